Background: an optimization exercise with open tools, aiming at a short achievable clock period and few clock cycles. Do not read the settings as production practice.
RTL that was checked went through simulation tests only; none was proved equivalent to the original.
The runs stand in the order in which they began. Some may have run side by side, so a run need not build on the results above it, and the first need not be the original design.
Not every run is shown, and edits may drop behaviour that the tests do not exercise.
Only the layout flow was run in runs 2 to 4, 6, 7, 9, 11, 12 and 16; the RTL was not checked for function there.
Power figures rest on the tool's default switching activity, not on a simulated workload.

==> flow/design.v <==
module inst_decoder(
	input  logic [31:0] instr,       
	output logic [6:0]  opcode,
	output logic [4:0]  rd,
	output logic [4:0]  rs1,
	output logic [4:0]  rs2,
	output logic [2:0]  funct3,
	output logic [6:0]  funct7
);
	assign opcode = instr[6:0];
	assign rd     = instr[11:7];
	assign funct3 = instr[14:12];
	assign rs1    = instr[19:15];
	assign rs2    = instr[24:20];
	assign funct7 = instr[31:25];
endmodule
module control(
	input  logic [6:0] opcode,
	input  logic [2:0] funct3,
	input  logic [6:0] funct7,
	input  logic [4:0] rs2,
	output logic       Branch,
	output logic       MemRead,
	output logic       MemtoReg,
	output logic [1:0] ALUOp,
	output logic       MemWrite,
	output logic       ALUSrc,
	output logic       RegWrite,
	output logic       Jump,     
	output logic       Jalr,      
	output logic [1:0] NByteOp,   
	output logic       Unsigned,
	output logic       CSRRead,   
	output logic       CSRWrite,  
	output logic       IsEcall,
	output logic       IsMret
);
	always_comb begin
		Branch   = 1'b0;
		MemRead  = 1'b0;
		MemtoReg = 1'b0;
		ALUOp    = 2'b00;
		MemWrite = 1'b0;
		ALUSrc   = 1'b0;
		RegWrite = 1'b0;
		Jump     = 1'b0;
		Jalr     = 1'b0;
		NByteOp  = 2'b00;  
		Unsigned = 1'b0;
		CSRRead  = 1'b0;
		CSRWrite = 1'b0;
		IsEcall  = 1'b0;
		IsMret   = 1'b0;
		unique case (opcode)
			7'b1110011: begin  
				if (funct3 == 3'b000) begin
					if (funct7 == 7'b0000000 && rs2 == 5'b00000) IsEcall = 1'b1;
					if (funct7 == 7'b0011000 && rs2 == 5'b00010) IsMret  = 1'b1;
				end else begin  
					RegWrite = 1'b1;  
					CSRRead  = 1'b1;  
					CSRWrite = 1'b1;  
				end
			end
			7'b0110011: begin  
				RegWrite = 1'b1;
				ALUSrc   = 1'b0;
				ALUOp    = 2'b10;
			end
			7'b0010011: begin  
				RegWrite = 1'b1;
				ALUSrc   = 1'b1;
				ALUOp    = 2'b10;
			end
			7'b0110111: begin  
				RegWrite = 1'b1;
				ALUSrc   = 1'b1;
				ALUOp    = 2'b11;
			end
			7'b0010111: begin  
				RegWrite = 1'b1;
				ALUSrc   = 1'b1;
				ALUOp    = 2'b11;
			end
			7'b0000011: begin  
				RegWrite = 1'b1;
				MemRead  = 1'b1;
				MemtoReg = 1'b1;
				ALUSrc   = 1'b1;
				ALUOp    = 2'b00;
				case (funct3)
					3'b000: NByteOp = 2'b01;  
					3'b001: NByteOp = 2'b10;  
					3'b010: NByteOp = 2'b00;  
					3'b100: begin
						NByteOp = 2'b01;  
						Unsigned = 1'b1;
					end
					3'b101: begin
						NByteOp = 2'b10;  
						Unsigned = 1'b1;
					end
					default: NByteOp = 2'b11;
				endcase
			end
			7'b0100011: begin  
				RegWrite = 1'b0;
				MemWrite = 1'b1;
				ALUSrc   = 1'b1;
				ALUOp    = 2'b00;
				case (funct3)
					3'b000: NByteOp = 2'b01;  
					3'b001: NByteOp = 2'b10;  
					3'b010: NByteOp = 2'b00;  
					default: NByteOp = 2'bxx;
				endcase
			end
			7'b1100011: begin  
				Branch   = 1'b1;
				ALUSrc   = 1'b0;
				ALUOp    = 2'b01;
			end
			7'b1100111: begin  
				Jump     = 1'b1;   
				Jalr     = 1'b1;   
				RegWrite = 1'b1;   
				ALUSrc   = 1'b1;   
				ALUOp    = 2'b00;  
			end
			7'b1101111: begin  
				Jump     = 1'b1;   
				Jalr     = 1'b0;
				RegWrite = 1'b1;   
				ALUOp    = 2'b00;  
			end
			default: begin
			end
		endcase
	end
endmodule
module control_ALU(
    input  logic [1:0] ALUOp,
    input  logic [6:0] opcode,
    input  logic [2:0] funct3,
    input  logic [6:0] funct7,
    output logic [3:0] ALU_ctl
);
    logic funct30;
    assign funct30 = funct7[5];  
    localparam ALU_ADD  = 4'b0010;
    localparam ALU_SUB  = 4'b0110;
    localparam ALU_AND  = 4'b0000;
    localparam ALU_OR   = 4'b0111;
    localparam ALU_XOR  = 4'b0100;
    localparam ALU_SLT  = 4'b1010;  
    localparam ALU_SLTU = 4'b0011;
    localparam ALU_SLL  = 4'b0001;
    localparam ALU_SRL  = 4'b0101;
    localparam ALU_SRA  = 4'b1101;
    localparam ALU_LUI  = 4'b1111;  
    localparam ALU_COPY_B = 4'b1000;  
    always_comb begin
        unique case (ALUOp)
            2'b00: ALU_ctl = ALU_ADD;   
            2'b01: ALU_ctl = ALU_SUB;   
            2'b11: ALU_ctl = ALU_COPY_B;  
            2'b10: begin  
                unique case (funct3)
                    3'b000: ALU_ctl = (funct7[5] && opcode == 7'b0110011) ? ALU_SUB : ALU_ADD;  
                    3'b001: ALU_ctl = ALU_SLL;   
                    3'b010: ALU_ctl = ALU_SLT;   
                    3'b011: ALU_ctl = ALU_SLTU;  
                    3'b100: ALU_ctl = ALU_XOR;   
                    3'b101: ALU_ctl = (funct7[5]) ? ALU_SRA : ALU_SRL;  
                    3'b110: ALU_ctl = ALU_OR;    
                    3'b111: ALU_ctl = ALU_AND;   
                    default: ALU_ctl = 4'bxxxx;
                endcase
            end
            default: ALU_ctl = 4'bxxxx;
        endcase
    end
endmodule
module immGen(
    input  logic [31:0] instr,        
    input  logic [31:0] pc,           
    output logic [31:0] imm_out       
);
    localparam OP_LUI   = 7'b0110111;  
    localparam OP_AUIPC = 7'b0010111;  
    localparam OP_JAL   = 7'b1101111;  
    localparam OP_JALR  = 7'b1100111;  
    localparam OP_BRANCH= 7'b1100011;  
    localparam OP_LOAD  = 7'b0000011;  
    localparam OP_STORE = 7'b0100011;  
    localparam OP_IMM   = 7'b0010011;  
    localparam OP_SYSTEM= 7'b1110011;  
    logic [6:0] opcode;
    assign opcode = instr[6:0];
    always_comb begin
        unique case (opcode)
            OP_IMM,      
            OP_JALR,     
            OP_LOAD,     
            OP_SYSTEM:   
                imm_out = {{20{instr[31]}}, instr[31:20]};
            OP_STORE:    
                imm_out = {{20{instr[31]}}, instr[31:25], instr[11:7]};
            OP_LUI:      
                imm_out = {instr[31:12], 12'b0};
            OP_AUIPC:    
                imm_out = {instr[31:12], 12'b0} + pc;
            OP_BRANCH:   
                imm_out = {{19{instr[31]}}, instr[31], instr[7], instr[30:25], instr[11:8], 1'b0};
            OP_JAL:      
                imm_out = {{11{instr[31]}}, instr[31], instr[19:12], instr[20], instr[30:21], 1'b0};
            default:
                imm_out = 32'b0;  
        endcase
    end
endmodule
module register_file #(ADDR_WIDTH = 5, DATA_WIDTH = 32) (
    input  logic        clk,
    input  logic        RegWrite,
    input  logic [ADDR_WIDTH-1:0]  rs1_addr,
    input  logic [ADDR_WIDTH-1:0]  rs2_addr,
    input  logic [ADDR_WIDTH-1:0]  rd_addr,
    input  logic [DATA_WIDTH-1:0] rd_wdata,
    output logic [DATA_WIDTH-1:0] rs1_rdata,
    output logic [DATA_WIDTH-1:0] rs2_rdata
);
    logic [DATA_WIDTH-1:0] regs [0:2**ADDR_WIDTH-1];
    always_ff @(posedge clk) begin
        if (RegWrite && (rd_addr != {ADDR_WIDTH{1'b0}})) begin
            regs[rd_addr] <= rd_wdata;
        end
    end
    assign rs1_rdata = (rs1_addr == {ADDR_WIDTH{1'b0}}) ? {DATA_WIDTH{1'b0}} : regs[rs1_addr];
    assign rs2_rdata = (rs2_addr == {ADDR_WIDTH{1'b0}}) ? {DATA_WIDTH{1'b0}} : regs[rs2_addr];
endmodule
module csr_file(
    input  logic        clk,
    input  logic        rst,
    input  logic [11:0] csr_addr,
    input  logic [31:0] csr_wdata,
    input  logic        csr_write,
    input  logic [31:0] pc,
    input  logic        is_ecall,
    input  logic        is_mret,
    output logic [31:0] csr_rdata,
    output logic [31:0] mtvec_out,
    output logic [31:0] mepc_out
);
    localparam MSTATUS_ADDR   = 12'h300;
    localparam MTVEC_ADDR     = 12'h305;
    localparam MEPC_ADDR      = 12'h341;
    localparam MCAUSE_ADDR    = 12'h342;
    localparam MCYCLE_ADDR    = 12'hB00;
    localparam MCYCLEH_ADDR   = 12'hB80;
    localparam MVENDORID_ADDR = 12'hF11;
    localparam MARCHID_ADDR   = 12'hF12;
    logic [63:0] mcycle;
    logic [31:0] mstatus;
    logic [31:0] mtvec;
    logic [31:0] mepc;
    logic [31:0] mcause;
    assign mtvec_out = mtvec;
    assign mepc_out  = mepc;
    always_comb begin
        case (csr_addr)
            MSTATUS_ADDR:   csr_rdata = mstatus;
            MTVEC_ADDR:     csr_rdata = mtvec;
            MEPC_ADDR:      csr_rdata = mepc;
            MCAUSE_ADDR:    csr_rdata = mcause;
            MCYCLE_ADDR:    csr_rdata = mcycle[31:0];
            MCYCLEH_ADDR:   csr_rdata = mcycle[63:32];
            MVENDORID_ADDR: csr_rdata = 32'h79737978;  
            MARCHID_ADDR:   csr_rdata = 32'h26964ECE;  
            default:        csr_rdata = 32'b0;
        endcase
    end
    always_ff @(posedge clk or posedge rst) begin
        if (rst) begin
            mcycle  <= 64'b0;
            mstatus <= 32'h1800;  
            mtvec   <= 32'b0;
            mepc    <= 32'b0;
            mcause  <= 32'b0;
        end else begin
            mcycle <= mcycle + 1;
            if (is_ecall) begin
                mepc   <= pc;
                mcause <= 32'd11;  
            end else if (csr_write) begin
                case (csr_addr)
                    MSTATUS_ADDR: mstatus <= csr_wdata;
                    MTVEC_ADDR:   mtvec   <= csr_wdata;
                    MEPC_ADDR:    mepc    <= csr_wdata;
                    MCAUSE_ADDR:  mcause  <= csr_wdata;
                    MCYCLE_ADDR:  mcycle[31:0]  <= csr_wdata;
                    MCYCLEH_ADDR: mcycle[63:32] <= csr_wdata;
                endcase
            end
        end
    end
endmodule
module alu(
    input  logic [3:0]  alu_ctrl,
    input  logic [31:0] data1,
    input  logic [31:0] data2,
    output logic [31:0] ALU_out,
    output logic        zero,
    output logic        less,
    output logic        less_unsigned
);
    logic [4:0] shift_amount;
    assign shift_amount = data2[4:0];  
    assign less = ($signed(data1) < $signed(data2));
    assign less_unsigned = (data1 < data2);
    always_comb begin
        unique case (alu_ctrl)
            4'b0010: ALU_out = data1 + data2;  
            4'b0110: ALU_out = data1 - data2;  
            4'b0000: ALU_out = data1 & data2;  
            4'b0111: ALU_out = data1 | data2;  
            4'b0100: ALU_out = data1 ^ data2;  
            4'b1010: ALU_out = ($signed(data1) < $signed(data2)) ? 32'd1 : 32'd0;  
            4'b0011: ALU_out = (data1 < data2) ? 32'd1 : 32'd0;  
            4'b0001: ALU_out = data1 << shift_amount;  
            4'b0101: ALU_out = data1 >> shift_amount;  
            4'b1101: ALU_out = $signed(data1) >>> shift_amount;  
            4'b1000: ALU_out = data2;  
            default: ALU_out = 32'hdeadbeef;
        endcase
    end
    assign zero = (ALU_out == 32'b0);
endmodule
module mux_rs2orImm(
    input  logic        ALUSrc,     
    input  logic [31:0] rs2_data,
    input  logic [31:0] imm_data,
    output logic [31:0] mux_out    
);
    always_comb begin
        if (ALUSrc) begin
            mux_out = imm_data;  
        end else begin
            mux_out = rs2_data;  
        end
    end
endmodule
module memory(
  input  logic        clk,
  input  logic        MemRead,
  input  logic        MemWrite,
  input  logic [1:0]  NByteOp,     
  input  logic        Unsigned,
  input  logic [31:0] addr,
  input  logic [31:0] write_data,
  output logic [31:0] read_data,
  input  logic [31:0] mem_rdata,   
  output logic        mem_we,      
  output logic [1:0]  mem_size,    
  output logic [31:0] mem_wdata
);
  always_comb begin
    mem_we    = 1'b0;
    mem_size  = NByteOp;
    mem_wdata = 32'b0;
    if (MemWrite) begin
      if (NByteOp == 2'b01) begin  
          mem_we = 1'b1;
          mem_wdata = write_data & 32'h000000FF;
      end else if (NByteOp == 2'b10) begin  
          mem_we = 1'b1;
          mem_wdata = write_data & 32'h0000FFFF;
      end else if (NByteOp == 2'b00) begin  
          mem_we = 1'b1;
          mem_wdata = write_data;
      end
    end
  end
  logic [31:0] mem_data;
  always_comb begin
    if (MemRead) begin
      mem_data = mem_rdata;
      unique case ({NByteOp, Unsigned})
        {2'b01, 1'b1}:  
          read_data = mem_data & 32'h000000FF;
        {2'b01, 1'b0}:  
          read_data = {{24{mem_data[7]}}, mem_data[7:0]};
        {2'b10, 1'b1}:  
          read_data = mem_data & 32'h0000FFFF;
        {2'b10, 1'b0}:  
          read_data = {{16{mem_data[15]}}, mem_data[15:0]};
        {2'b00, 1'b0},  
        {2'b00, 1'b1}:
          read_data = mem_data;
        default:
          read_data = 32'hdeadbeef;  
      endcase
    end else begin
      mem_data = 32'b0;  
      read_data = 32'b0;  
    end
  end
endmodule
module mux_memorAluorPc(
  input logic        Jump,
  input logic        MemtoReg,
  input logic        CSRRead,  
  input logic [31:0] alu_result,
  input logic [31:0] pc,
  input logic [31:0] mem_read_data,
  input logic [31:0] csr_rdata,  
  output logic [31:0] wb_data
);
  always_comb begin
    if (Jump) begin
      wb_data = pc + 4;
    end else if (MemtoReg) begin
      wb_data = mem_read_data;
    end else if (CSRRead) begin  
      wb_data = csr_rdata;
    end else begin
      wb_data = alu_result;
    end
  end
endmodule
module add_branch(
    input  logic [31:0] pc,
    input  logic [31:0] imm,
    output logic [31:0] branch_target
);
    assign branch_target = pc + imm;
endmodule
module mux_branch(
    input  logic        Branch,
    input  logic        zero,
    input  logic        less,
    input  logic        less_unsigned,
    input  logic [2:0]  funct3,
    input  logic        Jump,            
    input  logic        Jalr,            
    input  logic        IsEcall,         
    input  logic        IsMret,          
    input  logic [31:0] pc,
    input  logic [31:0] branch_target,  
    input  logic [31:0] jalr_target,    
    input  logic [31:0] mtvec,          
    input  logic [31:0] mepc,           
    output logic [31:0] pc_next
);
    logic branch_taken;
    always_comb begin
        case (funct3)
            3'b000: branch_taken = zero;           
            3'b001: branch_taken = !zero;          
            3'b100: branch_taken = less;           
            3'b101: branch_taken = !less;          
            3'b110: branch_taken = less_unsigned;  
            3'b111: branch_taken = !less_unsigned; 
            default: branch_taken = 1'b0;
        endcase
    end
    always_comb begin
        if (IsEcall) begin
            pc_next = mtvec;
        end else if (IsMret) begin
            pc_next = mepc;
        end else if (Jump && Jalr) begin              
            pc_next = {jalr_target[31:1], 1'b0};
        end else if (Jump && !Jalr) begin    
            pc_next = branch_target;
        end else if (Branch && branch_taken) begin
            pc_next = branch_target;
        end else begin
            pc_next = pc + 4;
        end
    end
endmodule
module pc(
    input  logic        clk,
    input  logic        rst,
    input  logic [31:0] next_pc,
    output logic [31:0] pc
);
    always_ff @(posedge clk or posedge rst) begin
        if (rst) begin
            pc <= 32'h80000000;  
        end else begin
            pc <= next_pc;  
        end
    end
endmodule  
module npc(
    input  wire clk,
    input  wire rst,
    output wire [31:0] pc,           
    input  wire [31:0] instr,        
    output wire [31:0] dmem_addr,    
    input  wire [31:0] dmem_rdata,   
    output wire        dmem_we,
    output wire [1:0]  dmem_size,
    output wire [31:0] dmem_wdata
);
    wire [31:0] t_pc, t_pc_next;
    wire [31:0] t_instr;
    wire        t_Branch, t_MemRead, t_MemtoReg, t_MemWrite, t_ALUSrc, t_RegWrite, t_Jump, t_Jalr, t_Unsigned;
    wire        t_CSRRead, t_CSRWrite;  
    wire        t_zero, t_less, t_less_unsigned;
    wire [1:0]  t_ALUOp, t_NByteOp;
    wire [3:0]  t_ALU_control;
    wire [6:0]  t_opcode;
    wire [4:0]  t_rd, t_rs1, t_rs2;
    wire [2:0]  t_funct3;
    wire [6:0]  t_funct7;
    wire [31:0] t_rs1_rdata, t_rs2_rdata, t_imm_data;
    wire [31:0] t_ALU_input2, t_ALU_result;
    wire [31:0] t_mem_read_data;
    wire [31:0] t_write_back_data;
    wire [31:0] t_branch_target;
    wire [31:0] t_csr_rdata;  
    wire [31:0] t_csr_wdata;  
    wire [11:0] t_csr_addr;   
    wire        t_IsEcall, t_IsMret;
    wire [31:0] t_mtvec, t_mepc;
    reg  [31:0] t_csr_wdata_comb;
    assign pc =  t_pc;
    assign dmem_addr = t_ALU_result;
    assign t_instr = instr;
    assign t_csr_addr = t_imm_data[11:0];  
    assign t_csr_wdata = t_csr_wdata_comb;
    pc pc_inst( 
        .clk        (clk),
        .rst        (rst),
        .next_pc    (t_pc_next),
        .pc         (t_pc)
    );
    inst_decoder inst_decoder_inst( 
        .instr      (t_instr),
        .opcode     (t_opcode),
        .rd         (t_rd),
        .rs1        (t_rs1),
        .rs2        (t_rs2),
        .funct3     (t_funct3),
        .funct7     (t_funct7)
    );
    control control_inst( 
        .opcode     (t_opcode),
        .funct3     (t_funct3),
        .funct7     (t_funct7),
        .rs2        (t_rs2),
        .Branch     (t_Branch),
        .MemRead    (t_MemRead),
        .MemtoReg   (t_MemtoReg),
        .ALUOp      (t_ALUOp),
        .MemWrite   (t_MemWrite),
        .ALUSrc     (t_ALUSrc),
        .RegWrite   (t_RegWrite),
        .Jump       (t_Jump),
        .Jalr       (t_Jalr),
        .NByteOp    (t_NByteOp),
        .Unsigned   (t_Unsigned),
        .CSRRead    (t_CSRRead),
        .CSRWrite   (t_CSRWrite),
        .IsEcall    (t_IsEcall),
        .IsMret     (t_IsMret)
    );
    register_file register_file_inst( 
        .clk        (clk),
        .RegWrite   (t_RegWrite),
        .rs1_addr   (t_rs1),
        .rs2_addr   (t_rs2),
        .rd_addr    (t_rd),
        .rd_wdata   (t_write_back_data),
        .rs1_rdata  (t_rs1_rdata),
        .rs2_rdata  (t_rs2_rdata)
    );
    csr_file csr_file_inst( 
        .clk        (clk),
        .rst        (rst),
        .csr_addr   (t_csr_addr),
        .csr_wdata  (t_csr_wdata),
        .csr_write  (t_CSRWrite && (
            (t_funct3 == 3'b001) ||  
            (t_funct3 == 3'b101) ||  
            ((t_funct3 == 3'b010 || t_funct3 == 3'b011) && t_rs1 != 5'b0) ||  
            ((t_funct3 == 3'b110 || t_funct3 == 3'b111) && t_rs1 != 5'b0)     
        )),
        .pc         (t_pc),
        .is_ecall   (t_IsEcall),
        .is_mret    (t_IsMret),
        .csr_rdata  (t_csr_rdata),
        .mtvec_out  (t_mtvec),
        .mepc_out   (t_mepc)
    );
    always_comb begin
        case (t_funct3)
            3'b001: t_csr_wdata_comb = t_rs1_rdata;  
            3'b010: t_csr_wdata_comb = t_csr_rdata | t_rs1_rdata;  
            3'b011: t_csr_wdata_comb = t_csr_rdata & ~t_rs1_rdata;  
            3'b101: t_csr_wdata_comb = {27'b0, t_rs1};  
            3'b110: t_csr_wdata_comb = t_csr_rdata | {27'b0, t_rs1};  
            3'b111: t_csr_wdata_comb = t_csr_rdata & ~{27'b0, t_rs1};  
            default: t_csr_wdata_comb = 32'b0;
        endcase
    end
    immGen immGen_inst( 
        .instr     (t_instr),
        .pc        (t_pc),
        .imm_out   (t_imm_data)
    );
    control_ALU control_ALU_inst( 
        .ALUOp      (t_ALUOp),
        .opcode     (t_opcode),
        .funct3     (t_funct3),
        .funct7     (t_funct7),
        .ALU_ctl    (t_ALU_control)
    );
    mux_rs2orImm mux_rs2orImm_inst( 
        .ALUSrc     (t_ALUSrc),
        .rs2_data   (t_rs2_rdata),
        .imm_data   (t_imm_data),
        .mux_out    (t_ALU_input2)
    );
    alu alu_inst( 
        .alu_ctrl   (t_ALU_control),
        .data1      (t_rs1_rdata),
        .data2      (t_ALU_input2),
        .ALU_out    (t_ALU_result),
        .zero       (t_zero),
        .less       (t_less),
        .less_unsigned(t_less_unsigned)
    );
    memory memory_inst( 
        .clk         (clk),
        .MemRead     (t_MemRead),
        .MemWrite    (t_MemWrite),
        .NByteOp     (t_NByteOp),
        .Unsigned    (t_Unsigned),
        .addr        (t_ALU_result),
        .write_data  (t_rs2_rdata),
        .read_data   (t_mem_read_data),
        .mem_rdata   (dmem_rdata),
        .mem_we      (dmem_we),
        .mem_size    (dmem_size),
        .mem_wdata   (dmem_wdata)
    );
    mux_memorAluorPc mux_memorAluorPc_inst( 
        .Jump         (t_Jump),
        .MemtoReg     (t_MemtoReg),
        .CSRRead      (t_CSRRead),
        .alu_result   (t_ALU_result),
        .pc           (t_pc),
        .mem_read_data(t_mem_read_data),
        .csr_rdata    (t_csr_rdata),
        .wb_data      (t_write_back_data)
    );
    add_branch add_branch_inst( 
        .pc           (t_pc),
        .imm          (t_imm_data),
        .branch_target(t_branch_target)
    );
    mux_branch mux_branch_inst( 
        .Branch       (t_Branch),
        .zero         (t_zero),
        .less         (t_less),
        .less_unsigned(t_less_unsigned),
        .funct3       (t_funct3),
        .Jump         (t_Jump),
        .Jalr         (t_Jalr),
        .IsEcall      (t_IsEcall),
        .IsMret       (t_IsMret),
        .pc           (t_pc),
        .branch_target(t_branch_target),
        .jalr_target  (t_ALU_result),
        .mtvec        (t_mtvec),
        .mepc         (t_mepc),
        .pc_next      (t_pc_next)
    );
endmodule
==> flow/run.sh <==
#!/bin/bash
# synth_recipe.tcl (not shown) runs the flow's synth.tcl, then flattens the netlist and writes it again
# the make line also repeats each setting of config.mk as NAME=value (left out here)
make -C /OpenROAD-flow-scripts/flow DESIGN_CONFIG=/design/flow/config.mk WORK_HOME=/design/flow/orfs CLKGATE_MAP_FILE= SYNTH_SCRIPT=/design/flow/synth_recipe.tcl finish
==> flow/config.mk <==
export PLATFORM = sky130hd
export DESIGN_NAME = npc
export DESIGN_NICKNAME = npc
export VERILOG_FILES = /design/flow/design.v
export SDC_FILE = /design/flow/constraint.sdc
export NUM_CORES = 4
export LEC_CHECK = 0
export CAP_MARGIN = 20
export CORE_MARGIN = 2
export CORE_UTILIZATION = 40
export SETUP_SLACK_MARGIN = 0.3
export SLEW_MARGIN = 20
==> flow/constraint.sdc <==
create_clock -name core_clock -period 11.0 [get_ports {clk}]
set_input_delay 2.2000 -clock core_clock [delete_from_list [all_inputs] [get_ports {clk}]]
set_output_delay 2.2000 -clock core_clock [all_outputs]
set_load 0.01 [all_outputs]
==> results of run 1 <==
## power by group through the flow
stage	Combinational (mW)	Sequential [mW]	Clock (mW)
after CTS	5.12	5.95	4.62
after global placement	5.06	6.04	0
after floorplan	2.36	6.01	0
after global routing	5.51	5.95	4.81
final	5.37	5.96	4.58
after detailed placement	5.07	6.04	0
## metal layers
metal	track usage [%]	routed length, um	part of all wire [%]	up-vias
met5	0	92	0.026	-
met4	27.1	31500	8.8	14
met3	8.12	38100	11	1136
met2	56.1	157000	44	4548
met1	47.6	131000	37	31800
li1	-	-	-	25100
## cell families after synthesis
kind of cell	count (synthesis)	share of synthesized area [%]
xor+xnor	146	1.73
compound gates	1513	14.0
mux	847	19.9
fa+ha+maj	154	2.64
simple gates	1490	9.26
buf+inv	581	3.37
flops	1248	49.1
other cells	1	0.00506
## how the worst min path moves through the flow
| stage | start | to | slack (ns) |
|---|---|---|---|
| 2_1_floorplan | csr_file_inst.mstatus[14]$_DFFE_PP0P_ | csr_file_inst.mstatus[14]$_DFFE_PP0P_ | 0.45 |
| 3_3_place_gp | csr_file_inst.mstatus[20]$_DFFE_PP0P_ | csr_file_inst.mstatus[20]$_DFFE_PP0P_ | 0.46 |
| 3_5_place_dp | csr_file_inst.mstatus[2]$_DFFE_PP0P_ | csr_file_inst.mstatus[2]$_DFFE_PP0P_ | 0.47 |
| 4_1_cts | csr_file_inst.mstatus[2]$_DFFE_PP0P_ | csr_file_inst.mstatus[2]$_DFFE_PP0P_ | 0.48 |
| 5_1_grt | csr_file_inst.mstatus[11]$_DFFE_PP1P_ | csr_file_inst.mstatus[11]$_DFFE_PP1P_ | 0.49 |
| 6_report | csr_file_inst.mstatus[2]$_DFFE_PP0P_ | csr_file_inst.mstatus[2]$_DFFE_PP0P_ | 0.48 |
## sequential cells by signal (all words and copies together), names as in the netlist
name and flops:
pc_inst.pc 32, register_file_inst.regs 1024, csr_file_inst.mepc 32, csr_file_inst.mcause 32, csr_file_inst.mcycle 64, csr_file_inst.mstatus 32, csr_file_inst.mtvec 32
## per-stage QoR
step,cell area (um2),setup TNS [ns],worst slack [ns],util (%)
finish,88600,0,0.297,48.2
detailed placement,83300,-0.102,-0.0844,45.4
global route,88600,0,0.180,48.2
CTS,88100,0,0.0967,47.9
floorplan,74300,0,0.286,-
global placement,83300,-0.0380,-0.0380,45.3
## cells in the mapped netlist (25+ instances only)
cell,n
sky130_fd_sc_hd__a211oi_1,60
sky130_fd_sc_hd__inv_1,136
sky130_fd_sc_hd__o21ai_0,348
sky130_fd_sc_hd__clkbuf_1,281
sky130_fd_sc_hd__nor2_1,407
sky130_fd_sc_hd__and3_1,57
sky130_fd_sc_hd__nand3_1,169
sky130_fd_sc_hd__nand2_1,513
sky130_fd_sc_hd__a21oi_1,260
sky130_fd_sc_hd__or3_1,25
sky130_fd_sc_hd__edfxtp_1,1024
sky130_fd_sc_hd__buf_1,58
sky130_fd_sc_hd__nor3_1,104
sky130_fd_sc_hd__mux4_2,494
sky130_fd_sc_hd__o211ai_1,44
sky130_fd_sc_hd__xor2_1,53
sky130_fd_sc_hd__mux2i_1,284
sky130_fd_sc_hd__a222oi_1,32
sky130_fd_sc_hd__xnor2_1,93
sky130_fd_sc_hd__dfrtp_1,221
sky130_fd_sc_hd__buf_2,59
sky130_fd_sc_hd__a31oi_1,48
sky130_fd_sc_hd__mux2_2,63
sky130_fd_sc_hd__nand4_1,34
sky130_fd_sc_hd__a21o_1,53
sky130_fd_sc_hd__nand2b_1,28
sky130_fd_sc_hd__a221oi_1,76
sky130_fd_sc_hd__a22oi_1,186
sky130_fd_sc_hd__ha_1,150
sky130_fd_sc_hd__a22o_1,25
sky130_fd_sc_hd__o22ai_1,66
## layout make-up
cell class              count  area, um2  area share (%)
clock buffers             164       3630            4.10
well taps                2464       3080            3.48
multi-input cells        4182      36300            40.9
inverters                 145        559           0.631
flip-flops and latches   1248      36400            41.1
clock inverters            78        878           0.992
repair buffers            888       7780            8.78
diodes                     11       27.5          0.0311
## what timing repair did
| action | 4_1_cts | 5_1_grt |
|---|---|---|
| setup endpoints to repair | 9 | 12 |
| buffers inserted | 6 | 8 |
| gates cloned | 3 | 3 |
| gates resized for setup | 27 | 64 |
| pin swaps | 1 | 8 |
## critical path: stages
cell                              delay [ns]
sky130_fd_sc_hd__clkdlybuf4s50_1        0.54
sky130_fd_sc_hd__ha_1                   0.41
sky130_fd_sc_hd__a21oi_1                0.09
sky130_fd_sc_hd__o21bai_1               0.20
sky130_fd_sc_hd__a21oi_1                0.13
sky130_fd_sc_hd__o21ai_0                0.36
sky130_fd_sc_hd__a21oi_1                0.14
sky130_fd_sc_hd__xnor2_1                0.48
sky130_fd_sc_hd__mux2i_1                0.14
sky130_fd_sc_hd__o21ai_1                0.35
sky130_fd_sc_hd__buf_4                  0.25
sky130_fd_sc_hd__a21o_1                 0.15
sky130_fd_sc_hd__ha_1                   0.32
sky130_fd_sc_hd__a21oi_2                0.24
sky130_fd_sc_hd__nor2_1                 0.10
sky130_fd_sc_hd__nor2_1                 0.16
sky130_fd_sc_hd__o311ai_1               0.22
sky130_fd_sc_hd__buf_4                  0.22
sky130_fd_sc_hd__a21o_1                 0.22
sky130_fd_sc_hd__a2111o_1               0.42
sky130_fd_sc_hd__o311ai_0               0.16
sky130_fd_sc_hd__nand2_1                0.10
sky130_fd_sc_hd__mux2_2                 0.28
sky130_fd_sc_hd__o211ai_1               0.28
sky130_fd_sc_hd__dlygate4sd2_1          0.34
## cell usage in the layout, fill, tap and decap left out, drive strengths merged, types with 77 or more instances in the layout
cell and instances:
dfrtp 221, a21oi 260, nand2 515, clkbuf 167, mux4 496, inv 145
nor3 105, nand3 169, edfxtp 1024, o21ai 358, buf 734, xnor2 93
a22oi 187, mux2i 285, ha 150, clkdlybuf4s50 145, a221oi 77, nor2 408
==> results.py, run 1 <==
metrics = {
    "yosys": {
        "asyncSetResetFlopFracSynth_pct": 17.9,
        "post_synth_instance_area_um2": 74100,
        "synth_seq_area_share_pct": 49.1,
        "synth-edff-count": 1024,
        "post_synth_top_area_share_pct": 41.5,
        "post_synth.cell_area_avg_um2": 12.4,
        "synth_flop_cell": "sky130_fd_sc_hd__edfxtp_1",
        "netlist_top_cells_area": "sky130_fd_sc_hd__edfxtp_1 41%, sky130_fd_sc_hd__mux4_2 15%, sky130_fd_sc_hd__dfrtp_1 7.5%",
        "post_synth_inst_count": 5980,
        "synth.yosys.warnings": 12,
        "synth.largest_area_cell": "sky130_fd_sc_hd__edfxtp_1",
        "synth.lib_cells_used.distinct": 119,
        "synth-seq-cells": 1248,
    },
    "worst_setup_path": {
        "end_kind": "output port",
        "reg2reg_to": "pc_inst.pc[5]$_DFF_PP0_",
        "critical_path.startpoint": "instr[14]",
        "reg2regPathDepth": 32,
        "crit_type": "in2out",
        "setup.reg_to_reg.worst_slack_ns": 2.71,
        "critical_path.max_fanout": 7,
        "crit-reg2reg-launch": "pc_inst.pc[14]$_DFF_PP0_",
        "crit_path_start_kind": "input port",
        "cp.arrival_ns": 8.50,
        "worst_path_required_ns": 8.80,
        "crit_end": "dmem_addr[31]",
    },
    "routing": {
        "ant_nets": 0,
        "detailedRoute.firstPassIterationCount": 6,
        "totalWireLength_um": 358000,
        "via_count": 62600,
        "drt_first_iter_violations": 9736,
        "detail_route.vias_per_cell": 6.82,
        "wl_per_cell_um": 38.9,
        "drc": 0,
    },
    "power_and_ir_drop": {
        "static-leakage-power_nw": 32.4,
        "p_seq_share_pct": 37.4,
        "p_total_mw": 15.9,
        "sw_share_pct": 36.1,
        "power_density_nw_per_um2": 180,
        "internal_power_mw": 10.2,
        "p_sw_mw": 5.75,
        "share_comb_of_total_power_pct": 33.8,
        "p_clk_share_pct": 28.8,
        "worst_ir_drop_vdd_mv": 0.128,
    },
    "sta": {
        "rsz0062_at_grt": "true",
        "tightest_pin_transition_ns": 1.34,
        "fin_skew_ns": 0.0675,
        "hold_violation_total_from_the_final_report": 0,
        "timing.final.crit_period_ns": 10.70,
        "number_of_setup_violations_in_the_final_report": 0,
        "relSlewSlack_pct": 10.5,
        "highest_attainable_clock_frequency_mhz": 93.4,
        "final.hold.worst_slack_ns": 0.482,
        "final_max_slew_viol_count": 0,
        "timing.final.crit_share_pct": 97.3,
    },
    "floorplanning": {
        "rows": 157,
        "fp.dieW_um": 434,
        "start_util_pct": 40.4,
        "ios": 165,
        "core_region_area_um2": 184000,
        "die_area_um2": 189000,
        "chipHeight_um": 434,
    },
    "finish": {
        "fin_cells": 9180,
        "layout.nets": 6821,
        "layout-drive-gt1-share_pct": 25.6,
        "area_growth_pct": 19.5,
        "fillerInstances": 16400,
    },
    "clock_tree": {
        "clkSlewWorstSetupHoldPaths_ns": 0.06,
        "cts_tree": "done",
        "cts_made_buffers": 136,
        "worstSkewPairLatency_ns": 0.84,
        "clock_sink_count": 1248,
        "cts_max_level": 4,
        "clock_tree.buffer_depth": 3,
        "cts_root_buffer": "sky130_fd_sc_hd__clkbuf_16",
        "holdBufCountCts": 0,
    },
    "grt": {
        "grt_max_degree": 101,
        "grt_util_all_layers_pct": 37.3,
        "grt_antenna_before_repair": 29,
        "grt_first_pass_wirelength_um": 486000,
        "first_global_vias": 59500,
        "global_route.overflow_total": 0,
    },
    "hold_path": {
        "hold_path_depth": 2,
        "hp-class": "reg2reg",
    },
    "flow_run": {
        "drv.max_cap_violation_count": 0,
    },
    "placed_design": {
        "gp_congestion": 1.09,
        "hpwlAfterDp_um": 255000,
        "placement.io_buffers": 164,
        "placed_cells": 8905,
    },
    "run_status": {
        "status": "no timing/DRC/antenna violations",
    },
}
Testbench counts, summed over its fixed seeds: cycles 542,865.
==> run 2: changes to the inputs <==
==> flow/design.v (replaced) <==
module npc(
    input  wire        clk,
    input  wire        rst,
    output wire [31:0] pc,
    input  wire [31:0] instr,
    output wire [31:0] dmem_addr,
    input  wire [31:0] dmem_rdata,
    output wire        dmem_we,
    output wire [1:0]  dmem_size,
    output wire [31:0] dmem_wdata
);
    localparam OP_LUI   = 7'b0110111;
    localparam OP_AUIPC = 7'b0010111;
    localparam OP_JAL   = 7'b1101111;
    localparam OP_JALR  = 7'b1100111;
    localparam OP_BR    = 7'b1100011;
    localparam OP_LD    = 7'b0000011;
    localparam OP_ST    = 7'b0100011;
    localparam OP_IMM   = 7'b0010011;
    localparam OP_OP    = 7'b0110011;
    localparam OP_SYS   = 7'b1110011;
    reg  [31:0] pc_f;
    reg         v_d;
    reg  [31:0] ins_d, pc_d;
    reg         v_x;
    reg  [31:0] pc_x, a_x, b_x, s_x, dval_x, alt_x, imm_x;
    reg  [4:0]  rd_x, zimm_x;
    reg  [2:0]  f3_x;
    reg         wen_x, ld_x, st_x, br_x, jalr_x, ecall_x, csr_x, csrw_x, pred_x;
    reg         sub_x;
    reg         s_add, s_sll, s_sr, s_sra, s_slt, s_sltu, s_xor, s_or, s_and, s_dval, s_csr;
    reg         fa_m, fa_w, fb_m, fb_w, fs_m, fs_w;
    reg         c_mstatus, c_mtvec, c_mepc, c_mcause, c_mvendorid, c_marchid;
    reg         wen_m, ld_m, we_m;
    reg  [4:0]  rd_m;
    reg  [2:0]  f3_m;
    reg  [31:0] res_m, wd_m;
    reg  [1:0]  sz_m;
    reg         wen_w;
    reg  [4:0]  rd_w;
    reg  [31:0] res_w;
    reg  [31:0] regs [1:31];
    reg  [31:0] mstatus, mtvec, mepc, mcause;
    wire [6:0] op_d  = ins_d[6:0];
    wire [4:0] rd_d  = ins_d[11:7];
    wire [2:0] f3_d  = ins_d[14:12];
    wire [4:0] rs1_d = ins_d[19:15];
    wire [4:0] rs2_d = ins_d[24:20];
    wire is_lui   = op_d == OP_LUI;
    wire is_auipc = op_d == OP_AUIPC;
    wire is_jal   = op_d == OP_JAL;
    wire is_jalr  = op_d == OP_JALR;
    wire is_br    = op_d == OP_BR;
    wire is_ld    = op_d == OP_LD;
    wire is_st    = op_d == OP_ST;
    wire is_imm   = op_d == OP_IMM;
    wire is_op    = op_d == OP_OP;
    wire is_sys   = op_d == OP_SYS;
    wire is_csr   = is_sys && f3_d != 3'b000;
    wire is_ecall = is_sys && f3_d == 3'b000 && ins_d[31:25] == 7'b0000000 && rs2_d == 5'b00000;
    wire is_mret  = is_sys && f3_d == 3'b000 && ins_d[31:25] == 7'b0011000 && rs2_d == 5'b00010;
    wire [31:0] imm_i = {{20{ins_d[31]}}, ins_d[31:20]};
    wire [31:0] imm_s = {{20{ins_d[31]}}, ins_d[31:25], ins_d[11:7]};
    wire [31:0] imm_b = {{19{ins_d[31]}}, ins_d[31], ins_d[7], ins_d[30:25], ins_d[11:8], 1'b0};
    wire [31:0] imm_u = {ins_d[31:12], 12'b0};
    wire [31:0] imm_j = {{11{ins_d[31]}}, ins_d[31], ins_d[19:12], ins_d[20], ins_d[30:21], 1'b0};
    wire [31:0] imm_d = is_st ? imm_s : imm_i;                  
    wire [31:0] tgt_d = pc_d + (is_jal ? imm_j : imm_b);        
    wire [31:0] pc4_d = pc_d + 32'd4;
    wire [31:0] dval_d = is_lui ? imm_u : is_auipc ? (pc_d + imm_u) : pc4_d;
    wire wen_d  = (is_lui | is_auipc | is_jal | is_jalr | is_ld | is_imm | is_op | is_csr) && rd_d != 5'd0;
    wire use1_d = is_jalr | is_br | is_ld | is_st | is_imm | is_op | (is_csr & ~f3_d[2]);
    wire use2_d = is_br | is_st | is_op;
    wire useimm_d = is_ld | is_st | is_imm | is_jalr;
    wire [31:0] rf1 = (rs1_d == 5'd0) ? 32'd0 : (wen_w && rd_w == rs1_d) ? res_w : regs[rs1_d];
    wire [31:0] rf2 = (rs2_d == 5'd0) ? 32'd0 : (wen_w && rd_w == rs2_d) ? res_w : regs[rs2_d];
    wire m1 = wen_x && rd_x == rs1_d;
    wire w1 = wen_m && rd_m == rs1_d;
    wire m2 = wen_x && rd_x == rs2_d;
    wire w2 = wen_m && rd_m == rs2_d;
    wire lduse   = v_x && ld_x && ((use1_d && m1) || (use2_d && m2));
    wire csrhaz  = v_x && (csr_x || ecall_x) && (is_ecall || is_mret);
    wire stall_d = v_d && (lduse || csrhaz);
    wire pred_d  = is_jal || (is_br && ins_d[31]) || is_ecall || is_mret;
    wire [31:0] dtgt_d = is_ecall ? mtvec : is_mret ? mepc : tgt_d;
    wire [31:0] A  = fa_m ? res_m : fa_w ? res_w : a_x;
    wire [31:0] B  = fb_m ? res_m : fb_w ? res_w : b_x;
    wire [31:0] SD = fs_m ? res_m : fs_w ? res_w : s_x;
    wire [31:0] sum  = A + B;
    wire [31:0] diff = A - B;
    wire        eq   = A == B;
    wire        ltu  = A < B;
    wire        lts  = $signed(A) < $signed(B);
    wire [31:0] shl  = A << B[4:0];
    wire [31:0] shr  = {{32{s_sra & A[31]}}, A} >> B[4:0];
    wire [31:0] csr_old = ({32{c_mstatus}} & mstatus) | ({32{c_mtvec}} & mtvec) |
                          ({32{c_mepc}} & mepc) | ({32{c_mcause}} & mcause) |
                          ({32{c_mvendorid}} & 32'h79737978) | ({32{c_marchid}} & 32'h26964ECE);
    wire [31:0] csr_src = f3_x[2] ? {27'd0, zimm_x} : A;
    wire [31:0] csr_new = (f3_x[1:0] == 2'b01) ? csr_src :
                          (f3_x[1:0] == 2'b10) ? (csr_old | csr_src) : (csr_old & ~csr_src);
    wire [31:0] res_x = ({32{s_add & ~sub_x}} & sum) | ({32{s_add & sub_x}} & diff) |
                        ({32{s_sll}} & shl) | ({32{s_sr}} & shr[31:0]) |
                        {31'd0, (s_slt & lts) | (s_sltu & ltu)} |
                        ({32{s_xor}} & (A ^ B)) | ({32{s_or}} & (A | B)) | ({32{s_and}} & (A & B)) |
                        ({32{s_dval}} & dval_x) | ({32{s_csr}} & csr_old);
    reg taken_x;
    always @(*) begin
        case (f3_x)
            3'b000: taken_x = eq;
            3'b001: taken_x = ~eq;
            3'b100: taken_x = lts;
            3'b101: taken_x = ~lts;
            3'b110: taken_x = ltu;
            3'b111: taken_x = ~ltu;
            default: taken_x = 1'b0;
        endcase
    end
    wire redir_x = v_x && ((br_x && (taken_x != pred_x)) || jalr_x);
    wire [31:0] xtgt = jalr_x ? {sum[31:1], 1'b0} : alt_x;
    reg [31:0] ldv;
    always @(*) begin
        case (f3_m[1:0])
            2'b00:   ldv = {{24{~f3_m[2] & dmem_rdata[7]}},  dmem_rdata[7:0]};
            2'b01:   ldv = {{16{~f3_m[2] & dmem_rdata[15]}}, dmem_rdata[15:0]};
            default: ldv = dmem_rdata;
        endcase
    end
    assign pc         = pc_f;
    assign dmem_addr  = res_m;
    assign dmem_we    = we_m;
    assign dmem_size  = sz_m;
    assign dmem_wdata = wd_m;
    wire redir_d = v_d && pred_d && !stall_d;
    always @(posedge clk or posedge rst) begin
        if (rst) begin
            pc_f  <= 32'h80000000;
            v_d   <= 1'b0;
            v_x   <= 1'b0;
            wen_x <= 1'b0;
            ld_x  <= 1'b0;
            st_x  <= 1'b0;
            br_x  <= 1'b0;
            jalr_x  <= 1'b0;
            ecall_x <= 1'b0;
            csr_x   <= 1'b0;
            csrw_x  <= 1'b0;
            wen_m <= 1'b0;
            we_m  <= 1'b0;
            ld_m  <= 1'b0;
            wen_w <= 1'b0;
            mstatus <= 32'h1800;
            mtvec   <= 32'd0;
            mepc    <= 32'd0;
            mcause  <= 32'd0;
        end else begin
            if (redir_x)       pc_f <= xtgt;
            else if (stall_d)  pc_f <= pc_f;
            else if (redir_d)  pc_f <= dtgt_d;
            else               pc_f <= pc_f + 32'd4;
            if (redir_x || redir_d) v_d <= 1'b0;
            else if (!stall_d)      v_d <= 1'b1;
            v_x     <= v_d && !stall_d && !redir_x;
            wen_x   <= v_d && !stall_d && !redir_x && wen_d;
            ld_x    <= v_d && !stall_d && !redir_x && is_ld;
            st_x    <= v_d && !stall_d && !redir_x && is_st;
            br_x    <= v_d && !stall_d && !redir_x && is_br;
            jalr_x  <= v_d && !stall_d && !redir_x && is_jalr;
            ecall_x <= v_d && !stall_d && !redir_x && is_ecall;
            csr_x   <= v_d && !stall_d && !redir_x && is_csr;
            csrw_x  <= v_d && !stall_d && !redir_x && is_csr &&
                       (f3_d[1:0] == 2'b01 || (f3_d[1] && rs1_d != 5'd0));
            wen_m <= wen_x;
            ld_m  <= ld_x;
            we_m  <= st_x && (f3_x[1:0] != 2'b11);
            wen_w <= wen_m;
            if (ecall_x) begin
                mepc   <= pc_x;
                mcause <= 32'd11;
            end else if (csrw_x) begin
                if (c_mstatus) mstatus <= csr_new;
                if (c_mtvec)   mtvec   <= csr_new;
                if (c_mepc)    mepc    <= csr_new;
                if (c_mcause)  mcause  <= csr_new;
            end
        end
    end
    always @(posedge clk) begin
        if (!stall_d) begin
            ins_d <= instr;
            pc_d  <= pc_f;
        end
        pc_x   <= pc_d;
        a_x    <= rf1;
        b_x    <= useimm_d ? imm_d : rf2;
        s_x    <= rf2;
        imm_x  <= imm_d;
        dval_x <= dval_d;
        alt_x  <= pred_d ? pc4_d : tgt_d;
        rd_x   <= rd_d;
        zimm_x <= rs1_d;
        f3_x   <= f3_d;
        pred_x <= pred_d;
        sub_x  <= (is_op && f3_d == 3'b000 && ins_d[30]);
        s_add  <= (is_op || is_imm) && f3_d == 3'b000 || is_ld || is_st;
        s_sll  <= (is_op || is_imm) && f3_d == 3'b001;
        s_sr   <= (is_op || is_imm) && f3_d == 3'b101;
        s_sra  <= (is_op || is_imm) && f3_d == 3'b101 && ins_d[30];
        s_slt  <= (is_op || is_imm) && f3_d == 3'b010;
        s_sltu <= (is_op || is_imm) && f3_d == 3'b011;
        s_xor  <= (is_op || is_imm) && f3_d == 3'b100;
        s_or   <= (is_op || is_imm) && f3_d == 3'b110;
        s_and  <= (is_op || is_imm) && f3_d == 3'b111;
        s_dval <= is_lui || is_auipc || is_jal || is_jalr;
        s_csr  <= is_csr;
        fa_m   <= m1;
        fa_w   <= !m1 && w1;
        fb_m   <= !useimm_d && m2;
        fb_w   <= !useimm_d && !m2 && w2;
        fs_m   <= m2;
        fs_w   <= !m2 && w2;
        c_mstatus   <= ins_d[31:20] == 12'h300;
        c_mtvec     <= ins_d[31:20] == 12'h305;
        c_mepc      <= ins_d[31:20] == 12'h341;
        c_mcause    <= ins_d[31:20] == 12'h342;
        c_mvendorid <= ins_d[31:20] == 12'hF11;
        c_marchid   <= ins_d[31:20] == 12'hF12;
        res_m <= res_x;
        rd_m  <= rd_x;
        f3_m  <= f3_x;
        sz_m  <= (f3_x[1:0] == 2'b00) ? 2'b01 : (f3_x[1:0] == 2'b01) ? 2'b10 : 2'b00;
        wd_m  <= (f3_x[1:0] == 2'b00) ? {24'd0, SD[7:0]} :
                 (f3_x[1:0] == 2'b01) ? {16'd0, SD[15:0]} : SD;
        res_w <= ld_m ? ldv : res_m;
        rd_w  <= rd_m;
        if (wen_w) regs[rd_w] <= res_w;
    end
endmodule
==> run 2 against run 1 <==
Against the previous run: clock power grew 25%; worst setup slack better by 4.5 ns; area after synthesis grew 11%; combinational power shrank 27%; register-to-register slack improved by 2.1 ns; synthesized cell count up 10%; final cell count up 2.6%; clock skew down 0.019 ns; non-clock buffer count shrank 559.
==> results.py, run 2 <==
metrics = {
    "hold_path": {
        "hold-path-endpoint": "rd_m[3]$_DFF_P_",
        "hold_path_depth": 0,
        "min_from": "rd_x[3]$_DFF_P_",
        "hp-class": "reg2reg",
    },
    "floorplanning": {
        "chipHeight_um": 457,
        "die_area_um2": 209000,
        "start_util_pct": 40.2,
        "core_region_area_um2": 204000,
        "ios": 165,
        "rows": 166,
        "fp.dieW_um": 457,
    },
    "flow_run": {
        "drv.max_cap_violation_count": 0,
    },
    "power_and_ir_drop": {
        "worst_ir_drop_vdd_mv": 0.149,
        "power_density_nw_per_um2": 184,
        "static-leakage-power_nw": 32.5,
        "p_total_mw": 17.0,
    },
    "grt": {
        "grt_first_pass_wirelength_um": 444000,
        "first_global_vias": 58300,
        "grt_util_all_layers_pct": 29.8,
        "grt_max_degree": 109,
        "global_route.overflow_total": 0,
        "grt_antenna_before_repair": 14,
    },
    "yosys": {
        "post_synth_instance_area_um2": 82000,
        "post_synth_top_area_share_pct": 38.7,
        "netlist_top_cells_area": "sky130_fd_sc_hd__edfxtp_1 39%, sky130_fd_sc_hd__mux4_2 15%, sky130_fd_sc_hd__dfxtp_1 8.4%",
        "synth.largest_area_cell": "sky130_fd_sc_hd__edfxtp_1",
        "synth.lib_cells_used.distinct": 91,
        "netlist_top_cells_count": "1,056 x sky130_fd_sc_hd__edfxtp_1, 606 x sky130_fd_sc_hd__nand2_1, 537 x sky130_fd_sc_hd__mux4_2",
        "post_synth_inst_count": 6580,
        "synth_flop_cell": "sky130_fd_sc_hd__edfxtp_1",
        "synth.yosys.warnings": 1,
        "synth_seq_area_share_pct": 52.4,
        "post_synth.cell_area_avg_um2": 12.5,
        "synth-seq-cells": 1575,
        "synth.most_common_cell": "sky130_fd_sc_hd__edfxtp_1",
        "asyncSetResetFlopFracSynth_pct": 11.0,
        "synth-edff-count": 1056,
    },
    "finish": {
        "mostFrequentLayoutCells": "1,056 x sky130_fd_sc_hd__edfxtp_1, 605 x sky130_fd_sc_hd__nand2_1, 537 x sky130_fd_sc_hd__mux4_2, 483 x sky130_fd_sc_hd__nor2_1, 396 x sky130_fd_sc_hd__o21ai_0",
        "layout.cells.most_common": "sky130_fd_sc_hd__edfxtp_1",
        "finalInstanceArea_um2": 92300,
        "layout.nets": 6794,
        "area_growth_pct": 12.6,
        "max_ffs_per_register": 992,
        "largest_register": "regs",
        "layout-drive-gt1-share_pct": 16.7,
    },
    "worst_setup_path": {
        "reg2reg_to": "csrw_x$_DFF_PP0_",
        "reg2regPathDepth": 18,
        "end_kind": "register",
        "critical_path.max_fanout": 46,
        "crit_type": "reg2reg",
        "crit-reg2reg-launch": "fb_w$_DFF_P_",
        "crit_path_start_kind": "register",
        "worst_path_required_ns": 11.74,
        "cp.arrival_ns": 6.91,
        "setup.reg_to_reg.worst_slack_ns": 4.83,
    },
    "routing": {
        "wl_met3_um": 29000,
        "routed.top_layer": "met4",
        "ant_nets": 0,
        "detailedRoute.firstPassIterationCount": 6,
        "totalWireLength_um": 317000,
        "dr_wl_met2_um": 143000,
        "detail_route.vias_per_cell": 6.36,
        "drc": 0,
        "drt_first_iter_violations": 8466,
        "route.layer.met1.wl_um": 124000,
        "wl_per_cell_um": 33.6,
        "via_count": 59900,
    },
    "clock_tree": {
        "ctsResizeCount": 0,
        "clock_sink_count": 1575,
        "post-cts-setup-buffers": 0,
        "worstSkewPairLatency_ns": 0.87,
        "cts_root_buffer": "sky130_fd_sc_hd__clkbuf_16",
        "cts_max_level": 4,
        "cts_made_buffers": 170,
        "holdBufCountCts": 0,
        "clkSlewWorstSetupHoldPaths_ns": 0.06,
        "clock_tree.buffer_depth": 3,
        "cts_tree": "done",
    },
    "sta": {
        "rsz0062_at_grt": "false",
        "final.hold.worst_slack_ns": 0.407,
        "tightest_pin_transition_ns": 1.24,
        "fin_skew_ns": 0.0488,
        "hold_violation_total_from_the_final_report": 0,
        "number_of_setup_violations_in_the_final_report": 0,
        "highest_attainable_clock_frequency_mhz": 162,
        "final.setup.tns_ns": 0,
        "timing.final.crit_period_ns": 6.17,
        "relSlewSlack_pct": 17.4,
        "final_max_slew_viol_count": 0,
        "timing.final.crit_share_pct": 56.1,
    },
    "placed_design": {
        "dpl-instance-area_um2": 86700,
        "hpwlAfterDp_um": 211000,
        "placement.io_buffers": 164,
        "gp_congestion": 1.02,
    },
    "run_status": {
        "status": "no timing/DRC/antenna violations",
    },
}
[run 2: stage by stage]
stage	util [%]	setup WS, ns	std cells
after floorplan	-	3.97	6580
after global placement	42.5	4.99	9091
after detailed placement	42.5	5.03	9091
after CTS	45.2	4.99	9403
after global routing	45.2	4.55	9408
final	45.2	4.83	9415
[run 2: power by group]
part	leakage (nW)	total (mW)	switching [mW]	internal [mW]
Combinational	14.9	3.90	2.45	1.45
Clock	2.67	5.71	2.52	3.20
Sequential	14.9	7.37	0.662	6.71
Total	32.5	17.0	5.62	11.4
[run 2: how the worst max path moves through the flow]
stage,startpoint,to,cells after the start
after global placement,fb_w$_DFF_P_,csrw_x$_DFF_PP0_,18
after floorplan,ins_d[3]$_DFFE_PN_,ins_d[0]$_DFFE_PN_,8
after global routing,ins_d[5]$_DFFE_PN_,pc_f[31]$_DFFE_PP1P_,17
final,fb_w$_DFF_P_,csrw_x$_DFF_PP0_,18
after CTS,fb_w$_DFF_P_,csrw_x$_DFF_PP0_,18
after detailed placement,fb_w$_DFF_P_,csrw_x$_DFF_PP0_,18
[run 2: cell type report]
class / count / area (um2)
inverters: 143 / 543
well taps: 2688 / 3360
flip-flops and latches: 1575 / 43000
repair buffers: 329 / 2960
fillers: 18300 / 112000
clock inverters: 92 / 936
diodes: 11 / 27.5
clock buffers: 220 / 4580
multi-input cells: 4357 / 36900
[run 2: per-layer routing]
metal	track usage, %	up-vias
li1	-	25300
met1	39.8	30500
met2	45.8	3401
met3	5.31	721
met4	16.9	0
met5	0	-
[run 2: cells by family (layout without fill, tap and decap cells)]
| family | after synthesis | count (layout) | share of synthesized area, % |
|---|---|---|---|
| DFF | 1575 | 1575 | 52.4 |
| AOI/OAI and AO/OA | 1526 | 1526 | 11.9 |
| and+or+nand+nor | 1516 | 1516 | 8.07 |
| muxes | 959 | 959 | 20.0 |
| buffers and inverters | 648 | 784 | 3.06 |
| xor gates and xnor gates | 204 | 204 | 2.20 |
| adders and majority gates | 152 | 152 | 2.36 |
| other | 0 | 11 | 0 |
[run 2: worst max-delay path, cell delays in order, from the launching register on]
cell                        delay (ns)
sky130_fd_sc_hd__dfxtp_2          0.31
sky130_fd_sc_hd__buf_4            0.51
sky130_fd_sc_hd__mux2i_1          0.27
sky130_fd_sc_hd__o21a_2           0.14
sky130_fd_sc_hd__buf_4            0.55
sky130_fd_sc_hd__inv_1            0.08
sky130_fd_sc_hd__buf_4            0.33
sky130_fd_sc_hd__ha_1             0.33
sky130_fd_sc_hd__fa_1             0.45
sky130_fd_sc_hd__nor3_1           0.27
sky130_fd_sc_hd__o31a_1           0.25
sky130_fd_sc_hd__o311a_1          0.35
sky130_fd_sc_hd__o31ai_1          0.16
sky130_fd_sc_hd__and3_1           0.23
sky130_fd_sc_hd__a21o_1           0.25
sky130_fd_sc_hd__a211o_1          0.28
sky130_fd_sc_hd__buf_4            0.26
sky130_fd_sc_hd__or2_1            0.47
sky130_fd_sc_hd__a2111oi_4        0.37
==> run 3: changes to the inputs <==
--- a/flow/design.v
+++ b/flow/design.v
@@ -22,4 +22,7 @@
     reg  [31:0] pc_f;
-    reg         v_d;
+    reg         v_d, pb_d;
     reg  [31:0] ins_d, pc_d;
+    reg  [7:0]  bt_v;
+    reg  [26:0] bt_tag [0:7];
+    reg  [31:0] bt_tgt [0:7];
     reg         v_x;
@@ -36,3 +39,3 @@
     reg  [2:0]  f3_m;
-    reg  [31:0] res_m, wd_m;
+    reg  [31:0] res_m, wd_m, ad_m;
     reg  [1:0]  sz_m;
@@ -81,6 +84,11 @@
     wire lduse   = v_x && ld_x && ((use1_d && m1) || (use2_d && m2));
-    wire csrhaz  = v_x && (csr_x || ecall_x) && (is_ecall || is_mret);
-    wire stall_d = v_d && (lduse || csrhaz);
+    wire stall_d = v_d && lduse;
+    wire [31:0] mtvec_f = (csrw_x && c_mtvec) ? csr_new : mtvec;
+    wire [31:0] mepc_f  = ecall_x ? pc_x : (csrw_x && c_mepc) ? csr_new : mepc;
     wire pred_d  = is_jal || (is_br && ins_d[31]) || is_ecall || is_mret;
-    wire [31:0] dtgt_d = is_ecall ? mtvec : is_mret ? mepc : tgt_d;
+    wire [31:0] dtgt_d = is_ecall ? mtvec_f : is_mret ? mepc_f : tgt_d;
+    wire dfix_d  = pred_d ? (!pb_d || ((is_ecall || is_mret) && pc_f != dtgt_d)) : pb_d;
+    wire [31:0] dnext_d = pred_d ? dtgt_d : pc4_d;
+    wire [2:0]  bi_f  = pc_f[4:2];
+    wire        hit_f = bt_v[bi_f] && bt_tag[bi_f] == pc_f[31:5];
     wire [31:0] A  = fa_m ? res_m : fa_w ? res_w : a_x;
@@ -129,3 +137,3 @@
     assign pc         = pc_f;
-    assign dmem_addr  = res_m;
+    assign dmem_addr  = ad_m;
     assign dmem_we    = we_m;
@@ -133,3 +141,3 @@
     assign dmem_wdata = wd_m;
-    wire redir_d = v_d && pred_d && !stall_d;
+    wire redir_d = v_d && dfix_d && !stall_d;
     always @(posedge clk or posedge rst) begin
@@ -138,2 +146,3 @@
             v_d   <= 1'b0;
+            bt_v  <= 8'd0;
             v_x   <= 1'b0;
@@ -158,4 +167,6 @@
             else if (stall_d)  pc_f <= pc_f;
-            else if (redir_d)  pc_f <= dtgt_d;
+            else if (redir_d)  pc_f <= dnext_d;
+            else if (hit_f)    pc_f <= bt_tgt[bi_f];
             else               pc_f <= pc_f + 32'd4;
+            if (redir_d && !redir_x && pred_d) bt_v[pc_d[4:2]] <= 1'b1;
             if (redir_x || redir_d) v_d <= 1'b0;
@@ -191,2 +202,7 @@
             pc_d  <= pc_f;
+            pb_d  <= hit_f;
+        end
+        if (redir_d && !redir_x && pred_d) begin
+            bt_tag[pc_d[4:2]] <= pc_d[31:5];
+            bt_tgt[pc_d[4:2]] <= dtgt_d;
         end
@@ -228,2 +244,3 @@
         res_m <= res_x;
+        if (ld_x || st_x) ad_m <= sum;
         rd_m  <= rd_x;
==> flow/flow/run.sh (new file) <==
#!/bin/bash
# Own layout flow: the standard synthesis unchanged, then the standard ORFS layout with
# a larger setup margin for repair_timing, so the resizer aims at a cycle much shorter than
# the 11 ns clock of the (unchanged) SDC. Each tool's output goes to a log file here.
set -euo pipefail
MARGIN=$(cat flow/margin.txt)
bash standard.sh synth > synth.log 2>&1
bash standard.sh SETUP_SLACK_MARGIN=$MARGIN finish > layout.log 2>&1
==> flow/flow/margin.txt (new file) <==
7.4
==> flow/standard.sh (new file) <==
#!/bin/bash
# synth_recipe.tcl (not shown) runs the flow's synth.tcl, then flattens the netlist and writes it again
# the make line also repeats each setting of config.mk as NAME=value (left out here)
make -C /OpenROAD-flow-scripts/flow DESIGN_CONFIG=/design/flow/config.mk WORK_HOME=/design/flow/orfs CLKGATE_MAP_FILE= SYNTH_SCRIPT=/design/flow/synth_recipe.tcl "${@:-finish}"
--- a/flow/config.mk
+++ b/flow/config.mk
@@ -7,2 +7,3 @@
 export LEC_CHECK = 0
+export ABC_CLOCK_PERIOD_IN_PS = 3000
 export CAP_MARGIN = 20
@@ -10,3 +11,2 @@
 export CORE_UTILIZATION = 40
-export SETUP_SLACK_MARGIN = 0.3
 export SLEW_MARGIN = 20
removed: flow/run.sh
==> run 3 against run 2 <==
Against the previous run: still clean; global-route usage grew 1.9 points; register-to-register slack gained 0.21 ns; critical path depth grew 4; area after synthesis rose by 26%; clock power increased by 35%; count of clock-buffer cells in the layout grew 61; sequential share of layout area shrank 0.68 points; design area increased by 38%; first-iteration DRC count is 36% higher; critical endpoint is now bt_tag[4][1]$_DFFE_PP_; largest cell class unchanged; largest power group unchanged.
==> results.py, run 3 <==
metrics = {
    "finish": {
        "mostFrequentLayoutCells": "1,561 x sky130_fd_sc_hd__edfxtp_1, 652 x sky130_fd_sc_hd__mux4_2, 635 x sky130_fd_sc_hd__nand2_1, 534 x sky130_fd_sc_hd__nor2_1, 420 x sky130_fd_sc_hd__buf_4",
        "finalInstanceArea_um2": 127000,
        "layout.nets": 8513,
        "area_growth_pct": 23.4,
        "max_ffs_per_register": 992,
        "layout-drive-gt1-share_pct": 29.1,
        "fin_cells": 11900,
        "largest_register": "regs",
        "layout.cells.most_common": "sky130_fd_sc_hd__edfxtp_1",
    },
    "routing": {
        "ant_nets": 0,
        "drc": 0,
        "totalWireLength_um": 431000,
        "detailedRoute.firstPassIterationCount": 8,
        "detail_route.vias_per_cell": 6.50,
        "wl_per_cell_um": 36.3,
        "via_count": 77300,
        "drt_first_iter_violations": 11500,
    },
    "power_and_ir_drop": {
        "static-leakage-power_nw": 45.1,
        "worst_ir_drop_vdd_mv": 0.199,
        "power_density_nw_per_um2": 206,
        "p_seq_share_pct": 36.5,
        "share_comb_of_total_power_pct": 34.2,
        "p_clk_share_pct": 29.3,
        "p_total_mw": 26.3,
        "p_sw_mw": 9.21,
        "internal_power_mw": 17.0,
        "sw_share_pct": 35.1,
    },
    "yosys": {
        "synth.largest_area_cell": "sky130_fd_sc_hd__edfxtp_1",
        "synth_flop_cell": "sky130_fd_sc_hd__edfxtp_1",
        "netlist_top_cells_count": "1,561 x sky130_fd_sc_hd__edfxtp_1, 652 x sky130_fd_sc_hd__mux4_2, 644 x sky130_fd_sc_hd__nand2_1",
        "post_synth_top_area_share_pct": 45.4,
        "post_synth_instance_area_um2": 103000,
        "synth-edff-count": 1561,
        "synth.most_common_cell": "sky130_fd_sc_hd__edfxtp_1",
        "asyncSetResetFlopFracSynth_pct": 8.67,
        "synth.lib_cells_used.distinct": 94,
        "synth_seq_area_share_pct": 56.5,
        "post_synth_inst_count": 7769,
        "synth.yosys.warnings": 1,
        "netlist_top_cells_area": "sky130_fd_sc_hd__edfxtp_1 45%, sky130_fd_sc_hd__mux4_2 14%, sky130_fd_sc_hd__dfxtp_1 6.7%",
        "post_synth.cell_area_avg_um2": 13.3,
        "synth-seq-cells": 2087,
    },
    "grt": {
        "busiest_layer": "met2",
        "global_route.overflow_total": 0,
        "grt_first_pass_wirelength_um": 584000,
        "first_global_vias": 73500,
        "gr-usage-met1_pct": 41.0,
        "grt_antenna_before_repair": 28,
        "grt_max_degree": 95,
        "grtUsageMet3_pct": 7.41,
        "grt_use_met2_pct": 48.1,
        "grt_util_all_layers_pct": 31.6,
    },
    "floorplanning": {
        "die_area_um2": 262000,
        "rows": 186,
        "fp.dieW_um": 512,
        "start_util_pct": 40.2,
        "chipHeight_um": 512,
        "core_region_area_um2": 257000,
        "ios": 165,
    },
    "worst_setup_path": {
        "max_stage_delay_ns": 0.78,
        "critical_path.max_fanout": 10,
        "delay_heaviest_family_cp": "compound AO/OA/AOI/OAI gates",
        "cpMaxStageDelayCell": "sky130_fd_sc_hd__a21boi_1",
        "worst_path_bufs_invs": 8,
        "end_kind": "register",
        "worst_path_required_ns": 11.63,
        "crit_path_cell_trace": "buf_4, buf_16, mux2i_1, o21a_2, inv_1, a21boi_1, o211ai_1, a221o_2, xnor2_1, nand4_1, or4_4, nor4_4, nand4_1, o21ai_4, nor2_4, buf_6, nand3_4, buf_6, nor2_4, buf_12, buf_8, buf_16",
        "cp.arrival_ns": 6.59,
        "crit_type": "reg2reg",
        "crit_path_start_kind": "register",
    },
    "sta": {
        "timing.final.crit_period_ns": 5.96,
        "tightest_pin_transition_ns": 1.36,
        "hold_violation_total_from_the_final_report": 0,
        "timing.final.crit_share_pct": 54.2,
        "highest_attainable_clock_frequency_mhz": 168,
        "relSlewSlack_pct": 8.87,
        "fin_skew_ns": 0.119,
        "rsz0062_at_grt": "true",
        "final_max_slew_viol_count": 0,
        "number_of_setup_violations_in_the_final_report": 0,
        "final.setup.tns_ns": 0,
    },
    "hold_path": {
        "hp-class": "reg2reg",
    },
    "placed_design": {
        "gp_congestion": 1.04,
        "hpwlAfterDp_um": 270000,
        "placed_cells": 11000,
        "placement.io_buffers": 164,
        "dpl-instance-area_um2": 110000,
    },
    "run_status": {
        "status": "no timing/DRC/antenna violations",
    },
    "clock_tree": {
        "cts_tree": "done",
        "clkSlewWorstSetupHoldPaths_ns": 0.06,
        "cts_max_level": 4,
        "cts_root_buffer": "sky130_fd_sc_hd__clkbuf_16",
        "cts_made_buffers": 218,
        "clock_tree.buffer_depth": 3,
        "clock_sink_count": 2087,
        "worstSkewPairLatency_ns": 0.94,
    },
    "flow_run": {
        "drv.max_cap_violation_count": 0,
    },
}
run 3: cell count changes after synthesis, moves of 35 or more:
cell / before / now
sky130_fd_sc_hd__a211oi_1: 175 / 223
sky130_fd_sc_hd__a21oi_1: 372 / 429
sky130_fd_sc_hd__clkbuf_1: 369 / 445
sky130_fd_sc_hd__edfxtp_1: 1056 / 1561
sky130_fd_sc_hd__mux4_2: 537 / 652
sky130_fd_sc_hd__nand2_1: 606 / 644
sky130_fd_sc_hd__nor2_1: 517 / 612
sky130_fd_sc_hd__xnor2_1: 127 / 162
run 3: layout make-up:
type | count | area, um2
Fill cell | 21700 | 129000
Clock buffer | 281 | 5990
Multi-Input combinational cell | 4932 | 46000
Tap cell | 3384 | 4230
Inverter | 166 | 661
Sequential cell | 2087 | 58500
Timing Repair Buffer | 887 | 10400
Antenna cell | 13 | 32.5
Clock inverter | 132 | 1580
run 3: path summary, 6_finish.rpt:
| path | start | endpoint | slack (ns) | cells past startpoint |
|---|---|---|---|---|
| max | fa_w$_DFF_P_ | bt_tag[4][1]$_DFFE_PP_ | 5.04 | 22 |
| min | rd_x[3]$_DFF_P_ | rd_m[3]$_DFF_P_ | 0.39 | 0 |
| max reg2reg | fa_w$_DFF_P_ | bt_tag[4][1]$_DFFE_PP_ | 5.04 | 22 |
| min reg2reg | rd_x[3]$_DFF_P_ | rd_m[3]$_DFF_P_ | 0.39 | 0 |
| max in group asynchronous | rst | mtvec[3]$_DFFE_PP0P_ | 7.57 | 4 |
| min in group asynchronous | rst | jalr_x$_DFF_PP0_ | 1.96 | 2 |
run 3: cells by family after synthesis:
| family | after synthesis | synth area share [%] |
|---|---|---|
| AO/OA/AOI/OAI | 1709 | 10.8 |
| XOR/XNOR | 244 | 2.07 |
| adder cells (fa/ha/maj) | 155 | 1.91 |
| buffers and inverters | 754 | 2.80 |
| flip-flops | 2087 | 56.5 |
| multiplexers | 1086 | 18.5 |
| AND/OR/NAND/NOR | 1734 | 7.39 |
run 3: what timing repair did:
item,in CTS,in global routing
cloned,58,28
pin swaps,161,165
buffers inserted,290,106
gates resized for setup,1166,308
setup endpoints to repair,1178,1001
hold buffers,0,0
run 3: metrics by stage:
step           hold WS [ns]  util [%]  worst slack (ns)
6_report              0.392      49.6              5.04
5_1_grt               0.387      49.6              5.03
4_1_cts               0.390      48.4              5.27
3_5_place_dp          0.387      42.7              3.50
3_3_place_gp          0.387      42.7              3.46
2_1_floorplan         0.329         -              4.91
run 3: power by group through the flow:
stage	Clock, mW	Combinational [mW]	Sequential (mW)
5_1_grt	8.06	9.14	9.59
3_3_place_gp	0	6.48	9.94
6_report	7.69	8.97	9.59
2_1_floorplan	0	3.79	9.64
3_5_place_dp	0	6.49	9.94
4_1_cts	7.76	7.97	9.58
run 3: routing by layer:
layer | part of all wire (%) | vias up | wire length [um]
li1 | - | 31300 | -
met1 | 37 | 39400 | 159000
met2 | 44 | 5325 | 191000
met3 | 11 | 1235 | 48500
met4 | 7.6 | 8 | 32600
met5 | 0.014 | - | 61
==> run 4: changes to the inputs <==
--- a/flow/design.v
+++ b/flow/design.v
@@ -22,4 +22,2 @@
     reg  [31:0] pc_f;
-    reg         v_d, pb_d;
-    reg  [31:0] ins_d, pc_d;
     reg  [7:0]  bt_v;
@@ -27,10 +25,11 @@
     reg  [31:0] bt_tgt [0:7];
+    reg         v_d, pb_d;
+    reg  [31:0] ins_d, pc_d;
     reg         v_x;
-    reg  [31:0] pc_x, a_x, b_x, s_x, dval_x, alt_x, imm_x;
+    reg  [31:0] pc_x, a_x, b_x, s_x, dval_x, alt_x;
     reg  [4:0]  rd_x, zimm_x;
     reg  [2:0]  f3_x;
-    reg         wen_x, ld_x, st_x, br_x, jalr_x, ecall_x, csr_x, csrw_x, pred_x;
+    reg         wen_x, ld_x, st_x, br_x, jalr_x, ecall_x, csrw_x, dv_x, pred_x;
     reg         sub_x;
     reg         s_add, s_sll, s_sr, s_sra, s_slt, s_sltu, s_xor, s_or, s_and, s_dval, s_csr;
-    reg         fa_m, fa_w, fb_m, fb_w, fs_m, fs_w;
     reg         c_mstatus, c_mtvec, c_mepc, c_mcause, c_mvendorid, c_marchid;
@@ -46,2 +45,3 @@
     reg  [31:0] mstatus, mtvec, mepc, mcause;
+    wire [31:0] res_x, wres_m, mtvec_fw, mepc_fw;
     wire [6:0] op_d  = ins_d[6:0];
@@ -83,15 +83,20 @@
     wire w2 = wen_m && rd_m == rs2_d;
-    wire lduse   = v_x && ld_x && ((use1_d && m1) || (use2_d && m2));
+    wire [31:0] op1 = m1 ? res_x : w1 ? wres_m : rf1;
+    wire [31:0] op2 = m2 ? res_x : w2 ? wres_m : rf2;
+    wire lduse   = ld_x && ((use1_d && m1) || (use2_d && m2));
     wire stall_d = v_d && lduse;
-    wire [31:0] mtvec_f = (csrw_x && c_mtvec) ? csr_new : mtvec;
-    wire [31:0] mepc_f  = ecall_x ? pc_x : (csrw_x && c_mepc) ? csr_new : mepc;
-    wire pred_d  = is_jal || (is_br && ins_d[31]) || is_ecall || is_mret;
-    wire [31:0] dtgt_d = is_ecall ? mtvec_f : is_mret ? mepc_f : tgt_d;
-    wire dfix_d  = pred_d ? (!pb_d || ((is_ecall || is_mret) && pc_f != dtgt_d)) : pb_d;
-    wire [31:0] dnext_d = pred_d ? dtgt_d : pc4_d;
+    wire jalr_ok = is_jalr && m1 && dv_x;       
+    wire [31:0] jtgt = dval_x + imm_i;
+    wire want_d  = is_jal || (is_br && ins_d[31]) || is_ecall || is_mret || jalr_ok;
+    wire [31:0] dtgt_d = is_ecall ? mtvec_fw : is_mret ? mepc_fw :
+                         jalr_ok ? {jtgt[31:1], 1'b0} : tgt_d;
+    wire trap_ok = is_ecall ? (pc_f == mtvec && !(csrw_x && c_mtvec)) :
+                              (pc_f == mepc && !ecall_x && !(csrw_x && c_mepc));
+    wire dfix_d  = want_d ? (!pb_d || ((is_ecall || is_mret) && !trap_ok) || jalr_ok) : pb_d;
+    wire [31:0] dnext_d = want_d ? dtgt_d : pc4_d;
     wire [2:0]  bi_f  = pc_f[4:2];
     wire        hit_f = bt_v[bi_f] && bt_tag[bi_f] == pc_f[31:5];
-    wire [31:0] A  = fa_m ? res_m : fa_w ? res_w : a_x;
-    wire [31:0] B  = fb_m ? res_m : fb_w ? res_w : b_x;
-    wire [31:0] SD = fs_m ? res_m : fs_w ? res_w : s_x;
+    wire [31:0] pc4_f = pc_f + 32'd4;
+    wire [31:0] A = a_x;
+    wire [31:0] B = b_x;
     wire [31:0] sum  = A + B;
@@ -109,7 +114,9 @@
                           (f3_x[1:0] == 2'b10) ? (csr_old | csr_src) : (csr_old & ~csr_src);
-    wire [31:0] res_x = ({32{s_add & ~sub_x}} & sum) | ({32{s_add & sub_x}} & diff) |
-                        ({32{s_sll}} & shl) | ({32{s_sr}} & shr[31:0]) |
-                        {31'd0, (s_slt & lts) | (s_sltu & ltu)} |
-                        ({32{s_xor}} & (A ^ B)) | ({32{s_or}} & (A | B)) | ({32{s_and}} & (A & B)) |
-                        ({32{s_dval}} & dval_x) | ({32{s_csr}} & csr_old);
+    assign mtvec_fw = (csrw_x && c_mtvec) ? csr_new : mtvec;
+    assign mepc_fw  = ecall_x ? pc_x : (csrw_x && c_mepc) ? csr_new : mepc;
+    assign res_x = ({32{s_add & ~sub_x}} & sum) | ({32{s_add & sub_x}} & diff) |
+                   ({32{s_sll}} & shl) | ({32{s_sr}} & shr[31:0]) |
+                   {31'd0, (s_slt & lts) | (s_sltu & ltu)} |
+                   ({32{s_xor}} & (A ^ B)) | ({32{s_or}} & (A | B)) | ({32{s_and}} & (A & B)) |
+                   ({32{s_dval}} & dval_x) | ({32{s_csr}} & csr_old);
     reg taken_x;
@@ -126,3 +133,3 @@
     end
-    wire redir_x = v_x && ((br_x && (taken_x != pred_x)) || jalr_x);
+    wire redir_x = v_x && ((br_x && (taken_x != pred_x)) || (jalr_x && !pred_x));
     wire [31:0] xtgt = jalr_x ? {sum[31:1], 1'b0} : alt_x;
@@ -136,2 +143,3 @@
     end
+    assign wres_m = ld_m ? ldv : res_m;
     assign pc         = pc_f;
@@ -142,20 +150,22 @@
     wire redir_d = v_d && dfix_d && !stall_d;
+    wire go_d    = v_d && !stall_d && !redir_x;       
+    wire bt_wr   = redir_d && !redir_x && want_d && !jalr_ok;
     always @(posedge clk or posedge rst) begin
         if (rst) begin
-            pc_f  <= 32'h80000000;
-            v_d   <= 1'b0;
-            bt_v  <= 8'd0;
-            v_x   <= 1'b0;
-            wen_x <= 1'b0;
-            ld_x  <= 1'b0;
-            st_x  <= 1'b0;
-            br_x  <= 1'b0;
+            pc_f    <= 32'h80000000;
+            bt_v    <= 8'd0;
+            v_d     <= 1'b0;
+            v_x     <= 1'b0;
+            wen_x   <= 1'b0;
+            ld_x    <= 1'b0;
+            st_x    <= 1'b0;
+            br_x    <= 1'b0;
             jalr_x  <= 1'b0;
             ecall_x <= 1'b0;
-            csr_x   <= 1'b0;
             csrw_x  <= 1'b0;
-            wen_m <= 1'b0;
-            we_m  <= 1'b0;
-            ld_m  <= 1'b0;
-            wen_w <= 1'b0;
+            dv_x    <= 1'b0;
+            wen_m   <= 1'b0;
+            we_m    <= 1'b0;
+            ld_m    <= 1'b0;
+            wen_w   <= 1'b0;
             mstatus <= 32'h1800;
@@ -169,16 +179,15 @@
             else if (hit_f)    pc_f <= bt_tgt[bi_f];
-            else               pc_f <= pc_f + 32'd4;
-            if (redir_d && !redir_x && pred_d) bt_v[pc_d[4:2]] <= 1'b1;
+            else               pc_f <= pc4_f;
+            if (bt_wr) bt_v[pc_d[4:2]] <= 1'b1;
             if (redir_x || redir_d) v_d <= 1'b0;
             else if (!stall_d)      v_d <= 1'b1;
-            v_x     <= v_d && !stall_d && !redir_x;
-            wen_x   <= v_d && !stall_d && !redir_x && wen_d;
-            ld_x    <= v_d && !stall_d && !redir_x && is_ld;
-            st_x    <= v_d && !stall_d && !redir_x && is_st;
-            br_x    <= v_d && !stall_d && !redir_x && is_br;
-            jalr_x  <= v_d && !stall_d && !redir_x && is_jalr;
-            ecall_x <= v_d && !stall_d && !redir_x && is_ecall;
-            csr_x   <= v_d && !stall_d && !redir_x && is_csr;
-            csrw_x  <= v_d && !stall_d && !redir_x && is_csr &&
-                       (f3_d[1:0] == 2'b01 || (f3_d[1] && rs1_d != 5'd0));
+            v_x     <= go_d;
+            wen_x   <= go_d && wen_d;
+            ld_x    <= go_d && is_ld;
+            st_x    <= go_d && is_st;
+            br_x    <= go_d && is_br;
+            jalr_x  <= go_d && is_jalr;
+            ecall_x <= go_d && is_ecall;
+            dv_x    <= go_d && (is_lui || is_auipc || is_jal || is_jalr);
+            csrw_x  <= go_d && is_csr && (f3_d[1:0] == 2'b01 || (f3_d[1] && rs1_d != 5'd0));
             wen_m <= wen_x;
@@ -204,3 +213,3 @@
         end
-        if (redir_d && !redir_x && pred_d) begin
+        if (bt_wr) begin
             bt_tag[pc_d[4:2]] <= pc_d[31:5];
@@ -209,8 +218,8 @@
         pc_x   <= pc_d;
-        a_x    <= rf1;
-        b_x    <= useimm_d ? imm_d : rf2;
-        s_x    <= rf2;
-        imm_x  <= imm_d;
+        a_x    <= op1;
+        b_x    <= useimm_d ? imm_d : op2;
+        s_x    <= op2;
         dval_x <= dval_d;
-        alt_x  <= pred_d ? pc4_d : tgt_d;
+        alt_x  <= want_d ? pc4_d : tgt_d;
+        pred_x <= want_d;
         rd_x   <= rd_d;
@@ -218,4 +227,3 @@
         f3_x   <= f3_d;
-        pred_x <= pred_d;
-        sub_x  <= (is_op && f3_d == 3'b000 && ins_d[30]);
+        sub_x  <= is_op && f3_d == 3'b000 && ins_d[30];
         s_add  <= (is_op || is_imm) && f3_d == 3'b000 || is_ld || is_st;
@@ -231,8 +239,2 @@
         s_csr  <= is_csr;
-        fa_m   <= m1;
-        fa_w   <= !m1 && w1;
-        fb_m   <= !useimm_d && m2;
-        fb_w   <= !useimm_d && !m2 && w2;
-        fs_m   <= m2;
-        fs_w   <= !m2 && w2;
         c_mstatus   <= ins_d[31:20] == 12'h300;
@@ -248,5 +250,5 @@
         sz_m  <= (f3_x[1:0] == 2'b00) ? 2'b01 : (f3_x[1:0] == 2'b01) ? 2'b10 : 2'b00;
-        wd_m  <= (f3_x[1:0] == 2'b00) ? {24'd0, SD[7:0]} :
-                 (f3_x[1:0] == 2'b01) ? {16'd0, SD[15:0]} : SD;
-        res_w <= ld_m ? ldv : res_m;
+        wd_m  <= (f3_x[1:0] == 2'b00) ? {24'd0, s_x[7:0]} :
+                 (f3_x[1:0] == 2'b01) ? {16'd0, s_x[15:0]} : s_x;
+        res_w <= wres_m;
         rd_w  <= rd_m;
==> run 4 against run 3 <==
Against the previous run: die area increased by 0.46%; still clean; final cell count rose by 0.48%; combinational power is 1% higher; register-to-register slack improved by 1.6 ns; fmax increased by 37%; sequential power is 0.9% higher; utilization increased by 1.3 points; via count increased by 0.43%; largest power group unchanged; hold slack worse by 0.063 ns.
==> results.py, run 4 <==
metrics = {
    "run_status": {
        "status": "no timing/DRC/antenna violations",
    },
    "floorplanning": {
        "rows": 186,
        "die_area_um2": 263000,
        "ios": 165,
        "core_region_area_um2": 257000,
        "start_util_pct": 40.3,
        "fp.dieW_um": 513,
        "chipHeight_um": 513,
    },
    "worst_setup_path": {
        "end_kind": "register",
        "crit_path_start_kind": "register",
        "crit_end": "bt_tgt[5][29]$_DFFE_PP_",
        "reg2regPathDepth": 17,
        "reg2reg_to": "bt_tgt[5][29]$_DFFE_PP_",
        "setup.reg_to_reg.worst_slack_ns": 6.65,
        "crit_type": "reg2reg",
        "critical_path.max_fanout": 12,
        "cp.arrival_ns": 4.95,
        "critical_path.startpoint": "a_x[27]$_DFF_P_",
        "worst_path_required_ns": 11.60,
        "crit-reg2reg-launch": "a_x[27]$_DFF_P_",
    },
    "yosys": {
        "synth-edff-count": 1561,
        "synth-seq-cells": 2087,
        "post_synth_inst_count": 7616,
        "synth.yosys.warnings": 1,
        "synth_seq_area_share_pct": 56.3,
        "synth_flop_cell": "sky130_fd_sc_hd__edfxtp_1",
        "synth.lib_cells_used.distinct": 99,
        "post_synth_top_area_share_pct": 45.2,
        "netlist_top_cells_count": "1,561 x sky130_fd_sc_hd__edfxtp_1, 709 x sky130_fd_sc_hd__mux4_2, 539 x sky130_fd_sc_hd__nor2_1",
        "asyncSetResetFlopFracSynth_pct": 8.72,
        "post_synth_instance_area_um2": 104000,
        "synth.most_common_cell": "sky130_fd_sc_hd__edfxtp_1",
        "synth.largest_area_cell": "sky130_fd_sc_hd__edfxtp_1",
        "netlist_top_cells_area": "sky130_fd_sc_hd__edfxtp_1 45%, sky130_fd_sc_hd__mux4_2 15%, sky130_fd_sc_hd__dfxtp_1 6.6%",
        "post_synth.cell_area_avg_um2": 13.6,
    },
    "flow_run": {
        "drv.max_cap_violation_count": 0,
    },
    "sta": {
        "relSlewSlack_pct": 14.0,
        "final.setup.tns_ns": 0,
        "rsz0062_at_grt": "true",
        "timing.final.crit_share_pct": 39.5,
        "number_of_setup_violations_in_the_final_report": 0,
        "final_max_slew_viol_count": 0,
        "timing.final.crit_period_ns": 4.35,
        "tightest_pin_transition_ns": 1.26,
        "fin_skew_ns": 0.122,
        "hold_violation_total_from_the_final_report": 0,
        "highest_attainable_clock_frequency_mhz": 230,
    },
    "power_and_ir_drop": {
        "internal_power_mw": 17.3,
        "p_clk_share_pct": 29.6,
        "share_comb_of_total_power_pct": 34.1,
        "p_seq_share_pct": 36.4,
        "sw_share_pct": 35.1,
        "worst_ir_drop_vdd_mv": 0.179,
        "p_sw_mw": 9.35,
        "static-leakage-power_nw": 47.2,
        "power_density_nw_per_um2": 203,
    },
    "clock_tree": {
        "cts_made_buffers": 224,
        "clock_tree.buffer_depth": 3,
        "cts_max_level": 4,
        "clock_sink_count": 2087,
        "clkSlewWorstSetupHoldPaths_ns": 0.07,
        "worstSkewPairLatency_ns": 0.95,
        "cts_tree": "done",
        "holdBufCountCts": 0,
        "cts_root_buffer": "sky130_fd_sc_hd__clkbuf_16",
    },
    "finish": {
        "largest_register": "regs",
        "layout.nets": 8590,
        "sequential_cell_area_um2": 58600,
        "area_growth_pct": 26.3,
        "multi_input_comb_area_um2": 47200,
        "mostFrequentLayoutCells": "1,561 x sky130_fd_sc_hd__edfxtp_1, 709 x sky130_fd_sc_hd__mux4_2, 501 x sky130_fd_sc_hd__buf_4, 499 x sky130_fd_sc_hd__nand2_1, 469 x sky130_fd_sc_hd__nor2_1",
        "layout-drive-gt1-share_pct": 33.2,
        "fillerInstances": 21100,
        "layout.cells.most_common": "sky130_fd_sc_hd__edfxtp_1",
        "max_ffs_per_register": 992,
        "finalCoreUtilization_pct": 50.9,
    },
    "hold_path": {
        "hp-class": "reg2reg",
        "hold_path_depth": 0,
    },
    "routing": {
        "drt_first_iter_violations": 11600,
        "via_count": 77600,
        "detail_route.vias_per_cell": 6.50,
        "ant_nets": 0,
        "totalWireLength_um": 434000,
        "drc": 0,
        "wl_per_cell_um": 36.3,
        "detailedRoute.firstPassIterationCount": 9,
    },
    "grt": {
        "grt_first_pass_wirelength_um": 588000,
        "global_route.overflow_total": 0,
        "grt_antenna_before_repair": 25,
        "grt_max_degree": 160,
        "first_global_vias": 74300,
        "grt_util_all_layers_pct": 31.7,
    },
    "placed_design": {
        "gp_congestion": 1.03,
        "hpwlAfterDp_um": 258000,
        "placement.io_buffers": 164,
    },
}
-- run 4: worst min path at each step --
stage,start,to
after floorplan,s_x[0]$_DFF_P_,wd_m[0]$_DFF_P_
after global placement,s_x[6]$_DFF_P_,wd_m[6]$_DFF_P_
after detailed placement,s_x[6]$_DFF_P_,wd_m[6]$_DFF_P_
after CTS,s_x[6]$_DFF_P_,wd_m[6]$_DFF_P_
after global routing,s_x[6]$_DFF_P_,wd_m[6]$_DFF_P_
final,s_x[6]$_DFF_P_,wd_m[6]$_DFF_P_
-- run 4: area by class of cell --
cell class	count	area share (%)
flip-flops and latches	2087	44.8
multi-input cells	4795	36.0
repair buffers	1035	9.36
clock buffers	272	4.55
well taps	3384	3.23
clock inverters	152	1.33
inverters	190	0.633
diodes	20	0.0382
repair inverters	4	0.0268
-- run 4: kinds of logic (layout without fill, tap and decap cells) --
family | count (synthesis) | count (layout) | synth area share (%)
flip-flops | 2087 | 2087 | 56.3
XOR/XNOR | 324 | 324 | 2.74
multiplexers | 1058 | 1058 | 18.8
buffers and inverters | 746 | 1653 | 2.84
AO/OA/AOI/OAI | 1655 | 1657 | 10.3
adder cells (fa/ha/maj) | 187 | 187 | 2.29
other | 0 | 20 | 0
AND/OR/NAND/NOR | 1559 | 1569 | 6.76
-- run 4: metal layers --
layer | vias to the layer above | global-route usage (%) | wire, um
li1 | 31300 | - | -
met1 | 39600 | 40.7 | 157000
met2 | 5465 | 48.6 | 195000
met3 | 1280 | 7.74 | 48200
met4 | 12 | 19.2 | 33300
met5 | - | 0 | 84
-- run 4: power groups by stage --
stage | clock network (mW) | registers [mW] | logic [mW]
global placement | 0 | 10.1 | 5.99
floorplan | 0 | 9.60 | 3.76
global route | 8.25 | 9.68 | 9.22
detailed placement | 0 | 10.1 | 6.01
finish | 7.87 | 9.68 | 9.07
CTS | 7.93 | 9.66 | 8.02
-- run 4: metrics by stage --
step | worst slack [ns] | total power [mW] | cells | hold WS, ns | instance area (um2)
final | 6.65 | 26.6 | 11900 | 0.328 | 131000
after global placement | 4.47 | 16.1 | 10800 | 0.315 | 110000
after detailed placement | 4.44 | 16.1 | 10800 | 0.315 | 110000
after CTS | 6.76 | 25.6 | 11700 | 0.330 | 127000
after floorplan | 5.57 | 13.4 | 7616 | 0.310 | 104000
after global routing | 6.58 | 27.1 | 11900 | 0.335 | 131000
-- run 4: worst max-delay path: stages (launching register included) --
cell and delay [ns]:
sky130_fd_sc_hd__dfxtp_4 0.42, sky130_fd_sc_hd__inv_1 0.10, sky130_fd_sc_hd__ha_4 0.38, sky130_fd_sc_hd__inv_1 0.17, sky130_fd_sc_hd__a21o_1 0.20, sky130_fd_sc_hd__o41a_1 0.14, sky130_fd_sc_hd__o41ai_4 0.48, sky130_fd_sc_hd__o32ai_2 0.18
sky130_fd_sc_hd__o311a_1 0.39, sky130_fd_sc_hd__a221oi_4 0.23, sky130_fd_sc_hd__buf_12 0.16, sky130_fd_sc_hd__nand3_4 0.15, sky130_fd_sc_hd__clkinv_8 0.14, sky130_fd_sc_hd__nand3_4 0.13, sky130_fd_sc_hd__nor3b_4 0.31, sky130_fd_sc_hd__buf_6 0.24
sky130_fd_sc_hd__buf_12 0.13, sky130_fd_sc_hd__buf_16 0.12
-- run 4: repair_timing --
action	in CTS	in global routing
cloned	90	16
endpoints found under the setup margin	1153	1041
gates resized for setup	1436	351
buffers inserted	412	174
pin swaps	178	195
==> run 5: changes to the inputs <==
--- a/flow/design.v
+++ b/flow/design.v
@@ -25,4 +25,8 @@
     reg  [31:0] bt_tgt [0:7];
+    reg         bw_v;                 
+    reg  [2:0]  bw_i;
+    reg  [26:0] bw_tag;
+    reg  [31:0] bw_tgt;
     reg         v_d, pb_d;
-    reg  [31:0] ins_d, pc_d;
+    reg  [31:0] ins_d, pc_d, pc4_d;
     reg         v_x;
@@ -70,4 +74,5 @@
     wire [31:0] imm_d = is_st ? imm_s : imm_i;                  
-    wire [31:0] tgt_d = pc_d + (is_jal ? imm_j : imm_b);        
-    wire [31:0] pc4_d = pc_d + 32'd4;
+    wire [31:0] tgtb_d = pc_d + imm_b;
+    wire [31:0] tgtj_d = pc_d + imm_j;
+    wire [31:0] tgt_d = is_jal ? tgtj_d : tgtb_d;               
     wire [31:0] dval_d = is_lui ? imm_u : is_auipc ? (pc_d + imm_u) : pc4_d;
@@ -151,3 +156,3 @@
     wire go_d    = v_d && !stall_d && !redir_x;       
-    wire bt_wr   = redir_d && !redir_x && want_d && !jalr_ok;
+    wire bt_wr   = redir_d && want_d && !jalr_ok;
     always @(posedge clk or posedge rst) begin
@@ -156,2 +161,3 @@
             bt_v    <= 8'd0;
+            bw_v    <= 1'b0;
             v_d     <= 1'b0;
@@ -180,3 +186,4 @@
             else               pc_f <= pc4_f;
-            if (bt_wr) bt_v[pc_d[4:2]] <= 1'b1;
+            bw_v <= bt_wr;
+            if (bw_v) bt_v[bw_i] <= 1'b1;
             if (redir_x || redir_d) v_d <= 1'b0;
@@ -212,6 +219,10 @@
             pb_d  <= hit_f;
+            pc4_d  <= pc4_f;
         end
-        if (bt_wr) begin
-            bt_tag[pc_d[4:2]] <= pc_d[31:5];
-            bt_tgt[pc_d[4:2]] <= dtgt_d;
+        bw_i   <= pc_d[4:2];
+        bw_tag <= pc_d[31:5];
+        bw_tgt <= dtgt_d;
+        if (bw_v) begin
+            bt_tag[bw_i] <= bw_tag;
+            bt_tgt[bw_i] <= bw_tgt;
         end
==> run 5 against run 4 <==
Against the previous run: die area increased by 1.4%; still clean on timing, DRC and antenna; final cell count decreased by 1.2%; highest routed layer unchanged; clock skew decreased by 0.015 ns.
==> results.py, run 5 <==
metrics = {
    "run_status": {
        "status": "no timing/DRC/antenna violations",
    },
    "sta": {
        "fin_skew_ns": 0.108,
        "final.hold.worst_slack_ns": 0.327,
        "final_max_slew_viol_count": 0,
        "tightest_pin_transition_ns": 1.19,
        "timing.final.crit_share_pct": 40.3,
        "final.setup.tns_ns": 0,
        "highest_attainable_clock_frequency_mhz": 226,
        "rsz0062_at_grt": "true",
        "hold_violation_total_from_the_final_report": 0,
        "timing.final.crit_period_ns": 4.43,
        "number_of_setup_violations_in_the_final_report": 0,
        "relSlewSlack_pct": 20.7,
    },
    "routing": {
        "ant_nets": 0,
        "via_count": 75400,
        "detail_route.vias_per_cell": 6.39,
        "totalWireLength_um": 420000,
        "drc": 0,
        "drt_first_iter_violations": 9960,
        "detailedRoute.firstPassIterationCount": 8,
        "wl_per_cell_um": 35.6,
    },
    "worst_setup_path": {
        "worst_path_required_ns": 11.79,
        "cp.arrival_ns": 5.22,
        "critical_path.max_fanout": 4,
        "end_kind": "register",
        "crit_path_start_kind": "register",
        "crit_type": "reg2reg",
    },
    "yosys": {
        "synth.most_common_cell": "sky130_fd_sc_hd__edfxtp_1",
        "synth_seq_area_share_pct": 57.0,
        "post_synth.cell_area_avg_um2": 13.7,
        "netlist_top_cells_area": "sky130_fd_sc_hd__edfxtp_1 45%, sky130_fd_sc_hd__mux4_2 15%, sky130_fd_sc_hd__dfxtp_1 7.2%",
        "synth_fa_ha_area_share_pct": 2.25,
        "synthesized_area_fraction_occupied_by_xor_and_xnor_cells_pct": 2.48,
        "synth-edff-count": 1591,
        "post_synth_inst_count": 7682,
        "largest_family_of_logic_cells_by_synthesized_area": "multiplexers",
        "netlist_top_cells_count": "1,591 x sky130_fd_sc_hd__edfxtp_1, 720 x sky130_fd_sc_hd__mux4_2, 614 x sky130_fd_sc_hd__nand2_1",
        "synth_flop_cell": "sky130_fd_sc_hd__edfxtp_1",
        "synth.lib_cells_used.distinct": 96,
        "synth_mux_area_share_pct": 18.4,
        "synth-compound-area-share_pct": 10.2,
        "synth.largest_area_cell": "sky130_fd_sc_hd__edfxtp_1",
        "post_synth_instance_area_um2": 105000,
        "synth-seq-cells": 2151,
        "post_synth_top_area_share_pct": 45.5,
        "asyncSetResetFlopFracSynth_pct": 8.51,
        "synth.yosys.warnings": 1,
        "synthSimpleGateAreaFrac_pct": 6.92,
    },
    "finish": {
        "finalCoreUtilization_pct": 48.4,
        "layout.cells.most_common": "sky130_fd_sc_hd__edfxtp_1",
        "layout-drive-gt1-share_pct": 29.5,
        "sequential_cell_area_um2": 60200,
        "max_ffs_per_register": 992,
        "fillerInstances": 22400,
        "multi_input_comb_area_um2": 46100,
        "area_growth_pct": 20.7,
        "largest_register": "regs",
        "layout.nets": 8333,
        "mostFrequentLayoutCells": "1,591 x sky130_fd_sc_hd__edfxtp_1, 720 x sky130_fd_sc_hd__mux4_2, 597 x sky130_fd_sc_hd__nand2_1, 452 x sky130_fd_sc_hd__nor2_1, 402 x sky130_fd_sc_hd__buf_4",
    },
    "power_and_ir_drop": {
        "static-leakage-power_nw": 45.1,
        "p_total_mw": 26.3,
        "power_density_nw_per_um2": 207,
        "worst_ir_drop_vdd_mv": 0.160,
    },
    "floorplanning": {
        "ios": 165,
        "core_region_area_um2": 262000,
        "fp.dieW_um": 517,
        "chipHeight_um": 517,
        "start_util_pct": 40.1,
        "rows": 188,
        "die_area_um2": 267000,
    },
    "grt": {
        "grt_antenna_before_repair": 28,
        "global_route.overflow_total": 0,
        "grt_util_all_layers_pct": 30.7,
        "grt_max_degree": 159,
        "grt_first_pass_wirelength_um": 576000,
        "first_global_vias": 72800,
    },
    "clock_tree": {
        "holdBufCountCts": 0,
        "clkSlewWorstSetupHoldPaths_ns": 0.06,
        "worstSkewPairLatency_ns": 0.92,
        "cts_made_buffers": 234,
        "cts_max_level": 4,
        "clock_tree.buffer_depth": 4,
        "clock_sink_count": 2151,
        "cts_root_buffer": "sky130_fd_sc_hd__clkbuf_16",
        "cts_tree": "done",
    },
    "flow_run": {
        "drv.max_cap_violation_count": 0,
    },
    "hold_path": {
        "hp-class": "reg2reg",
    },
    "placed_design": {
        "gp_congestion": 1.00,
        "placement.io_buffers": 164,
        "hpwlAfterDp_um": 267000,
    },
}
run 5: cell types whose count changed after synthesis, moves of 26 or more:
cell,previous run,this run
sky130_fd_sc_hd__a211oi_1,117,178
sky130_fd_sc_hd__a21oi_1,439,381
sky130_fd_sc_hd__clkbuf_1,360,426
sky130_fd_sc_hd__dfxtp_1,344,377
sky130_fd_sc_hd__edfxtp_1,1561,1591
sky130_fd_sc_hd__mux2i_1,311,265
sky130_fd_sc_hd__nand2_1,534,614
sky130_fd_sc_hd__nand3_1,109,70
sky130_fd_sc_hd__nor2_1,539,513
sky130_fd_sc_hd__xnor2_1,227,155
sky130_fd_sc_hd__xor2_1,97,143
run 5: routing by layer:
layer  vias up  global-route usage (%)  wire length [um]
li1      30800                       -                 -
met1     38900                    39.3            155000
met2      4614                    47.9            192000
met3      1093                    6.99             43200
met4         8                    17.7             29300
met5         -                       0                48
run 5: area by class of cell:
type	instances	area share, %
Timing Repair Buffer	729	6.03
Clock inverter	123	0.943
Timing Repair inverter	5	0.0316
Sequential cell	2151	47.5
Antenna cell	11	0.0217
Tap cell	3515	3.47
Multi-Input combinational cell	4777	36.4
Inverter	183	0.600
Clock buffer	301	5.07
run 5: power by group:
group | switching (mW) | internal, mW | total (mW)
combinational | 4.56 | 3.30 | 7.86
clock | 3.34 | 4.58 | 7.92
sequential | 0.987 | 9.51 | 10.5
run 5: worst paths after layout:
check	slack [ns]	from	cells past startpoint	endpoint
min reg2reg	0.33	s_x[5]$_DFF_P_	0	wd_m[5]$_DFF_P_
max in group asynchronous	7.62	rst	5	pc_f[21]$_DFFE_PP0P_
max reg2reg	6.57	ins_d[1]$_DFFE_PN_	18	pc_f[21]$_DFFE_PP0P_
min in group asynchronous	2.17	rst	3	br_x$_DFF_PP0_
max	6.57	ins_d[1]$_DFFE_PN_	18	pc_f[21]$_DFFE_PP0P_
min	0.33	s_x[5]$_DFF_P_	0	wd_m[5]$_DFF_P_
run 5: metrics by stage:
stage	cell area (um2)	cells	setup slack [ns]
after floorplan	106000	7682	6.45
after global placement	111000	11000	4.88
after detailed placement	111000	11000	4.67
after CTS	125000	11700	6.64
after global routing	127000	11800	6.43
final	127000	11800	6.57
run 5: timing repair:
item,4_1_cts,5_1_grt
gates resized for setup,1197,212
setup buffers,250,83
setup endpoints to repair,478,253
cloned,38,7
pin swaps,142,131
run 5: worst max-delay path: stages, from the launching register on:
cell and delay [ns]:
sky130_fd_sc_hd__edfxtp_1 0.42, sky130_fd_sc_hd__nand3_1 0.13, sky130_fd_sc_hd__or2_4 0.29, sky130_fd_sc_hd__nor2_4 0.17, sky130_fd_sc_hd__mux2_4 0.33, sky130_fd_sc_hd__ha_4 0.17, sky130_fd_sc_hd__fa_2 0.37, sky130_fd_sc_hd__a211oi_2 0.25
sky130_fd_sc_hd__o21ai_2 0.12, sky130_fd_sc_hd__a31oi_4 0.21, sky130_fd_sc_hd__o31ai_4 0.10, sky130_fd_sc_hd__buf_12 0.16, sky130_fd_sc_hd__o31ai_4 0.35, sky130_fd_sc_hd__nor2_4 0.07, sky130_fd_sc_hd__a2111oi_4 0.35, sky130_fd_sc_hd__mux2_4 0.25
sky130_fd_sc_hd__o21ai_2 0.05, sky130_fd_sc_hd__a221o_1 0.34, sky130_fd_sc_hd__a31oi_1 0.17
run 5: cell families after synthesis:
family | count (synthesis)
compound gates | 1645
fa+ha+maj | 186
mux | 1025
flops | 2151
buf+inv | 756
xor+xnor | 298
simple gates | 1621
Testbench counts for the RTL of run 5, summed over its fixed seeds: cycles 636,206.
==> run 6: changes to the inputs <==
--- a/flow/design.v
+++ b/flow/design.v
@@ -1 +1,50 @@
+module pfx_gp(input wire gh, input wire ph, input wire gl, input wire pl, output wire g, output wire p);
+    assign g = gh | (ph & gl);
+    assign p = ph & pl;
+endmodule
+module pfx_g(input wire gh, input wire ph, input wire gl, output wire g);
+    assign g = gh | (ph & gl);
+endmodule
+module ks32(input wire [31:0] g, input wire [31:0] p, output wire [31:0] G);
+    wire [31:0] gl [0:5];
+    wire [31:0] pl [0:4];
+    assign gl[0] = g;
+    assign pl[0] = p;
+    genvar l, i;
+    generate
+        for (l = 0; l < 5; l = l + 1) begin : lv
+            for (i = 0; i < 32; i = i + 1) begin : bt
+                if (i >= (1 << l)) begin : c
+                    if (l < 4) begin : gp
+                        pfx_gp u(.gh(gl[l][i]), .ph(pl[l][i]), .gl(gl[l][i - (1 << l)]),
+                                 .pl(pl[l][i - (1 << l)]), .g(gl[l+1][i]), .p(pl[l+1][i]));
+                    end else begin : go
+                        pfx_g u(.gh(gl[l][i]), .ph(pl[l][i]), .gl(gl[l][i - (1 << l)]), .g(gl[l+1][i]));
+                    end
+                end else begin : k
+                    assign gl[l+1][i] = gl[l][i];
+                    if (l < 4) begin : kp
+                        assign pl[l+1][i] = pl[l][i];
+                    end
+                end
+            end
+        end
+    endgenerate
+    assign G = gl[5];
+endmodule
+module add32(input wire [31:0] a, input wire [31:0] b, output wire [31:0] s);
+    wire [31:0] p = a ^ b;
+    wire [31:0] G;
+    ks32 u(.g(a & b), .p(p), .G(G));
+    assign s = p ^ {G[30:0], 1'b0};
+endmodule
+module sub32(input wire [31:0] a, input wire [31:0] b, output wire [31:0] d,
+             output wire ltu, output wire lts);
+    wire [31:0] p = a ^ ~b;
+    wire [31:0] G;
+    ks32 u(.g({a[31:1] & ~b[31:1], a[0] | ~b[0]}), .p(p), .G(G));
+    assign d   = p ^ {G[30:0], 1'b1};
+    assign ltu = ~G[31];
+    assign lts = ~G[31] ^ a[31] ^ b[31];
+endmodule
 module npc(
@@ -31,3 +80,14 @@
     reg  [31:0] ins_d, pc_d, pc4_d;
-    reg         v_x;
+    reg  [31:0] tgtb_d, tgtj_d, aui_d, jtgt_d;
+    reg         q_jal, q_jalr, q_br, q_ecall, q_mret;
+    reg         v_xr, wen_xr, ld_xr, st_xr, br_xr, jalr_xr, ecall_xr, csrw_xr, dv_xr, kill_x;
+    wire        v_x     = v_xr     & ~kill_x;
+    wire        wen_x   = wen_xr   & ~kill_x;
+    wire        ld_x    = ld_xr    & ~kill_x;
+    wire        st_x    = st_xr    & ~kill_x;
+    wire        br_x    = br_xr    & ~kill_x;
+    wire        jalr_x  = jalr_xr  & ~kill_x;
+    wire        ecall_x = ecall_xr & ~kill_x;
+    wire        csrw_x  = csrw_xr  & ~kill_x;
+    wire        dv_x    = dv_xr    & ~kill_x;
     reg  [31:0] pc_x, a_x, b_x, s_x, dval_x, alt_x;
@@ -35,3 +95,3 @@
     reg  [2:0]  f3_x;
-    reg         wen_x, ld_x, st_x, br_x, jalr_x, ecall_x, csrw_x, dv_x, pred_x;
+    reg         pred_x;
     reg         sub_x;
@@ -48,3 +108,10 @@
     reg  [31:0] regs [1:31];
-    reg  [31:0] mstatus, mtvec, mepc, mcause;
+    reg  [31:0] mstatus_r, mtvec_r, mepc_r, mcause_r;
+    reg         mst_w, mtv_w, mep_w, mca_w;
+    wire [31:0] mstatus = mst_w ? mstatus_r : 32'h1800;
+    wire [31:0] mtvec   = mtv_w ? mtvec_r   : 32'd0;
+    wire [31:0] mepc    = mep_w ? mepc_r    : 32'd0;
+    wire [31:0] mcause  = mca_w ? mcause_r  : 32'd0;
+    reg  [31:0] pc_o;
+    wire [31:0] npc_f;
     wire [31:0] res_x, wres_m, mtvec_fw, mepc_fw;
@@ -57,5 +124,5 @@
     wire is_auipc = op_d == OP_AUIPC;
-    wire is_jal   = op_d == OP_JAL;
-    wire is_jalr  = op_d == OP_JALR;
-    wire is_br    = op_d == OP_BR;
+    wire is_jal   = q_jal;
+    wire is_jalr  = q_jalr;
+    wire is_br    = q_br;
     wire is_ld    = op_d == OP_LD;
@@ -66,4 +133,4 @@
     wire is_csr   = is_sys && f3_d != 3'b000;
-    wire is_ecall = is_sys && f3_d == 3'b000 && ins_d[31:25] == 7'b0000000 && rs2_d == 5'b00000;
-    wire is_mret  = is_sys && f3_d == 3'b000 && ins_d[31:25] == 7'b0011000 && rs2_d == 5'b00010;
+    wire is_ecall = q_ecall;
+    wire is_mret  = q_mret;
     wire [31:0] imm_i = {{20{ins_d[31]}}, ins_d[31:20]};
@@ -74,6 +141,4 @@
     wire [31:0] imm_d = is_st ? imm_s : imm_i;                  
-    wire [31:0] tgtb_d = pc_d + imm_b;
-    wire [31:0] tgtj_d = pc_d + imm_j;
     wire [31:0] tgt_d = is_jal ? tgtj_d : tgtb_d;               
-    wire [31:0] dval_d = is_lui ? imm_u : is_auipc ? (pc_d + imm_u) : pc4_d;
+    wire [31:0] dval_d = is_lui ? imm_u : is_auipc ? aui_d : pc4_d;
     wire wen_d  = (is_lui | is_auipc | is_jal | is_jalr | is_ld | is_imm | is_op | is_csr) && rd_d != 5'd0;
@@ -93,3 +158,3 @@
     wire jalr_ok = is_jalr && m1 && dv_x;       
-    wire [31:0] jtgt = dval_x + imm_i;
+    wire [31:0] jtgt = jtgt_d;
     wire want_d  = is_jal || (is_br && ins_d[31]) || is_ecall || is_mret || jalr_ok;
@@ -104,9 +169,18 @@
     wire [31:0] pc4_f = pc_f + 32'd4;
+    wire [31:0] fimm_i = {{20{instr[31]}}, instr[31:20]};
+    wire [31:0] fimm_b = {{19{instr[31]}}, instr[31], instr[7], instr[30:25], instr[11:8], 1'b0};
+    wire [31:0] fimm_j = {{11{instr[31]}}, instr[31], instr[19:12], instr[20], instr[30:21], 1'b0};
+    wire [31:0] fimm_u = {instr[31:12], 12'b0};
+    wire [31:0] tgtb_f, tgtj_f, aui_f, jtgt_f;
+    add32 u_tgtb(.a(pc_f), .b(fimm_b), .s(tgtb_f));
+    add32 u_tgtj(.a(pc_f), .b(fimm_j), .s(tgtj_f));
+    add32 u_aui(.a(pc_f), .b(fimm_u), .s(aui_f));
+    add32 u_jtgt(.a(dval_d), .b(fimm_i), .s(jtgt_f));
     wire [31:0] A = a_x;
     wire [31:0] B = b_x;
-    wire [31:0] sum  = A + B;
-    wire [31:0] diff = A - B;
+    wire [31:0] sum, diff;
+    wire        ltu, lts;
+    add32 u_sum(.a(A), .b(B), .s(sum));
+    sub32 u_sub(.a(A), .b(B), .d(diff), .ltu(ltu), .lts(lts));
     wire        eq   = A == B;
-    wire        ltu  = A < B;
-    wire        lts  = $signed(A) < $signed(B);
     wire [31:0] shl  = A << B[4:0];
@@ -149,3 +223,3 @@
     assign wres_m = ld_m ? ldv : res_m;
-    assign pc         = pc_f;
+    assign pc         = pc_o;
     assign dmem_addr  = ad_m;
@@ -155,3 +229,3 @@
     wire redir_d = v_d && dfix_d && !stall_d;
-    wire go_d    = v_d && !stall_d && !redir_x;       
+    wire go_d    = v_d && !stall_d;                   
     wire bt_wr   = redir_d && want_d && !jalr_ok;
@@ -161,28 +235,9 @@
             bt_v    <= 8'd0;
-            bw_v    <= 1'b0;
             v_d     <= 1'b0;
-            v_x     <= 1'b0;
-            wen_x   <= 1'b0;
-            ld_x    <= 1'b0;
-            st_x    <= 1'b0;
-            br_x    <= 1'b0;
-            jalr_x  <= 1'b0;
-            ecall_x <= 1'b0;
-            csrw_x  <= 1'b0;
-            dv_x    <= 1'b0;
-            wen_m   <= 1'b0;
-            we_m    <= 1'b0;
-            ld_m    <= 1'b0;
-            wen_w   <= 1'b0;
-            mstatus <= 32'h1800;
-            mtvec   <= 32'd0;
-            mepc    <= 32'd0;
-            mcause  <= 32'd0;
+            mst_w   <= 1'b0;
+            mtv_w   <= 1'b0;
+            mep_w   <= 1'b0;
+            mca_w   <= 1'b0;
         end else begin
-            if (redir_x)       pc_f <= xtgt;
-            else if (stall_d)  pc_f <= pc_f;
-            else if (redir_d)  pc_f <= dnext_d;
-            else if (hit_f)    pc_f <= bt_tgt[bi_f];
-            else               pc_f <= pc4_f;
-            bw_v <= bt_wr;
+            pc_f <= npc_f;
             if (bw_v) bt_v[bw_i] <= 1'b1;
@@ -190,11 +245,30 @@
             else if (!stall_d)      v_d <= 1'b1;
-            v_x     <= go_d;
-            wen_x   <= go_d && wen_d;
-            ld_x    <= go_d && is_ld;
-            st_x    <= go_d && is_st;
-            br_x    <= go_d && is_br;
-            jalr_x  <= go_d && is_jalr;
-            ecall_x <= go_d && is_ecall;
-            dv_x    <= go_d && (is_lui || is_auipc || is_jal || is_jalr);
-            csrw_x  <= go_d && is_csr && (f3_d[1:0] == 2'b01 || (f3_d[1] && rs1_d != 5'd0));
+            if (ecall_x) begin
+                mep_w <= 1'b1;
+                mca_w <= 1'b1;
+            end else if (csrw_x) begin
+                if (c_mstatus) mst_w <= 1'b1;
+                if (c_mtvec)   mtv_w <= 1'b1;
+                if (c_mepc)    mep_w <= 1'b1;
+                if (c_mcause)  mca_w <= 1'b1;
+            end
+        end
+    end
+    wire ecall_f = instr == 32'h00000073 && !(is_sys && ins_d[31:20] == 12'h305);
+    wire pf_f    = ecall_f || hit_f;
+    assign npc_f = redir_x ? xtgt : stall_d ? pc_f : redir_d ? dnext_d :
+                   ecall_f ? mtvec_fw : hit_f ? bt_tgt[bi_f] : pc4_f;
+    always @(posedge clk) begin
+            pc_o <= rst ? 32'h80000000 : npc_f;
+            bw_v <= bt_wr;
+            kill_x   <= redir_x;
+            v_xr     <= go_d;
+            wen_xr   <= go_d && wen_d;
+            ld_xr    <= go_d && is_ld;
+            st_xr    <= go_d && is_st;
+            br_xr    <= go_d && is_br;
+            jalr_xr  <= go_d && is_jalr;
+            ecall_xr <= go_d && is_ecall;
+            dv_xr    <= go_d && (is_lui || is_auipc || is_jal || is_jalr);
+            csrw_xr  <= go_d && is_csr && (f3_d[1:0] == 2'b01 || (f3_d[1] && rs1_d != 5'd0));
             wen_m <= wen_x;
@@ -204,11 +278,10 @@
             if (ecall_x) begin
-                mepc   <= pc_x;
-                mcause <= 32'd11;
+                mepc_r   <= pc_x;
+                mcause_r <= 32'd11;
             end else if (csrw_x) begin
-                if (c_mstatus) mstatus <= csr_new;
-                if (c_mtvec)   mtvec   <= csr_new;
-                if (c_mepc)    mepc    <= csr_new;
-                if (c_mcause)  mcause  <= csr_new;
+                if (c_mstatus) mstatus_r <= csr_new;
+                if (c_mtvec)   mtvec_r   <= csr_new;
+                if (c_mepc)    mepc_r    <= csr_new;
+                if (c_mcause)  mcause_r  <= csr_new;
             end
-        end
     end
@@ -218,4 +291,15 @@
             pc_d  <= pc_f;
-            pb_d  <= hit_f;
+            pb_d  <= pf_f;
             pc4_d  <= pc4_f;
+            tgtb_d <= tgtb_f;
+            tgtj_d <= tgtj_f;
+            aui_d  <= aui_f;
+            jtgt_d <= jtgt_f;
+            q_jal   <= instr[6:0] == OP_JAL;
+            q_jalr  <= instr[6:0] == OP_JALR;
+            q_br    <= instr[6:0] == OP_BR;
+            q_ecall <= instr[6:0] == OP_SYS && instr[14:12] == 3'b000 && instr[31:25] == 7'b0000000 &&
+                       instr[24:20] == 5'b00000;
+            q_mret  <= instr[6:0] == OP_SYS && instr[14:12] == 3'b000 && instr[31:25] == 7'b0011000 &&
+                       instr[24:20] == 5'b00010;
         end
@@ -257,3 +341,3 @@
         res_m <= res_x;
-        if (ld_x || st_x) ad_m <= sum;
+        ad_m  <= sum;
         rd_m  <= rd_x;
==> flow/flow/run.sh (replaced) <==
#!/bin/bash
# Own layout flow: the standard synthesis unchanged, then the standard ORFS layout with
#  - a larger setup margin for repair_timing, so the resizer aims at a cycle much shorter than
#    the 11 ns clock of the (unchanged) SDC;
#  - port buffers of a stronger cell than the default choice (every port still gets one).
# Each tool's output goes to a log file here.
set -euo pipefail
MARGIN=$(cat flow/margin.txt)
bash standard.sh synth > synth.log 2>&1
bash standard.sh SETUP_SLACK_MARGIN=$MARGIN "BUFFER_PORTS_ARGS=-buffer_cell sky130_fd_sc_hd__buf_4" finish > layout.log 2>&1
--- a/flow/config.mk
+++ b/flow/config.mk
@@ -12 +12,2 @@
 export SLEW_MARGIN = 20
+export SYNTH_HIERARCHICAL = 1
==> run 6 against run 5 <==
Against the previous run: die area rose by 14%; critical path depth up 2; fmax increased by 4.4%; final cell count is 15% higher; clock skew shrank 0.024 ns; worst setup slack better by 0.19 ns; global-route usage is 1.2 points higher; combinational power rose by 35%; still clean on timing, DRC and antenna.
==> results.py, run 6 <==
metrics = {
    "grt": {
        "grt_util_all_layers_pct": 31.9,
        "first_global_vias": 83500,
        "global_route.overflow_total": 0,
        "grt_first_pass_wirelength_um": 676000,
        "grt_max_degree": 85,
        "grt_antenna_before_repair": 40,
    },
    "sta": {
        "number_of_setup_violations_in_the_final_report": 0,
        "final_max_slew_viol_count": 0,
        "timing.final.crit_share_pct": 38.5,
        "highest_attainable_clock_frequency_mhz": 236,
        "final.hold.worst_slack_ns": 0.326,
        "layout_setup_ws_ns": 6.76,
        "hold_violation_total_from_the_final_report": 0,
        "relSlewSlack_pct": 9.42,
        "final.setup.tns_ns": 0,
        "fin_skew_ns": 0.0836,
        "tightest_pin_transition_ns": 1.35,
        "rsz0062_at_grt": "true",
        "timing.final.crit_period_ns": 4.24,
    },
    "floorplanning": {
        "core_region_area_um2": 297000,
        "start_util_pct": 40.2,
        "fp.dieW_um": 551,
        "ios": 165,
        "chipHeight_um": 551,
        "rows": 200,
        "die_area_um2": 303000,
    },
    "routing": {
        "drc": 0,
        "totalWireLength_um": 497000,
        "wl_per_cell_um": 36.5,
        "via_count": 86100,
        "detailedRoute.firstPassIterationCount": 9,
        "drt_first_iter_violations": 12300,
        "ant_nets": 0,
        "detail_route.vias_per_cell": 6.33,
    },
    "worst_setup_path": {
        "delay_heaviest_family_cp": "compound AO/OA/AOI/OAI gates",
        "worst_path_required_ns": 11.77,
        "cp.arrival_ns": 5.01,
        "worst_path_bufs_invs": 5,
        "critical_path_cell_count": 20,
        "critical_path.max_fanout": 11,
        "crit_path_start_kind": "register",
        "crit_type": "reg2reg",
        "crit_path_cell_trace": "ha_4, and2_4, a21o_1, a21o_1, a21o_1, a21o_4, xnor3_1, mux2i_2, xnor2_1, nand2_1, nand4_1, and3_4, buf_12, clkinvlp_4, buf_8, buf_6, buf_4, nor2_4, nor2_4, a211oi_2",
        "cpMaxStageDelayCell": "sky130_fd_sc_hd__dfxtp_4",
        "max_stage_delay_ns": 0.52,
        "cp_common_cell": "sky130_fd_sc_hd__a21o_1",
        "reg2regPathDepth": 20,
        "end_kind": "register",
    },
    "clock_tree": {
        "clock_sink_count": 2320,
        "cts_tree": "done",
        "cts_made_buffers": 264,
        "cts_root_buffer": "sky130_fd_sc_hd__clkbuf_16",
        "worstSkewPairLatency_ns": 0.92,
        "clkSlewWorstSetupHoldPaths_ns": 0.06,
        "clock_tree.buffer_depth": 4,
        "cts_max_level": 5,
    },
    "yosys": {
        "post_synth.cell_area_avg_um2": 13.1,
        "post_synth_inst_count": 9096,
        "synth.yosys.warnings": 8,
        "post_synth_instance_area_um2": 119000,
    },
    "placed_design": {
        "placed_cells": 12800,
        "place_worst_setup_slack_ns": 5.31,
        "placement.io_buffers": 164,
        "dpl-instance-area_um2": 127000,
        "gp_congestion": 1.02,
        "hpwlAfterDp_um": 328000,
    },
    "power_and_ir_drop": {
        "power_density_nw_per_um2": 219,
        "static-leakage-power_nw": 55.0,
        "worst_ir_drop_vdd_mv": 0.154,
    },
    "finish": {
        "layout.cells.most_common": "sky130_fd_sc_hd__edfxtp_1",
        "finalInstanceArea_um2": 143000,
        "fillerInstances": 25600,
        "area_growth_pct": 20.0,
        "layout-drive-gt1-share_pct": 28.1,
        "mostFrequentLayoutCells": "1,787 x sky130_fd_sc_hd__edfxtp_1, 768 x sky130_fd_sc_hd__a21o_1, 698 x sky130_fd_sc_hd__mux4_2, 550 x sky130_fd_sc_hd__and2_1, 520 x sky130_fd_sc_hd__nor2_1",
        "max_ffs_per_register": 992,
        "layout.nets": 9765,
        "fin_cells": 13600,
        "largest_register": "regs",
    },
    "run_status": {
        "status": "no timing/DRC/antenna violations",
    },
    "hold_path": {
        "hp-class": "reg2reg",
        "hold_path_depth": 0,
    },
    "flow_run": {
        "drv.max_cap_violation_count": 0,
    },
}
## run 6: changes by cell type in the layout (fill, tap and decap cells not counted), moves of 99 or more
cell / change
sky130_fd_sc_hd__o21ai_0: -114
sky130_fd_sc_hd__dfrtp_1: -124
sky130_fd_sc_hd__ha_4: +109
sky130_fd_sc_hd__a21oi_1: -99
sky130_fd_sc_hd__a21o_1: +695
sky130_fd_sc_hd__nand2_1: -121
sky130_fd_sc_hd__edfxtp_1: +196
sky130_fd_sc_hd__and2_1: +502
## run 6: path summary, 6_finish.rpt
kind                              startpoint             endpoint  slack [ns]
min                        pc_d[3]$_DFFE_PN_      pc_x[3]$_DFF_P_        0.33
min reg2reg                pc_d[3]$_DFFE_PN_      pc_x[3]$_DFF_P_        0.33
max reg2reg                   a_x[2]$_DFF_P_  pc_o[29]$_SDFF_PP0_        6.76
min in group asynchronous                rst   pc_f[20]$_DFF_PP0_        1.76
max                           a_x[2]$_DFF_P_  pc_o[29]$_SDFF_PP0_        6.76
max in group asynchronous                rst    pc_f[2]$_DFF_PP0_        8.42
## run 6: through the flow
step | utilization [%] | power, mW
floorplan | - | 17.1
global placement | 42.8 | 21.2
detailed placement | 42.8 | 21.2
CTS | 47.5 | 30.9
global route | 48.3 | 32.2
finish | 48.3 | 31.4
## run 6: worst reg2reg max path: cells and delay by family, from the launching register on
family / cells / cell delay, ns
AOI/OAI and AO/OA: 5 / 1.06
muxes: 1 / 0.23
xor gates and xnor gates: 2 / 0.39
DFF: 1 / 0.52
and+or+nand+nor: 6 / 0.86
adders and majority gates: 1 / 0.28
buffers and inverters: 5 / 0.81
## run 6: what timing repair did
action | in CTS | in global routing
endpoints found under the hold margin | 0 | 0
setup buffers | 157 | 93
pin swaps | 53 | 79
gates resized for setup | 678 | 257
hold buffers | 0 | 0
gates cloned | 29 | 10
endpoints found under the setup margin | 467 | 248
## run 6: final cells by class
class,count,area [um2],share of cell area [%]
timing repair inverter,1,8.76,0.00611
clock buffer,359,7480,5.22
clock inverter,117,1200,0.835
inverter,242,957,0.668
multi-input combinational,5902,56100,39.1
sequential,2320,64900,45.3
tap,3939,4930,3.44
antenna,16,40.0,0.0279
timing repair buffer,707,7760,5.41
## run 6: power by group
part           internal, mW  leakage (nW)  total, mW  switching, mW
registers              10.7          21.3       11.8           1.11
clock network          5.22          4.25       8.96           3.74
logic                  4.24          29.5       10.6           6.38
total                  20.2          55.0       31.4           11.2
## run 6: routing by layer
layer | global-route usage, % | vias up | share of wire (%) | routed length [um]
met5 | 0 | - | 0.032 | 160
met4 | 17.0 | 24 | 6.4 | 31700
met3 | 7.32 | 1192 | 10 | 49700
met2 | 49.9 | 5225 | 46 | 226000
met1 | 41.3 | 44100 | 38 | 189000
li1 | - | 35600 | - | -
==> run 7: changes to the inputs <==
--- a/flow/design.v
+++ b/flow/design.v
@@ -41,3 +41,3 @@
 module sub32(input wire [31:0] a, input wire [31:0] b, output wire [31:0] d,
-             output wire ltu, output wire lts);
+             output wire ltu, output wire lts, output wire co);
     wire [31:0] p = a ^ ~b;
@@ -48,2 +48,3 @@
     assign lts = ~G[31] ^ a[31] ^ b[31];
+    assign co  = G[31];
 endmodule
@@ -96,2 +97,3 @@
     reg         pred_x;
+    reg         bq_eq, bq_lt, bq_lu, bq_nv, bk_x;
     reg         sub_x;
@@ -181,5 +183,5 @@
     wire [31:0] sum, diff;
-    wire        ltu, lts;
+    wire        ltu, lts, sub_co;
     add32 u_sum(.a(A), .b(B), .s(sum));
-    sub32 u_sub(.a(A), .b(B), .d(diff), .ltu(ltu), .lts(lts));
+    sub32 u_sub(.a(A), .b(B), .d(diff), .ltu(ltu), .lts(lts), .co(sub_co));
     wire        eq   = A == B;
@@ -212,3 +214,5 @@
     end
-    wire redir_x = v_x && ((br_x && (taken_x != pred_x)) || (jalr_x && !pred_x));
+    wire bmis_x  = (bq_eq && (eq ^ bk_x)) || (bq_lt && (sub_co ^ ~(A[31] ^ B[31] ^ bk_x))) ||
+                   (bq_lu && (sub_co ^ ~bk_x)) || (bq_nv && pred_x);
+    wire redir_x = v_x && (bmis_x || (jalr_x && !pred_x));
     wire [31:0] xtgt = jalr_x ? {sum[31:1], 1'b0} : alt_x;
@@ -256,6 +260,9 @@
     end
-    wire ecall_f = instr == 32'h00000073 && !(is_sys && ins_d[31:20] == 12'h305);
-    wire pf_f    = ecall_f || hit_f;
+    wire ecall_f = instr[6:0] == OP_SYS && instr[14:12] == 3'b000 && !instr[20] && !instr[21] &&
+                   !instr[28] && !(is_sys && ins_d[31:20] == 12'h305);
+    wire jal_f   = instr[6:0] == OP_JAL;
+    wire bwd_f   = instr[6:0] == OP_BR && instr[31];
+    wire pf_f    = ecall_f || jal_f || bwd_f || hit_f;
     assign npc_f = redir_x ? xtgt : stall_d ? pc_f : redir_d ? dnext_d :
-                   ecall_f ? mtvec_fw : hit_f ? bt_tgt[bi_f] : pc4_f;
+                   ecall_f ? mtvec_fw : jal_f ? tgtj_f : bwd_f ? tgtb_f : hit_f ? bt_tgt[bi_f] : pc4_f;
     always @(posedge clk) begin
@@ -319,2 +326,7 @@
         pred_x <= want_d;
+        bq_eq  <= is_br && f3_d[2:1] == 2'b00;
+        bq_lt  <= is_br && f3_d[2:1] == 2'b10;
+        bq_lu  <= is_br && f3_d[2:1] == 2'b11;
+        bq_nv  <= is_br && f3_d[2:1] == 2'b01;
+        bk_x   <= f3_d[0] ^ want_d;
         rd_x   <= rd_d;
==> run 7 against run 6 <==
Against the previous run: sequential power is essentially flat; register-to-register slack got worse by 0.05 ns; critical path type unchanged; clock power increased by 3.2%; critical path depth increased by 5; flip-flop and latch count is 4 higher; total power is 5.7% higher; still clean; design area rose by 1.1%.
==> results.py, run 7 <==
metrics = {
    "routing": {
        "detail_route.vias_per_cell": 6.47,
        "drt_first_iter_violations": 13100,
        "via_count": 88800,
        "totalWireLength_um": 516000,
        "detailedRoute.firstPassIterationCount": 9,
        "drc": 0,
        "wl_per_cell_um": 37.5,
        "ant_nets": 0,
    },
    "floorplanning": {
        "fp.dieW_um": 552,
        "start_util_pct": 40.1,
        "chipHeight_um": 552,
        "ios": 165,
        "rows": 201,
        "die_area_um2": 305000,
        "core_region_area_um2": 299000,
    },
    "power_and_ir_drop": {
        "sw_share_pct": 37.1,
        "p_sw_mw": 12.3,
        "share_comb_of_total_power_pct": 35.7,
        "p_total_mw": 33.2,
        "power_density_nw_per_um2": 229,
        "static-leakage-power_nw": 56.0,
        "worst_ir_drop_vdd_mv": 0.149,
        "p_clk_share_pct": 27.9,
        "internal_power_mw": 20.9,
        "p_seq_share_pct": 36.4,
    },
    "placed_design": {
        "placement.io_buffers": 164,
        "hpwlAfterDp_um": 344000,
        "gp_congestion": 1.04,
    },
    "finish": {
        "max_ffs_per_register": 992,
        "layout.cells.most_common": "sky130_fd_sc_hd__edfxtp_1",
        "area_growth_pct": 20.7,
        "layout-drive-gt1-share_pct": 28.5,
        "mostFrequentLayoutCells": "1,787 x sky130_fd_sc_hd__edfxtp_1, 768 x sky130_fd_sc_hd__a21o_1, 694 x sky130_fd_sc_hd__mux4_2, 564 x sky130_fd_sc_hd__buf_4, 551 x sky130_fd_sc_hd__and2_1",
        "largest_register": "regs",
        "layout.nets": 9865,
    },
    "sta": {
        "timing.final.crit_share_pct": 39.0,
        "fin_skew_ns": 0.0844,
        "number_of_setup_violations_in_the_final_report": 0,
        "final_max_slew_viol_count": 0,
        "final.setup.tns_ns": 0,
        "rsz0062_at_grt": "true",
        "timing.final.crit_period_ns": 4.29,
        "relSlewSlack_pct": 8.93,
        "highest_attainable_clock_frequency_mhz": 233,
        "hold_violation_total_from_the_final_report": 0,
        "tightest_pin_transition_ns": 1.35,
    },
    "worst_setup_path": {
        "reg2regPathDepth": 25,
        "crit_type": "reg2reg",
        "setup.reg_to_reg.worst_slack_ns": 6.71,
        "worst_path_required_ns": 11.78,
        "critical_path.startpoint": "b_x[3]$_DFF_P_",
        "reg2reg_to": "pc_o[30]$_SDFF_PP0_",
        "crit-reg2reg-launch": "b_x[3]$_DFF_P_",
        "cp.arrival_ns": 5.07,
        "critical_path.max_fanout": 8,
        "crit_end": "pc_o[30]$_SDFF_PP0_",
        "end_kind": "register",
        "crit_path_start_kind": "register",
    },
    "grt": {
        "global_route.overflow_total": 0,
        "grt_max_degree": 146,
        "grt_antenna_before_repair": 41,
        "first_global_vias": 85700,
        "grt_first_pass_wirelength_um": 698000,
        "grt_util_all_layers_pct": 32.9,
    },
    "clock_tree": {
        "cts_made_buffers": 266,
        "holdBufCountCts": 0,
        "clkSlewWorstSetupHoldPaths_ns": 0.06,
        "clock_sink_count": 2324,
        "worstSkewPairLatency_ns": 0.92,
        "clock_tree.buffer_depth": 4,
        "cts_root_buffer": "sky130_fd_sc_hd__clkbuf_16",
        "cts_tree": "done",
        "cts_max_level": 5,
    },
    "yosys": {
        "post_synth.cell_area_avg_um2": 13.1,
        "post_synth_instance_area_um2": 120000,
        "post_synth_inst_count": 9135,
        "synth.yosys.warnings": 8,
    },
    "run_status": {
        "status": "no timing/DRC/antenna violations",
    },
    "flow_run": {
        "drv.max_cap_violation_count": 0,
    },
    "hold_path": {
        "hold_path_depth": 0,
        "hp-class": "reg2reg",
    },
}
-- run 7: metrics by stage --
stage	cells	util, %	instance area, um2	worst slack, ns	hold slack, ns
CTS	13600	47.7	143000	6.79	0.322
floorplan	9148	-	122000	6.62	0.310
finish	13700	48.4	145000	6.71	0.321
global route	13700	48.4	145000	6.58	0.321
global placement	12900	42.6	128000	4.81	0.315
detailed placement	12900	42.7	128000	4.86	0.317
-- run 7: worst min-delay path by stage --
| stage | startpoint | end | slack (ns) |
|---|---|---|---|
| 2_1_floorplan | s_x[0]$_DFF_P_ | wd_m[0]$_DFF_P_ | 0.31 |
| 3_3_place_gp | s_x[3]$_DFF_P_ | wd_m[3]$_DFF_P_ | 0.31 |
| 3_5_place_dp | s_x[1]$_DFF_P_ | wd_m[1]$_DFF_P_ | 0.32 |
| 4_1_cts | s_x[5]$_DFF_P_ | wd_m[5]$_DFF_P_ | 0.32 |
| 5_1_grt | s_x[5]$_DFF_P_ | wd_m[5]$_DFF_P_ | 0.32 |
| 6_report | s_x[5]$_DFF_P_ | wd_m[5]$_DFF_P_ | 0.32 |
-- run 7: layout make-up --
type                    instances  area, um2
well taps                    3958       4950
repair inverters                1       8.76
clock buffers                 349       7360
fillers                     25900     154000
diodes                         24       60.1
multi-input cells            5945      56900
inverters                     225        873
repair buffers                775       8040
clock inverters               136       1680
flip-flops and latches       2324      65000
-- run 7: power groups by stage --
stage	registers, mW	clock network, mW	logic (mW)
floorplan	11.6	0	6.09
global placement	12.2	0	10.1
detailed placement	12.3	0	10.0
CTS	12.0	9.31	11.1
global route	12.1	9.65	12.1
finish	12.1	9.25	11.9
-- run 7: timing repair --
action,CTS,global route
cloned,34,9
setup endpoints to repair,578,183
pin swaps,77,99
gates resized for setup,755,251
setup buffers,215,103
-- run 7: worst max-delay path: stages, from the launching register on --
cell and delay, ns:
sky130_fd_sc_hd__dfxtp_4 0.35, sky130_fd_sc_hd__buf_12 0.13, sky130_fd_sc_hd__inv_6 0.05, sky130_fd_sc_hd__ha_4 0.20
sky130_fd_sc_hd__a21o_1 0.19, sky130_fd_sc_hd__a21o_1 0.18, sky130_fd_sc_hd__a21o_1 0.23, sky130_fd_sc_hd__a21o_1 0.22
sky130_fd_sc_hd__a21o_4 0.27, sky130_fd_sc_hd__xor2_2 0.16, sky130_fd_sc_hd__a31oi_1 0.16, sky130_fd_sc_hd__o21ai_1 0.09
sky130_fd_sc_hd__and2_4 0.17, sky130_fd_sc_hd__a31oi_4 0.17, sky130_fd_sc_hd__buf_12 0.17, sky130_fd_sc_hd__clkinvlp_4 0.12
sky130_fd_sc_hd__buf_12 0.15, sky130_fd_sc_hd__a311oi_4 0.22, sky130_fd_sc_hd__buf_4 0.16, sky130_fd_sc_hd__buf_6 0.11
sky130_fd_sc_hd__buf_8 0.14, sky130_fd_sc_hd__buf_16 0.16, sky130_fd_sc_hd__buf_4 0.14, sky130_fd_sc_hd__nand2_4 0.04
sky130_fd_sc_hd__o211ai_2 0.06, sky130_fd_sc_hd__and2_1 0.14
-- run 7: layer usage --
| metal | up-vias | share of wire, % | track usage [%] |
|---|---|---|---|
| met3 | 1486 | 11 | 8.30 |
| met1 | 45200 | 37 | 42.0 |
| li1 | 36100 | - | - |
| met4 | 22 | 8.0 | 21.0 |
| met2 | 6051 | 44 | 50.1 |
| met5 | - | 0.030 | 0 |
==> run 8: changes to the inputs <==
--- a/flow/design.v
+++ b/flow/design.v
@@ -50,2 +50,9 @@
 endmodule
+module redir_unit(input wire v, input wire bq_eq, input wire bq_lt, input wire bq_lu, input wire bq_nv,
+                  input wire bk, input wire pred, input wire jalr, input wire eq, input wire co,
+                  input wire a31, input wire b31, output wire redir);
+    wire bmis = (bq_eq && (eq ^ bk)) || (bq_lt && (co ^ ~(a31 ^ b31 ^ bk))) ||
+                (bq_lu && (co ^ ~bk)) || (bq_nv && pred);
+    assign redir = v && (bmis || (jalr && !pred));
+endmodule
 module npc(
@@ -214,5 +221,9 @@
     end
-    wire bmis_x  = (bq_eq && (eq ^ bk_x)) || (bq_lt && (sub_co ^ ~(A[31] ^ B[31] ^ bk_x))) ||
-                   (bq_lu && (sub_co ^ ~bk_x)) || (bq_nv && pred_x);
-    wire redir_x = v_x && (bmis_x || (jalr_x && !pred_x));
+    wire redir_x, redir_o;
+    redir_unit u_redir(.v(v_x), .bq_eq(bq_eq), .bq_lt(bq_lt), .bq_lu(bq_lu), .bq_nv(bq_nv), .bk(bk_x),
+                       .pred(pred_x), .jalr(jalr_x), .eq(eq), .co(sub_co), .a31(A[31]), .b31(B[31]),
+                       .redir(redir_x));
+    redir_unit u_redir_o(.v(v_x), .bq_eq(bq_eq), .bq_lt(bq_lt), .bq_lu(bq_lu), .bq_nv(bq_nv), .bk(bk_x),
+                         .pred(pred_x), .jalr(jalr_x), .eq(eq), .co(sub_co), .a31(A[31]), .b31(B[31]),
+                         .redir(redir_o));
     wire [31:0] xtgt = jalr_x ? {sum[31:1], 1'b0} : alt_x;
@@ -265,6 +276,7 @@
     wire pf_f    = ecall_f || jal_f || bwd_f || hit_f;
-    assign npc_f = redir_x ? xtgt : stall_d ? pc_f : redir_d ? dnext_d :
+    wire [31:0] npc_nx = stall_d ? pc_f : redir_d ? dnext_d :
                    ecall_f ? mtvec_fw : jal_f ? tgtj_f : bwd_f ? tgtb_f : hit_f ? bt_tgt[bi_f] : pc4_f;
+    assign npc_f = redir_x ? xtgt : npc_nx;
     always @(posedge clk) begin
-            pc_o <= rst ? 32'h80000000 : npc_f;
+            pc_o <= rst ? 32'h80000000 : redir_o ? xtgt : npc_nx;
             bw_v <= bt_wr;
==> run 8 against run 7 <==
Against the previous run: design area increased by 0.25%; utilization increased by 0.49 points; via count decreased by 1.4%; flip-flop and latch count unchanged; hold slack got worse by 0.044 ns; combinational power increased by 5%; critical path depth decreased by 14; sequential share of layout area decreased by 0.12 points; register-to-register slack improved by 0.28 ns; total power decreased by 0.48%.
==> results.py, run 8 <==
metrics = {
    "floorplanning": {
        "fp.dieW_um": 551,
        "ios": 165,
        "rows": 200,
        "start_util_pct": 40.2,
        "chipHeight_um": 551,
        "core_region_area_um2": 297000,
        "die_area_um2": 303000,
    },
    "routing": {
        "drt_first_iter_violations": 12600,
        "detail_route.vias_per_cell": 6.40,
        "wl_met3_um": 56000,
        "totalWireLength_um": 502000,
        "drc": 0,
        "routed.top_layer": "met5",
        "wl_per_cell_um": 36.7,
        "ant_nets": 0,
        "via_count": 87600,
        "route.layer.met1.wl_um": 192000,
        "dr_wl_met2_um": 222000,
        "detailedRoute.firstPassIterationCount": 9,
    },
    "power_and_ir_drop": {
        "worst_ir_drop_vdd_mv": 0.160,
        "power_density_nw_per_um2": 227,
        "static-leakage-power_nw": 55.7,
    },
    "sta": {
        "relSlewSlack_pct": 13.9,
        "timing.final.crit_share_pct": 37.9,
        "final_max_slew_viol_count": 0,
        "highest_attainable_clock_frequency_mhz": 240,
        "fin_skew_ns": 0.0958,
        "number_of_setup_violations_in_the_final_report": 0,
        "tightest_pin_transition_ns": 1.26,
        "hold_violation_total_from_the_final_report": 0,
        "rsz0062_at_grt": "true",
        "timing.final.crit_period_ns": 4.17,
        "final.setup.tns_ns": 0,
    },
    "yosys": {
        "post_synth_inst_count": 9074,
        "post_synth_instance_area_um2": 120000,
        "synth.yosys.warnings": 8,
        "post_synth.cell_area_avg_um2": 13.2,
    },
    "finish": {
        "mostFrequentLayoutCells": "1,787 x sky130_fd_sc_hd__edfxtp_1, 748 x sky130_fd_sc_hd__a21o_1, 708 x sky130_fd_sc_hd__mux4_2, 570 x sky130_fd_sc_hd__buf_4, 494 x sky130_fd_sc_hd__nand2_1",
        "layout.nets": 9833,
        "max_ffs_per_register": 992,
        "layout-drive-gt1-share_pct": 30.4,
        "area_growth_pct": 21.5,
        "finalInstanceArea_um2": 145000,
        "largest_register": "regs",
        "layout.cells.most_common": "sky130_fd_sc_hd__edfxtp_1",
    },
    "placed_design": {
        "placement.io_buffers": 164,
        "dpl-instance-area_um2": 127000,
        "gp_congestion": 1.05,
        "hpwlAfterDp_um": 334000,
    },
    "grt": {
        "grt_first_pass_wirelength_um": 681000,
        "global_route.overflow_total": 0,
        "grt_antenna_before_repair": 46,
        "grt_max_degree": 113,
        "grt_util_all_layers_pct": 32.2,
        "first_global_vias": 83900,
    },
    "hold_path": {
        "hp-class": "reg2reg",
    },
    "worst_setup_path": {
        "worst_path_bufs_invs": 2,
        "cpMaxStageDelayCell": "sky130_fd_sc_hd__a222oi_1",
        "crit_path_cell_trace": "buf_16, ha_4, buf_4, and2_4, a21o_1, a21o_4, xor2_4, a222oi_1, nand3_1, o221ai_2, mux2i_1",
        "worst_path_required_ns": 11.81,
        "max_stage_delay_ns": 0.99,
        "cp.arrival_ns": 4.98,
        "crit_path_start_kind": "input port",
        "end_kind": "register",
        "delay_heaviest_family_cp": "compound AO/OA/AOI/OAI gates",
        "crit_type": "in2reg",
        "critical_path.max_fanout": 4,
    },
    "clock_tree": {
        "cts_tree": "done",
        "cts_made_buffers": 245,
        "clkSlewWorstSetupHoldPaths_ns": 0.07,
        "holdBufCountCts": 0,
        "cts_max_level": 4,
        "clock_tree.buffer_depth": 4,
        "cts_root_buffer": "sky130_fd_sc_hd__clkbuf_16",
        "clock_sink_count": 2324,
        "worstSkewPairLatency_ns": 0.94,
    },
    "run_status": {
        "status": "no timing/DRC/antenna violations",
    },
    "flow_run": {
        "drv.max_cap_violation_count": 0,
    },
}
run 8: worst reg2reg max path: cells and delay by family, from the launching register on:
family	cells	cell delay (ns)
and+or+nand+nor	3	0.63
buffers and inverters	3	1.13
muxes	1	0.14
DFF	1	0.68
AOI/OAI and AO/OA	4	1.35
run 8: per-layer routing:
metal  vias up  GRT usage [%]
met2      5593           48.8
met4        14           17.3
met3      1302           8.38
met5         -              0
li1      35800              -
met1     44900           42.3
run 8: cell type report:
type / instances / area, um2
Antenna cell: 23 / 57.6
Clock buffer: 313 / 6690
Clock inverter: 142 / 1360
Fill cell: 25600 / 152000
Inverter: 233 / 931
Multi-Input combinational cell: 5876 / 57300
Sequential cell: 2324 / 65000
Tap cell: 3939 / 4930
Timing Repair Buffer: 826 / 9040
run 8: per-stage QoR:
step / utilization, % / total power [mW] / worst slack, ns / instances / hold slack (ns)
after detailed placement: 42.7 / 22.3 / 5.00 / 12800 / 0.315
final: 48.9 / 33.0 / 6.83 / 13700 / 0.277
after global routing: 48.9 / 33.8 / 6.82 / 13700 / 0.279
after global placement: 42.7 / 22.3 / 4.89 / 12800 / 0.314
after floorplan: - / 17.7 / 6.69 / 9087 / 0.310
after CTS: 48.0 / 32.0 / 7.08 / 13500 / 0.271
run 8: final timing paths:
check                      depth (start not counted)  slack [ns]                 end               start
max in group asynchronous                          3        8.14   pc_f[3]$_DFF_PP0_                 rst
setup / recovery                                  11        6.83   pc_f[5]$_DFF_PP0_           instr[23]
hold / removal                                     0        0.28    pc_x[13]$_DFF_P_  pc_d[13]$_DFFE_PN_
hold reg to reg                                    0        0.28    pc_x[13]$_DFF_P_  pc_d[13]$_DFFE_PN_
min in group asynchronous                          2        1.46  pc_f[18]$_DFF_PP0_                 rst
setup reg to reg                                  11        6.99  pc_f[29]$_DFF_PP0_  pc_f[29]$_DFF_PP0_
run 8: timing repair:
action | CTS | global route
pin swaps | 142 | 182
setup endpoints to repair | 464 | 223
buffers inserted | 258 | 119
resized for setup | 991 | 265
gates cloned | 27 | 10
run 8: power by group:
part | switching [mW] | internal [mW] | total (mW)
combinational | 7.45 | 5.06 | 12.5
sequential | 1.26 | 10.9 | 12.1
clock | 3.65 | 4.77 | 8.42
Testbench counts for the RTL of run 8, summed over its fixed seeds: cycles 610,580.
==> run 9: changes to the inputs <==
--- a/flow/design.v
+++ b/flow/design.v
@@ -1,11 +1,15 @@
-module pfx_gp(input wire gh, input wire ph, input wire gl, input wire pl, output wire g, output wire p);
-    assign g = gh | (ph & gl);
-    assign p = ph & pl;
+module pfx_gp_n(input wire gh, input wire ph, input wire gl, input wire pl, output wire gn, output wire pn);
+    assign gn = ~(gh | (ph & gl));
+    assign pn = ~(ph & pl);
 endmodule
-module pfx_g(input wire gh, input wire ph, input wire gl, output wire g);
-    assign g = gh | (ph & gl);
+module pfx_gp_p(input wire gnh, input wire pnh, input wire gnl, input wire pnl, output wire g, output wire p);
+    assign g = ~(gnh & (pnh | gnl));
+    assign p = ~(pnh | pnl);
 endmodule
-module ks32(input wire [31:0] g, input wire [31:0] p, output wire [31:0] G);
+module pfx_inv(input wire a, output wire y);
+    assign y = ~a;
+endmodule
+module ks32(input wire [31:0] g, input wire [31:0] p, output wire [31:0] GN);
     wire [31:0] gl [0:5];
-    wire [31:0] pl [0:4];
+    wire [31:0] pl [0:5];
     assign gl[0] = g;
@@ -17,13 +21,12 @@
                 if (i >= (1 << l)) begin : c
-                    if (l < 4) begin : gp
-                        pfx_gp u(.gh(gl[l][i]), .ph(pl[l][i]), .gl(gl[l][i - (1 << l)]),
-                                 .pl(pl[l][i - (1 << l)]), .g(gl[l+1][i]), .p(pl[l+1][i]));
-                    end else begin : go
-                        pfx_g u(.gh(gl[l][i]), .ph(pl[l][i]), .gl(gl[l][i - (1 << l)]), .g(gl[l+1][i]));
+                    if (l % 2 == 0) begin : n
+                        pfx_gp_n u(.gh(gl[l][i]), .ph(pl[l][i]), .gl(gl[l][i - (1 << l)]),
+                                   .pl(pl[l][i - (1 << l)]), .gn(gl[l+1][i]), .pn(pl[l+1][i]));
+                    end else begin : q
+                        pfx_gp_p u(.gnh(gl[l][i]), .pnh(pl[l][i]), .gnl(gl[l][i - (1 << l)]),
+                                   .pnl(pl[l][i - (1 << l)]), .g(gl[l+1][i]), .p(pl[l+1][i]));
                     end
                 end else begin : k
-                    assign gl[l+1][i] = gl[l][i];
-                    if (l < 4) begin : kp
-                        assign pl[l+1][i] = pl[l][i];
-                    end
+                    pfx_inv ug(.a(gl[l][i]), .y(gl[l+1][i]));
+                    pfx_inv up(.a(pl[l][i]), .y(pl[l+1][i]));
                 end
@@ -32,3 +35,3 @@
     endgenerate
-    assign G = gl[5];
+    assign GN = gl[5];
 endmodule
@@ -36,5 +39,5 @@
     wire [31:0] p = a ^ b;
-    wire [31:0] G;
-    ks32 u(.g(a & b), .p(p), .G(G));
-    assign s = p ^ {G[30:0], 1'b0};
+    wire [31:0] GN;
+    ks32 u(.g(a & b), .p(p), .GN(GN));
+    assign s = p ^ ~{GN[30:0], 1'b1};
 endmodule
@@ -43,16 +46,19 @@
     wire [31:0] p = a ^ ~b;
-    wire [31:0] G;
-    ks32 u(.g({a[31:1] & ~b[31:1], a[0] | ~b[0]}), .p(p), .G(G));
-    assign d   = p ^ {G[30:0], 1'b1};
-    assign ltu = ~G[31];
-    assign lts = ~G[31] ^ a[31] ^ b[31];
-    assign co  = G[31];
+    wire [31:0] GN;
+    ks32 u(.g({a[31:1] & ~b[31:1], a[0] | ~b[0]}), .p(p), .GN(GN));
+    assign d   = p ^ ~{GN[30:0], 1'b0};
+    assign ltu = GN[31];
+    assign lts = GN[31] ^ a[31] ^ b[31];
+    assign co  = ~GN[31];
 endmodule
 module redir_unit(input wire v, input wire bq_eq, input wire bq_lt, input wire bq_lu, input wire bq_nv,
-                  input wire bk, input wire pred, input wire jalr, input wire eq, input wire co,
+                  input wire bk, input wire pred, input wire jalr, input wire eq, input wire ltu,
                   input wire a31, input wire b31, output wire redir);
-    wire bmis = (bq_eq && (eq ^ bk)) || (bq_lt && (co ^ ~(a31 ^ b31 ^ bk))) ||
-                (bq_lu && (co ^ ~bk)) || (bq_nv && pred);
+    wire bmis = (bq_eq && (eq ^ bk)) || (bq_lt && (ltu ^ a31 ^ b31 ^ bk)) ||
+                (bq_lu && (ltu ^ bk)) || (bq_nv && pred);
     assign redir = v && (bmis || (jalr && !pred));
 endmodule
+module mux32(input wire sel, input wire [31:0] a, input wire [31:0] b, output wire [31:0] y);
+    assign y = sel ? a : b;
+endmodule
 module npc(
@@ -223,6 +229,6 @@
     redir_unit u_redir(.v(v_x), .bq_eq(bq_eq), .bq_lt(bq_lt), .bq_lu(bq_lu), .bq_nv(bq_nv), .bk(bk_x),
-                       .pred(pred_x), .jalr(jalr_x), .eq(eq), .co(sub_co), .a31(A[31]), .b31(B[31]),
+                       .pred(pred_x), .jalr(jalr_x), .eq(eq), .ltu(ltu), .a31(A[31]), .b31(B[31]),
                        .redir(redir_x));
     redir_unit u_redir_o(.v(v_x), .bq_eq(bq_eq), .bq_lt(bq_lt), .bq_lu(bq_lu), .bq_nv(bq_nv), .bk(bk_x),
-                         .pred(pred_x), .jalr(jalr_x), .eq(eq), .co(sub_co), .a31(A[31]), .b31(B[31]),
+                         .pred(pred_x), .jalr(jalr_x), .eq(eq), .ltu(ltu), .a31(A[31]), .b31(B[31]),
                          .redir(redir_o));
@@ -249,2 +255,3 @@
             pc_f    <= 32'h80000000;
+            pc_o    <= 32'h80000000;
             bt_v    <= 8'd0;
@@ -257,2 +264,3 @@
             pc_f <= npc_f;
+            pc_o <= npc_o;
             if (bw_v) bt_v[bw_i] <= 1'b1;
@@ -276,7 +284,12 @@
     wire pf_f    = ecall_f || jal_f || bwd_f || hit_f;
-    wire [31:0] npc_nx = stall_d ? pc_f : redir_d ? dnext_d :
-                   ecall_f ? mtvec_fw : jal_f ? tgtj_f : bwd_f ? tgtb_f : hit_f ? bt_tgt[bi_f] : pc4_f;
-    assign npc_f = redir_x ? xtgt : npc_nx;
+    wire [31:0] fe  = ecall_f ? mtvec_fw : hit_f ? bt_tgt[bi_f] : pc4_f;
+    wire [31:0] dh  = stall_d ? pc_f : dnext_d;
+    wire [31:0] fjb, fg, npc_nx;
+    mux32 u_fjb(.sel(jal_f), .a(tgtj_f), .b(tgtb_f), .y(fjb));
+    mux32 u_fg(.sel(jal_f || bwd_f), .a(fjb), .b(fe), .y(fg));
+    mux32 u_fd(.sel(stall_d || redir_d), .a(dh), .b(fg), .y(npc_nx));
+    mux32 u_npc(.sel(redir_x), .a(xtgt), .b(npc_nx), .y(npc_f));
+    wire [31:0] npc_o;
+    mux32 u_npc_o(.sel(redir_o), .a(xtgt), .b(npc_nx), .y(npc_o));
     always @(posedge clk) begin
-            pc_o <= rst ? 32'h80000000 : redir_o ? xtgt : npc_nx;
             bw_v <= bt_wr;
==> run 9 against run 8 <==
Against the previous run: utilization decreased by 1.3 points; design area fell by 0.85%; clock power grew 0.6%; flip-flop and latch count stayed put; die area increased by 1.5%; area after synthesis grew 1.5%; critical path depth down 3; sequential power is essentially flat; hold slack improved by 0.051 ns; highest routed layer unchanged; first-iteration DRC count shrank 1.8%; largest cell class unchanged; total power grew 1.8%; wire length is 1.3% lower.
==> results.py, run 9 <==
metrics = {
    "worst_setup_path": {
        "end_kind": "register",
        "cp_common_cell": "sky130_fd_sc_hd__mux2_4",
        "crit_path_start_kind": "register",
        "critical_path.max_fanout": 28,
        "worst_path_required_ns": 11.82,
        "crit_path_cell_trace": "buf_4, mux2i_2, o21ai_0, a22oi_1, a221o_1, a21oi_1, mux2_4, mux2_4",
        "cpMaxStageDelayCell": "sky130_fd_sc_hd__edfxtp_1",
        "crit-reg2reg-launch": "q_jal$_DFFE_PN_",
        "crit_type": "reg2reg",
        "max_stage_delay_ns": 0.74,
        "cp.arrival_ns": 4.98,
        "worst_path_bufs_invs": 1,
        "critical_path.startpoint": "q_jal$_DFFE_PN_",
        "delay_heaviest_family_cp": "compound AO/OA/AOI/OAI gates",
    },
    "finish": {
        "fin_cells": 13500,
        "finalInstanceArea_um2": 144000,
        "largest_register": "regs",
        "finalCoreUtilization_pct": 47.6,
        "layout.nets": 9658,
        "max_ffs_per_register": 992,
        "layout.cells.most_common": "sky130_fd_sc_hd__edfxtp_1",
        "mostFrequentLayoutCells": "1,787 x sky130_fd_sc_hd__edfxtp_1, 751 x sky130_fd_sc_hd__mux4_2, 600 x sky130_fd_sc_hd__nand2_1, 570 x sky130_fd_sc_hd__nor2_1, 395 x sky130_fd_sc_hd__buf_4",
        "layout-drive-gt1-share_pct": 37.0,
        "area_growth_pct": 18.7,
    },
    "routing": {
        "detailedRoute.firstPassIterationCount": 9,
        "detail_route.vias_per_cell": 6.38,
        "drc": 0,
        "totalWireLength_um": 496000,
        "wl_per_cell_um": 36.6,
        "drt_first_iter_violations": 12400,
        "via_count": 86500,
        "ant_nets": 0,
    },
    "floorplanning": {
        "die_area_um2": 308000,
        "start_util_pct": 40.1,
        "fp.dieW_um": 555,
        "chipHeight_um": 555,
        "rows": 202,
        "ios": 165,
        "core_region_area_um2": 302000,
    },
    "clock_tree": {
        "clock_sink_count": 2324,
        "worstSkewPairLatency_ns": 0.99,
        "clkSlewWorstSetupHoldPaths_ns": 0.07,
        "cts_tree": "done",
        "cts_made_buffers": 245,
        "cts_max_level": 4,
        "cts_root_buffer": "sky130_fd_sc_hd__clkbuf_16",
        "clock_tree.buffer_depth": 4,
    },
    "placed_design": {
        "place_worst_setup_slack_ns": 4.99,
        "dpl-instance-area_um2": 127000,
        "gp_congestion": 1.03,
        "placement.io_buffers": 164,
        "placed_cells": 12800,
        "hpwlAfterDp_um": 330000,
    },
    "sta": {
        "final.setup.tns_ns": 0,
        "fin_skew_ns": 0.128,
        "tightest_pin_transition_ns": 1.25,
        "layout_setup_ws_ns": 6.84,
        "hold_violation_total_from_the_final_report": 0,
        "final.hold.worst_slack_ns": 0.328,
        "timing.final.crit_period_ns": 4.16,
        "timing.final.crit_share_pct": 37.8,
        "final_max_slew_viol_count": 0,
        "rsz0062_at_grt": "true",
        "highest_attainable_clock_frequency_mhz": 241,
        "relSlewSlack_pct": 15.8,
        "number_of_setup_violations_in_the_final_report": 0,
    },
    "power_and_ir_drop": {
        "static-leakage-power_nw": 50.6,
        "p_total_mw": 33.6,
        "worst_ir_drop_vdd_mv": 0.169,
        "power_density_nw_per_um2": 234,
    },
    "yosys": {
        "post_synth_instance_area_um2": 121000,
        "synth.yosys.warnings": 8,
        "post_synth_inst_count": 9018,
        "post_synth.cell_area_avg_um2": 13.5,
    },
    "grt": {
        "grt_first_pass_wirelength_um": 674000,
        "grt_max_degree": 102,
        "grt_util_all_layers_pct": 31.3,
        "global_route.overflow_total": 0,
        "first_global_vias": 83600,
        "grt_antenna_before_repair": 56,
    },
    "flow_run": {
        "drv.max_cap_violation_count": 0,
    },
    "hold_path": {
        "min_from": "pc_d[24]$_DFFE_PN_",
        "hp-class": "reg2reg",
    },
    "run_status": {
        "status": "no timing/DRC/antenna violations",
    },
}
[run 9: cell types whose count changed in the layout (fill, tap and decap cells not counted), moves of 121 or more]
| cell | change |
|---|---|
| sky130_fd_sc_hd__xnor2_1 | +123 |
| sky130_fd_sc_hd__mux2i_1 | -147 |
| sky130_fd_sc_hd__a21oi_2 | +338 |
| sky130_fd_sc_hd__and2_1 | -445 |
| sky130_fd_sc_hd__buf_4 | -175 |
| sky130_fd_sc_hd__a21o_1 | -729 |
| sky130_fd_sc_hd__inv_1 | +168 |
| sky130_fd_sc_hd__o21ai_2 | +284 |
| sky130_fd_sc_hd__mux2_4 | +129 |
| sky130_fd_sc_hd__xor2_1 | -121 |
[run 9: final cells by class]
class	count	area [um2]
fill	26000	158000
sequential	2324	65000
multi-input combinational	5751	57400
timing repair buffer	620	6960
clock buffer	319	6800
tap	3978	4980
inverter	389	1500
clock inverter	137	1330
antenna	25	62.6
[run 9: worst paths after layout]
path                       cells past startpoint                 end  slack, ns
max in group asynchronous                      3   pc_o[5]$_DFF_PP0_       8.26
min in group asynchronous                      2   pc_f[2]$_DFF_PP0_       1.40
setup / recovery                               8  pc_f[25]$_DFF_PP0_       6.84
hold reg to reg                                0    pc_x[24]$_DFF_P_       0.33
hold / removal                                 0    pc_x[24]$_DFF_P_       0.33
setup reg to reg                               8  pc_f[25]$_DFF_PP0_       6.84
[run 9: layer usage]
| layer | global-route usage [%] | vias to the layer above | wire length (um) |
|---|---|---|---|
| met5 | 0.188 | - | 275 |
| met4 | 17.8 | 38 | 34100 |
| met3 | 8.06 | 1317 | 55200 |
| met2 | 48.2 | 5380 | 223000 |
| met1 | 40.1 | 44200 | 184000 |
| li1 | - | 35500 | - |
[run 9: power by group]
| group | internal, mW | switching (mW) |
|---|---|---|
| Sequential | 10.8 | 1.20 |
| Combinational | 5.12 | 8.03 |
| Clock | 4.84 | 3.63 |
[run 9: repair_timing]
action                     4_1_cts  5_1_grt
pin swaps                      122       75
buffers inserted               125       51
gates resized for setup        937      235
cloned                          32        8
setup endpoints to repair      539      201
hold buffers                     0        0
==> run 10: changes to the inputs <==
--- a/flow/design.v
+++ b/flow/design.v
@@ -63,2 +63,9 @@
 endmodule
+module sel7(input wire s0, input wire [31:0] d0, input wire s1, input wire [31:0] d1,
+            input wire s2, input wire [31:0] d2, input wire s3, input wire [31:0] d3,
+            input wire s4, input wire [31:0] d4, input wire s5, input wire [31:0] d5,
+            input wire s6, input wire [31:0] d6, output wire [31:0] y);
+    assign y = ({32{s0}} & d0) | ({32{s1}} & d1) | ({32{s2}} & d2) | ({32{s3}} & d3) |
+               ({32{s4}} & d4) | ({32{s5}} & d5) | ({32{s6}} & d6);
+endmodule
 module npc(
@@ -85,12 +92,7 @@
     reg  [31:0] pc_f;
-    reg  [7:0]  bt_v;
-    reg  [26:0] bt_tag [0:7];
-    reg  [31:0] bt_tgt [0:7];
-    reg         bw_v;                 
-    reg  [2:0]  bw_i;
-    reg  [26:0] bw_tag;
-    reg  [31:0] bw_tgt;
     reg         v_d, pb_d;
+    reg         dfx_q;
+    reg  [31:0] dtgt_q;
     reg  [31:0] ins_d, pc_d, pc4_d;
-    reg  [31:0] tgtb_d, tgtj_d, aui_d, jtgt_d;
+    reg  [31:0] tgtb_d, tgtj_d, dval_d, jtgt_d;
     reg         q_jal, q_jalr, q_br, q_ecall, q_mret;
@@ -130,2 +132,4 @@
     reg  [31:0] pc_o;
+    reg  [31:0] rp;
+    reg         rp_v;
     wire [31:0] npc_f;
@@ -157,3 +161,2 @@
     wire [31:0] tgt_d = is_jal ? tgtj_d : tgtb_d;               
-    wire [31:0] dval_d = is_lui ? imm_u : is_auipc ? aui_d : pc4_d;
     wire wen_d  = (is_lui | is_auipc | is_jal | is_jalr | is_ld | is_imm | is_op | is_csr) && rd_d != 5'd0;
@@ -177,8 +180,5 @@
                          jalr_ok ? {jtgt[31:1], 1'b0} : tgt_d;
-    wire trap_ok = is_ecall ? (pc_f == mtvec && !(csrw_x && c_mtvec)) :
-                              (pc_f == mepc && !ecall_x && !(csrw_x && c_mepc));
-    wire dfix_d  = want_d ? (!pb_d || ((is_ecall || is_mret) && !trap_ok) || jalr_ok) : pb_d;
+    wire trap_ok = pc_f == (is_ecall ? mtvec_fw : mepc_fw);
+    wire dfix_d  = want_d ? (!pb_d || ((is_ecall || is_mret) && !trap_ok)) : pb_d;
     wire [31:0] dnext_d = want_d ? dtgt_d : pc4_d;
-    wire [2:0]  bi_f  = pc_f[4:2];
-    wire        hit_f = bt_v[bi_f] && bt_tag[bi_f] == pc_f[31:5];
     wire [31:0] pc4_f = pc_f + 32'd4;
@@ -251,3 +251,2 @@
     wire go_d    = v_d && !stall_d;                   
-    wire bt_wr   = redir_d && want_d && !jalr_ok;
     always @(posedge clk or posedge rst) begin
@@ -256,4 +255,5 @@
             pc_o    <= 32'h80000000;
-            bt_v    <= 8'd0;
+            rp_v    <= 1'b0;
             v_d     <= 1'b0;
+            dfx_q   <= 1'b0;
             mst_w   <= 1'b0;
@@ -265,4 +265,5 @@
             pc_o <= npc_o;
-            if (bw_v) bt_v[bw_i] <= 1'b1;
-            if (redir_x || redir_d) v_d <= 1'b0;
+            if (ecall_x) rp_v <= 1'b1;
+            dfx_q <= redir_d && !redir_x;
+            if (redir_x || redir_d || dfx_q) v_d <= 1'b0;
             else if (!stall_d)      v_d <= 1'b1;
@@ -279,13 +280,22 @@
     end
-    wire ecall_f = instr[6:0] == OP_SYS && instr[14:12] == 3'b000 && !instr[20] && !instr[21] &&
+    wire ecall_f = instr[6:2] == 5'b11100 && instr[14:12] == 3'b000 && !instr[20] && !instr[21] &&
                    !instr[28] && !(is_sys && ins_d[31:20] == 12'h305);
-    wire jal_f   = instr[6:0] == OP_JAL;
-    wire bwd_f   = instr[6:0] == OP_BR && instr[31];
-    wire pf_f    = ecall_f || jal_f || bwd_f || hit_f;
-    wire [31:0] fe  = ecall_f ? mtvec_fw : hit_f ? bt_tgt[bi_f] : pc4_f;
-    wire [31:0] dh  = stall_d ? pc_f : dnext_d;
-    wire [31:0] fjb, fg, npc_nx;
-    mux32 u_fjb(.sel(jal_f), .a(tgtj_f), .b(tgtb_f), .y(fjb));
-    mux32 u_fg(.sel(jal_f || bwd_f), .a(fjb), .b(fe), .y(fg));
-    mux32 u_fd(.sel(stall_d || redir_d), .a(dh), .b(fg), .y(npc_nx));
+    wire jal_f   = instr[6:2] == 5'b11011;
+    wire bwd_f   = instr[6:2] == 5'b11000 && instr[31];
+    wire jalr_f  = instr[6:2] == 5'b11001 && v_d && wen_d && rd_d == instr[19:15] &&
+                   (is_lui || is_auipc || is_jal || is_jalr);
+    wire mret_f  = instr[6:2] == 5'b11100 && instr[14:12] == 3'b000 && instr[21] && instr[28] &&
+                   instr[29] && rp_v;
+    wire pf_f    = ecall_f || mret_f || jal_f || bwd_f || jalr_f;
+    wire [31:0] dh    = dfx_q ? dtgt_q : pc_f;
+    wire        ovr_d = stall_d || dfx_q;
+    wire        f_any = ecall_f || mret_f || jal_f || bwd_f || jalr_f;
+    wire [31:0] npc_nx;
+    sel7 u_fsel(.s0(ovr_d), .d0(dh),
+                .s1(!ovr_d && jal_f), .d1(tgtj_f),
+                .s2(!ovr_d && bwd_f), .d2(tgtb_f),
+                .s3(!ovr_d && jalr_f), .d3({jtgt_f[31:1], 1'b0}),
+                .s4(!ovr_d && ecall_f), .d4(mtvec_fw),
+                .s5(!ovr_d && mret_f), .d5(rp),
+                .s6(!ovr_d && !f_any), .d6(pc4_f), .y(npc_nx));
     mux32 u_npc(.sel(redir_x), .a(xtgt), .b(npc_nx), .y(npc_f));
@@ -294,3 +304,2 @@
     always @(posedge clk) begin
-            bw_v <= bt_wr;
             kill_x   <= redir_x;
@@ -327,3 +336,3 @@
             tgtj_d <= tgtj_f;
-            aui_d  <= aui_f;
+            dval_d <= (instr[6:2] == 5'b01101) ? fimm_u : (instr[6:2] == 5'b00101) ? aui_f : pc4_f;
             jtgt_d <= jtgt_f;
@@ -337,10 +346,5 @@
         end
-        bw_i   <= pc_d[4:2];
-        bw_tag <= pc_d[31:5];
-        bw_tgt <= dtgt_d;
-        if (bw_v) begin
-            bt_tag[bw_i] <= bw_tag;
-            bt_tgt[bw_i] <= bw_tgt;
-        end
         pc_x   <= pc_d;
+        dtgt_q <= dnext_d;
+        if (ecall_x) rp <= alt_x;
         a_x    <= op1;
==> run 10 against run 9 <==
Against the previous run: largest power group unchanged; worst setup slack gained 0.24 ns; design area shrank 14%; global-route usage grew 0.75 points; total power shrank 20%.
==> results.py, run 10 <==
metrics = {
    "routing": {
        "detailedRoute.firstPassIterationCount": 12,
        "detail_route.vias_per_cell": 6.43,
        "ant_nets": 0,
        "totalWireLength_um": 430000,
        "wl_per_cell_um": 35.4,
        "via_count": 78200,
        "drt_first_iter_violations": 11300,
        "drc": 0,
    },
    "yosys": {
        "post_synth_inst_count": 8204,
        "synth.yosys.warnings": 8,
        "post_synth_instance_area_um2": 102000,
        "post_synth.cell_area_avg_um2": 12.5,
    },
    "floorplanning": {
        "start_util_pct": 40.2,
        "chipHeight_um": 510,
        "die_area_um2": 260000,
        "fp.dieW_um": 510,
        "ios": 165,
        "core_region_area_um2": 254000,
        "rows": 185,
    },
    "finish": {
        "layout.nets": 8906,
        "layout-drive-gt1-share_pct": 38.3,
        "area_growth_pct": 21.7,
        "finalCoreUtilization_pct": 49.0,
        "max_ffs_per_register": 992,
        "layout.cells.most_common": "sky130_fd_sc_hd__edfxtp_1",
        "fin_cells": 12200,
        "finalInstanceArea_um2": 124000,
        "largest_register": "regs",
        "mostFrequentLayoutCells": "1,347 x sky130_fd_sc_hd__edfxtp_1, 624 x sky130_fd_sc_hd__mux4_2, 582 x sky130_fd_sc_hd__nand2_1, 543 x sky130_fd_sc_hd__nor2_1, 461 x sky130_fd_sc_hd__buf_4",
    },
    "sta": {
        "fin_skew_ns": 0.117,
        "timing.final.crit_period_ns": 3.92,
        "layout_setup_ws_ns": 7.08,
        "highest_attainable_clock_frequency_mhz": 255,
        "relSlewSlack_pct": 20.1,
        "timing.final.crit_share_pct": 35.6,
        "tightest_pin_transition_ns": 1.20,
        "rsz0062_at_grt": "true",
        "final.setup.tns_ns": 0,
        "final.hold.worst_slack_ns": 0.295,
        "hold_violation_total_from_the_final_report": 0,
        "final_max_slew_viol_count": 0,
        "number_of_setup_violations_in_the_final_report": 0,
    },
    "worst_setup_path": {
        "crit-reg2reg-launch": "pc_f[6]$_DFF_PP0_",
        "setup.reg_to_reg.worst_slack_ns": 7.31,
        "reg2regPathDepth": 12,
        "crit_type": "in2reg",
        "critical_path.max_fanout": 6,
        "crit_path_start_kind": "input port",
        "cp.arrival_ns": 4.67,
        "worst_path_required_ns": 11.75,
        "reg2reg_to": "pc_f[29]$_DFF_PP0_",
        "crit_end": "pc_o[7]$_DFF_PP0_",
        "end_kind": "register",
        "critical_path.startpoint": "instr[12]",
    },
    "power_and_ir_drop": {
        "worst_ir_drop_vdd_mv": 0.172,
        "power_density_nw_per_um2": 216,
        "static-leakage-power_nw": 44.3,
        "p_total_mw": 26.9,
    },
    "hold_path": {
        "hp-class": "reg2reg",
    },
    "placed_design": {
        "placement.io_buffers": 164,
        "hpwlAfterDp_um": 280000,
        "gp_congestion": 1.00,
        "placed_cells": 11500,
        "place_worst_setup_slack_ns": 5.50,
        "dpl-instance-area_um2": 108000,
    },
    "grt": {
        "grt_max_degree": 86,
        "first_global_vias": 74800,
        "global_route.overflow_total": 0,
        "grt_first_pass_wirelength_um": 586000,
        "grt_util_all_layers_pct": 32.1,
        "grt_antenna_before_repair": 33,
    },
    "flow_run": {
        "drv.max_cap_violation_count": 0,
    },
    "run_status": {
        "status": "no timing/DRC/antenna violations",
    },
    "clock_tree": {
        "cts_tree": "done",
        "clock_tree.buffer_depth": 3,
        "clkSlewWorstSetupHoldPaths_ns": 0.07,
        "worstSkewPairLatency_ns": 0.92,
        "cts_root_buffer": "sky130_fd_sc_hd__clkbuf_16",
        "cts_max_level": 4,
        "clock_sink_count": 1877,
        "cts_made_buffers": 198,
        "holdBufCountCts": 0,
    },
}
[run 10: final cells by class]
cell class                      count  area, um2
Clock inverter                     88       1130
Antenna cell                       41        103
Inverter                          414       1590
Fill cell                       22100     130000
Clock buffer                      279       5710
Sequential cell                  1877      51700
Multi-Input combinational cell   5424      52700
Tap cell                         3366       4210
Timing Repair Buffer              667       7310
[run 10: how the worst min path moves through the flow]
stage / endpoint / start / slack [ns] / depth (start not counted)
5_1_grt: pc_x[15]$_DFF_P_ / pc_d[15]$_DFFE_PN_ / 0.30 / 0
2_1_floorplan: wd_m[0]$_DFF_P_ / s_x[0]$_DFF_P_ / 0.31 / 0
3_3_place_gp: wd_m[2]$_DFF_P_ / s_x[2]$_DFF_P_ / 0.31 / 0
4_1_cts: pc_x[15]$_DFF_P_ / pc_d[15]$_DFFE_PN_ / 0.29 / 0
6_report: pc_x[15]$_DFF_P_ / pc_d[15]$_DFFE_PN_ / 0.30 / 0
3_5_place_dp: wd_m[2]$_DFF_P_ / s_x[2]$_DFF_P_ / 0.31 / 0
[run 10: critical path, stage by stage]
cell	delay [ns]
sky130_fd_sc_hd__buf_12	0.11
sky130_fd_sc_hd__nor4b_4	0.43
sky130_fd_sc_hd__nand2_2	0.15
sky130_fd_sc_hd__or3_4	0.40
sky130_fd_sc_hd__and3_4	0.19
sky130_fd_sc_hd__nand3_4	0.07
sky130_fd_sc_hd__nor2_4	0.10
sky130_fd_sc_hd__bufbuf_16	0.30
sky130_fd_sc_hd__a222oi_1	0.26
sky130_fd_sc_hd__nand3_1	0.15
sky130_fd_sc_hd__mux2_4	0.29
[run 10: what timing repair did]
item / CTS / global route
hold endpoints to repair: 0 / 0
gates resized for setup: 854 / 382
buffers inserted: 167 / 83
pin swaps: 123 / 124
cloned: 26 / 11
setup endpoints to repair: 371 / 227
[run 10: metal layers]
metal  share of wire, %  vias up  track usage (%)
li1                   -    32000                -
met1                 37    39600             41.6
met2                 45     5291             48.9
met3                 11     1228             7.51
met4                7.2       28             19.1
met5              0.045        -                0
[run 10: power by group]
group          internal [mW]  total (mW)  switching, mW
Sequential              8.64        9.59          0.950
Combinational           3.87        10.3           6.46
Clock                   3.97        7.02           3.04
Testbench counts for the RTL of run 10, summed over its fixed seeds: cycles 592,159.
==> run 11: changes to the inputs <==
--- a/flow/design.v
+++ b/flow/design.v
@@ -284,4 +284,3 @@
     wire bwd_f   = instr[6:2] == 5'b11000 && instr[31];
-    wire jalr_f  = instr[6:2] == 5'b11001 && v_d && wen_d && rd_d == instr[19:15] &&
-                   (is_lui || is_auipc || is_jal || is_jalr);
+    wire jalr_f  = instr[6:2] == 5'b11001;
     wire mret_f  = instr[6:2] == 5'b11100 && instr[14:12] == 3'b000 && instr[21] && instr[28] &&
==> run 11 against run 10 <==
Against the previous run: still clean on timing, DRC and antenna; register-to-register slack lost 0.27 ns; total power shrank 0.14%; final cell count shrank 0.12%; synthesized cell count grew 0.20%; wire length grew 1.7%; clock power shrank 2%; sequential power shrank 0.4%; hold slack gained 0.015 ns; highest routed layer unchanged.
==> results.py, run 11 <==
metrics = {
    "run_status": {
        "status": "no timing/DRC/antenna violations",
    },
    "power_and_ir_drop": {
        "worst_ir_drop_vdd_mv": 0.210,
        "p_sw_mw": 10.5,
        "p_total_mw": 26.9,
        "sw_share_pct": 38.9,
        "share_comb_of_total_power_pct": 39.0,
        "internal_power_mw": 16.4,
        "static-leakage-power_nw": 43.8,
        "p_clk_share_pct": 25.5,
        "power_density_nw_per_um2": 217,
        "p_seq_share_pct": 35.5,
    },
    "finish": {
        "max_ffs_per_register": 992,
        "finalCoreUtilization_pct": 48.8,
        "layout.nets": 8909,
        "layout.cells.most_common": "sky130_fd_sc_hd__edfxtp_1",
        "fin_cells": 12100,
        "fillerInstances": 22100,
        "mostFrequentLayoutCells": "1,347 x sky130_fd_sc_hd__edfxtp_1, 606 x sky130_fd_sc_hd__nand2_1, 604 x sky130_fd_sc_hd__mux4_2, 550 x sky130_fd_sc_hd__nor2_1, 486 x sky130_fd_sc_hd__buf_4",
        "largest_register": "regs",
        "layout-drive-gt1-share_pct": 38.4,
        "finalInstanceArea_um2": 124000,
        "area_growth_pct": 21.0,
    },
    "worst_setup_path": {
        "cpMaxStageDelayCell": "sky130_fd_sc_hd__and2_1",
        "crit_type": "reg2reg",
        "worst_path_required_ns": 11.71,
        "critical_path.max_fanout": 19,
        "crit_path_cell_trace": "buf_6, and2_1, o21ai_0, o211ai_2, inv_2, o211ai_1, o21ai_1, o32ai_1, o2111ai_1, or4b_1, o32ai_2",
        "cp.arrival_ns": 4.67,
        "max_stage_delay_ns": 0.60,
        "crit_path_start_kind": "register",
        "end_kind": "register",
        "worst_path_bufs_invs": 2,
        "delay_heaviest_family_cp": "compound AO/OA/AOI/OAI gates",
    },
    "sta": {
        "hold_violation_total_from_the_final_report": 0,
        "final.hold.worst_slack_ns": 0.311,
        "tightest_pin_transition_ns": 1.37,
        "relSlewSlack_pct": 8.10,
        "fin_skew_ns": 0.0845,
        "layout_setup_ws_ns": 7.04,
        "highest_attainable_clock_frequency_mhz": 253,
        "final_max_slew_viol_count": 0,
        "timing.final.crit_period_ns": 3.96,
        "number_of_setup_violations_in_the_final_report": 0,
        "final.setup.tns_ns": 0,
        "timing.final.crit_share_pct": 36.0,
        "rsz0062_at_grt": "true",
    },
    "clock_tree": {
        "clock_tree.buffer_depth": 3,
        "clock_sink_count": 1877,
        "holdBufCountCts": 0,
        "cts_root_buffer": "sky130_fd_sc_hd__clkbuf_16",
        "worstSkewPairLatency_ns": 0.91,
        "clkSlewWorstSetupHoldPaths_ns": 0.06,
        "cts_max_level": 4,
        "cts_tree": "done",
        "cts_made_buffers": 198,
    },
    "routing": {
        "detail_route.vias_per_cell": 6.45,
        "wl_per_cell_um": 36.1,
        "detailedRoute.firstPassIterationCount": 9,
        "drc": 0,
        "totalWireLength_um": 438000,
        "drt_first_iter_violations": 11500,
        "ant_nets": 0,
        "via_count": 78300,
    },
    "floorplanning": {
        "chipHeight_um": 510,
        "ios": 165,
        "start_util_pct": 40.3,
        "die_area_um2": 261000,
        "core_region_area_um2": 255000,
        "rows": 185,
        "fp.dieW_um": 510,
    },
    "grt": {
        "grt_first_pass_wirelength_um": 597000,
        "first_global_vias": 75500,
        "busiest_layer": "met2",
        "grt_antenna_before_repair": 35,
        "gr-usage-met1_pct": 42.0,
        "grt_max_degree": 132,
        "grtUsageMet3_pct": 7.81,
        "global_route.overflow_total": 0,
        "grt_util_all_layers_pct": 32.7,
        "grt_use_met2_pct": 50.0,
    },
    "hold_path": {
        "hp-class": "reg2reg",
    },
    "placed_design": {
        "hpwlAfterDp_um": 289000,
        "gp_congestion": 0.992,
        "place_worst_setup_slack_ns": 5.46,
        "placement.io_buffers": 164,
        "dpl-instance-area_um2": 109000,
        "placed_cells": 11500,
    },
    "yosys": {
        "post_synth.cell_area_avg_um2": 12.5,
        "post_synth_instance_area_um2": 103000,
        "synth.yosys.warnings": 8,
        "post_synth_inst_count": 8220,
    },
    "flow_run": {
        "drv.max_cap_violation_count": 0,
    },
}
run 11: final cells by class:
class,instances,area (um2),share of cell area (%)
Clock buffer,270,5520,4.44
Clock inverter,101,1140,0.918
Tap cell,3366,4210,3.39
Sequential cell,1877,51600,41.6
Timing Repair Buffer,675,7160,5.76
Multi-Input combinational cell,5483,53200,42.8
Inverter,350,1330,1.07
Antenna cell,19,47.5,0.0383
run 11: path summary, 6_finish.rpt:
| check | start | endpoint | slack (ns) | cells past startpoint |
|---|---|---|---|---|
| setup / recovery | f3_x[0]$_DFF_P_ | v_d$_DFFE_PP0P_ | 7.04 | 11 |
| hold / removal | pc_d[9]$_DFFE_PN_ | pc_x[9]$_DFF_P_ | 0.31 | 0 |
| max in group asynchronous | rst | pc_o[15]$_DFF_PP0_ | 8.19 | 3 |
| hold reg to reg | pc_d[9]$_DFFE_PN_ | pc_x[9]$_DFF_P_ | 0.31 | 0 |
| setup reg to reg | f3_x[0]$_DFF_P_ | v_d$_DFFE_PP0P_ | 7.04 | 11 |
| min in group asynchronous | rst | pc_f[30]$_DFF_PP0_ | 1.40 | 2 |
run 11: per-layer routing:
layer	wire length, um	vias to the layer above
met3	46800	1199
met5	164	-
met4	32000	24
li1	-	32200
met2	196000	5067
met1	163000	39800
run 11: power by group through the flow:
stage	Clock (mW)	Sequential [mW]	Combinational (mW)
floorplan	0	9.22	5.29
global placement	0	9.62	8.76
detailed placement	0	9.63	8.76
CTS	6.92	9.51	9.81
global route	7.19	9.57	10.8
finish	6.85	9.55	10.5
run 11: what timing repair did:
item                                    in CTS  in global routing
gates cloned                                29                  6
resized for setup                          849                257
pin swaps                                  162                121
endpoints found under the setup margin     517                271
setup buffers                              172                 81
==> run 12: changes to the inputs <==
--- a/flow/design.v
+++ b/flow/design.v
@@ -280,9 +280,9 @@
     end
-    wire ecall_f = instr[6:2] == 5'b11100 && instr[14:12] == 3'b000 && !instr[20] && !instr[21] &&
-                   !instr[28] && !(is_sys && ins_d[31:20] == 12'h305);
+    wire sys0_f  = instr[6:2] == 5'b11100 && instr[14:12] == 3'b000;
+    wire ecall_f = sys0_f && !instr[21];
     wire jal_f   = instr[6:2] == 5'b11011;
     wire bwd_f   = instr[6:2] == 5'b11000 && instr[31];
-    wire jalr_f  = instr[6:2] == 5'b11001;
-    wire mret_f  = instr[6:2] == 5'b11100 && instr[14:12] == 3'b000 && instr[21] && instr[28] &&
-                   instr[29] && rp_v;
+    wire jalr_f  = instr[6:2] == 5'b11001 && v_d && wen_d && rd_d == instr[19:15] &&
+                   (is_lui || is_auipc || is_jal || is_jalr);
+    wire mret_f  = sys0_f && instr[21] && rp_v;
     wire pf_f    = ecall_f || mret_f || jal_f || bwd_f || jalr_f;
==> run 12 against run 11 <==
Against the previous run: still clean on timing, DRC and antenna; utilization is 0.36 points lower; sequential share of layout area is 0.36 points higher; total power is 2.5% lower; clock power hardly changed; global-route usage is 0.84 points lower; design area is 0.83% lower; first-iteration DRC count is 3.8% lower; wire length is 2.4% lower; die area is 0.22% lower; largest cell class unchanged; largest power group unchanged.
==> results.py, run 12 <==
metrics = {
    "run_status": {
        "status": "no timing/DRC/antenna violations",
    },
    "finish": {
        "finalCoreUtilization_pct": 48.4,
        "mostFrequentLayoutCells": "1,347 x sky130_fd_sc_hd__edfxtp_1, 629 x sky130_fd_sc_hd__nand2_1, 609 x sky130_fd_sc_hd__mux4_2, 565 x sky130_fd_sc_hd__nor2_1, 415 x sky130_fd_sc_hd__buf_4",
        "finalInstanceArea_um2": 123000,
        "area_growth_pct": 20.3,
        "layout-drive-gt1-share_pct": 37.4,
        "largest_register": "regs",
        "layout.nets": 8922,
        "layout.cells.most_common": "sky130_fd_sc_hd__edfxtp_1",
        "fillerInstances": 22100,
        "max_ffs_per_register": 992,
    },
    "hold_path": {
        "hp-class": "reg2reg",
        "hold_path_depth": 0,
        "hold-path-endpoint": "pc_x[30]$_DFF_P_",
        "min_from": "pc_d[30]$_DFFE_PN_",
    },
    "sta": {
        "timing.final.crit_period_ns": 3.86,
        "number_of_setup_violations_in_the_final_report": 0,
        "fin_skew_ns": 0.124,
        "highest_attainable_clock_frequency_mhz": 259,
        "hold_violation_total_from_the_final_report": 0,
        "rsz0062_at_grt": "true",
        "relSlewSlack_pct": 14.4,
        "tightest_pin_transition_ns": 1.28,
        "timing.final.crit_share_pct": 35.1,
        "final.setup.tns_ns": 0,
        "final_max_slew_viol_count": 0,
    },
    "worst_setup_path": {
        "crit_type": "reg2reg",
        "cp_common_cell": "sky130_fd_sc_hd__and2_1",
        "crit_path_start_kind": "register",
        "delay_heaviest_family_cp": "compound AO/OA/AOI/OAI gates",
        "worst_path_required_ns": 11.79,
        "crit-reg2reg-launch": "c_mcause$_DFF_P_",
        "critical_path.startpoint": "c_mcause$_DFF_P_",
        "end_kind": "register",
        "max_stage_delay_ns": 0.74,
        "critical_path.max_fanout": 27,
        "cpMaxStageDelayCell": "sky130_fd_sc_hd__o21ai_0",
        "reg2regPathDepth": 9,
        "crit_path_cell_trace": "buf_4, and2_1, a221oi_1, a31o_2, and2_1, o21ai_0, o2111ai_1, or4_1, o21ai_1",
        "setup.reg_to_reg.worst_slack_ns": 7.14,
        "cp.arrival_ns": 4.65,
        "worst_path_bufs_invs": 1,
        "reg2reg_to": "v_d$_DFFE_PP0P_",
    },
    "grt": {
        "grt_antenna_before_repair": 29,
        "global_route.overflow_total": 0,
        "first_global_vias": 75500,
        "grt_util_all_layers_pct": 31.9,
        "grt_max_degree": 84,
        "grt_first_pass_wirelength_um": 584000,
    },
    "placed_design": {
        "hpwlAfterDp_um": 280000,
        "placement.io_buffers": 164,
        "dpl-instance-area_um2": 108000,
        "gp_congestion": 1.01,
    },
    "clock_tree": {
        "cts_made_buffers": 197,
        "clock_tree.buffer_depth": 3,
        "cts_root_buffer": "sky130_fd_sc_hd__clkbuf_16",
        "cts_tree": "done",
        "clock_sink_count": 1877,
        "cts_max_level": 4,
        "clkSlewWorstSetupHoldPaths_ns": 0.06,
        "worstSkewPairLatency_ns": 0.93,
    },
    "power_and_ir_drop": {
        "internal_power_mw": 16.1,
        "p_sw_mw": 10.1,
        "share_comb_of_total_power_pct": 37.3,
        "power_density_nw_per_um2": 213,
        "static-leakage-power_nw": 43.5,
        "p_clk_share_pct": 26.0,
        "p_seq_share_pct": 36.7,
        "sw_share_pct": 38.5,
        "worst_ir_drop_vdd_mv": 0.170,
    },
    "routing": {
        "detailedRoute.firstPassIterationCount": 9,
        "drt_first_iter_violations": 11000,
        "ant_nets": 0,
        "detail_route.vias_per_cell": 6.41,
        "wl_per_cell_um": 35.2,
        "via_count": 77900,
        "drc": 0,
        "totalWireLength_um": 427000,
    },
    "flow_run": {
        "drv.max_cap_violation_count": 0,
    },
    "yosys": {
        "post_synth_inst_count": 8256,
        "post_synth.cell_area_avg_um2": 12.4,
        "post_synth_instance_area_um2": 102000,
        "synth.yosys.warnings": 8,
    },
    "floorplanning": {
        "start_util_pct": 40.2,
        "chipHeight_um": 510,
        "ios": 165,
        "fp.dieW_um": 510,
        "rows": 185,
        "core_region_area_um2": 254000,
        "die_area_um2": 260000,
    },
}
run 12: power by group through the flow:
stage	clock network, mW	registers [mW]	logic (mW)
final	6.82	9.62	9.80
after floorplan	0	9.16	5.09
after detailed placement	0	9.68	8.13
after global routing	7.14	9.62	10.1
after global placement	0	9.66	8.10
after CTS	6.85	9.56	9.03
run 12: worst max path at each step:
stage / endpoint / slack (ns) / depth (start not counted)
after floorplan: dval_d[0]$_SDFFCE_PP0N_ / 5.45 / 8
after global placement: pc_o[13]$_DFF_PP0_ / 5.79 / 10
after detailed placement: pc_f[12]$_DFF_PP0_ / 5.80 / 12
after CTS: pc[31] / 7.13 / 1
after global routing: pc_o[10]$_DFF_PP0_ / 7.12 / 13
final: v_d$_DFFE_PP0P_ / 7.14 / 9
run 12: timing repair:
action	CTS	global route
endpoints found under the setup margin	569	300
gates resized for setup	797	341
pin swaps	91	122
hold buffers	0	0
cloned	31	10
buffers inserted	123	108
run 12: cell type report:
class | count | area (um2) | area share, %
tap | 3366 | 4210 | 3.42
timing repair buffer | 642 | 7080 | 5.75
timing repair inverter | 2 | 10.0 | 0.00813
inverter | 392 | 1500 | 1.22
clock inverter | 107 | 1220 | 0.995
antenna | 13 | 32.5 | 0.0264
sequential | 1877 | 51700 | 41.9
multi-input combinational | 5486 | 52000 | 42.2
clock buffer | 265 | 5430 | 4.41
run 12: routing by layer:
layer | GRT usage (%) | wire (um)
met4 | 21.2 | 35800
met2 | 49.2 | 190000
met3 | 7.66 | 47000
met5 | 0.238 | 225
met1 | 39.8 | 154000
run 12: metrics by stage:
stage / std cells / hold slack [ns] / total power [mW] / setup slack (ns)
6_report: 12200 / 0.301 / 26.2 / 7.14
5_1_grt: 12100 / 0.331 / 26.9 / 7.12
4_1_cts: 12000 / 0.297 / 25.4 / 7.13
3_5_place_dp: 11500 / 0.315 / 17.8 / 5.80
3_3_place_gp: 11500 / 0.315 / 17.8 / 5.79
2_1_floorplan: 8270 / 0.310 / 14.3 / 5.45
run 12: worst register-to-register path, cell delays in order (launching register included):
cell and delay [ns]:
sky130_fd_sc_hd__dfxtp_1 0.31, sky130_fd_sc_hd__buf_4 0.40, sky130_fd_sc_hd__and2_1 0.52, sky130_fd_sc_hd__a221oi_1 0.20, sky130_fd_sc_hd__a31o_2 0.32, sky130_fd_sc_hd__and2_1 0.23
sky130_fd_sc_hd__o21ai_0 0.74, sky130_fd_sc_hd__o2111ai_1 0.37, sky130_fd_sc_hd__or4_1 0.60, sky130_fd_sc_hd__o21ai_1 0.14
==> run 13: changes to the inputs <==
--- a/flow/design.v
+++ b/flow/design.v
@@ -254,3 +254,2 @@
             pc_f    <= 32'h80000000;
-            pc_o    <= 32'h80000000;
             rp_v    <= 1'b0;
@@ -264,3 +263,2 @@
             pc_f <= npc_f;
-            pc_o <= npc_o;
             if (ecall_x) rp_v <= 1'b1;
@@ -289,3 +287,3 @@
     wire [31:0] dh    = dfx_q ? dtgt_q : pc_f;
-    wire        ovr_d = stall_d || dfx_q;
+    wire        ovr_d = stall_d || dfx_q || rst;
     wire        f_any = ecall_f || mret_f || jal_f || bwd_f || jalr_f;
@@ -303,2 +301,3 @@
     always @(posedge clk) begin
+            pc_o <= npc_o;
             kill_x   <= redir_x;
==> run 13 against run 12 <==
Against the previous run: utilization is 0.57 points higher; sequential power is 0.9% lower; clock skew is 0.044 ns lower; still clean on timing, DRC and antenna; combinational power is 0.6% lower; largest cell class unchanged; global-route usage is 0.29 points lower.
==> results.py, run 13 <==
metrics = {
    "run_status": {
        "status": "no timing/DRC/antenna violations",
    },
    "hold_path": {
        "hold-path-endpoint": "pc_x[5]$_DFF_P_",
        "hold_path_depth": 0,
        "min_from": "pc_d[5]$_DFFE_PN_",
        "hp-class": "reg2reg",
    },
    "power_and_ir_drop": {
        "worst_ir_drop_vdd_mv": 0.172,
        "power_density_nw_per_um2": 210,
        "static-leakage-power_nw": 44.1,
    },
    "sta": {
        "timing.final.crit_share_pct": 34.7,
        "final.setup.tns_ns": 0,
        "number_of_setup_violations_in_the_final_report": 0,
        "final_max_slew_viol_count": 0,
        "fin_skew_ns": 0.0799,
        "hold_violation_total_from_the_final_report": 0,
        "highest_attainable_clock_frequency_mhz": 262,
        "rsz0062_at_grt": "true",
        "relSlewSlack_pct": 21.6,
        "timing.final.crit_period_ns": 3.82,
        "tightest_pin_transition_ns": 1.18,
        "layout_setup_ws_ns": 7.18,
    },
    "floorplanning": {
        "die_area_um2": 259000,
        "start_util_pct": 40.2,
        "ios": 165,
        "fp.dieW_um": 509,
        "rows": 185,
        "core_region_area_um2": 254000,
        "chipHeight_um": 509,
    },
    "finish": {
        "sequential_cell_area_um2": 51600,
        "area_growth_pct": 21.9,
        "largest_register": "regs",
        "multi_input_comb_area_um2": 53000,
        "mostFrequentLayoutCells": "1,347 x sky130_fd_sc_hd__edfxtp_1, 625 x sky130_fd_sc_hd__mux4_2, 581 x sky130_fd_sc_hd__nand2_1, 563 x sky130_fd_sc_hd__nor2_1, 480 x sky130_fd_sc_hd__buf_4",
        "layout.cells.most_common": "sky130_fd_sc_hd__edfxtp_1",
        "layout.nets": 8921,
        "fillerInstances": 21800,
        "layout-drive-gt1-share_pct": 38.9,
        "finalInstanceArea_um2": 124000,
        "max_ffs_per_register": 992,
    },
    "clock_tree": {
        "clock_tree.buffer_depth": 3,
        "clkSlewWorstSetupHoldPaths_ns": 0.06,
        "cts_tree": "done",
        "holdBufCountCts": 0,
        "cts_made_buffers": 193,
        "cts_root_buffer": "sky130_fd_sc_hd__clkbuf_16",
        "clock_sink_count": 1877,
        "cts_max_level": 4,
        "worstSkewPairLatency_ns": 0.89,
    },
    "worst_setup_path": {
        "worst_path_bufs_invs": 2,
        "cp.arrival_ns": 4.60,
        "critical_path.max_fanout": 8,
        "critical_path.startpoint": "instr[13]",
        "end_kind": "register",
        "max_stage_delay_ns": 0.55,
        "crit_path_start_kind": "input port",
        "crit-reg2reg-launch": "a_x[3]$_DFF_P_",
        "cpMaxStageDelayCell": "sky130_fd_sc_hd__or4b_4",
        "reg2reg_to": "b_x[8]$_DFF_P_",
        "reg2regPathDepth": 14,
        "worst_path_required_ns": 11.77,
        "crit_type": "in2reg",
        "setup.reg_to_reg.worst_slack_ns": 7.30,
        "delay_heaviest_family_cp": "simple AND/OR/NAND/NOR gates",
        "crit_path_cell_trace": "buf_12, or4b_4, nor4_4, o21ai_1, nand4_1, buf_6, nor2_4, a222oi_1, nand3_1, mux2_4",
    },
    "routing": {
        "via_count": 78300,
        "drc": 0,
        "detailedRoute.firstPassIterationCount": 10,
        "wl_per_cell_um": 35.0,
        "totalWireLength_um": 425000,
        "detail_route.vias_per_cell": 6.45,
        "drt_first_iter_violations": 11200,
        "ant_nets": 0,
    },
    "yosys": {
        "synth.yosys.warnings": 8,
        "post_synth.cell_area_avg_um2": 12.4,
        "post_synth_inst_count": 8204,
        "post_synth_instance_area_um2": 102000,
    },
    "grt": {
        "global_route.overflow_total": 0,
        "grt_first_pass_wirelength_um": 578000,
        "grt_max_degree": 86,
        "first_global_vias": 75000,
        "grt_antenna_before_repair": 23,
        "grt_util_all_layers_pct": 31.6,
    },
    "placed_design": {
        "hpwlAfterDp_um": 278000,
        "dpl-instance-area_um2": 108000,
        "placement.io_buffers": 164,
        "place_worst_setup_slack_ns": 5.60,
        "gp_congestion": 1.03,
    },
    "flow_run": {
        "drv.max_cap_violation_count": 0,
    },
}
-- run 13: how the worst max path moves through the flow --
stage,end,slack [ns],depth (start not counted)
finish,pc_o[12]$_DFF_P_,7.18,10
global route,pc_f[15]$_DFF_PP0_,7.18,10
CTS,pc_f[29]$_DFF_PP0_,7.30,11
detailed placement,pc_f[10]$_DFF_PP0_,5.60,8
global placement,pc_f[10]$_DFF_PP0_,5.62,8
floorplan,dval_d[0]$_SDFFCE_PP0N_,5.53,8
-- run 13: what timing repair did --
action / in CTS / in global routing
buffers inserted: 142 / 124
gates cloned: 25 / 16
pin swaps: 115 / 180
endpoints found under the setup margin: 518 / 287
resized for setup: 922 / 462
-- run 13: metrics by stage --
step                hold slack [ns]  util, %  cells  total power [mW]
finish                        0.325     49.0  12100              26.1
global route                  0.321     49.0  12100              26.7
CTS                           0.316     47.6  12000              25.1
detailed placement            0.313     42.5  11500              17.5
global placement              0.321     42.5  11500              17.4
floorplan                     0.310        -   8218              14.0
-- run 13: report_power, final --
part / switching, mW / leakage, nW / internal [mW]
combinational: 6.06 / 23.4 / 3.69
clock: 3.00 / 3.23 / 3.83
sequential: 0.913 / 17.4 / 8.61
-- run 13: cell type report --
type | count | area share [%]
diodes | 16 | 0.0322
clock inverters | 110 | 0.912
flip-flops and latches | 1877 | 41.4
well taps | 3366 | 3.39
multi-input cells | 5433 | 42.6
inverters | 406 | 1.25
repair buffers | 686 | 5.95
clock buffers | 254 | 4.39
-- run 13: routing by layer --
layer	vias up	track usage, %	wire, um
li1	32100	-	-
met3	1279	7.94	50200
met4	12	19.1	32700
met2	5411	48.4	188000
met1	39600	40.3	154000
met5	-	0	69
Testbench counts for the RTL of run 13, summed over its fixed seeds: cycles 592,019.
==> run 14: changes to the inputs <==
--- a/flow/design.v
+++ b/flow/design.v
@@ -171,4 +171,8 @@
     wire w2 = wen_m && rd_m == rs2_d;
-    wire [31:0] op1 = m1 ? res_x : w1 ? wres_m : rf1;
-    wire [31:0] op2 = m2 ? res_x : w2 ? wres_m : rf2;
+    wire [31:0] op1, op2, opb;
+    wire [31:0] op1_nx = w1 ? wres_m : rf1;
+    wire [31:0] op2_nx = w2 ? wres_m : rf2;
+    mux32 u_op1(.sel(m1), .a(res_x), .b(op1_nx), .y(op1));
+    mux32 u_op2(.sel(m2), .a(res_x), .b(op2_nx), .y(op2));
+    mux32 u_opb(.sel(m2 && !useimm_d), .a(res_x), .b(useimm_d ? imm_d : op2_nx), .y(opb));
     wire lduse   = ld_x && ((use1_d && m1) || (use2_d && m2));
@@ -210,4 +214,6 @@
     assign mepc_fw  = ecall_x ? pc_x : (csrw_x && c_mepc) ? csr_new : mepc;
-    assign res_x = ({32{s_add & ~sub_x}} & sum) | ({32{s_add & sub_x}} & diff) |
-                   ({32{s_sll}} & shl) | ({32{s_sr}} & shr[31:0]) |
+    wire [31:0] as_x, oth_x;
+    mux32 u_as(.sel(sub_x), .a(diff), .b(sum), .y(as_x));
+    mux32 u_res(.sel(s_add), .a(as_x), .b(oth_x), .y(res_x));
+    assign oth_x = ({32{s_sll}} & shl) | ({32{s_sr}} & shr[31:0]) |
                    {31'd0, (s_slt & lts) | (s_sltu & ltu)} |
@@ -288,3 +294,5 @@
     wire        ovr_d = stall_d || dfx_q || rst;
-    wire        f_any = ecall_f || mret_f || jal_f || bwd_f || jalr_f;
+    wire        f_any = instr[6] && instr[5] &&
+                        ((!instr[4] && (instr[2] || (!instr[3] && instr[31]))) ||
+                         (sys0_f && (!instr[21] || rp_v)));
     wire [31:0] npc_nx;
@@ -348,3 +356,3 @@
         a_x    <= op1;
-        b_x    <= useimm_d ? imm_d : op2;
+        b_x    <= opb;
         s_x    <= op2;
==> run 14 against run 13 <==
Against the previous run: synthesized cell count increased by 0.32%; global-route usage barely moved; critical endpoint is now a_x[11]$_DFF_P_; largest power group is now registers; area after synthesis grew 1.1%; final cell count is 0.60% lower; still clean on timing, DRC and antenna; register-to-register slack improved by 0.04 ns; largest cell class unchanged; sequential share of layout area rose by 0.62 points; wire length rose by 1.2%; utilization fell by 1.3 points.
==> results.py, run 14 <==
metrics = {
    "run_status": {
        "status": "no timing/DRC/antenna violations",
    },
    "grt": {
        "grt_max_degree": 89,
        "gr-usage-met1_pct": 41.9,
        "grt_util_all_layers_pct": 31.6,
        "grt_antenna_before_repair": 30,
        "grt_use_met2_pct": 47.0,
        "grtUsageMet3_pct": 7.22,
        "busiest_layer": "met2",
        "grt_first_pass_wirelength_um": 585000,
        "global_route.overflow_total": 0,
        "first_global_vias": 73600,
    },
    "finish": {
        "finalInstanceArea_um2": 122000,
        "max_ffs_per_register": 992,
        "mostFrequentLayoutCells": "1,347 x sky130_fd_sc_hd__edfxtp_1, 573 x sky130_fd_sc_hd__mux4_2, 567 x sky130_fd_sc_hd__nor2_1, 560 x sky130_fd_sc_hd__nand2_1, 409 x sky130_fd_sc_hd__dfxtp_1",
        "fillerInstances": 22400,
        "layout.cells.most_common": "sky130_fd_sc_hd__edfxtp_1",
        "layout.nets": 8823,
        "largest_register": "regs",
        "layout-drive-gt1-share_pct": 36.4,
        "area_growth_pct": 18.6,
    },
    "clock_tree": {
        "clock_tree.buffer_depth": 3,
        "cts_max_level": 4,
        "cts_tree": "done",
        "cts_made_buffers": 199,
        "worstSkewPairLatency_ns": 0.96,
        "clkSlewWorstSetupHoldPaths_ns": 0.06,
        "clock_sink_count": 1877,
        "cts_root_buffer": "sky130_fd_sc_hd__clkbuf_16",
    },
    "worst_setup_path": {
        "reg2regPathDepth": 12,
        "max_stage_delay_ns": 0.83,
        "end_kind": "register",
        "worst_path_required_ns": 11.75,
        "cpMaxStageDelayCell": "sky130_fd_sc_hd__xnor2_2",
        "crit_path_start_kind": "register",
        "crit_path_cell_trace": "buf_12, buf_12, ha_1, nand2_1, nor2_1, nand2_1, o21ai_2, inv_1, xnor2_2, mux2_4, mux2_4, mux2_4",
        "crit_type": "reg2reg",
        "critical_path.max_fanout": 26,
        "cp.arrival_ns": 4.41,
        "cp_common_cell": "sky130_fd_sc_hd__mux2_4",
        "setup.reg_to_reg.worst_slack_ns": 7.34,
    },
    "hold_path": {
        "hp-class": "reg2reg",
        "hold_path_depth": 0,
    },
    "floorplanning": {
        "core_region_area_um2": 257000,
        "start_util_pct": 40.2,
        "fp.dieW_um": 512,
        "rows": 186,
        "ios": 165,
        "die_area_um2": 262000,
        "chipHeight_um": 512,
    },
    "sta": {
        "timing.final.crit_period_ns": 3.66,
        "fin_skew_ns": 0.162,
        "timing.final.crit_share_pct": 33.3,
        "relSlewSlack_pct": 16.2,
        "number_of_setup_violations_in_the_final_report": 0,
        "final_max_slew_viol_count": 0,
        "rsz0062_at_grt": "true",
        "final.setup.tns_ns": 0,
        "highest_attainable_clock_frequency_mhz": 273,
        "hold_violation_total_from_the_final_report": 0,
        "tightest_pin_transition_ns": 1.25,
    },
    "placed_design": {
        "placement.io_buffers": 164,
        "dpl-instance-area_um2": 109000,
        "hpwlAfterDp_um": 289000,
        "gp_congestion": 1.02,
    },
    "power_and_ir_drop": {
        "sw_share_pct": 38.0,
        "internal_power_mw": 16.1,
        "p_sw_mw": 9.88,
        "power_density_nw_per_um2": 212,
        "p_clk_share_pct": 27.2,
        "share_comb_of_total_power_pct": 36.4,
        "p_seq_share_pct": 36.5,
        "worst_ir_drop_vdd_mv": 0.175,
        "static-leakage-power_nw": 43.5,
    },
    "routing": {
        "detailedRoute.firstPassIterationCount": 10,
        "via_count": 77000,
        "wl_per_cell_um": 35.6,
        "totalWireLength_um": 430000,
        "drt_first_iter_violations": 10800,
        "drc": 0,
        "detail_route.vias_per_cell": 6.38,
        "ant_nets": 0,
    },
    "flow_run": {
        "drv.max_cap_violation_count": 0,
    },
    "yosys": {
        "post_synth_inst_count": 8230,
        "post_synth.cell_area_avg_um2": 12.5,
        "post_synth_instance_area_um2": 103000,
        "synth.yosys.warnings": 8,
    },
}
run 14: changes by cell type in the layout (fill, tap and decap cells not counted), sizes merged, moves of 24 or more:
cell,before,now
mux2i,236,307
mux2,186,303
nand2,667,630
mux4,625,573
buf,657,523
o22ai,39,67
a211oi,124,100
inv,409,381
run 14: layer usage:
layer / up-vias / wire [um]
met1: 39100 / 166000
li1: 31800 / -
met4: 10 / 29800
met5: - / 52
met2: 5056 / 188000
met3: 1050 / 46300
run 14: path summary, 6_finish.rpt:
| kind | start | to |
|---|---|---|
| min in group asynchronous | rst | pc_f[30]$_DFF_PP0_ |
| worst min-delay path | s_x[7]$_DFF_P_ | wd_m[7]$_DFF_P_ |
| worst max register to register | b_x[4]$_DFF_P_ | a_x[11]$_DFF_P_ |
| worst min register to register | s_x[7]$_DFF_P_ | wd_m[7]$_DFF_P_ |
| worst max-delay path | b_x[4]$_DFF_P_ | a_x[11]$_DFF_P_ |
| max in group asynchronous | rst | pc_f[5]$_DFF_PP0_ |
run 14: power groups by stage:
stage                     Sequential [mW]  Clock [mW]  Combinational, mW
after floorplan                      9.09           0               4.77
after global placement               9.49           0               7.92
after detailed placement             9.51           0               7.93
after CTS                            9.42        7.11               8.64
after global routing                 9.49        7.38               9.74
final                                9.48        7.06               9.46
run 14: what timing repair did:
item / in CTS / in global routing
pin swaps: 61 / 86
gates cloned: 20 / 11
setup buffers: 74 / 46
setup endpoints to repair: 535 / 167
resized for setup: 602 / 381
hold buffers: 0 / 0
run 14: critical path: cells and delay by family (launching register included):
kind                       cells  cell delay [ns]
and+or+nand+nor                3             0.55
adders and majority gates      1             0.46
AOI/OAI and AO/OA              1             0.19
xor gates and xnor gates       1             0.83
buffers and inverters          3             0.42
muxes                          3             0.71
DFF                            1             0.32
run 14: per-stage QoR:
step	total power [mW]	std cells	hold WS, ns	util, %	setup slack [ns]
after floorplan	13.9	8244	0.310	-	5.44
after global placement	17.4	11500	0.317	42.4	5.61
after detailed placement	17.4	11500	0.313	42.5	5.68
after CTS	25.2	12000	0.325	46.7	7.33
after global routing	26.6	12100	0.330	47.7	7.35
final	26.0	12100	0.325	47.7	7.34
run 14: cell type report:
class                           count  area, um2  share of cell area [%]
Clock inverter                     99       1320                    1.08
Multi-Input combinational cell   5495      52600                    42.9
Tap cell                         3384       4230                    3.46
Clock buffer                      277       5560                    4.54
Antenna cell                       17       42.5                  0.0347
Timing Repair inverter              3       20.0                  0.0164
Inverter                          381       1460                    1.20
Sequential cell                  1877      51500                    42.1
Timing Repair Buffer              542       5720                    4.67
Testbench counts for the RTL of run 14, summed over its fixed seeds: cycles 592,019.
==> run 15: changes to the inputs <==
--- a/flow/config.mk
+++ b/flow/config.mk
@@ -10,3 +10,3 @@
 export CORE_MARGIN = 2
-export CORE_UTILIZATION = 40
+export CORE_UTILIZATION = 55
 export SLEW_MARGIN = 20
==> run 15 against run 14 <==
Against the previous run: register-to-register slack lost 0.02 ns; clock skew shrank 0.069 ns; sequential power grew 0.4%; via count grew 1.9%; design area shrank 1.1%; combinational power shrank 2.2%; final cell count shrank 7.2%; worst setup slack lost 0.023 ns; critical endpoint is now pc_o[18]$_DFF_P_.
==> results.py, run 15 <==
metrics = {
    "run_status": {
        "status": "no timing/DRC/antenna violations",
    },
    "floorplanning": {
        "fp.dieW_um": 437,
        "chipHeight_um": 437,
        "rows": 158,
        "start_util_pct": 55.5,
        "die_area_um2": 191000,
        "core_region_area_um2": 186000,
        "ios": 165,
    },
    "clock_tree": {
        "holdBufCountCts": 0,
        "clkSlewWorstSetupHoldPaths_ns": 0.06,
        "cts_root_buffer": "sky130_fd_sc_hd__clkbuf_16",
        "worstSkewPairLatency_ns": 0.91,
        "cts_made_buffers": 196,
        "clock_tree.buffer_depth": 3,
        "cts_tree": "done",
        "cts_max_level": 4,
        "clock_sink_count": 1877,
    },
    "sta": {
        "fin_skew_ns": 0.0927,
        "final_max_slew_viol_count": 0,
        "final.setup.tns_ns": 0,
        "highest_attainable_clock_frequency_mhz": 272,
        "tightest_pin_transition_ns": 1.29,
        "relSlewSlack_pct": 13.6,
        "number_of_setup_violations_in_the_final_report": 0,
        "timing.final.crit_share_pct": 33.5,
        "timing.final.crit_period_ns": 3.68,
        "hold_violation_total_from_the_final_report": 0,
        "rsz0062_at_grt": "true",
    },
    "worst_setup_path": {
        "crit_path_start_kind": "input port",
        "worst_path_required_ns": 11.82,
        "crit_path_cell_trace": "buf_6, ha_4, nand2_1, o21ai_2, a21oi_2, o21ai_2, a21oi_2, xnor2_1, a22oi_1, nand3_1, mux2_4",
        "max_stage_delay_ns": 0.56,
        "setup.reg_to_reg.worst_slack_ns": 7.32,
        "crit_type": "in2reg",
        "cp.arrival_ns": 4.50,
        "cpMaxStageDelayCell": "sky130_fd_sc_hd__xnor2_1",
        "end_kind": "register",
        "worst_path_bufs_invs": 1,
        "delay_heaviest_family_cp": "compound AO/OA/AOI/OAI gates",
        "critical_path.max_fanout": 7,
    },
    "finish": {
        "area_growth_pct": 17.3,
        "mostFrequentLayoutCells": "1,347 x sky130_fd_sc_hd__edfxtp_1, 573 x sky130_fd_sc_hd__mux4_2, 567 x sky130_fd_sc_hd__nor2_1, 549 x sky130_fd_sc_hd__nand2_1, 414 x sky130_fd_sc_hd__dfxtp_1",
        "sequential_cell_area_um2": 51500,
        "layout.nets": 8851,
        "layout.cells.most_common": "sky130_fd_sc_hd__edfxtp_1",
        "largest_register": "regs",
        "multi_input_comb_area_um2": 52200,
        "max_ffs_per_register": 992,
        "layout-drive-gt1-share_pct": 36.4,
        "fin_cells": 11200,
        "fillerInstances": 13900,
    },
    "power_and_ir_drop": {
        "static-leakage-power_nw": 43.5,
        "power_density_nw_per_um2": 212,
        "worst_ir_drop_vdd_mv": 0.197,
        "p_total_mw": 25.7,
    },
    "placed_design": {
        "gp_congestion": 1.05,
        "placed_cells": 10600,
        "hpwlAfterDp_um": 277000,
        "placement.io_buffers": 164,
    },
    "routing": {
        "ant_nets": 0,
        "drc": 0,
        "drt_first_iter_violations": 12700,
        "detail_route.vias_per_cell": 7.01,
        "totalWireLength_um": 423000,
        "via_count": 78500,
        "wl_per_cell_um": 37.8,
        "detailedRoute.firstPassIterationCount": 8,
    },
    "grt": {
        "global_route.overflow_total": 0,
        "grt_first_pass_wirelength_um": 572000,
        "grt_max_degree": 89,
        "first_global_vias": 73700,
        "grt_antenna_before_repair": 34,
        "grt_util_all_layers_pct": 42.9,
    },
    "hold_path": {
        "hp-class": "reg2reg",
    },
    "flow_run": {
        "drv.max_cap_violation_count": 0,
    },
    "yosys": {
        "post_synth_instance_area_um2": 103000,
        "post_synth.cell_area_avg_um2": 12.5,
        "post_synth_inst_count": 8230,
        "synth.yosys.warnings": 8,
    },
}
-- run 15: worst paths after layout --
check	start	depth (start not counted)	to
setup / recovery	instr[25]	11	pc_o[18]$_DFF_P_
hold / removal	pc_d[3]$_DFFE_PN_	0	pc_x[3]$_DFF_P_
setup reg to reg	register	10	b_x[4]$_DFF_P_
hold reg to reg	pc_d[3]$_DFFE_PN_	0	pc_x[3]$_DFF_P_
max in group asynchronous	rst	3	pc_f[4]$_DFF_PP0_
min in group asynchronous	rst	3	pc_f[14]$_DFF_PP0_
-- run 15: cell type report --
| type | instances | share of cell area [%] |
|---|---|---|
| Clock inverter | 92 | 0.917 |
| Inverter | 381 | 1.20 |
| Timing Repair Buffer | 571 | 5.05 |
| Sequential cell | 1877 | 42.5 |
| Timing Repair inverter | 2 | 0.0103 |
| Antenna cell | 22 | 0.0455 |
| Tap cell | 2480 | 2.56 |
| Clock buffer | 277 | 4.60 |
| Multi-Input combinational cell | 5498 | 43.1 |
-- run 15: metal layers --
metal	global-route usage [%]	part of all wire [%]
met5	0	0.087
met1	58.2	37
met4	25.1	7.1
met2	60.1	41
met3	14.2	14
-- run 15: stage by stage --
| stage | hold WS (ns) | util, % | area (um2) | worst slack (ns) |
|---|---|---|---|---|
| after floorplan | 0.310 | - | 104000 | 5.44 |
| after global placement | 0.314 | 57.9 | 108000 | 5.68 |
| after detailed placement | 0.312 | 57.9 | 108000 | 5.64 |
| after CTS | 0.289 | 63.4 | 118000 | 7.34 |
| after global routing | 0.298 | 65.1 | 121000 | 7.28 |
| final | 0.301 | 65.1 | 121000 | 7.32 |
-- run 15: power by group --
part           total, mW  switching [mW]  internal, mW
Combinational       9.25            5.78          3.47
Clock               6.90            2.97          3.93
Sequential          9.52           0.940          8.58
Total               25.7            9.68          16.0
-- run 15: what timing repair did --
item                       CTS  global route
gates cloned                24            15
resized for setup          516           446
setup endpoints to repair  509           280
pin swaps                   50            71
buffers inserted            65            88
==> run 16: changes to the inputs <==
--- a/flow/design.v
+++ b/flow/design.v
@@ -202,2 +202,4 @@
     add32 u_sum(.a(A), .b(B), .s(sum));
+    wire [31:0] asum;
+    add32 u_asum(.a(A), .b(B), .s(asum));
     sub32 u_sub(.a(A), .b(B), .d(diff), .ltu(ltu), .lts(lts), .co(sub_co));
@@ -240,3 +242,3 @@
                          .redir(redir_o));
-    wire [31:0] xtgt = jalr_x ? {sum[31:1], 1'b0} : alt_x;
+    wire [31:0] xtgt = jalr_x ? {asum[31:1], 1'b0} : alt_x;
     reg [31:0] ldv;
@@ -388,3 +390,3 @@
         res_m <= res_x;
-        ad_m  <= sum;
+        ad_m  <= asum;
         rd_m  <= rd_x;
--- a/flow/config.mk
+++ b/flow/config.mk
@@ -10,3 +10,3 @@
 export CORE_MARGIN = 2
-export CORE_UTILIZATION = 55
+export CORE_UTILIZATION = 40
 export SLEW_MARGIN = 20
==> run 16 against run 15 <==
Against the previous run: utilization down 18 points; hold slack gained 0.027 ns; global-route usage fell by 11 points; count of clock-buffer cells in the layout is 1 higher; die area grew 40%; fmax is 0.42% lower; clock skew grew 0.014 ns; sequential power is 0.6% lower; synthesized cell count grew 3.8%; total power is essentially flat; critical endpoint is now pc_f[12]$_DFF_PP0_.
==> results.py, run 16 <==
metrics = {
    "finish": {
        "finalInstanceArea_um2": 124000,
        "finalCoreUtilization_pct": 47.2,
        "layout.cells.most_common": "sky130_fd_sc_hd__edfxtp_1",
        "mostFrequentLayoutCells": "1,347 x sky130_fd_sc_hd__edfxtp_1, 632 x sky130_fd_sc_hd__nand2_1, 620 x sky130_fd_sc_hd__nor2_1, 573 x sky130_fd_sc_hd__mux4_2, 483 x sky130_fd_sc_hd__a21oi_2",
        "layout.nets": 9179,
        "largest_register": "regs",
        "fillerInstances": 23300,
        "area_growth_pct": 17.3,
        "max_ffs_per_register": 992,
        "layout-drive-gt1-share_pct": 36.1,
    },
    "worst_setup_path": {
        "crit_type": "in2reg",
        "cp_common_cell": "sky130_fd_sc_hd__nand2_1",
        "crit_path_start_kind": "input port",
        "crit_path_cell_trace": "buf_8, ha_4, nand2_1, nor2_2, nand2_1, o21ai_2, inv_1, xnor2_1, a22oi_2, nand3_1, mux2_4",
        "max_stage_delay_ns": 0.35,
        "worst_path_required_ns": 11.76,
        "cpMaxStageDelayCell": "sky130_fd_sc_hd__ha_4",
        "end_kind": "register",
        "cp.arrival_ns": 4.45,
        "critical_path.max_fanout": 7,
    },
    "routing": {
        "wl_met3_um": 54200,
        "detail_route.vias_per_cell": 6.33,
        "drt_first_iter_violations": 11300,
        "totalWireLength_um": 443000,
        "dr_wl_met2_um": 190000,
        "route.layer.met1.wl_um": 173000,
        "via_count": 79200,
        "detailedRoute.firstPassIterationCount": 7,
        "drc": 0,
        "routed.top_layer": "met5",
        "wl_per_cell_um": 35.3,
        "ant_nets": 0,
    },
    "sta": {
        "tightest_pin_transition_ns": 1.33,
        "final.setup.tns_ns": 0,
        "final_max_slew_viol_count": 0,
        "number_of_setup_violations_in_the_final_report": 0,
        "fin_skew_ns": 0.107,
        "hold_violation_total_from_the_final_report": 0,
        "timing.final.crit_period_ns": 3.70,
        "relSlewSlack_pct": 11.2,
        "timing.final.crit_share_pct": 33.6,
        "highest_attainable_clock_frequency_mhz": 270,
        "rsz0062_at_grt": "true",
    },
    "clock_tree": {
        "cts_max_level": 4,
        "clock_sink_count": 1877,
        "cts_made_buffers": 191,
        "clkSlewWorstSetupHoldPaths_ns": 0.06,
        "cts_root_buffer": "sky130_fd_sc_hd__clkbuf_16",
        "cts_tree": "done",
        "clock_tree.buffer_depth": 3,
        "worstSkewPairLatency_ns": 0.91,
    },
    "placed_design": {
        "dpl-instance-area_um2": 111000,
        "placement.io_buffers": 164,
        "hpwlAfterDp_um": 297000,
        "gp_congestion": 0.995,
    },
    "floorplanning": {
        "fp.dieW_um": 517,
        "start_util_pct": 40.2,
        "chipHeight_um": 517,
        "die_area_um2": 268000,
        "rows": 188,
        "ios": 165,
        "core_region_area_um2": 262000,
    },
    "power_and_ir_drop": {
        "sw_share_pct": 38.6,
        "p_clk_share_pct": 25.8,
        "power_density_nw_per_um2": 208,
        "p_seq_share_pct": 36.8,
        "static-leakage-power_nw": 44.1,
        "p_total_mw": 25.7,
        "internal_power_mw": 15.8,
        "p_sw_mw": 9.91,
        "worst_ir_drop_vdd_mv": 0.151,
        "share_comb_of_total_power_pct": 37.4,
    },
    "grt": {
        "grt_first_pass_wirelength_um": 599000,
        "grt_antenna_before_repair": 44,
        "grt_max_degree": 77,
        "grt_util_all_layers_pct": 32.1,
        "first_global_vias": 76400,
        "global_route.overflow_total": 0,
    },
    "yosys": {
        "synth.yosys.warnings": 8,
        "post_synth_inst_count": 8543,
        "post_synth.cell_area_avg_um2": 12.3,
        "post_synth_instance_area_um2": 105000,
    },
    "run_status": {
        "status": "no timing/DRC/antenna violations",
    },
    "flow_run": {
        "drv.max_cap_violation_count": 0,
    },
    "hold_path": {
        "hp-class": "reg2reg",
    },
}
==> run 16: stage by stage <==
stage / hold WS [ns] / cells / setup slack, ns
floorplan: 0.310 / 8557 / 5.44
global placement: 0.311 / 12000 / 5.36
detailed placement: 0.316 / 12000 / 5.25
CTS: 0.327 / 12400 / 7.33
global route: 0.332 / 12500 / 7.25
finish: 0.328 / 12500 / 7.30
==> run 16: power by group through the flow <==
stage / registers [mW] / logic, mW / clock network, mW
floorplan: 9.10 / 5.07 / 0
global placement: 9.47 / 8.26 / 0
detailed placement: 9.49 / 8.27 / 0
CTS: 9.39 / 8.94 / 6.67
global route: 9.48 / 9.95 / 6.93
finish: 9.46 / 9.60 / 6.62
==> run 16: metal layers <==
metal	vias up	GRT usage, %
li1	33000	-
met4	12	15.8
met2	5220	47.3
met3	987	9.12
met1	40000	43.2
met5	-	0
==> run 16: worst paths after layout <==
path,startpoint,endpoint,slack (ns),cells past startpoint
worst min-delay path,s_x[0]$_DFF_P_,wd_m[0]$_DFF_P_,0.33,0
worst max register to register,c_mcause$_DFF_P_,pc_f[9]$_DFF_PP0_,7.33,9
max in group asynchronous,rst,pc_f[3]$_DFF_PP0_,8.69,3
min in group asynchronous,rst,pc_f[9]$_DFF_PP0_,1.61,3
worst min register to register,s_x[0]$_DFF_P_,wd_m[0]$_DFF_P_,0.33,0
worst max-delay path,instr[30],pc_f[12]$_DFF_PP0_,7.30,11
==> run 16: cell type report <==
cell class | count | area [um2] | share of cell area (%)
well taps | 3515 | 4400 | 3.55
inverters | 412 | 1570 | 1.27
clock inverters | 86 | 978 | 0.791
flip-flops and latches | 1877 | 51500 | 41.6
diodes | 13 | 32.5 | 0.0263
clock buffers | 278 | 5430 | 4.39
repair inverters | 2 | 12.5 | 0.0101
repair buffers | 564 | 5870 | 4.75
multi-input cells | 5775 | 53900 | 43.6
==> run 16: what timing repair did <==
| action | 4_1_cts | 5_1_grt |
|---|---|---|
| setup buffers | 90 | 53 |
| cloned | 17 | 12 |
| resized for setup | 550 | 309 |
| hold buffers | 0 | 0 |
| endpoints found under the setup margin | 517 | 176 |
| pin swaps | 75 | 82 |
==> run 16: worst max-delay path, delay by kind of cell <==
kind,cells,cell delay (ns)
buf+inv,2,0.24
mux,1,0.28
simple gates,4,0.64
compound gates,2,0.50
fa+ha+maj,1,0.35
xor+xnor,1,0.21

port drivers added, routing unchanged:
Ports are ideal in the flow. The routed layouts listed here were re-timed in OpenROAD.
Step 1 (the two cells are an assumption about what drives the block):
set clk [get_ports {clk}]
set_driving_cell -lib_cell sky130_fd_sc_hd__clkbuf_16 $clk
set_driving_cell -lib_cell sky130_fd_sc_hd__buf_2 [delete_from_list [all_inputs] $clk]
Step 2, shift: input delay + t, output delay - t, t = (earliest + latest rising clock arrival at the registers) / 2. This alone moves slack from input paths to output paths.
a / b / c = ideal ports / drivers / drivers and shift; a / b = the first two.
| run | shift t [ns] | setup slack, ns | hold WS [ns] | worst setup path after step 2 | slew at the worst register clock pin (ns) |
|---|---|---|---|---|---|
| run 1 | 0.891 | 0.297 / 0.244 / 0.244 | 0.482 / 0.482 / 0.482 | input to output | 0.08 / 0.08 |
| run 2 | 0.938 | 4.827 / 4.827 / 4.827 | 0.407 / 0.407 / 0.407 | register to register | 0.07 / 0.07 |
| run 3 | 0.972 | 5.039 / 5.039 / 5.039 | 0.392 / 0.392 / 0.392 | register to register | 0.07 / 0.07 |
| run 4 | 0.979 | 6.653 / 6.653 / 6.123 | 0.328 / 0.328 / 0.328 | input to register | 0.07 / 0.07 |
| run 5 | 0.972 | 6.572 / 6.572 / 6.464 | 0.327 / 0.327 / 0.327 | input to register | 0.07 / 0.07 |
| run 6 | 0.977 | 6.760 / 6.760 / 6.233 | 0.326 / 0.326 / 0.326 | input to register | 0.07 / 0.07 |
| run 7 | 0.975 | 6.713 / 6.673 / 5.698 | 0.321 / 0.321 / 0.321 | input to register | 0.07 / 0.07 |
| run 8 | 0.990 | 6.834 / 6.660 / 5.671 | 0.277 / 0.277 / 0.277 | input to register | 0.07 / 0.07 |
| run 9 | 1.022 | 6.845 / 6.809 / 5.787 | 0.328 / 0.328 / 0.328 | input to register | 0.07 / 0.07 |
| run 10 | 0.950 | 7.084 / 7.107 / 6.157 | 0.295 / 0.295 / 0.295 | input to register | 0.08 / 0.08 |
| run 11 | 0.961 | 7.042 / 7.010 / 6.049 | 0.311 / 0.311 / 0.311 | input to register | 0.07 / 0.07 |
| run 12 | 0.962 | 7.142 / 7.058 / 6.148 | 0.301 / 0.301 / 0.301 | input to register | 0.07 / 0.07 |
| run 13 | 0.946 | 7.178 / 7.127 / 6.181 | 0.325 / 0.325 / 0.325 | input to register | 0.08 / 0.08 |
| run 14 | 0.962 | 7.341 / 7.127 / 6.166 | 0.325 / 0.325 / 0.325 | input to register | 0.08 / 0.08 |
| run 15 | 0.971 | 7.318 / 7.112 / 6.141 | 0.301 / 0.301 / 0.301 | input to register | 0.08 / 0.08 |
| run 16 | 0.966 | 7.303 / 6.972 / 6.006 | 0.328 / 0.328 / 0.328 | input to register | 0.07 / 0.07 |
After both steps every run listed still meets setup and hold. For run 16, which loses most, drivers alone change the setup slack by -0.331 ns; drivers and shift together by -1.297 ns.
